Background: an optimization exercise with open tools, aiming at small area. Do not read the settings as production practice. RTL that was checked went through simulation tests only; none was proved equivalent to the original. Runs are listed by start time; runs that overlapped did not see each other's results, and the first one shown may already differ from the original design. The series may have gaps, and a smaller design here may also do less where the tests do not look. Function not checked in run 1: the RTL went through the layout flow alone. The clock port is modelled as an ideal driver; clocking choices that lean on that would not hold on a real chip. Power figures rest on the tool's default switching activity, not on a simulated workload.

==> flow/run.sh <==
#!/bin/bash
# synth_recipe.tcl (not shown) runs the flow's synth.tcl, then flattens the netlist and writes it again
# the make line also repeats each setting of config.mk as NAME=value (left out here)
make -C /OpenROAD-flow-scripts/flow DESIGN_CONFIG=/design/flow/config.mk WORK_HOME=/design/flow/orfs CLKGATE_MAP_FILE= SYNTH_SCRIPT=/design/flow/synth_recipe.tcl finish
==> flow/config.mk <==
export PLATFORM = sky130hd
export DESIGN_NAME = elevator
export DESIGN_NICKNAME = elevator
export VERILOG_FILES = /design/flow/design.v
export SDC_FILE = /design/flow/constraint.sdc
export NUM_CORES = 4
export LEC_CHECK = 0
export CAP_MARGIN = 20
export CORE_MARGIN = 2
export CORE_UTILIZATION = 40
export PLACE_DENSITY = 0.6
export SLEW_MARGIN = 20
==> flow/constraint.sdc <==
create_clock -name core_clock -period 10.0 [get_ports {clk}]
set_input_delay 2.0000 -clock core_clock [delete_from_list [all_inputs] [get_ports {clk}]]
set_output_delay 2.0000 -clock core_clock [all_outputs]
set_load 0.01 [all_outputs]
==> flow/design.v <==
module frequency_divider(clk_1KHz,rst,en_100Hz);
	input clk_1KHz,rst;
	output en_100Hz;
	reg clk_100Hz;
	reg [31:0]cnt_100Hz;
	parameter N_100=50000000;parameter N_1000=50000000;
	assign en_100Hz = !(cnt_100Hz < N_100/100/2/(N_1000/1000)-1) && !clk_100Hz;
	always @ (posedge clk_1KHz)
		begin
			if (!rst) 
				begin
				clk_100Hz<=1'b0;
				cnt_100Hz<=1'b0;
				end
			else
			begin
					if (cnt_100Hz < N_100/100/2/(N_1000/1000)-1) cnt_100Hz<=cnt_100Hz+1'b1;
					else
						begin	
							cnt_100Hz<=1'b0;
							clk_100Hz<=~clk_100Hz;
						end
			end
		end
endmodule
module keyboard_shake(clk,rst_n,en,F_IN,F_OUT);
input clk,rst_n,en,F_IN;
output reg F_OUT;
parameter S0=0,S1=1,S2=2,S3=3;
reg [1:0]state;
always @ (state)
begin
	if (state==S3) F_OUT=1'b0;
	else F_OUT=1'b1;
end
always @ (posedge clk)
begin
	if (!rst_n) state<=S0;
	else if (en)
	begin
	if (F_IN == 1'b0)
		begin
		case (state)
			S0:state<=S1;
			S1:state<=S2;
			S2:state<=S3;
			S3:state<=S3;
			default:state<=S0;
		endcase
		end
	else
		begin
		case (state)
			S0:state<=S0;
			S1:state<=S0;
			S2:state<=S0;
			S3:state<=S0;
			default:state<=S0;
		endcase
		end
	end
end
endmodule
module floor(Fin_1up,Fin_2up,Fin_3up,Fin_2dn,Fin_3dn,Fin_4dn,
Fin_1,Fin_2,Fin_3,Fin_4,clk_1KHz,rst_n,c_floor,drc,Fout_1up,Fout_2up,Fout_3up,Fout_2dn,Fout_3dn,Fout_4dn,
Fout_1,Fout_2,Fout_3,Fout_4,arrival,door,lock,err,full);
input lock,err,full;
input Fin_1up,Fin_2up,Fin_3up;
input Fin_2dn,Fin_3dn,Fin_4dn;
input Fin_1,Fin_2,Fin_3,Fin_4;
input clk_1KHz,rst_n;
input [1:0]c_floor,drc;
output reg Fout_1up,Fout_2up,Fout_3up,Fout_2dn,Fout_3dn,Fout_4dn,Fout_1,Fout_2,Fout_3,Fout_4;
output reg arrival,door;
reg [15:0]cnt_0;
reg [31:0]cnt_1;
reg [31:0]cnt_2;
reg [31:0]cnt_3;
reg [31:0]cnt_4;
reg [15:0]c0; 
always @ (posedge clk_1KHz)
begin
c0=cnt_0;
if (!rst_n)
	begin
	Fout_1up<=1;Fout_2up<=1;Fout_3up<=1;Fout_2dn<=1;Fout_3dn<=1;Fout_4dn<=1;Fout_1<=1;Fout_2<=1;Fout_3<=1;Fout_4<=1;
	arrival<=1;door<=1;
	cnt_0<=0;cnt_1<=0;cnt_2<=0;cnt_3<=0;cnt_4<=0;
	end
else if (err) 
	begin
	Fout_1up<=1;Fout_2up<=1;Fout_3up<=1;Fout_2dn<=1;Fout_3dn<=1;Fout_4dn<=1;Fout_1<=0;Fout_2<=1;Fout_3<=1;Fout_4<=1;
	if (c_floor==2'b00) door<=0;else begin arrival<=1; door<=1;end
	end
else if (full) 
	begin
	if (lock) 
		case (c_floor)
		2'b00:begin if (Fout_1==1'b0) begin arrival<=0;Fout_1<=1'b1;end end
		2'b01:begin if (Fout_2==1'b0) begin arrival<=0;Fout_2<=1'b1;end end
		2'b10:begin if (Fout_3==1'b0) begin arrival<=0;Fout_3<=1'b1;end end
		2'b11:begin if (Fout_4==1'b0) begin arrival<=0;Fout_4<=1'b1;end end
		endcase
	if (Fin_1up==0) Fout_1up<=0; 
	if (Fin_2up==0) Fout_2up<=0;
	if (Fin_3up==0) Fout_3up<=0;
	if (Fin_2dn==0) Fout_2dn<=0;
	if (Fin_3dn==0) Fout_3dn<=0;
	if (Fin_4dn==0) Fout_4dn<=0;
	if (Fin_1==0) begin cnt_1<=cnt_1+1'b1; if (cnt_1<=1000) Fout_1<=0;else Fout_1<=1;end else cnt_1<=0; 
	if (Fin_2==0) begin cnt_2<=cnt_2+1'b1; if (cnt_2<=1000) Fout_2<=0;else Fout_2<=1;end else cnt_2<=0;
	if (Fin_3==0) begin cnt_3<=cnt_3+1'b1; if (cnt_3<=1000) Fout_3<=0;else Fout_3<=1;end else cnt_3<=0;
	if (Fin_4==0) begin cnt_4<=cnt_4+1'b1; if (cnt_4<=1000) Fout_4<=0;else Fout_4<=1;end else cnt_4<=0;
		if (arrival==0) 
		begin
		if ((c0<=6000))
		begin
		case (c_floor) 
		2'b00:begin if (Fout_1==1'b0) begin begin if (c0>1000)c0=1000;end Fout_1<=1'b1;end end
		2'b01:begin if (Fout_2==1'b0) begin begin if (c0>1000)c0=1000;end Fout_2<=1'b1;end end
		2'b10:begin if (Fout_3==1'b0) begin begin if (c0>1000)c0=1000;end Fout_3<=1'b1;end end
		2'b11:begin if (Fout_4==1'b0) begin begin if (c0>1000)c0=1000;end Fout_4<=1'b1;end end
		endcase
			if (c0<=1000)
				cnt_0<=c0+1'b1;
			else begin 
				door<=0;
				cnt_0<=c0+1'b1;
				end
		end
		else 
		begin
			door<=1; 
			arrival<=1;
			cnt_0<=0;
		end
		end
	end
else if (lock||(drc==2'b00||arrival==0)) 
	begin
	if (arrival==1) 
	begin
	case ({c_floor,drc}) 
		4'b0000:begin if ((Fout_1up==1'b0)||(Fout_1==1'b0))begin arrival<=0;Fout_1up<=1'b1;Fout_1<=1'b1;end end
		4'b0001:begin if ((Fout_1up==1'b0)||(Fout_1==1'b0))begin arrival<=0;Fout_1up<=1'b1;Fout_1<=1'b1;end end
		4'b0010:begin if ((Fout_1up==1'b0)||(Fout_1==1'b0))begin arrival<=0;Fout_1up<=1'b1;Fout_1<=1'b1;end end
		4'b0100:begin if ((Fout_2up==1'b0)||(Fout_2dn==1'b0)||(Fout_2==1'b0))
			begin arrival<=0;Fout_2up<=1'b1;Fout_2dn<=1'b1;Fout_2<=1'b1;end end
		4'b0101:begin if ((Fout_2up==1'b0)||(Fout_2==1'b0))begin arrival<=0;Fout_2up<=1'b1;Fout_2<=1'b1;end end
		4'b0110:begin if ((Fout_2dn==1'b0)||(Fout_2==1'b0))begin arrival<=0;Fout_2dn<=1'b1;Fout_2<=1'b1;end end
		4'b1000:begin if ((Fout_3up==1'b0)||(Fout_3dn==1'b0)||(Fout_3==1'b0))
			begin arrival<=0;Fout_3up<=1'b1;Fout_3dn<=1'b1;Fout_3<=1'b1;end end
		4'b1001:begin if ((Fout_3up==1'b0)||(Fout_3==1'b0))begin arrival<=0;Fout_3up<=1'b1;Fout_3<=1'b1;end end
		4'b1010:begin if ((Fout_3dn==1'b0)||(Fout_3==1'b0))begin arrival<=0;Fout_3dn<=1'b1;Fout_3<=1'b1;end end
		4'b1100:begin if ((Fout_4dn==1'b0)||(Fout_4==1'b0))begin arrival<=0;Fout_4dn<=1'b1;Fout_4<=1'b1;end end
		4'b1101:begin if ((Fout_4dn==1'b0)||(Fout_4==1'b0))begin arrival<=0;Fout_4dn<=1'b1;Fout_4<=1'b1;end end
		4'b1110:begin if ((Fout_4dn==1'b0)||(Fout_4==1'b0))begin arrival<=0;Fout_4dn<=1'b1;Fout_4<=1'b1;end end
		default:arrival<=1;
	endcase
	if (Fin_1up==0) Fout_1up<=0; 
	if (Fin_2up==0) Fout_2up<=0;
	if (Fin_3up==0) Fout_3up<=0;
	if (Fin_2dn==0) Fout_2dn<=0;
	if (Fin_3dn==0) Fout_3dn<=0;
	if (Fin_4dn==0) Fout_4dn<=0;
	if (Fin_1==0) begin cnt_1<=cnt_1+1'b1; if (cnt_1<=1000) Fout_1<=0;else Fout_1<=1;end else cnt_1<=0;
	if (Fin_2==0) begin cnt_2<=cnt_2+1'b1; if (cnt_2<=1000) Fout_2<=0;else Fout_2<=1;end else cnt_2<=0;
	if (Fin_3==0) begin cnt_3<=cnt_3+1'b1; if (cnt_3<=1000) Fout_3<=0;else Fout_3<=1;end else cnt_3<=0;
	if (Fin_4==0) begin cnt_4<=cnt_4+1'b1; if (cnt_4<=1000) Fout_4<=0;else Fout_4<=1;end else cnt_4<=0;
	end
	else begin 
	if (Fin_1up==0) Fout_1up<=0; 
	if (Fin_2up==0) Fout_2up<=0;
	if (Fin_3up==0) Fout_3up<=0;
	if (Fin_2dn==0) Fout_2dn<=0;
	if (Fin_3dn==0) Fout_3dn<=0;
	if (Fin_4dn==0) Fout_4dn<=0;
	if (Fin_1==0) begin cnt_1<=cnt_1+1'b1; if (cnt_1<=1000) Fout_1<=0;else Fout_1<=1;end else cnt_1<=0;
	if (Fin_2==0) begin cnt_2<=cnt_2+1'b1; if (cnt_2<=1000) Fout_2<=0;else Fout_2<=1;end else cnt_2<=0;
	if (Fin_3==0) begin cnt_3<=cnt_3+1'b1; if (cnt_3<=1000) Fout_3<=0;else Fout_3<=1;end else cnt_3<=0;
	if (Fin_4==0) begin cnt_4<=cnt_4+1'b1; if (cnt_4<=1000) Fout_4<=0;else Fout_4<=1;end else cnt_4<=0;
		if (c0<=6000)
		begin
			case ({c_floor,drc}) 
		4'b0000:begin if ((Fout_1up==1'b0)||(Fout_1==1'b0))begin Fout_1up<=1'b1;Fout_1<=1'b1;begin if (c0>1000)c0=1000;end end end
		4'b0001:begin if ((Fout_1up==1'b0)||(Fout_1==1'b0))begin Fout_1up<=1'b1;Fout_1<=1'b1;begin if (c0>1000)c0=1000;end end end
		4'b0010:begin if ((Fout_1up==1'b0)||(Fout_1==1'b0))begin Fout_1up<=1'b1;Fout_1<=1'b1;begin if (c0>1000)c0=1000;end end end
		4'b0100:begin if ((Fout_2up==1'b0)||(Fout_2dn==1'b0)||(Fout_2==1'b0))
			begin Fout_2up<=1'b1;Fout_2dn<=1'b1;Fout_2<=1'b1;begin if (c0>1000)c0=1000;end end end
		4'b0101:begin if ((Fout_2up==1'b0)||(Fout_2==1'b0))begin Fout_2up<=1'b1;Fout_2<=1'b1;begin if (c0>1000)c0=1000;end end end
		4'b0110:begin if ((Fout_2dn==1'b0)||(Fout_2==1'b0))begin Fout_2dn<=1'b1;Fout_2<=1'b1;begin if (c0>1000)c0=1000;end end end
		4'b1000:begin if ((Fout_3up==1'b0)||(Fout_3dn==1'b0)||(Fout_3==1'b0))
			begin Fout_3up<=1'b1;Fout_3dn<=1'b1;Fout_3<=1'b1;begin if (c0>1000)c0=1000;end end end
		4'b1001:begin if ((Fout_3up==1'b0)||(Fout_3==1'b0))begin Fout_3up<=1'b1;Fout_3<=1'b1;begin if (c0>1000)c0=1000;end end end
		4'b1010:begin if ((Fout_3dn==1'b0)||(Fout_3==1'b0))begin Fout_3dn<=1'b1;Fout_3<=1'b1;begin if (c0>1000)c0=1000;end end end
		4'b1100:begin if ((Fout_4dn==1'b0)||(Fout_4==1'b0))begin Fout_4dn<=1'b1;Fout_4<=1'b1;begin if (c0>1000)c0=1000;end end end
		4'b1101:begin if ((Fout_4dn==1'b0)||(Fout_4==1'b0))begin Fout_4dn<=1'b1;Fout_4<=1'b1;begin if (c0>1000)c0=1000;end end end
		4'b1110:begin if ((Fout_4dn==1'b0)||(Fout_4==1'b0))begin Fout_4dn<=1'b1;Fout_4<=1'b1;begin if (c0>1000)c0=1000;end end end
		default:arrival<=1;
		endcase
			if (c0<=1000)
				cnt_0<=c0+1'b1;
			else begin 
				door<=0;
				cnt_0<=c0+1'b1;
				end
		end
		else begin 
			door<=1;
			arrival<=1;
			cnt_0<=0;
		end
		end
	end
else 
	begin
	if (Fin_1up==0) Fout_1up<=0;
	if (Fin_2up==0) Fout_2up<=0;
	if (Fin_3up==0) Fout_3up<=0;
	if (Fin_2dn==0) Fout_2dn<=0;
	if (Fin_3dn==0) Fout_3dn<=0;
	if (Fin_4dn==0) Fout_4dn<=0;
	if (Fin_1==0) begin cnt_1<=cnt_1+1'b1; if (cnt_1<=1000) Fout_1<=0;else Fout_1<=1;end else cnt_1<=0;
	if (Fin_2==0) begin cnt_2<=cnt_2+1'b1; if (cnt_2<=1000) Fout_2<=0;else Fout_2<=1;end else cnt_2<=0;
	if (Fin_3==0) begin cnt_3<=cnt_3+1'b1; if (cnt_3<=1000) Fout_3<=0;else Fout_3<=1;end else cnt_3<=0;
	if (Fin_4==0) begin cnt_4<=cnt_4+1'b1; if (cnt_4<=1000) Fout_4<=0;else Fout_4<=1;end else cnt_4<=0;
	end
end
endmodule
module state(Fin_1up,Fin_2up,Fin_3up,Fin_2dn,Fin_3dn,Fin_4dn,Fin_1,Fin_2,Fin_3,Fin_4,clk_1KHz,rst_n,c_floor,drc,t_floor,full,arrival);
input full,arrival;
input Fin_1up,Fin_2up,Fin_3up;
input Fin_2dn,Fin_3dn,Fin_4dn;
input Fin_1,Fin_2,Fin_3,Fin_4;
input [1:0]c_floor;
input clk_1KHz,rst_n;
output reg [1:0]drc; 
output reg [1:0]t_floor; 
always @ (posedge clk_1KHz)
begin
if (!rst_n) begin drc<=2'b00; t_floor<=2'b00; end
else if (full) 
	begin
		if (drc==2'b00) 
		case (c_floor)
		2'b00:
			begin
				if (Fin_1==0) drc<=2'b00;
				if (Fin_2==0) drc<=2'b01;
				if (Fin_3==0) drc<=2'b01;
				if (Fin_4==0) drc<=2'b01;
			end
		2'b01:
			begin
				if (Fin_1==0) drc<=2'b10;
				if (Fin_2==0) drc<=2'b00;
				if (Fin_3==0) drc<=2'b01;
				if (Fin_4==0) drc<=2'b01;
			end
		2'b10:
			begin
				if (Fin_1==0) drc<=2'b10;
				if (Fin_2==0) drc<=2'b10;
				if (Fin_3==0) drc<=2'b00;
				if (Fin_4==0) drc<=2'b01;
			end
		2'b11:
			begin
				if (Fin_1==0) drc<=2'b10;
				if (Fin_2==0) drc<=2'b10;
				if (Fin_3==0) drc<=2'b10;
				if (Fin_4==0) drc<=2'b00;
			end
		default:drc<=2'b00;
		endcase
		else if (drc==2'b01) 
			case (c_floor)
			2'b00:begin  
						if (Fin_2==0) t_floor<=2'b01; 
						else if (Fin_3==0) t_floor<=2'b10; 
						else if (Fin_4==0) t_floor<=2'b11; 
						else begin t_floor<=2'b00; drc<=2'b00;end 
					end
			2'b01:begin  
						if (Fin_3==0) t_floor<=2'b10;
						else if (Fin_4==0) t_floor<=2'b11;
						else begin t_floor<=2'b01; drc<=2'b00;end
					end	
			2'b10:begin  
						if (Fin_4==0) t_floor<=2'b11;
						else begin t_floor<=2'b10; drc<=2'b00;end
					end	
			2'b11:begin  
						begin t_floor<=2'b11; drc<=2'b00;end
					end	
			default:;
			endcase
		else if (drc==2'b10) 
			case (c_floor)
			2'b11:begin 
						if (Fin_3==0) t_floor<=2'b10;
						else if (Fin_2==0) t_floor<=2'b01;
						else if (Fin_1==0) t_floor<=2'b00;
						else begin t_floor<=2'b11; drc<=2'b00;end
					end
			2'b10:begin 
						if (Fin_2==0) t_floor<=2'b01;
						else if (Fin_1==0) t_floor<=2'b00;
						else begin t_floor<=2'b10; drc<=2'b00;end
					end	
			2'b01:begin 
						if (Fin_1==0) t_floor<=2'b00;
						else begin t_floor<=2'b01; drc<=2'b00;end
					end	
			2'b00:begin 
						begin t_floor<=2'b00; drc<=2'b00;end
					end	
			default:;
			endcase
		else drc<=2'b00;
	end
else 
	begin
		if (drc==2'b00) 
		case (c_floor)
		2'b00: 
			begin
				if (Fin_1up==0) drc<=2'b01;
				if (Fin_2up==0) drc<=2'b01;
				if (Fin_3up==0) drc<=2'b01;
				if (Fin_2dn==0) drc<=2'b01;
				if (Fin_3dn==0) drc<=2'b01;
				if (Fin_4dn==0) drc<=2'b01;
				if (Fin_1==0) drc<=2'b00;
				if (Fin_2==0) drc<=2'b01;
				if (Fin_3==0) drc<=2'b01;
				if (Fin_4==0) drc<=2'b01;
			end
		2'b01: 
			begin
			if (Fin_1up==0) drc<=2'b10;	 
				if (Fin_2up==0) drc<=2'b01; 
				if (Fin_3up==0) drc<=2'b01; 
				if (Fin_2dn==0) drc<=2'b10; 
				if (Fin_3dn==0) drc<=2'b01; 
				if (Fin_4dn==0) drc<=2'b01; 
				if (Fin_1==0) drc<=2'b10;	 
				if (Fin_2==0) drc<=2'b00;	 
				if (Fin_3==0) drc<=2'b01;	 
				if (Fin_4==0) drc<=2'b01;	 
			end
		2'b10: 
			begin
				if (Fin_1up==0) drc<=2'b10;
				if (Fin_2up==0) drc<=2'b10;
				if (Fin_3up==0) drc<=2'b01;
				if (Fin_2dn==0) drc<=2'b10;
				if (Fin_3dn==0) drc<=2'b10;
				if (Fin_4dn==0) drc<=2'b01;
				if (Fin_1==0) drc<=2'b10;
				if (Fin_2==0) drc<=2'b10;
				if (Fin_3==0) drc<=2'b00;
				if (Fin_4==0) drc<=2'b01;
			end
		2'b11: 
			begin
				if (Fin_1up==0) drc<=2'b10;
				if (Fin_2up==0) drc<=2'b10;
				if (Fin_3up==0) drc<=2'b10;
				if (Fin_2dn==0) drc<=2'b10;
				if (Fin_3dn==0) drc<=2'b10;
				if (Fin_4dn==0) drc<=2'b10;
				if (Fin_1==0) drc<=2'b10;
				if (Fin_2==0) drc<=2'b10;
				if (Fin_3==0) drc<=2'b10;
				if (Fin_4==0) drc<=2'b00;
			end
		default:drc<=2'b00;
		endcase
		else if (drc==2'b01) 
			case (c_floor)
			2'b00:begin 
						if ((Fin_2==0)|(Fin_2dn==0)|(Fin_2up==0)) t_floor<=2'b01;
						else if ((Fin_3==0)|(Fin_3dn==0)|(Fin_3up==0)) t_floor<=2'b10;
						else if ((Fin_4==0)|(Fin_4dn==0)) t_floor<=2'b11;
						else begin if (arrival==1)begin t_floor<=2'b00; drc<=2'b00;end else t_floor<=2'b00; end
					end
			2'b01:begin 
						if ((Fin_3==0)|(Fin_3dn==0)|(Fin_3up==0)) t_floor<=2'b10;
						else if ((Fin_4==0)|(Fin_4dn==0)) t_floor<=2'b11;
						else begin if (arrival==1)begin t_floor<=2'b01; drc<=2'b00;end else t_floor<=2'b01; end
					end	
			2'b10:begin 
						if ((Fin_4==0)|(Fin_4dn==0)) t_floor<=2'b11;
						else begin if (arrival)begin t_floor<=2'b10; drc<=2'b00;end else t_floor<=2'b10; end
					end	
			2'b11:begin 
						begin if (arrival)begin t_floor<=2'b11; drc<=2'b00;end else t_floor<=2'b11;end
					end	
			default:;
			endcase
		else if (drc==2'b10) 
			case (c_floor)
			2'b11:begin 
						if ((Fin_3==0)|(Fin_3dn==0)|(Fin_3up==0)) t_floor<=2'b10;
						else if ((Fin_2==0)|(Fin_2dn==0)|(Fin_2up==0)) t_floor<=2'b01;
						else if ((Fin_1==0)|(Fin_1up==0)) t_floor<=2'b00;
						else begin if (arrival)begin t_floor<=2'b11; drc<=2'b00;end else t_floor<=2'b11;end
					end
			2'b10:begin 
						if ((Fin_2==0)|(Fin_2dn==0)|(Fin_2up==0)) t_floor<=2'b01;
						else if ((Fin_1==0)|(Fin_1up==0)) t_floor<=2'b00;
						else begin if (arrival)begin t_floor<=2'b10; drc<=2'b00;end else t_floor<=2'b10; end
					end	
			2'b01:begin 
						if ((Fin_1==0)|(Fin_1up==0)) t_floor<=2'b00;
						else begin if (arrival)begin t_floor<=2'b01; drc<=2'b00;end else t_floor<=2'b01; end
					end	
			2'b00:begin 
						begin if (arrival)begin t_floor<=2'b00; drc<=2'b00;end else t_floor<=2'b00; end
					end	
			default:;
			endcase
		else drc<=2'b00;
	end
end	
endmodule
module motor_12(t_floor,clk_1KHz,rst_n,arrival,c_floor,lock);
input [1:0]t_floor;
output reg [1:0]c_floor;
output reg lock;
reg [1:0]c_floor_delay;
input clk_1KHz,rst_n,arrival;
reg [15:0]cnt_3;
reg clk_3Hz;
wire step;
assign step = (arrival==1) && (c_floor!=t_floor) && !(cnt_3<3000) && !clk_3Hz;
always @ (posedge clk_1KHz)
begin
if (!rst_n) begin cnt_3<=0; clk_3Hz<=0; end
else if (arrival==1)
	begin
	if (c_floor==t_floor) cnt_3<=0;
	else
		begin 
			if (cnt_3<3000)
				begin
				cnt_3<=cnt_3+1'b1;
				clk_3Hz<=0;
				end
			else
				begin
				cnt_3<=0;
				clk_3Hz<=1;
				end
		end
	end
	else cnt_3<=0;
end
always @ (posedge clk_1KHz)
	begin
	if (!rst_n) c_floor<=2'b00;
	else if (step)
	begin
	if (c_floor<t_floor)c_floor<=c_floor+1'b1;
	else if (c_floor>t_floor)c_floor<=c_floor-1'b1;
	else c_floor<=c_floor;
	end
	end
always @ (posedge clk_1KHz)
begin
	if (!rst_n) begin lock<=0; c_floor_delay<=2'b00; end
	else begin
	lock <= (c_floor[1]^c_floor_delay[1])|(c_floor[0]^c_floor_delay[0]);
	c_floor_delay <= c_floor;
	end
end
endmodule
module dot_matrix_ev(Fin_1up,Fin_2up,Fin_3up,Fin_2dn,Fin_3dn,Fin_4dn,Fin_1,Fin_2,Fin_3,Fin_4,drc,clk,rst_n,row,col,door,c_floor,err);
input door,err;
input Fin_1up,Fin_2up,Fin_3up;
input Fin_2dn,Fin_3dn,Fin_4dn;
input Fin_1,Fin_2,Fin_3,Fin_4;
input [1:0]drc,c_floor;
input clk,rst_n;
output reg [15:0] row; 
output reg [3:0] col; 
reg clk2;
reg [1:0]cnt_d;
integer j,k;
(* mem2reg *) reg [15:0]    r[0:15];
reg [7:0]    R[0:99];
wire en2;
always @* 
   begin
      for (k=0;k<100;k=k+1) R[k]=8'b0000_0000;
      R[0]=8'b0001_0000;R[1]=8'b0010_0000;R[2]=8'b0100_0000;
		R[3]=8'b1111_1111;R[4]=8'b0100_0000;R[5]=8'b0010_0000;
		R[6]=8'b0001_0000;R[7]=8'b0000_0000; 
		R[8]=8'b0000_1000;R[9]=8'b0000_0100;R[10]=8'b0000_0010;
		R[11]=8'b1111_1111;R[12]=8'b0000_0010;R[13]=8'b0000_0100;
		R[14]=8'b0000_1000;R[15]=8'b0000_0000; 
		R[16]=8'b0001_1000; 
		R[17]=8'b0000_0000;R[18]=8'b0010_0010;R[19]=8'b0111_1110;
		R[20]=8'b0000_0010;R[21]=8'b0000_0000;R[22]=8'b0000_0000;
		R[23]=8'b0000_0000;R[24]=8'b0000_0000; 
		R[25]=8'b0000_0000;R[26]=8'b0010_0010;R[27]=8'b0100_0110;
		R[28]=8'b0100_1010;R[29]=8'b0101_0010;R[30]=8'b0010_0010;
		R[31]=8'b0000_0000;R[32]=8'b0000_0000; 
		R[33]=8'b0000_0000;R[34]=8'b0010_0010;R[35]=8'b0100_0001;
		R[36]=8'b0100_1001;R[37]=8'b0100_1001;R[38]=8'b0011_0110;
		R[39]=8'b0000_0000;R[40]=8'b0000_0000; 
		R[41]=8'b0000_0100;R[42]=8'b0000_1100;R[43]=8'b0001_0100;
		R[44]=8'b0010_0100;R[45]=8'b0111_1111;R[46]=8'b0000_0100;
		R[47]=8'b0000_0000;R[48]=8'b0000_0000; 
		R[49]=8'b0100_0010;R[50]=8'b0010_0100;R[51]=8'b0001_1000;
		R[52]=8'b0001_1000;R[53]=8'b0010_0100;R[54]=8'b0100_0010;
		R[55]=8'b1000_0001;R[56]=8'b0000_0000; 
		R[99]=8'b0000_0000; 
	end
localparam [15:0] R97=16'b1000_0000_0000_0001; 
localparam [15:0] R98=16'b1111_1111_1111_1111; 
assign en2 = (j==100/2-1) && !clk2; 
always @(posedge clk) 
begin
	if (!rst_n) begin r[15]<=16'b0; cnt_d<=2'b00; end
	else if (en2)
	begin
	r[15]<={!Fin_4dn,!Fin_3up,!Fin_3dn,!Fin_2up,!Fin_2dn,!Fin_1up,4'b0000,!Fin_4,!Fin_3,!Fin_2,!Fin_1}; 
	if (door==0) 
		case (cnt_d)
		2'b00:cnt_d<=2'b01;
		2'b01:cnt_d<=2'b10;
		2'b10:cnt_d<=2'b11;
		2'b11:cnt_d<=2'b11;
		default:cnt_d<=2'b11;
		endcase
	else 
		case (cnt_d) 
		2'b00:cnt_d<=2'b00;
		2'b01:cnt_d<=2'b00;
		2'b10:cnt_d<=2'b01;
		2'b11:cnt_d<=2'b10;
		default:cnt_d<=2'b00;
		endcase
	end
end
always @(posedge clk) 
begin
	if (!rst_n)
	begin
	r[0]<=16'b0;r[1]<=16'b0;r[2]<=16'b0;r[3]<=16'b0;r[4]<=16'b0;r[5]<=16'b0;r[6]<=16'b0;
	r[7]<=16'b0;r[8]<=16'b0;r[9]<=16'b0;r[10]<=16'b0;r[11]<=16'b0;r[12]<=16'b0;r[13]<=16'b0;r[14]<=16'b0;
	end
	else
	begin
	begin
	if (err) 
	begin r[0][7:0]<=R[49];r[1][7:0]<=R[50];r[2][7:0]<=R[51];r[3][7:0]<=R[52];r[4][7:0]<=R[53];r[5][7:0]<=R[54];r[6][7:0]<=R[55];end
	else
	case (drc) 
	2'b00:begin r[0][7:0]<=R[16];r[1][7:0]<=R[16];r[2][7:0]<=R[16];r[3][7:0]<=R[16];r[4][7:0]<=R[16];r[5][7:0]<=R[16];r[6][7:0]<=R[99];end
	2'b01:begin r[0][7:0]<=R[0];r[1][7:0]<=R[1];r[2][7:0]<=R[2];r[3][7:0]<=R[3];r[4][7:0]<=R[4];r[5][7:0]<=R[5];r[6][7:0]<=R[6];end
	2'b10:begin r[0][7:0]<=R[8];r[1][7:0]<=R[9];r[2][7:0]<=R[10];r[3][7:0]<=R[11];r[4][7:0]<=R[12];r[5][7:0]<=R[13];r[6][7:0]<=R[14];end
	default:;
	endcase
	end
	case (c_floor) 
	2'b00:begin r[0][15:8]<=R[17];r[1][15:8]<=R[18];r[2][15:8]<=R[19];r[3][15:8]<=R[20];r[4][15:8]<=R[21];r[5][15:8]<=R[22];r[6][15:8]<=R[23];end
	2'b01:begin r[0][15:8]<=R[25];r[1][15:8]<=R[26];r[2][15:8]<=R[27];r[3][15:8]<=R[28];r[4][15:8]<=R[29];r[5][15:8]<=R[30];r[6][15:8]<=R[31];end
	2'b10:begin r[0][15:8]<=R[33];r[1][15:8]<=R[34];r[2][15:8]<=R[35];r[3][15:8]<=R[36];r[4][15:8]<=R[37];r[5][15:8]<=R[38];r[6][15:8]<=R[39];end
	2'b11:begin r[0][15:8]<=R[41];r[1][15:8]<=R[42];r[2][15:8]<=R[43];r[3][15:8]<=R[44];r[4][15:8]<=R[45];r[5][15:8]<=R[46];r[6][15:8]<=R[47];end
	default:;
	endcase
	case (cnt_d) 
	2'b00:begin r[7]<=R98; r[8]<=R98; r[9]<=R98; r[10]<=R98; r[11]<=R98; r[12]<=R98; r[13]<=R98; r[14]<=R98;end
	2'b01:begin r[7]<=R98; r[8]<=R98; r[9]<=R98; r[10]<=R97; r[11]<=R97; r[12]<=R98; r[13]<=R98; r[14]<=R98;end
	2'b10:begin r[7]<=R98; r[8]<=R98; r[9]<=R97; r[10]<=R97; r[11]<=R97; r[12]<=R97; r[13]<=R98; r[14]<=R98;end
	2'b11:begin r[7]<=R98; r[8]<=R97; r[9]<=R97; r[10]<=R97; r[11]<=R97; r[12]<=R97; r[13]<=R97; r[14]<=R98;end
	default:;
	endcase
	end
end
always @(posedge clk) 
	begin
	if (!rst_n) begin col<=4'b1111; row<=16'b0; end
	else
	begin
	col<=col+1'b1;
	row<=r[col];
	end
	end
always @(posedge clk) 
begin
	if (!rst_n) begin j<=0; clk2<=1'b0; end
        else if (j==100/2-1)  
           begin
             j<=0; clk2<=~clk2;
           end
        else  j<=j+1;
end
endmodule
module elevator(
  input  clk,
  input  rst_n,
  input  Fin_1up, Fin_2up, Fin_3up,
  input  Fin_2dn, Fin_3dn, Fin_4dn,
  input  Fin_1, Fin_2, Fin_3, Fin_4,
  input  full,
  input  err,
  output [15:0] row,
  output [3:0]  col,
  output [1:0]  c_floor,
  output [1:0]  drc,
  output        door,
  output [9:0]  req_n
);
  wire en_100Hz;
  wire [9:0] key_n;
  wire [1:0] t_floor;
  wire lock, arrival;
  wire Fout_1up, Fout_2up, Fout_3up, Fout_2dn, Fout_3dn, Fout_4dn, Fout_1, Fout_2, Fout_3, Fout_4;
  frequency_divider inst13(.clk_1KHz(clk), .rst(rst_n), .en_100Hz(en_100Hz));
  keyboard_shake sh0(.clk(clk), .rst_n(rst_n), .en(en_100Hz), .F_IN(Fin_1up), .F_OUT(key_n[0]));
  keyboard_shake sh1(.clk(clk), .rst_n(rst_n), .en(en_100Hz), .F_IN(Fin_2up), .F_OUT(key_n[1]));
  keyboard_shake sh2(.clk(clk), .rst_n(rst_n), .en(en_100Hz), .F_IN(Fin_3up), .F_OUT(key_n[2]));
  keyboard_shake sh3(.clk(clk), .rst_n(rst_n), .en(en_100Hz), .F_IN(Fin_2dn), .F_OUT(key_n[3]));
  keyboard_shake sh4(.clk(clk), .rst_n(rst_n), .en(en_100Hz), .F_IN(Fin_3dn), .F_OUT(key_n[4]));
  keyboard_shake sh5(.clk(clk), .rst_n(rst_n), .en(en_100Hz), .F_IN(Fin_4dn), .F_OUT(key_n[5]));
  keyboard_shake sh6(.clk(clk), .rst_n(rst_n), .en(en_100Hz), .F_IN(Fin_1),   .F_OUT(key_n[6]));
  keyboard_shake sh7(.clk(clk), .rst_n(rst_n), .en(en_100Hz), .F_IN(Fin_2),   .F_OUT(key_n[7]));
  keyboard_shake sh8(.clk(clk), .rst_n(rst_n), .en(en_100Hz), .F_IN(Fin_3),   .F_OUT(key_n[8]));
  keyboard_shake sh9(.clk(clk), .rst_n(rst_n), .en(en_100Hz), .F_IN(Fin_4),   .F_OUT(key_n[9]));
  floor inst(.Fin_1up(key_n[0]), .Fin_2up(key_n[1]), .Fin_3up(key_n[2]),
             .Fin_2dn(key_n[3]), .Fin_3dn(key_n[4]), .Fin_4dn(key_n[5]),
             .Fin_1(key_n[6]), .Fin_2(key_n[7]), .Fin_3(key_n[8]), .Fin_4(key_n[9]),
             .clk_1KHz(clk), .rst_n(rst_n), .c_floor(c_floor), .drc(drc),
             .Fout_1up(Fout_1up), .Fout_2up(Fout_2up), .Fout_3up(Fout_3up),
             .Fout_2dn(Fout_2dn), .Fout_3dn(Fout_3dn), .Fout_4dn(Fout_4dn),
             .Fout_1(Fout_1), .Fout_2(Fout_2), .Fout_3(Fout_3), .Fout_4(Fout_4),
             .arrival(arrival), .door(door), .lock(lock), .err(err), .full(full));
  state inst2(.Fin_1up(Fout_1up), .Fin_2up(Fout_2up), .Fin_3up(Fout_3up),
              .Fin_2dn(Fout_2dn), .Fin_3dn(Fout_3dn), .Fin_4dn(Fout_4dn),
              .Fin_1(Fout_1), .Fin_2(Fout_2), .Fin_3(Fout_3), .Fin_4(Fout_4),
              .clk_1KHz(clk), .rst_n(rst_n), .c_floor(c_floor), .drc(drc), .t_floor(t_floor),
              .full(full), .arrival(arrival));
  motor_12 inst1(.t_floor(t_floor), .clk_1KHz(clk), .rst_n(rst_n), .arrival(arrival),
                 .c_floor(c_floor), .lock(lock));
  dot_matrix_ev inst4(.Fin_1up(Fout_1up), .Fin_2up(Fout_2up), .Fin_3up(Fout_3up),
                      .Fin_2dn(Fout_2dn), .Fin_3dn(Fout_3dn), .Fin_4dn(Fout_4dn),
                      .Fin_1(Fout_1), .Fin_2(Fout_2), .Fin_3(Fout_3), .Fin_4(Fout_4),
                      .drc(drc), .clk(clk), .rst_n(rst_n), .row(row), .col(col),
                      .door(door), .c_floor(c_floor), .err(err));
  assign req_n = {Fout_4, Fout_3, Fout_2, Fout_1, Fout_4dn, Fout_3dn, Fout_2dn, Fout_3up, Fout_2up, Fout_1up};
endmodule
==> results.txt, run 1 <==
run status: timing/DRC/antenna clean
Slowest-stage cell, CP: ha_1
flops & latches, synth: 327
mapped cell area: 0.01572 mm2
Critical path buffers and inverters: 1
clock skew: 0.02039 ns
Root Driver: clkbuf_16
Setup Crit Path Kind: reg -> reg
Setup WS post-layout: 5.718 ns
Startpoint Class: flop
combinational power share: 17.8%
initial antenna violation count: 0
share of cells above drive strength 1: 5.539%
# fillers: 3791
IO Count: 49
Syn-to-layout area delta: 14.17%
post-detail-place hpwl: 26020 um
DRT Pass-1 Iters: 7
die extent in x: 202.3 um
PortBufs: 48
synth top area cells: dfxtp_1 42%, nor2_1 6.9%, xor2_1 5.3%, nand2_1 3.8%, a21oi_1 3.8%
CTS tree: yes
diodes inserted: 0
Routed wire per std cell: 15.50 um
sw frac: 28.81%
worst slew pin tran: 0.9228 ns
RSZ-0062 raised after global routing: no
grt ovf: 0
Max-Cap Viols: 0
crit path time final: 4.282 ns
Bufs on Longest Clock Path: 3
slew margin rel.: 38.39%
nets@finish: 1988
Post-DRT Antenna Nets: 0
area leader, netlist: dfxtp_1
Hold Buf Count CTS: 0
Arr. time, crit path: 4.65 ns
Synth top area share: 41.64%
Most used DFF post-synth: dfxtp_1
row cnt: 72
RePlAce Congestion: 0.9197
sequential share of the synthesized area: 41.64%
Worst setup EP type: flop
clock latency on the worst-skew pair: 0.54 ns
die height: 202.3 um
final wirelength: 38520 um
Final period util: 42.82%
largest net degree at the start of global routing: 70
Final Max Tran Viols: 0
drt first-iter violations: 896
setup bufs post-CTS: 0
setup_tns: 0 ns
Finish-stage setup viols: 0
pre-CTS setup slack: 5.285 ns
Flop pwr share: 40.9%
Yosys warnings: 7
clk sink count: 327
CP Max Fanout: 21
Worst EP required: 10.37 ns
Reg clk slew, reported paths: 0.07 ns
Clk network pwr share: 41.3%
count of cell types in the netlist: 84
switching power: 1.002 mW
Syn Area/Cell: 8.215 um2
Pint: 2.477 mW
CP peak stage delay: 0.70 ns
via count: 13520
CP delay by family, top: simple AND/OR/NAND/NOR gates
Post-synth EDFFs: 0
maximum vdd drop: 0.1173 mV
global-route wire length before repair: 64800 um
vias in the first global route: 12880
f_max: 0.2335 GHz
area of the core: 0.03874 mm2
Final Hold Vio Count: 0
Power Dens Cells: 193.8 mW/mm2
die area: 0.04091 mm2
CTS HTree Levels: 2
GRT Resource Usage Total: 18.78%
CTS Buf Count: 37
Via density: 5.439
LEAKAGE: 6.461 nW
drt drc: 0
Syn Inst Count: 1914
post-cts repair resize count: 0
Async SR Flop Fraction: 0%
Starting Density: 40.59%
crit-path cells: inv_1 > ha_1 > or3_1 > nand2_1 > a2111oi_0 > nand3_1 > and2_1 > ha_1 > nor2_1 > nor2_1 > o211ai_1 > a221oi_1 > o21ai_0 > a21oi_1
worst min path class: reg -> reg
-- cells by family (layout without fill, tap and decap cells) --
family | after synthesis | in the layout | synth area share, %
mux | 17 | 17 | 1.130
other cells | 1 | 33 | 0.02385
simple gates | 842 | 842 | 26.24
compound gates | 381 | 381 | 15.65
fa+ha+maj | 34 | 34 | 2.706
xor+xnor | 150 | 150 | 8.356
flops | 327 | 327 | 41.64
buf+inv | 162 | 184 | 4.265
-- cells in the final DEF (no fill, tap or decap), drive strengths merged, types with 28 or more instances in the layout --
master	Yosys	layout
nand4	44	44
nor4	41	41
xnor2	54	54
clkdlybuf4s50	0	47
ha	34	34
nand3	90	90
nand2	159	159
or3	32	32
xor2	96	96
inv	53	54
a31oi	28	28
conb	1	33
nor2	289	289
a21oi	120	120
o21ai	82	82
dfxtp	327	327
clkbuf	84	51
nor2b	34	34
nor3	39	39
and3	32	32
-- flip-flops by register name, summed over array words and instances (netlist names), 4 cells and up --
signal            cells
inst4.r              37
inst.cnt_1           32
inst.cnt_2           32
inst.cnt_3           32
inst.cnt_4           32
inst13.cnt_100Hz     32
inst4.j              32
inst.cnt_0           16
inst1.cnt_3          16
inst4.row            16
inst4.col             4
-- synthesized netlist by cell type, drive strengths merged (7+ instances only) --
cell / count
a211oi: 15
a21boi: 12
a21oi: 120
a221oi: 8
a222oi: 7
a22oi: 11
a31oi: 28
and2: 23
and3: 32
and4: 13
buf: 25
clkbuf: 84
dfxtp: 327
ha: 34
inv: 53
mux2i: 11
nand2: 159
nand2b: 11
nand3: 90
nand4: 44
nor2: 289
nor2b: 34
nor3: 39
nor4: 41
o2111ai: 7
o211ai: 12
o21ai: 82
o221ai: 7
o22ai: 7
or2: 8
or3: 32
or4: 8
xnor2: 54
xor2: 96
-- metal layers --
| layer | track usage [%] | vias to the layer above | part of all wire, % |
|---|---|---|---|
| met5 | 0 | - | 0 |
| met2 | 29.61 | 383 | 44 |
| met4 | 6.621 | 0 | 2.7 |
| met1 | 25.71 | 6289 | 47 |
| met3 | 3.467 | 72 | 5.9 |
| li1 | - | 6778 | - |
-- path summary, 6_finish.rpt --
path / startpoint / endpoint / slack, ns / cells after the start
max: inst2.drc[0]$_SDFFE_PN0P_ / inst.cnt_0[2]$_SDFFE_PN0P_ / 5.72 / 14
min: inst13.cnt_100Hz[0]$_SDFF_PN0_ / inst13.cnt_100Hz[0]$_SDFF_PN0_ / 0.42 / 1
max reg2reg: inst2.drc[0]$_SDFFE_PN0P_ / inst.cnt_0[2]$_SDFFE_PN0P_ / 5.72 / 14
min reg2reg: inst13.cnt_100Hz[0]$_SDFF_PN0_ / inst13.cnt_100Hz[0]$_SDFF_PN0_ / 0.42 / 1
-- power groups by stage --
stage | registers [mW] | clock network, mW | logic [mW]
after global routing | 1.43 | 1.54 | 0.676
after CTS | 1.42 | 1.48 | 0.611
after global placement | 1.45 | 0 | 0.601
final | 1.42 | 1.44 | 0.618
after floorplan | 1.43 | 0 | 0.446
after detailed placement | 1.45 | 0 | 0.606
-- metrics by stage --
step / std cells / utilization, % / hold slack (ns) / power, mW / area, um2
4_1_cts: 2486 / 46.34 / 0.4291 / 3.510 / 17950
3_3_place_gp: 2419 / 42.94 / 0.4064 / 2.052 / 16630
5_1_grt: 2486 / 46.34 / 0.4498 / 3.644 / 17950
6_report: 2486 / 46.34 / 0.4248 / 3.480 / 17950
2_1_floorplan: 1946 / - / 0.3978 / 1.877 / 15840
3_5_place_dp: 2419 / 42.96 / 0.4175 / 2.059 / 16640
-- cell type report --
type,count,area (um2),share of cell area (%)
clock inverters,16,241.5,1.345
flip-flops and latches,327,6546,36.47
well taps,518,648.1,3.611
multi-input cells,1457,8652,48.20
clock buffers,51,1069,5.952
inverters,53,198.9,1.108
repair buffers,64,595.6,3.318
==> run 2, diff against run 1 <==
--- a/flow/design.v
+++ b/flow/design.v
@@ -1,25 +1,16 @@
-module frequency_divider(clk_1KHz,rst,en_100Hz);
+module frequency_divider(clk_1KHz,rst,en_100Hz,en2,en2_dd);
 	input clk_1KHz,rst;
-	output en_100Hz;
-	reg clk_100Hz;
-	reg [31:0]cnt_100Hz;
-	parameter N_100=50000000;parameter N_1000=50000000;
-	assign en_100Hz = !(cnt_100Hz < N_100/100/2/(N_1000/1000)-1) && !clk_100Hz;
+	output en_100Hz,en2,en2_dd;
+	reg [3:0] u;  
+	reg [3:0] t;  
+	assign en_100Hz = (u==4'd4);
+	assign en2      = (t==4'd4) && (u==4'd9);
+	assign en2_dd   = (t==4'd5) && (u==4'd1);
 	always @ (posedge clk_1KHz)
-		begin
-			if (!rst) 
-				begin
-				clk_100Hz<=1'b0;
-				cnt_100Hz<=1'b0;
-				end
-			else
-			begin
-					if (cnt_100Hz < N_100/100/2/(N_1000/1000)-1) cnt_100Hz<=cnt_100Hz+1'b1;
-					else
-						begin	
-							cnt_100Hz<=1'b0;
-							clk_100Hz<=~clk_100Hz;
-						end
-			end
+		if (!rst) begin u<=4'd0; t<=4'd0; end
+		else if (u==4'd9) begin
+			u<=4'd0;
+			t<=(t==4'd9) ? 4'd0 : t+1'b1;
 		end
+		else u<=u+1'b1;
 endmodule
@@ -74,8 +65,8 @@
 output reg arrival,door;
-reg [15:0]cnt_0;
-reg [31:0]cnt_1;
-reg [31:0]cnt_2;
-reg [31:0]cnt_3;
-reg [31:0]cnt_4;
-reg [15:0]c0; 
+reg [12:0]cnt_0;
+reg [9:0]cnt_1;
+reg [9:0]cnt_2;
+reg [9:0]cnt_3;
+reg [9:0]cnt_4;
+reg [12:0]c0; 
 always @ (posedge clk_1KHz)
@@ -109,6 +100,6 @@
 	if (Fin_4dn==0) Fout_4dn<=0;
-	if (Fin_1==0) begin cnt_1<=cnt_1+1'b1; if (cnt_1<=1000) Fout_1<=0;else Fout_1<=1;end else cnt_1<=0; 
-	if (Fin_2==0) begin cnt_2<=cnt_2+1'b1; if (cnt_2<=1000) Fout_2<=0;else Fout_2<=1;end else cnt_2<=0;
-	if (Fin_3==0) begin cnt_3<=cnt_3+1'b1; if (cnt_3<=1000) Fout_3<=0;else Fout_3<=1;end else cnt_3<=0;
-	if (Fin_4==0) begin cnt_4<=cnt_4+1'b1; if (cnt_4<=1000) Fout_4<=0;else Fout_4<=1;end else cnt_4<=0;
+	if (Fin_1==0) begin if (cnt_1!=10'd1001) cnt_1<=cnt_1+1'b1; if (cnt_1!=10'd1001) Fout_1<=0;else Fout_1<=1;end else cnt_1<=0; 
+	if (Fin_2==0) begin if (cnt_2!=10'd1001) cnt_2<=cnt_2+1'b1; if (cnt_2!=10'd1001) Fout_2<=0;else Fout_2<=1;end else cnt_2<=0;
+	if (Fin_3==0) begin if (cnt_3!=10'd1001) cnt_3<=cnt_3+1'b1; if (cnt_3!=10'd1001) Fout_3<=0;else Fout_3<=1;end else cnt_3<=0;
+	if (Fin_4==0) begin if (cnt_4!=10'd1001) cnt_4<=cnt_4+1'b1; if (cnt_4!=10'd1001) Fout_4<=0;else Fout_4<=1;end else cnt_4<=0;
 		if (arrival==0) 
@@ -165,6 +156,6 @@
 	if (Fin_4dn==0) Fout_4dn<=0;
-	if (Fin_1==0) begin cnt_1<=cnt_1+1'b1; if (cnt_1<=1000) Fout_1<=0;else Fout_1<=1;end else cnt_1<=0;
-	if (Fin_2==0) begin cnt_2<=cnt_2+1'b1; if (cnt_2<=1000) Fout_2<=0;else Fout_2<=1;end else cnt_2<=0;
-	if (Fin_3==0) begin cnt_3<=cnt_3+1'b1; if (cnt_3<=1000) Fout_3<=0;else Fout_3<=1;end else cnt_3<=0;
-	if (Fin_4==0) begin cnt_4<=cnt_4+1'b1; if (cnt_4<=1000) Fout_4<=0;else Fout_4<=1;end else cnt_4<=0;
+	if (Fin_1==0) begin if (cnt_1!=10'd1001) cnt_1<=cnt_1+1'b1; if (cnt_1!=10'd1001) Fout_1<=0;else Fout_1<=1;end else cnt_1<=0;
+	if (Fin_2==0) begin if (cnt_2!=10'd1001) cnt_2<=cnt_2+1'b1; if (cnt_2!=10'd1001) Fout_2<=0;else Fout_2<=1;end else cnt_2<=0;
+	if (Fin_3==0) begin if (cnt_3!=10'd1001) cnt_3<=cnt_3+1'b1; if (cnt_3!=10'd1001) Fout_3<=0;else Fout_3<=1;end else cnt_3<=0;
+	if (Fin_4==0) begin if (cnt_4!=10'd1001) cnt_4<=cnt_4+1'b1; if (cnt_4!=10'd1001) Fout_4<=0;else Fout_4<=1;end else cnt_4<=0;
 	end
@@ -177,6 +168,6 @@
 	if (Fin_4dn==0) Fout_4dn<=0;
-	if (Fin_1==0) begin cnt_1<=cnt_1+1'b1; if (cnt_1<=1000) Fout_1<=0;else Fout_1<=1;end else cnt_1<=0;
-	if (Fin_2==0) begin cnt_2<=cnt_2+1'b1; if (cnt_2<=1000) Fout_2<=0;else Fout_2<=1;end else cnt_2<=0;
-	if (Fin_3==0) begin cnt_3<=cnt_3+1'b1; if (cnt_3<=1000) Fout_3<=0;else Fout_3<=1;end else cnt_3<=0;
-	if (Fin_4==0) begin cnt_4<=cnt_4+1'b1; if (cnt_4<=1000) Fout_4<=0;else Fout_4<=1;end else cnt_4<=0;
+	if (Fin_1==0) begin if (cnt_1!=10'd1001) cnt_1<=cnt_1+1'b1; if (cnt_1!=10'd1001) Fout_1<=0;else Fout_1<=1;end else cnt_1<=0;
+	if (Fin_2==0) begin if (cnt_2!=10'd1001) cnt_2<=cnt_2+1'b1; if (cnt_2!=10'd1001) Fout_2<=0;else Fout_2<=1;end else cnt_2<=0;
+	if (Fin_3==0) begin if (cnt_3!=10'd1001) cnt_3<=cnt_3+1'b1; if (cnt_3!=10'd1001) Fout_3<=0;else Fout_3<=1;end else cnt_3<=0;
+	if (Fin_4==0) begin if (cnt_4!=10'd1001) cnt_4<=cnt_4+1'b1; if (cnt_4!=10'd1001) Fout_4<=0;else Fout_4<=1;end else cnt_4<=0;
 		if (c0<=6000)
@@ -222,6 +213,6 @@
 	if (Fin_4dn==0) Fout_4dn<=0;
-	if (Fin_1==0) begin cnt_1<=cnt_1+1'b1; if (cnt_1<=1000) Fout_1<=0;else Fout_1<=1;end else cnt_1<=0;
-	if (Fin_2==0) begin cnt_2<=cnt_2+1'b1; if (cnt_2<=1000) Fout_2<=0;else Fout_2<=1;end else cnt_2<=0;
-	if (Fin_3==0) begin cnt_3<=cnt_3+1'b1; if (cnt_3<=1000) Fout_3<=0;else Fout_3<=1;end else cnt_3<=0;
-	if (Fin_4==0) begin cnt_4<=cnt_4+1'b1; if (cnt_4<=1000) Fout_4<=0;else Fout_4<=1;end else cnt_4<=0;
+	if (Fin_1==0) begin if (cnt_1!=10'd1001) cnt_1<=cnt_1+1'b1; if (cnt_1!=10'd1001) Fout_1<=0;else Fout_1<=1;end else cnt_1<=0;
+	if (Fin_2==0) begin if (cnt_2!=10'd1001) cnt_2<=cnt_2+1'b1; if (cnt_2!=10'd1001) Fout_2<=0;else Fout_2<=1;end else cnt_2<=0;
+	if (Fin_3==0) begin if (cnt_3!=10'd1001) cnt_3<=cnt_3+1'b1; if (cnt_3!=10'd1001) Fout_3<=0;else Fout_3<=1;end else cnt_3<=0;
+	if (Fin_4==0) begin if (cnt_4!=10'd1001) cnt_4<=cnt_4+1'b1; if (cnt_4!=10'd1001) Fout_4<=0;else Fout_4<=1;end else cnt_4<=0;
 	end
@@ -427,33 +418,17 @@
 endmodule
-module motor_12(t_floor,clk_1KHz,rst_n,arrival,c_floor,lock);
+module motor_12(t_floor,clk_1KHz,rst_n,arrival,c_floor,lock,c_floor_delay,c_floor_dd);
 input [1:0]t_floor;
 output reg [1:0]c_floor;
-output reg lock;
-reg [1:0]c_floor_delay;
+output lock;
+output reg [1:0]c_floor_delay;
+output reg [1:0]c_floor_dd;
 input clk_1KHz,rst_n,arrival;
-reg [15:0]cnt_3;
-reg clk_3Hz;
+reg [11:0]cnt_3;
 wire step;
-assign step = (arrival==1) && (c_floor!=t_floor) && !(cnt_3<3000) && !clk_3Hz;
+assign step = (arrival==1) && (c_floor!=t_floor) && (cnt_3==12'd3000);
 always @ (posedge clk_1KHz)
 begin
-if (!rst_n) begin cnt_3<=0; clk_3Hz<=0; end
-else if (arrival==1)
-	begin
-	if (c_floor==t_floor) cnt_3<=0;
-	else
-		begin 
-			if (cnt_3<3000)
-				begin
-				cnt_3<=cnt_3+1'b1;
-				clk_3Hz<=0;
-				end
-			else
-				begin
-				cnt_3<=0;
-				clk_3Hz<=1;
-				end
-		end
-	end
-	else cnt_3<=0;
+if (!rst_n) cnt_3<=0;
+else if (arrival==1 && c_floor!=t_floor && cnt_3!=12'd3000) cnt_3<=cnt_3+1'b1;
+else cnt_3<=0;
 end
@@ -465,12 +440,12 @@
 	if (c_floor<t_floor)c_floor<=c_floor+1'b1;
-	else if (c_floor>t_floor)c_floor<=c_floor-1'b1;
-	else c_floor<=c_floor;
+	else c_floor<=c_floor-1'b1;
 	end
 	end
+assign lock = (c_floor_delay!=c_floor_dd);
 always @ (posedge clk_1KHz)
 begin
-	if (!rst_n) begin lock<=0; c_floor_delay<=2'b00; end
+	if (!rst_n) begin c_floor_delay<=2'b00; c_floor_dd<=2'b00; end
 	else begin
-	lock <= (c_floor[1]^c_floor_delay[1])|(c_floor[0]^c_floor_delay[0]);
 	c_floor_delay <= c_floor;
+	c_floor_dd <= c_floor_delay;
 	end
@@ -478,4 +453,4 @@
 endmodule
-module dot_matrix_ev(Fin_1up,Fin_2up,Fin_3up,Fin_2dn,Fin_3dn,Fin_4dn,Fin_1,Fin_2,Fin_3,Fin_4,drc,clk,rst_n,row,col,door,c_floor,err);
-input door,err;
+module dot_matrix_ev(Fin_1up,Fin_2up,Fin_3up,Fin_2dn,Fin_3dn,Fin_4dn,Fin_1,Fin_2,Fin_3,Fin_4,drc,clk,rst_n,row,col,door,c_floor_dd,err,en2,en2_dd);
+input door,err,en2,en2_dd;
 input Fin_1up,Fin_2up,Fin_3up;
@@ -483,49 +458,26 @@
 input Fin_1,Fin_2,Fin_3,Fin_4;
-input [1:0]drc,c_floor;
+input [1:0]drc,c_floor_dd;
 input clk,rst_n;
-output reg [15:0] row; 
-output reg [3:0] col; 
-reg clk2;
-reg [1:0]cnt_d;
-integer j,k;
-(* mem2reg *) reg [15:0]    r[0:15];
-reg [7:0]    R[0:99];
-wire en2;
-always @* 
-   begin
-      for (k=0;k<100;k=k+1) R[k]=8'b0000_0000;
-      R[0]=8'b0001_0000;R[1]=8'b0010_0000;R[2]=8'b0100_0000;
-		R[3]=8'b1111_1111;R[4]=8'b0100_0000;R[5]=8'b0010_0000;
-		R[6]=8'b0001_0000;R[7]=8'b0000_0000; 
-		R[8]=8'b0000_1000;R[9]=8'b0000_0100;R[10]=8'b0000_0010;
-		R[11]=8'b1111_1111;R[12]=8'b0000_0010;R[13]=8'b0000_0100;
-		R[14]=8'b0000_1000;R[15]=8'b0000_0000; 
-		R[16]=8'b0001_1000; 
-		R[17]=8'b0000_0000;R[18]=8'b0010_0010;R[19]=8'b0111_1110;
-		R[20]=8'b0000_0010;R[21]=8'b0000_0000;R[22]=8'b0000_0000;
-		R[23]=8'b0000_0000;R[24]=8'b0000_0000; 
-		R[25]=8'b0000_0000;R[26]=8'b0010_0010;R[27]=8'b0100_0110;
-		R[28]=8'b0100_1010;R[29]=8'b0101_0010;R[30]=8'b0010_0010;
-		R[31]=8'b0000_0000;R[32]=8'b0000_0000; 
-		R[33]=8'b0000_0000;R[34]=8'b0010_0010;R[35]=8'b0100_0001;
-		R[36]=8'b0100_1001;R[37]=8'b0100_1001;R[38]=8'b0011_0110;
-		R[39]=8'b0000_0000;R[40]=8'b0000_0000; 
-		R[41]=8'b0000_0100;R[42]=8'b0000_1100;R[43]=8'b0001_0100;
-		R[44]=8'b0010_0100;R[45]=8'b0111_1111;R[46]=8'b0000_0100;
-		R[47]=8'b0000_0000;R[48]=8'b0000_0000; 
-		R[49]=8'b0100_0010;R[50]=8'b0010_0100;R[51]=8'b0001_1000;
-		R[52]=8'b0001_1000;R[53]=8'b0010_0100;R[54]=8'b0100_0010;
-		R[55]=8'b1000_0001;R[56]=8'b0000_0000; 
-		R[99]=8'b0000_0000; 
-	end
-localparam [15:0] R97=16'b1000_0000_0000_0001; 
-localparam [15:0] R98=16'b1111_1111_1111_1111; 
-assign en2 = (j==100/2-1) && !clk2; 
-always @(posedge clk) 
+output reg [15:0] row;
+output reg [3:0] col;
+reg rst_d;           
+reg [1:0] m_d,m_dd;  
+reg [1:0] cnt_d;     
+reg door_s;          
+reg [9:0] lamps;     
+wire [1:0] m = err ? 2'd3 : drc;
+always @(posedge clk)
 begin
-	if (!rst_n) begin r[15]<=16'b0; cnt_d<=2'b00; end
-	else if (en2)
-	begin
-	r[15]<={!Fin_4dn,!Fin_3up,!Fin_3dn,!Fin_2up,!Fin_2dn,!Fin_1up,4'b0000,!Fin_4,!Fin_3,!Fin_2,!Fin_1}; 
-	if (door==0) 
+	rst_d <= !rst_n;
+	m_d <= m;
+	m_dd <= m_d;
+	if (en2) door_s <= door;
+end
+always @(posedge clk)
+begin
+	if (!rst_n) begin lamps<=10'b0; cnt_d<=2'b00; end
+	else begin
+	if (en2) lamps<={!Fin_4dn,!Fin_3up,!Fin_3dn,!Fin_2up,!Fin_2dn,!Fin_1up,!Fin_4,!Fin_3,!Fin_2,!Fin_1};
+	if (en2_dd) begin
+	if (door_s==0)
 		case (cnt_d)
@@ -533,12 +485,8 @@
 		2'b01:cnt_d<=2'b10;
-		2'b10:cnt_d<=2'b11;
-		2'b11:cnt_d<=2'b11;
 		default:cnt_d<=2'b11;
 		endcase
-	else 
-		case (cnt_d) 
-		2'b00:cnt_d<=2'b00;
-		2'b01:cnt_d<=2'b00;
-		2'b10:cnt_d<=2'b01;
+	else
+		case (cnt_d)
 		2'b11:cnt_d<=2'b10;
+		2'b10:cnt_d<=2'b01;
 		default:cnt_d<=2'b00;
@@ -546,56 +494,45 @@
 	end
+	end
 end
-always @(posedge clk) 
+always @(posedge clk)
+	if (!rst_n) col<=4'b1111;
+	else col<=col+1'b1;
+reg [7:0] sym, dig;
+reg open;
+wire [3:0] c = col - 1'b1;  
+always @*
 begin
-	if (!rst_n)
-	begin
-	r[0]<=16'b0;r[1]<=16'b0;r[2]<=16'b0;r[3]<=16'b0;r[4]<=16'b0;r[5]<=16'b0;r[6]<=16'b0;
-	r[7]<=16'b0;r[8]<=16'b0;r[9]<=16'b0;r[10]<=16'b0;r[11]<=16'b0;r[12]<=16'b0;r[13]<=16'b0;r[14]<=16'b0;
-	end
-	else
-	begin
-	begin
-	if (err) 
-	begin r[0][7:0]<=R[49];r[1][7:0]<=R[50];r[2][7:0]<=R[51];r[3][7:0]<=R[52];r[4][7:0]<=R[53];r[5][7:0]<=R[54];r[6][7:0]<=R[55];end
-	else
-	case (drc) 
-	2'b00:begin r[0][7:0]<=R[16];r[1][7:0]<=R[16];r[2][7:0]<=R[16];r[3][7:0]<=R[16];r[4][7:0]<=R[16];r[5][7:0]<=R[16];r[6][7:0]<=R[99];end
-	2'b01:begin r[0][7:0]<=R[0];r[1][7:0]<=R[1];r[2][7:0]<=R[2];r[3][7:0]<=R[3];r[4][7:0]<=R[4];r[5][7:0]<=R[5];r[6][7:0]<=R[6];end
-	2'b10:begin r[0][7:0]<=R[8];r[1][7:0]<=R[9];r[2][7:0]<=R[10];r[3][7:0]<=R[11];r[4][7:0]<=R[12];r[5][7:0]<=R[13];r[6][7:0]<=R[14];end
-	default:;
+	case ({m_dd, c[2:0]})
+	5'b00_000,5'b00_001,5'b00_010,5'b00_011,5'b00_100,5'b00_101: sym=8'b0001_1000;
+	5'b01_000: sym=8'b0001_0000; 5'b01_001: sym=8'b0010_0000; 5'b01_010: sym=8'b0100_0000;
+	5'b01_011: sym=8'b1111_1111; 5'b01_100: sym=8'b0100_0000; 5'b01_101: sym=8'b0010_0000;
+	5'b01_110: sym=8'b0001_0000;
+	5'b10_000: sym=8'b0000_1000; 5'b10_001: sym=8'b0000_0100; 5'b10_010: sym=8'b0000_0010;
+	5'b10_011: sym=8'b1111_1111; 5'b10_100: sym=8'b0000_0010; 5'b10_101: sym=8'b0000_0100;
+	5'b10_110: sym=8'b0000_1000;
+	5'b11_000: sym=8'b0100_0010; 5'b11_001: sym=8'b0010_0100; 5'b11_010: sym=8'b0001_1000;
+	5'b11_011: sym=8'b0001_1000; 5'b11_100: sym=8'b0010_0100; 5'b11_101: sym=8'b0100_0010;
+	5'b11_110: sym=8'b1000_0001;
+	default: sym=8'b0000_0000;
 	endcase
-	end
-	case (c_floor) 
-	2'b00:begin r[0][15:8]<=R[17];r[1][15:8]<=R[18];r[2][15:8]<=R[19];r[3][15:8]<=R[20];r[4][15:8]<=R[21];r[5][15:8]<=R[22];r[6][15:8]<=R[23];end
-	2'b01:begin r[0][15:8]<=R[25];r[1][15:8]<=R[26];r[2][15:8]<=R[27];r[3][15:8]<=R[28];r[4][15:8]<=R[29];r[5][15:8]<=R[30];r[6][15:8]<=R[31];end
-	2'b10:begin r[0][15:8]<=R[33];r[1][15:8]<=R[34];r[2][15:8]<=R[35];r[3][15:8]<=R[36];r[4][15:8]<=R[37];r[5][15:8]<=R[38];r[6][15:8]<=R[39];end
-	2'b11:begin r[0][15:8]<=R[41];r[1][15:8]<=R[42];r[2][15:8]<=R[43];r[3][15:8]<=R[44];r[4][15:8]<=R[45];r[5][15:8]<=R[46];r[6][15:8]<=R[47];end
-	default:;
+	case ({c_floor_dd, c[2:0]})
+	5'b00_001: dig=8'b0010_0010; 5'b00_010: dig=8'b0111_1110; 5'b00_011: dig=8'b0000_0010;
+	5'b01_001: dig=8'b0010_0010; 5'b01_010: dig=8'b0100_0110; 5'b01_011: dig=8'b0100_1010;
+	5'b01_100: dig=8'b0101_0010; 5'b01_101: dig=8'b0010_0010;
+	5'b10_001: dig=8'b0010_0010; 5'b10_010: dig=8'b0100_0001; 5'b10_011: dig=8'b0100_1001;
+	5'b10_100: dig=8'b0100_1001; 5'b10_101: dig=8'b0011_0110;
+	5'b11_000: dig=8'b0000_0100; 5'b11_001: dig=8'b0000_1100; 5'b11_010: dig=8'b0001_0100;
+	5'b11_011: dig=8'b0010_0100; 5'b11_100: dig=8'b0111_1111; 5'b11_101: dig=8'b0000_0100;
+	default: dig=8'b0000_0000;
 	endcase
-	case (cnt_d) 
-	2'b00:begin r[7]<=R98; r[8]<=R98; r[9]<=R98; r[10]<=R98; r[11]<=R98; r[12]<=R98; r[13]<=R98; r[14]<=R98;end
-	2'b01:begin r[7]<=R98; r[8]<=R98; r[9]<=R98; r[10]<=R97; r[11]<=R97; r[12]<=R98; r[13]<=R98; r[14]<=R98;end
-	2'b10:begin r[7]<=R98; r[8]<=R98; r[9]<=R97; r[10]<=R97; r[11]<=R97; r[12]<=R97; r[13]<=R98; r[14]<=R98;end
-	2'b11:begin r[7]<=R98; r[8]<=R97; r[9]<=R97; r[10]<=R97; r[11]<=R97; r[12]<=R97; r[13]<=R97; r[14]<=R98;end
-	default:;
+	case (cnt_d)
+	2'b00: open = 1'b0;
+	2'b01: open = (c==4'd10)||(c==4'd11);
+	2'b10: open = (c>=4'd9)&&(c<=4'd12);
+	default: open = (c>=4'd8)&&(c<=4'd13);
 	endcase
-	end
-end
-always @(posedge clk) 
-	begin
-	if (!rst_n) begin col<=4'b1111; row<=16'b0; end
-	else
-	begin
-	col<=col+1'b1;
-	row<=r[col];
-	end
-	end
-always @(posedge clk) 
-begin
-	if (!rst_n) begin j<=0; clk2<=1'b0; end
-        else if (j==100/2-1)  
-           begin
-             j<=0; clk2<=~clk2;
-           end
-        else  j<=j+1;
+	if (col==4'd0) row = {2'b00,lamps[9:4],4'b0000,lamps[3:0]};
+	else if (col==4'd15) row = {16{!rst_d}};
+	else if (col[3]) row = {1'b1,{14{!open}},1'b1};
+	else row = {dig,sym};
 end
@@ -617,3 +554,4 @@
 );
-  wire en_100Hz;
+  wire en_100Hz, en2, en2_dd;
+  wire [1:0] c_floor_delay, c_floor_dd;
   wire [9:0] key_n;
@@ -622,3 +560,3 @@
   wire Fout_1up, Fout_2up, Fout_3up, Fout_2dn, Fout_3dn, Fout_4dn, Fout_1, Fout_2, Fout_3, Fout_4;
-  frequency_divider inst13(.clk_1KHz(clk), .rst(rst_n), .en_100Hz(en_100Hz));
+  frequency_divider inst13(.clk_1KHz(clk), .rst(rst_n), .en_100Hz(en_100Hz), .en2(en2), .en2_dd(en2_dd));
   keyboard_shake sh0(.clk(clk), .rst_n(rst_n), .en(en_100Hz), .F_IN(Fin_1up), .F_OUT(key_n[0]));
@@ -647,3 +585,4 @@
   motor_12 inst1(.t_floor(t_floor), .clk_1KHz(clk), .rst_n(rst_n), .arrival(arrival),
-                 .c_floor(c_floor), .lock(lock));
+                 .c_floor(c_floor), .lock(lock),
+                 .c_floor_delay(c_floor_delay), .c_floor_dd(c_floor_dd));
   dot_matrix_ev inst4(.Fin_1up(Fout_1up), .Fin_2up(Fout_2up), .Fin_3up(Fout_3up),
@@ -652,3 +591,3 @@
                       .drc(drc), .clk(clk), .rst_n(rst_n), .row(row), .col(col),
-                      .door(door), .c_floor(c_floor), .err(err));
+                      .door(door), .c_floor_dd(c_floor_dd), .err(err), .en2(en2), .en2_dd(en2_dd));
   assign req_n = {Fout_4, Fout_3, Fout_2, Fout_1, Fout_4dn, Fout_3dn, Fout_2dn, Fout_3up, Fout_2up, Fout_1up};
==> run 2 against run 1 <==
Compared with the run above: utilization decreased by 0.72 points; via count decreased by 34%; maximum frequency decreased by 31%; count of clock-buffer cells in the layout decreased by 32; die area decreased by 40%; critical path depth decreased by 4; cell area decreased by 42%; final cell count decreased by 39%; combinational power decreased by 67%; critical endpoint is now row[9]; highest routed layer unchanged.
==> results.txt, run 2 <==
run status: timing/DRC/antenna clean
clock skew: 0.01067 ns (-0.009718 ns)
final cell count without fillers: 1526 (-39%)
pre-CTS setup slack: 4.328 ns (-0.9571 ns)
r2r endpoint: inst.cnt_0[12]$_SDFFE_PN0P_
worst hold path depth: 0 (-1)
top cells by count, synth: 147 x nor2_1, 136 x dfxtp_1, 121 x nand2_1
grt met1 use: 28.80% (+3.1 points)
most numerous cell in the Yosys netlist: nor2_1
CP Max Fanout: 26 (+24%)
post-cts repair resize count: 0 (unchanged)
DRT Pass-1 Iters: 5 (-2)
Startpoint Class: flop
crit path time final: 6.220 ns (+1.938 ns)
total power: 1.441 mW (-59%)
clock latency on the worst-skew pair: 0.43 ns (-0.11 ns)
synth top area cells: dfxtp_1 29%, nor2_1 5.9%, a21oi_1 5.3%, nand2_1 4.9%, ha_1 4.3%
IO Count: 49 (unchanged)
area of the core: 0.02271 mm2 (-41%)
vias in the first global route: 8376 (-35%)
worst slew pin tran: 0.8634 ns (-0.05943 ns)
grt ovf: 0 (unchanged)
grt met2 use: 35.45% (+5.8 points)
initial antenna violation count: 0 (unchanged)
die area: 0.02443 mm2 (-40%)
Syn Inst Count: 1239 (-35%)
Async SR Flop Fraction: 0% (unchanged)
busiest grt layer: met2
RePlAce Congestion: 0.8974 (-2.4%)
maximum vdd drop: 0.1164 mV (-0.79%)
Synth top area share: 29.34% (-12 points)
Routed wire per std cell: 17.10 um (+10%)
Post-synth EDFFs: 1 (+1)
Starting Density: 40.87% (+0.28 points)
Final period util: 62.20% (+19 points)
r2r worst-path depth: 14 (unchanged)
diodes inserted: 0 (unchanged)
WHS: 0.3227 ns (-0.1021 ns)
CTS tree: yes
Power Dens Cells: 139.1 mW/mm2 (-28%)
slew margin rel.: 42.36% (+4.0 points)
Post-DRT Antenna Nets: 0 (unchanged)
row cnt: 55 (-24%)
M3 GR Usage: 4.154% (+0.69 points)
die extent in x: 156.3 um (-23%)
Hold Path Origin: inst4.m_d[1]$_SDFF_PP1_
Bufs on Longest Clock Path: 2 (-1)
Setup Crit Path Kind: reg -> out
die height: 156.3 um (-23%)
fin area: 0.01036 mm2 (-42%)
flops & latches, synth: 137 (-58%)
Reg2Reg Setup Slack: 5.96 ns (+0.24 ns)
Largest Register: inst.cnt_0
largest net degree at the start of global routing: 53 (-24%)
setup_tns: 0 ns (unchanged)
via count: 8957 (-34%)
placed inst area: 0.009738 mm2 (-41%)
Syn Area/Cell: 7.490 um2 (-8.8%)
biggest regs: inst.cnt_0 x13, inst1.cnt_3 x12
DP Cell Count: 1495 (-38%)
PortBufs: 48 (unchanged)
Via density: 5.870 (+7.9%)
clk sink count: 137 (-58%)
CTS HTree Levels: 4 (+2)
Arr. time, crit path: 4.22 ns (-0.43 ns)
Worst setup EP type: output port
final wirelength: 26100 um (-32%)
sequential share of the synthesized area: 29.66% (-12 points)
LEAKAGE: 3.749 nW (-42%)
drt drc: 0 (unchanged)
Root Driver: clkbuf_16
share of cells above drive strength 1: 6.527% (+0.99 points)
post-detail-place hpwl: 17980 um (-31%)
final core utilization: 45.62% (-0.72 points)
Hold EP: inst4.m_dd[1]$_DFF_P_
count of cell types in the netlist: 95 (+13%)
max reg flops: 13 (-65%)
Final Hold Vio Count: 0 (unchanged)
nets@finish: 1275 (-36%)
commonest non-fill, non-tap cell in the layout: nor2_1
commonest cells after routing, fill and taps aside: 147 x nor2_1, 136 x dfxtp_1, 121 x nand2_1
area leader, netlist: dfxtp_1
setup bufs post-CTS: 0 (unchanged)
Reg clk slew, reported paths: 0.06 ns (about the same)
GRT Resource Usage Total: 21.76% (+3.0 points)
worst min path class: reg -> reg
drt first-iter violations: 667 (-26%)
f_max: 0.1608 GHz (-31%)
Final Max Tran Viols: 0 (unchanged)
global-route wire length before repair: 43270 um (-33%)
Hold Buf Count CTS: 0 (unchanged)
reg2reg start: inst2.drc[0]$_SDFFE_PN0P_
RSZ-0062 raised after global routing: no
Worst EP required: 8.00 ns (-2.37 ns)
Setup WS post-layout: 3.780 ns (-1.938 ns)
Finish-stage setup viols: 0 (unchanged)
CTS Buf Count: 17 (-54%)
Syn-to-layout area delta: 11.64%
Max-Cap Viols: 0 (unchanged)
mapped cell area: 0.009280 mm2 (-41%)
Yosys warnings: 6 (-1)
Most used DFF post-synth: dfxtp_1
==> run 2: cell count changes after synthesis, sizes merged, moves of 21 or more <==
cell / change
dfxtp: -191
nor2: -141
xor2: -62
nand3: -39
nand2: -38
xnor2: -33
nor4: -29
nand4: -27
clkbuf: -26
a21oi: -21
==> run 2: where the power goes <==
part | total, mW | switching, mW | internal (mW)
Combinational | 0.207 | 0.115 | 0.0921
Sequential | 0.573 | 0.0190 | 0.554
Clock | 0.661 | 0.253 | 0.408
==> run 2: how the worst max path moves through the flow <==
stage | startpoint | endpoint | cells after the start
floorplan | inst4.col[0]$_SDFF_PN1_ | row[11] | 11
global placement | inst4.col[0]$_SDFF_PN1_ | row[13] | 10
detailed placement | inst4.col[0]$_SDFF_PN1_ | row[10] | 10
CTS | inst4.col[0]$_SDFF_PN1_ | row[10] | 10
global route | inst4.col[0]$_SDFF_PN1_ | row[10] | 10
finish | inst4.col[0]$_SDFF_PN1_ | row[9] | 10
==> run 2: worst max-delay path: stages (launching register included) <==
cell             delay [ns]
dfxtp_1                0.48
inv_1                  0.10
ha_1                   0.29
ha_1                   0.82
clkinv_1               0.46
a21oi_1                0.27
nor4_1                 0.08
o21ai_1                0.42
a21oi_1                0.13
a21oi_1                0.19
clkdlybuf4s50_1        0.56
==> run 2: logic make-up (layout without fill, tap and decap cells) <==
kind of cell    count (synthesis)  count (layout)  synth area share, %
compound gates                349             349                24.69
mux                            12              12                1.470
simple gates                  518             518                27.72
flops                         137             137                29.66
buf+inv                       136             138                6.957
xor+xnor                       55              55                5.191
fa+ha+maj                      32              32                4.314
==> run 2: per-layer routing <==
layer	vias up	wire, um
met1	4178	11920
met4	0	491
met5	-	0
met2	295	11890
li1	4441	-
met3	43	1795
==> run 2: cell type report <==
cell class / instances / area [um2]
Clock buffer: 19 / 452.9
Clock inverter: 12 / 163.9
Fill cell: 2277 / 12350
Inverter: 47 / 176.4
Multi-Input combinational cell: 966 / 5892
Sequential cell: 137 / 2753
Tap cell: 285 / 356.6
Timing Repair Buffer: 60 / 565.5
==> run 3, diff against run 2 <==
==> flow/design.v (replaced) <==
module frequency_divider(clk_1KHz,rst,col,en_100Hz,en2,en2_dd);
	input clk_1KHz,rst;
	input [3:0] col;
	output en_100Hz,en2,en2_dd;
	reg [2:0] a, b;
	wire a4 = (a==3'd4);
	assign en_100Hz = a4 && col[0];                          
	assign en2      = a4 && (b==3'd4) && (col[1:0]==2'd0);   
	assign en2_dd   = (a==3'd1) && (b==3'd0) && (col[1:0]==2'd2);  
	always @ (posedge clk_1KHz)
		if (!rst) begin a<=3'd0; b<=3'd0; end
		else if (a4) begin
			a<=3'd0;
			b<=(b==3'd4) ? 3'd0 : b+1'b1;
		end
		else a<=a+1'b1;
endmodule
module keyboard_shake(clk,rst_n,en,F_IN,F_OUT);
input clk,rst_n,en,F_IN;
output F_OUT;
reg [1:0]state;
assign F_OUT = !(state[1] && !state[0]);
always @ (posedge clk)
begin
	if (!rst_n) state<=2'b00;
	else if (en)
	begin
		if (F_IN == 1'b0) state<={state[1]|state[0], !state[1]};
		else state<=2'b00;
	end
end
endmodule
module floor(Fin_1up,Fin_2up,Fin_3up,Fin_2dn,Fin_3dn,Fin_4dn,
Fin_1,Fin_2,Fin_3,Fin_4,clk_1KHz,rst_n,c_floor,drc,Fout_1up,Fout_2up,Fout_3up,Fout_2dn,Fout_3dn,Fout_4dn,
Fout_1,Fout_2,Fout_3,Fout_4,arrival,door,lock,err,full);
input lock,err,full;
input Fin_1up,Fin_2up,Fin_3up;
input Fin_2dn,Fin_3dn,Fin_4dn;
input Fin_1,Fin_2,Fin_3,Fin_4;
input clk_1KHz,rst_n;
input [1:0]c_floor,drc;
output Fout_1up,Fout_2up,Fout_3up,Fout_2dn,Fout_3dn,Fout_4dn,Fout_1,Fout_2,Fout_3,Fout_4;
output reg arrival,door;
reg [2:0] up_n;
reg [3:1] dn_n;
reg [3:0] car_n;
assign {Fout_3up,Fout_2up,Fout_1up} = up_n;
assign {Fout_4dn,Fout_3dn,Fout_2dn} = dn_n;
assign {Fout_4,Fout_3,Fout_2,Fout_1} = car_n;
wire [2:0] kup = ~{Fin_3up,Fin_2up,Fin_1up};
wire [3:1] kdn = ~{Fin_4dn,Fin_3dn,Fin_2dn};
wire [3:0] kcar = ~{Fin_4,Fin_3,Fin_2,Fin_1};
localparam [12:0] X0 = 13'd586;
reg [12:0] x;
reg c0_open;
wire x_1000 = x[0] & !x[2] & !x[5] & !x[6] & !x[7] & !x[8] & !x[9];                             
wire x_5000 = !x[0] & x[1] & x[3] & !x[4] & x[5] & !x[6] & x[8] & !x[9] & !x[11] & !x[12];  
wire [12:0] x_next = {x[11:0], !(x[12]^x[9])};
localparam [9:0] K0 = 10'd761;
reg [9:0] cnt_k [0:3];
wire [3:0] expd;  
genvar g;
generate for (g=0; g<4; g=g+1) begin : ck
	wire low9 = &cnt_k[g][8:0];
	assign expd[g] = low9 & cnt_k[g][9];
	always @ (posedge clk_1KHz)
		if (!rst_n) cnt_k[g] <= K0;
		else if (!err) begin
			if (!kcar[g]) cnt_k[g] <= K0;
			else cnt_k[g] <= {cnt_k[g][8:0], !(cnt_k[g][9]^cnt_k[g][6]) | low9};
		end
end endgenerate
wire [3:0] at = 4'b0001 << c_floor;
wire [2:0] sup = at[2:0] & {3{drc!=2'b10}};
wire [3:1] sdn = at[3:1] & {3{drc!=2'b01}};
wire [3:0] scar = at;
wire any_s = |(sup & ~up_n) | |(sdn & ~dn_n) | |(scar & ~car_n);
wire car_here = |(at & ~car_n);
wire c0_run = !(c0_open && x_5000);
reg [2:0] clr_up_hi, clr_up_lo;
reg [3:1] clr_dn_hi, clr_dn_lo;
reg [3:0] clr_car_hi, clr_car_lo;  
reg cond;
always @*
begin
	clr_up_hi = 0; clr_up_lo = 0; clr_dn_hi = 0; clr_dn_lo = 0; clr_car_hi = 0; clr_car_lo = 0;
	cond = lock || drc==2'b00 || !arrival;
	if (full) begin
		clr_car_lo = (lock && car_here) ? at : 4'b0;
		clr_car_hi = (!arrival && c0_run && car_here) ? at : 4'b0;
	end else if (cond) begin
		if (arrival) begin
			if (any_s) begin clr_up_lo = sup; clr_dn_lo = sdn; clr_car_lo = scar; end
		end else if (c0_run && any_s) begin
			clr_up_hi = sup; clr_dn_hi = sdn; clr_car_hi = scar;
		end
	end
end
wire match = full ? car_here : any_s;
always @ (posedge clk_1KHz)
begin
if (!rst_n)
	begin
	up_n<=3'b111; dn_n<=3'b111; car_n<=4'b1111;
	arrival<=1; door<=1; x<=X0; c0_open<=0;
	end
else if (err)
	begin
	up_n<=3'b111; dn_n<=3'b111; car_n<=4'b1110;
	if (c_floor==2'b00) door<=0; else begin arrival<=1; door<=1; end
	end
else
	begin
	up_n <= clr_up_hi | (~kup & (up_n | clr_up_lo));
	dn_n <= clr_dn_hi | (~kdn & (dn_n | clr_dn_lo));
	car_n <= clr_car_hi | (kcar & expd) | (~kcar & (car_n | clr_car_lo));
	if (!arrival) begin
		if (c0_run) begin
			if ((match && c0_open) || (!c0_open && x_1000)) begin x <= X0; c0_open <= 1; end
			else x <= x_next;
			if (!match && c0_open) door <= 0;
		end else begin
			door <= 1; arrival <= 1; x <= X0; c0_open <= 0;
		end
	end else if (full ? (lock && car_here) : (cond && any_s))
		arrival <= 0;
	end
end
endmodule
module state(Fin_1up,Fin_2up,Fin_3up,Fin_2dn,Fin_3dn,Fin_4dn,Fin_1,Fin_2,Fin_3,Fin_4,clk_1KHz,rst_n,c_floor,drc,t_floor,full,arrival);
input full,arrival;
input Fin_1up,Fin_2up,Fin_3up;
input Fin_2dn,Fin_3dn,Fin_4dn;
input Fin_1,Fin_2,Fin_3,Fin_4;
input [1:0]c_floor;
input clk_1KHz,rst_n;
output reg [1:0]drc; 
output reg [1:0]t_floor; 
wire [3:0] car = ~{Fin_4,Fin_3,Fin_2,Fin_1};
wire [3:0] hall = ~{Fin_4dn, Fin_3dn|Fin_3up, Fin_2dn|Fin_2up, Fin_1up} & 4'b1111;
wire [3:0] hall_n = {Fin_4dn, Fin_3dn&Fin_3up, Fin_2dn&Fin_2up, Fin_1up};
wire [3:0] req = full ? car : (car | ~hall_n);
reg [1:0] idle_drc;
always @*
begin
	idle_drc = 2'b00;
	if (full)
		case (c_floor)
		2'b00: idle_drc = (car[3]|car[2]|car[1]) ? 2'b01 : 2'b00;
		2'b01: idle_drc = (car[3]|car[2]) ? 2'b01 : car[1] ? 2'b00 : car[0] ? 2'b10 : 2'b00;
		2'b10: idle_drc = car[3] ? 2'b01 : car[2] ? 2'b00 : (car[1]|car[0]) ? 2'b10 : 2'b00;
		default: idle_drc = car[3] ? 2'b00 : (car[2]|car[1]|car[0]) ? 2'b10 : 2'b00;
		endcase
	else
		case (c_floor)
		2'b00: idle_drc = (car[3]|car[2]|car[1]) ? 2'b01 : car[0] ? 2'b00 :
		                  (!Fin_1up|!Fin_2up|!Fin_3up|!Fin_2dn|!Fin_3dn|!Fin_4dn) ? 2'b01 : 2'b00;
		2'b01: idle_drc = (car[3]|car[2]) ? 2'b01 : car[1] ? 2'b00 : car[0] ? 2'b10 :
		                  (!Fin_4dn|!Fin_3dn) ? 2'b01 : !Fin_2dn ? 2'b10 : (!Fin_3up|!Fin_2up) ? 2'b01 :
		                  !Fin_1up ? 2'b10 : 2'b00;
		2'b10: idle_drc = car[3] ? 2'b01 : car[2] ? 2'b00 : (car[1]|car[0]) ? 2'b10 :
		                  !Fin_4dn ? 2'b01 : (!Fin_3dn|!Fin_2dn) ? 2'b10 : !Fin_3up ? 2'b01 :
		                  (!Fin_2up|!Fin_1up) ? 2'b10 : 2'b00;
		default: idle_drc = car[3] ? 2'b00 :
		                  (car[2]|car[1]|car[0]|!Fin_1up|!Fin_2up|!Fin_3up|!Fin_2dn|!Fin_3dn|!Fin_4dn) ? 2'b10 : 2'b00;
		endcase
end
reg [1:0] up_t, dn_t;
reg up_any, dn_any;
always @*
begin
	case (c_floor)
	2'b00: begin up_any = |req[3:1]; up_t = req[1] ? 2'd1 : req[2] ? 2'd2 : 2'd3; end
	2'b01: begin up_any = |req[3:2]; up_t = req[2] ? 2'd2 : 2'd3; end
	2'b10: begin up_any = req[3]; up_t = 2'd3; end
	default: begin up_any = 1'b0; up_t = 2'd3; end
	endcase
	case (c_floor)
	2'b11: begin dn_any = |req[2:0]; dn_t = req[2] ? 2'd2 : req[1] ? 2'd1 : 2'd0; end
	2'b10: begin dn_any = |req[1:0]; dn_t = req[1] ? 2'd1 : 2'd0; end
	2'b01: begin dn_any = req[0]; dn_t = 2'd0; end
	default: begin dn_any = 1'b0; dn_t = 2'd0; end
	endcase
end
always @ (posedge clk_1KHz)
begin
if (!rst_n) begin drc<=2'b00; t_floor<=2'b00; end
else case (drc)
	2'b00: drc <= idle_drc;
	2'b01: if (up_any) t_floor <= up_t;
	       else begin t_floor <= c_floor; if (full || arrival) drc <= 2'b00; end
	2'b10: if (dn_any) t_floor <= dn_t;
	       else begin t_floor <= c_floor; if (full || arrival) drc <= 2'b00; end
	default: drc <= 2'b00;
	endcase
end
endmodule
module motor_12(t_floor,clk_1KHz,rst_n,arrival,c_floor,lock,c_floor_delay,c_floor_dd);
input [1:0]t_floor;
output reg [1:0]c_floor;
output lock;
output reg [1:0]c_floor_delay;
output reg [1:0]c_floor_dd;
input clk_1KHz,rst_n,arrival;
localparam [11:0] S = 12'd3967;
reg [11:0]cnt_3;
wire run = arrival && (c_floor!=t_floor);
wire t_end = cnt_3[0] & !cnt_3[2] & cnt_3[3] & cnt_3[4] & !cnt_3[5] & cnt_3[6] & cnt_3[8] & !cnt_3[9] & !cnt_3[10];
wire step = run && t_end;
always @ (posedge clk_1KHz)
begin
if (!rst_n) cnt_3<=S;
else if (run && !t_end) cnt_3<={cnt_3[10:0], !(cnt_3[11]^cnt_3[10])};
else cnt_3<=S;
end
always @ (posedge clk_1KHz)
	begin
	if (!rst_n) c_floor<=2'b00;
	else if (step)
	begin
	if (c_floor<t_floor)c_floor<=c_floor+1'b1;
	else c_floor<=c_floor-1'b1;
	end
	end
assign lock = (c_floor_delay!=c_floor_dd);
always @ (posedge clk_1KHz)
begin
	if (!rst_n) begin c_floor_delay<=2'b00; c_floor_dd<=2'b00; end
	else begin
	c_floor_delay <= c_floor;
	c_floor_dd <= c_floor_delay;
	end
end
endmodule
module dot_matrix_ev(Fin_1up,Fin_2up,Fin_3up,Fin_2dn,Fin_3dn,Fin_4dn,Fin_1,Fin_2,Fin_3,Fin_4,drc,clk,rst_n,row,col,door,c_floor_dd,err,en2,en2_dd);
input door,err,en2,en2_dd;
input Fin_1up,Fin_2up,Fin_3up;
input Fin_2dn,Fin_3dn,Fin_4dn;
input Fin_1,Fin_2,Fin_3,Fin_4;
input [1:0]drc,c_floor_dd;
input clk,rst_n;
output reg [15:0] row;
output reg [3:0] col;
reg rst_d;           
reg [1:0] m_d,m_dd;  
reg [1:0] cnt_d;     
reg door_s;          
reg [9:0] lamps;     
wire [1:0] m = err ? 2'd3 : drc;
always @(posedge clk)
begin
	rst_d <= !rst_n;
	m_d <= m;
	m_dd <= m_d;
	if (en2) door_s <= door;
end
always @(posedge clk)
begin
	if (!rst_n) begin lamps<=10'b0; cnt_d<=2'b00; end
	else begin
	if (en2) lamps<={!Fin_4dn,!Fin_3up,!Fin_3dn,!Fin_2up,!Fin_2dn,!Fin_1up,!Fin_4,!Fin_3,!Fin_2,!Fin_1};
	if (en2_dd) begin
	if (door_s==0)
		case (cnt_d)
		2'b00:cnt_d<=2'b01;
		2'b01:cnt_d<=2'b10;
		default:cnt_d<=2'b11;
		endcase
	else
		case (cnt_d)
		2'b11:cnt_d<=2'b10;
		2'b10:cnt_d<=2'b01;
		default:cnt_d<=2'b00;
		endcase
	end
	end
end
always @(posedge clk)
	if (!rst_n) col<=4'b1111;
	else col<=col+1'b1;
reg [7:0] sym, dig;
reg open;
wire [3:0] c = col - 1'b1;  
always @*
begin
	case ({m_dd, c[2:0]})
	5'b00_000,5'b00_001,5'b00_010,5'b00_011,5'b00_100,5'b00_101: sym=8'b0001_1000;
	5'b01_000: sym=8'b0001_0000; 5'b01_001: sym=8'b0010_0000; 5'b01_010: sym=8'b0100_0000;
	5'b01_011: sym=8'b1111_1111; 5'b01_100: sym=8'b0100_0000; 5'b01_101: sym=8'b0010_0000;
	5'b01_110: sym=8'b0001_0000;
	5'b10_000: sym=8'b0000_1000; 5'b10_001: sym=8'b0000_0100; 5'b10_010: sym=8'b0000_0010;
	5'b10_011: sym=8'b1111_1111; 5'b10_100: sym=8'b0000_0010; 5'b10_101: sym=8'b0000_0100;
	5'b10_110: sym=8'b0000_1000;
	5'b11_000: sym=8'b0100_0010; 5'b11_001: sym=8'b0010_0100; 5'b11_010: sym=8'b0001_1000;
	5'b11_011: sym=8'b0001_1000; 5'b11_100: sym=8'b0010_0100; 5'b11_101: sym=8'b0100_0010;
	5'b11_110: sym=8'b1000_0001;
	default: sym=8'b0000_0000;
	endcase
	case ({c_floor_dd, c[2:0]})
	5'b00_001: dig=8'b0010_0010; 5'b00_010: dig=8'b0111_1110; 5'b00_011: dig=8'b0000_0010;
	5'b01_001: dig=8'b0010_0010; 5'b01_010: dig=8'b0100_0110; 5'b01_011: dig=8'b0100_1010;
	5'b01_100: dig=8'b0101_0010; 5'b01_101: dig=8'b0010_0010;
	5'b10_001: dig=8'b0010_0010; 5'b10_010: dig=8'b0100_0001; 5'b10_011: dig=8'b0100_1001;
	5'b10_100: dig=8'b0100_1001; 5'b10_101: dig=8'b0011_0110;
	5'b11_000: dig=8'b0000_0100; 5'b11_001: dig=8'b0000_1100; 5'b11_010: dig=8'b0001_0100;
	5'b11_011: dig=8'b0010_0100; 5'b11_100: dig=8'b0111_1111; 5'b11_101: dig=8'b0000_0100;
	default: dig=8'b0000_0000;
	endcase
	case (cnt_d)
	2'b00: open = 1'b0;
	2'b01: open = (c==4'd10)||(c==4'd11);
	2'b10: open = (c>=4'd9)&&(c<=4'd12);
	default: open = (c>=4'd8)&&(c<=4'd13);
	endcase
	if (col==4'd0) row = {2'b00,lamps[9:4],4'b0000,lamps[3:0]};
	else if (col==4'd15) row = {16{!rst_d}};
	else if (col[3]) row = {1'b1,{14{!open}},1'b1};
	else row = {dig,sym};
end
endmodule
module elevator(
  input  clk,
  input  rst_n,
  input  Fin_1up, Fin_2up, Fin_3up,
  input  Fin_2dn, Fin_3dn, Fin_4dn,
  input  Fin_1, Fin_2, Fin_3, Fin_4,
  input  full,
  input  err,
  output [15:0] row,
  output [3:0]  col,
  output [1:0]  c_floor,
  output [1:0]  drc,
  output        door,
  output [9:0]  req_n
);
  wire en_100Hz, en2, en2_dd;
  wire [1:0] c_floor_delay, c_floor_dd;
  wire [9:0] key_n;
  wire [1:0] t_floor;
  wire lock, arrival;
  wire Fout_1up, Fout_2up, Fout_3up, Fout_2dn, Fout_3dn, Fout_4dn, Fout_1, Fout_2, Fout_3, Fout_4;
  frequency_divider inst13(.clk_1KHz(clk), .rst(rst_n), .col(col), .en_100Hz(en_100Hz), .en2(en2), .en2_dd(en2_dd));
  keyboard_shake sh0(.clk(clk), .rst_n(rst_n), .en(en_100Hz), .F_IN(Fin_1up), .F_OUT(key_n[0]));
  keyboard_shake sh1(.clk(clk), .rst_n(rst_n), .en(en_100Hz), .F_IN(Fin_2up), .F_OUT(key_n[1]));
  keyboard_shake sh2(.clk(clk), .rst_n(rst_n), .en(en_100Hz), .F_IN(Fin_3up), .F_OUT(key_n[2]));
  keyboard_shake sh3(.clk(clk), .rst_n(rst_n), .en(en_100Hz), .F_IN(Fin_2dn), .F_OUT(key_n[3]));
  keyboard_shake sh4(.clk(clk), .rst_n(rst_n), .en(en_100Hz), .F_IN(Fin_3dn), .F_OUT(key_n[4]));
  keyboard_shake sh5(.clk(clk), .rst_n(rst_n), .en(en_100Hz), .F_IN(Fin_4dn), .F_OUT(key_n[5]));
  keyboard_shake sh6(.clk(clk), .rst_n(rst_n), .en(en_100Hz), .F_IN(Fin_1),   .F_OUT(key_n[6]));
  keyboard_shake sh7(.clk(clk), .rst_n(rst_n), .en(en_100Hz), .F_IN(Fin_2),   .F_OUT(key_n[7]));
  keyboard_shake sh8(.clk(clk), .rst_n(rst_n), .en(en_100Hz), .F_IN(Fin_3),   .F_OUT(key_n[8]));
  keyboard_shake sh9(.clk(clk), .rst_n(rst_n), .en(en_100Hz), .F_IN(Fin_4),   .F_OUT(key_n[9]));
  floor inst(.Fin_1up(key_n[0]), .Fin_2up(key_n[1]), .Fin_3up(key_n[2]),
             .Fin_2dn(key_n[3]), .Fin_3dn(key_n[4]), .Fin_4dn(key_n[5]),
             .Fin_1(key_n[6]), .Fin_2(key_n[7]), .Fin_3(key_n[8]), .Fin_4(key_n[9]),
             .clk_1KHz(clk), .rst_n(rst_n), .c_floor(c_floor), .drc(drc),
             .Fout_1up(Fout_1up), .Fout_2up(Fout_2up), .Fout_3up(Fout_3up),
             .Fout_2dn(Fout_2dn), .Fout_3dn(Fout_3dn), .Fout_4dn(Fout_4dn),
             .Fout_1(Fout_1), .Fout_2(Fout_2), .Fout_3(Fout_3), .Fout_4(Fout_4),
             .arrival(arrival), .door(door), .lock(lock), .err(err), .full(full));
  state inst2(.Fin_1up(Fout_1up), .Fin_2up(Fout_2up), .Fin_3up(Fout_3up),
              .Fin_2dn(Fout_2dn), .Fin_3dn(Fout_3dn), .Fin_4dn(Fout_4dn),
              .Fin_1(Fout_1), .Fin_2(Fout_2), .Fin_3(Fout_3), .Fin_4(Fout_4),
              .clk_1KHz(clk), .rst_n(rst_n), .c_floor(c_floor), .drc(drc), .t_floor(t_floor),
              .full(full), .arrival(arrival));
  motor_12 inst1(.t_floor(t_floor), .clk_1KHz(clk), .rst_n(rst_n), .arrival(arrival),
                 .c_floor(c_floor), .lock(lock),
                 .c_floor_delay(c_floor_delay), .c_floor_dd(c_floor_dd));
  dot_matrix_ev inst4(.Fin_1up(Fout_1up), .Fin_2up(Fout_2up), .Fin_3up(Fout_3up),
                      .Fin_2dn(Fout_2dn), .Fin_3dn(Fout_3dn), .Fin_4dn(Fout_4dn),
                      .Fin_1(Fout_1), .Fin_2(Fout_2), .Fin_3(Fout_3), .Fin_4(Fout_4),
                      .drc(drc), .clk(clk), .rst_n(rst_n), .row(row), .col(col),
                      .door(door), .c_floor_dd(c_floor_dd), .err(err), .en2(en2), .en2_dd(en2_dd));
  assign req_n = {Fout_4, Fout_3, Fout_2, Fout_1, Fout_4dn, Fout_3dn, Fout_2dn, Fout_3up, Fout_2up, Fout_1up};
endmodule
==> run 3 against run 2 <==
Compared with the run above: power decreased by 4.8%; routed wire length down 32%; clock skew fell by 0.0042 ns; critical path type unchanged; sequential share of layout area rose by 7.9 points; still clean on timing, DRC and antenna; combinational power fell by 19%; via count is 33% lower; first-iteration DRC count shrank 38%.
==> results.txt, run 3 <==
Post-DRT Antenna Nets: 0 (unchanged)
Worst EP required: 8.00 ns (about the same)
Root Driver: clkbuf_16
PortBufs: 48 (unchanged)
global-route wire length before repair: 29550 um (-32%)
count of cell types in the netlist: 80 (-16%)
Post-Synth Adder-Cell Area: 3.857% (-0.46 points)
drt drc: 0 (unchanged)
Worst setup EP type: output port
commonest non-fill, non-tap cell in the layout: dfxtp_1
Starting Density: 40.93% (+0.064 points)
Via density: 5.771 (-1.7%)
Hold Buf Count CTS: 0 (unchanged)
r2r endpoint: inst.x[1]$_SDFFE_PN1P_
via count: 6036 (-33%)
final cell count without fillers: 1046 (-31%)
largest net degree at the start of global routing: 56 (+5.7%)
Power Dens Cells: 172.9 mW/mm2 (+24%)
top cells by count, synth: 135 x dfxtp_1, 71 x nand2_1, 64 x a21oi_1
largest family of logic cells by synthesized area: compound AO/OA/AOI/OAI gates
die extent in x: 134.5 um (-14%)
post-detail-place hpwl: 12760 um (-29%)
max reg flops: 40 (+27)
grt ovf: 0 (unchanged)
Finish-stage setup viols: 0 (unchanged)
biggest regs: inst.cnt_k x40, inst.x x13, inst1.cnt_3 x12
die area: 0.01809 mm2 (-26%)
Final period util: 58.08% (-4.1 points)
Yosys warnings: 7 (+1)
mapped cell area: 0.006812 mm2 (-27%)
setup_tns: 0 ns (unchanged)
total power: 1.372 mW (-4.8%)
CTS Buf Count: 17 (unchanged)
f_max: 0.1722 GHz (+7.1%)
worst slew pin tran: 0.9226 ns (+0.05922 ns)
clk sink count: 136 (-0.73%)
maximum vdd drop: 0.1197 mV (+2.9%)
RePlAce Congestion: 0.8962 (-0.13%)
Reg2Reg Setup Slack: 7.42 ns (+1.46 ns)
reg2reg start: inst1.c_floor[0]$_SDFFE_PN0P_
post-cts repair resize count: 0 (unchanged)
commonest cells after routing, fill and taps aside: 135 x dfxtp_1, 71 x nand2_1, 64 x a21oi_1
Post-synth EDFFs: 1 (unchanged)
mux cell area share after synthesis: 1.176% (-0.29 points)
Most used DFF post-synth: dfxtp_1
placed inst area: 0.007316 mm2 (-25%)
share of cells above drive strength 1: 7.627% (+1.1 points)
crit-path cells: inv_1 > ha_1 > xor2_1 > o21ai_0 > a32o_1 > a21bo_1 > a31oi_1 > clkdlybuf4s50_1
r2r worst-path depth: 6 (-8)
Async SR Flop Fraction: 0% (unchanged)
Syn Inst Count: 801 (-35%)
Synth top area share: 39.68% (+10 points)
slew margin rel.: 38.34% (-4.0 points)
run status: timing/DRC/antenna clean
DP Cell Count: 1014 (-32%)
LEAKAGE: 2.839 nW (-24%)
Arr. time, crit path: 3.81 ns (-0.41 ns)
initial antenna violation count: 0 (unchanged)
area leader, netlist: dfxtp_1
flops & latches, synth: 136 (-0.73%)
GRT Resource Usage Total: 20.44% (-1.3 points)
row cnt: 47 (-15%)
final wirelength: 17850 um (-32%)
CTS tree: yes
CP peak stage delay: 0.72 ns (-0.10 ns)
die height: 134.5 um (-14%)
Setup Crit Path Kind: reg -> out
Startpoint Class: flop
clock latency on the worst-skew pair: 0.43 ns (about the same)
Syn-to-layout area delta: 16.46%
synth top area cells: dfxtp_1 40%, a21oi_1 4.7%, nand2_1 3.9%, ha_1 3.9%, o22a_1 3.3%
drt first-iter violations: 415 (-38%)
sequential share of the synthesized area: 40.12% (+10 points)
clock skew: 0.006458 ns (-0.004216 ns)
setup bufs post-CTS: 0 (unchanged)
most numerous cell in the Yosys netlist: dfxtp_1
Hold Path Origin: inst4.m_d[1]$_SDFF_PP1_
IO Count: 49 (unchanged)
post-synthesis compound-gate area fraction: 25.70% (+1.0 points)
vias in the first global route: 5984 (-29%)
Final Max Tran Viols: 0 (unchanged)
nets@finish: 848 (-33%)
Largest Register: inst.cnt_k
RSZ-0062 raised after global routing: no
Simple-Gate Fraction of Synth Area: 21.16% (-6.6 points)
crit path time final: 5.808 ns (-0.4114 ns)
Routed wire per std cell: 17.06 um (-0.22%)
diodes inserted: 0 (unchanged)
worst min path class: reg -> reg
DRT Pass-1 Iters: 6 (+1)
Syn Area/Cell: 8.504 um2 (+14%)
area of the core: 0.01664 mm2 (-27%)
fin area: 0.007933 mm2 (-23%)
CP Max Fanout: 14 (-46%)
CP delay by family, top: compound AO/OA/AOI/OAI gates
XOR/XNOR Fraction of Synth Area: 2.039% (-3.2 points)
CTS HTree Levels: 4 (unchanged)
Hold EP: inst4.m_dd[1]$_DFF_P_
Critical path buffers and inverters: 2 (-1)
Max-Cap Viols: 0 (unchanged)
worst hold path depth: 0 (unchanged)
Reg clk slew, reported paths: 0.06 ns (about the same)
Final Hold Vio Count: 0 (unchanged)
Slowest-stage cell, CP: xor2_1
Bufs on Longest Clock Path: 2 (unchanged)
run 3: cell types whose count changed in the layout (fill, tap and decap cells not counted), sizes merged, moves of 16 or more:
cell,change
nor2,-88
nand2,-50
o21ai,-43
a21oi,-33
xor2,-26
o22a,+25
inv,-17
and2,-16
run 3: how the worst max path moves through the flow:
| stage | startpoint | endpoint | slack [ns] | depth (start not counted) |
|---|---|---|---|---|
| final | inst4.col[0]$_SDFF_PN1_ | row[8] | 4.19 | 8 |
| after global routing | inst4.col[0]$_SDFF_PN1_ | row[8] | 3.98 | 8 |
| after CTS | inst4.col[0]$_SDFF_PN1_ | row[8] | 4.20 | 8 |
| after detailed placement | inst4.col[0]$_SDFF_PN1_ | row[8] | 4.64 | 8 |
| after global placement | inst4.col[0]$_SDFF_PN1_ | row[8] | 4.78 | 8 |
| after floorplan | inst4.col[0]$_SDFF_PN1_ | row[14] | 5.83 | 8 |
run 3: stage by stage:
step,worst slack [ns],hold WS [ns],utilization (%)
floorplan,5.834,0.3096,-
global placement,4.781,0.3137,43.96
detailed placement,4.643,0.3225,43.96
CTS,4.201,0.3358,47.67
global route,3.979,0.3488,47.67
finish,4.192,0.3373,47.67
run 3: layer usage:
metal  global-route usage [%]  wire [um]  vias to the layer above
met1                    25.32       7963                     2868
met2                    34.04       8444                      195
met3                    4.129        959                       34
li1                         -          -                     2939
met5                        0          0                        -
met4                    9.942        481                        0
run 3: kinds of logic after synthesis:
kind of cell	after synthesis
simple gates	287
compound gates	243
flops	136
buf+inv	91
fa+ha+maj	21
xor+xnor	15
mux	8
run 3: cell type report:
class / count / area [um2]
Fill cell: 1605 / 8710
Multi-Input combinational cell: 574 / 3674
Sequential cell: 136 / 2733
Timing Repair Buffer: 53 / 518.0
Clock buffer: 20 / 478.0
Tap cell: 220 / 275.3
Clock inverter: 12 / 138.9
Inverter: 31 / 116.4
run 3: worst reg2reg max path: stages, from the launching register on:
cell and delay (ns):
dfxtp_1 0.42, inv_1 0.19, ha_1 0.46, nand2b_1 0.19, nand4_1 0.35, o32ai_1 0.64, o21ai_0 0.18
run 3: where the power goes:
| group | switching [mW] | internal, mW | total [mW] |
|---|---|---|---|
| Sequential | 0.0146 | 0.550 | 0.565 |
| Combinational | 0.0922 | 0.0762 | 0.168 |
| Clock | 0.241 | 0.398 | 0.638 |
| Total | 0.348 | 1.02 | 1.37 |
==> run 4, diff against run 3 <==
--- a/flow/design.v
+++ b/flow/design.v
@@ -5,2 +5,12 @@
 	reg [2:0] a, b;
+	function [2:0] inc5;  
+		input [2:0] v;
+		case (v)
+		3'd0: inc5 = 3'd1;
+		3'd1: inc5 = 3'd2;
+		3'd2: inc5 = 3'd3;
+		3'd3: inc5 = 3'd4;
+		default: inc5 = 3'd0;
+		endcase
+	endfunction
 	wire a4 = (a==3'd4);
@@ -11,7 +21,6 @@
 		if (!rst) begin a<=3'd0; b<=3'd0; end
-		else if (a4) begin
-			a<=3'd0;
-			b<=(b==3'd4) ? 3'd0 : b+1'b1;
+		else begin
+			a<=inc5(a);
+			if (a4) b<=inc5(b);
 		end
-		else a<=a+1'b1;
 endmodule
@@ -139,47 +148,17 @@
 wire [3:0] car = ~{Fin_4,Fin_3,Fin_2,Fin_1};
-wire [3:0] hall = ~{Fin_4dn, Fin_3dn|Fin_3up, Fin_2dn|Fin_2up, Fin_1up} & 4'b1111;
-wire [3:0] hall_n = {Fin_4dn, Fin_3dn&Fin_3up, Fin_2dn&Fin_2up, Fin_1up};
-wire [3:0] req = full ? car : (car | ~hall_n);
-reg [1:0] idle_drc;
-always @*
-begin
-	idle_drc = 2'b00;
-	if (full)
-		case (c_floor)
-		2'b00: idle_drc = (car[3]|car[2]|car[1]) ? 2'b01 : 2'b00;
-		2'b01: idle_drc = (car[3]|car[2]) ? 2'b01 : car[1] ? 2'b00 : car[0] ? 2'b10 : 2'b00;
-		2'b10: idle_drc = car[3] ? 2'b01 : car[2] ? 2'b00 : (car[1]|car[0]) ? 2'b10 : 2'b00;
-		default: idle_drc = car[3] ? 2'b00 : (car[2]|car[1]|car[0]) ? 2'b10 : 2'b00;
-		endcase
-	else
-		case (c_floor)
-		2'b00: idle_drc = (car[3]|car[2]|car[1]) ? 2'b01 : car[0] ? 2'b00 :
-		                  (!Fin_1up|!Fin_2up|!Fin_3up|!Fin_2dn|!Fin_3dn|!Fin_4dn) ? 2'b01 : 2'b00;
-		2'b01: idle_drc = (car[3]|car[2]) ? 2'b01 : car[1] ? 2'b00 : car[0] ? 2'b10 :
-		                  (!Fin_4dn|!Fin_3dn) ? 2'b01 : !Fin_2dn ? 2'b10 : (!Fin_3up|!Fin_2up) ? 2'b01 :
-		                  !Fin_1up ? 2'b10 : 2'b00;
-		2'b10: idle_drc = car[3] ? 2'b01 : car[2] ? 2'b00 : (car[1]|car[0]) ? 2'b10 :
-		                  !Fin_4dn ? 2'b01 : (!Fin_3dn|!Fin_2dn) ? 2'b10 : !Fin_3up ? 2'b01 :
-		                  (!Fin_2up|!Fin_1up) ? 2'b10 : 2'b00;
-		default: idle_drc = car[3] ? 2'b00 :
-		                  (car[2]|car[1]|car[0]|!Fin_1up|!Fin_2up|!Fin_3up|!Fin_2dn|!Fin_3dn|!Fin_4dn) ? 2'b10 : 2'b00;
-		endcase
-end
-reg [1:0] up_t, dn_t;
-reg up_any, dn_any;
-always @*
-begin
-	case (c_floor)
-	2'b00: begin up_any = |req[3:1]; up_t = req[1] ? 2'd1 : req[2] ? 2'd2 : 2'd3; end
-	2'b01: begin up_any = |req[3:2]; up_t = req[2] ? 2'd2 : 2'd3; end
-	2'b10: begin up_any = req[3]; up_t = 2'd3; end
-	default: begin up_any = 1'b0; up_t = 2'd3; end
-	endcase
-	case (c_floor)
-	2'b11: begin dn_any = |req[2:0]; dn_t = req[2] ? 2'd2 : req[1] ? 2'd1 : 2'd0; end
-	2'b10: begin dn_any = |req[1:0]; dn_t = req[1] ? 2'd1 : 2'd0; end
-	2'b01: begin dn_any = req[0]; dn_t = 2'd0; end
-	default: begin dn_any = 1'b0; dn_t = 2'd0; end
-	endcase
-end
+wire [3:0] hup = full ? 4'b0 : ~{1'b1,Fin_3up,Fin_2up,Fin_1up};
+wire [3:0] hdn = full ? 4'b0 : ~{Fin_4dn,Fin_3dn,Fin_2dn,1'b1};
+wire [3:0] req = car | hup | hdn;
+wire [3:0] at = 4'b0001 << c_floor;
+wire [3:0] above = {at[2]|at[1]|at[0], at[1]|at[0], at[0], 1'b0};
+wire [3:0] below = {1'b0, at[3], at[3]|at[2], at[3]|at[2]|at[1]};
+wire car_a = |(car & above), car_h = |(car & at), car_b = |(car & below);
+wire dn_a = |(hdn & above), dn_hb = |(hdn & ~above);
+wire up_ha = |(hup & ~below), up_b = |(hup & below);
+wire go_up = car_a | (!car_h & !car_b & (dn_a | (!dn_hb & up_ha)));
+wire go_dn = !car_a & !car_h & (car_b | (!dn_a & (dn_hb | (!up_ha & up_b))));
+wire [3:0] ra = req & above, rb = req & below;
+wire up_any = |ra, dn_any = |rb;
+wire [1:0] up_t = ra[1] ? 2'd1 : ra[2] ? 2'd2 : 2'd3;
+wire [1:0] dn_t = rb[2] ? 2'd2 : rb[1] ? 2'd1 : 2'd0;
 always @ (posedge clk_1KHz)
@@ -188,3 +167,3 @@
 else case (drc)
-	2'b00: drc <= idle_drc;
+	2'b00: drc <= {go_dn, go_up};
 	2'b01: if (up_any) t_floor <= up_t;
@@ -220,4 +199,4 @@
 	begin
-	if (c_floor<t_floor)c_floor<=c_floor+1'b1;
-	else c_floor<=c_floor-1'b1;
+	if (c_floor<t_floor) c_floor<={c_floor[1]^c_floor[0], !c_floor[0]};
+	else c_floor<={c_floor[1]^!c_floor[0], !c_floor[0]};
 	end
@@ -279,40 +258,33 @@
 	if (!rst_n) col<=4'b1111;
-	else col<=col+1'b1;
-reg [7:0] sym, dig;
-reg open;
-wire [3:0] c = col - 1'b1;  
+	else col<={col[3]^(&col[2:0]), col[2]^(&col[1:0]), col[1]^col[0], !col[0]};
+wire [7:0] c_is = 8'b1 << col[2:0];
+wire [3:0] m_is = 4'b1 << m_dd;
+wire [3:0] f_is = 4'b1 << c_floor_dd;
+wire [7:0] sym;
+assign sym[0] = (m_is[1] & (c_is[4])) | (m_is[2] & (c_is[4])) | (m_is[3] & (c_is[7]));
+assign sym[1] = (m_is[1] & (c_is[4])) | (m_is[2] & (c_is[3] | c_is[4] | c_is[5])) | (m_is[3] & (c_is[1] | c_is[6]));
+assign sym[2] = (m_is[1] & (c_is[4])) | (m_is[2] & (c_is[2] | c_is[4] | c_is[6])) | (m_is[3] & (c_is[2] | c_is[5]));
+assign sym[3] = (m_is[0] & (c_is[1] | c_is[2] | c_is[3] | c_is[4] | c_is[5] | c_is[6])) | (m_is[1] & (c_is[4])) | (m_is[2] & (c_is[1] | c_is[4] | c_is[7])) | (m_is[3] & (c_is[3] | c_is[4]));
+assign sym[4] = (m_is[0] & (c_is[1] | c_is[2] | c_is[3] | c_is[4] | c_is[5] | c_is[6])) | (m_is[1] & (c_is[1] | c_is[4] | c_is[7])) | (m_is[2] & (c_is[4])) | (m_is[3] & (c_is[3] | c_is[4]));
+assign sym[5] = (m_is[1] & (c_is[2] | c_is[4] | c_is[6])) | (m_is[2] & (c_is[4])) | (m_is[3] & (c_is[2] | c_is[5]));
+assign sym[6] = (m_is[1] & (c_is[3] | c_is[4] | c_is[5])) | (m_is[2] & (c_is[4])) | (m_is[3] & (c_is[1] | c_is[6]));
+assign sym[7] = (m_is[1] & (c_is[4])) | (m_is[2] & (c_is[4])) | (m_is[3] & (c_is[7]));
+wire [7:0] dig;
+assign dig[0] = (f_is[2] & (c_is[3] | c_is[4] | c_is[5])) | (f_is[3] & (c_is[5]));
+assign dig[1] = (f_is[0] & (c_is[2] | c_is[3] | c_is[4])) | (f_is[1] & (c_is[2] | c_is[3] | c_is[4] | c_is[5] | c_is[6])) | (f_is[2] & (c_is[2] | c_is[6])) | (f_is[3] & (c_is[5]));
+assign dig[2] = (f_is[0] & (c_is[3])) | (f_is[1] & (c_is[3])) | (f_is[2] & (c_is[6])) | (f_is[3] & (c_is[1] | c_is[2] | c_is[3] | c_is[4] | c_is[5] | c_is[6]));
+assign dig[3] = (f_is[0] & (c_is[3])) | (f_is[1] & (c_is[4])) | (f_is[2] & (c_is[4] | c_is[5])) | (f_is[3] & (c_is[2] | c_is[5]));
+assign dig[4] = (f_is[0] & (c_is[3])) | (f_is[1] & (c_is[5])) | (f_is[2] & (c_is[6])) | (f_is[3] & (c_is[3] | c_is[5]));
+assign dig[5] = (f_is[0] & (c_is[2] | c_is[3])) | (f_is[1] & (c_is[2] | c_is[6])) | (f_is[2] & (c_is[2] | c_is[6])) | (f_is[3] & (c_is[4] | c_is[5]));
+assign dig[6] = (f_is[0] & (c_is[3])) | (f_is[1] & (c_is[3] | c_is[4] | c_is[5])) | (f_is[2] & (c_is[3] | c_is[4] | c_is[5])) | (f_is[3] & (c_is[5]));
+assign dig[7] = 1'b0;
+wire [1:0] d = col[2] ? ~col[1:0] : col[1:0];
+wire open = (d[1] & cnt_d[1]) | ((d[1] | cnt_d[1]) & d[0] & cnt_d[0]);
+wire lit = !rst_d;           
+wire mid = lit & !open;
+wire c0 = (col[2:0]==3'd0);  
 always @*
 begin
-	case ({m_dd, c[2:0]})
-	5'b00_000,5'b00_001,5'b00_010,5'b00_011,5'b00_100,5'b00_101: sym=8'b0001_1000;
-	5'b01_000: sym=8'b0001_0000; 5'b01_001: sym=8'b0010_0000; 5'b01_010: sym=8'b0100_0000;
-	5'b01_011: sym=8'b1111_1111; 5'b01_100: sym=8'b0100_0000; 5'b01_101: sym=8'b0010_0000;
-	5'b01_110: sym=8'b0001_0000;
-	5'b10_000: sym=8'b0000_1000; 5'b10_001: sym=8'b0000_0100; 5'b10_010: sym=8'b0000_0010;
-	5'b10_011: sym=8'b1111_1111; 5'b10_100: sym=8'b0000_0010; 5'b10_101: sym=8'b0000_0100;
-	5'b10_110: sym=8'b0000_1000;
-	5'b11_000: sym=8'b0100_0010; 5'b11_001: sym=8'b0010_0100; 5'b11_010: sym=8'b0001_1000;
-	5'b11_011: sym=8'b0001_1000; 5'b11_100: sym=8'b0010_0100; 5'b11_101: sym=8'b0100_0010;
-	5'b11_110: sym=8'b1000_0001;
-	default: sym=8'b0000_0000;
-	endcase
-	case ({c_floor_dd, c[2:0]})
-	5'b00_001: dig=8'b0010_0010; 5'b00_010: dig=8'b0111_1110; 5'b00_011: dig=8'b0000_0010;
-	5'b01_001: dig=8'b0010_0010; 5'b01_010: dig=8'b0100_0110; 5'b01_011: dig=8'b0100_1010;
-	5'b01_100: dig=8'b0101_0010; 5'b01_101: dig=8'b0010_0010;
-	5'b10_001: dig=8'b0010_0010; 5'b10_010: dig=8'b0100_0001; 5'b10_011: dig=8'b0100_1001;
-	5'b10_100: dig=8'b0100_1001; 5'b10_101: dig=8'b0011_0110;
-	5'b11_000: dig=8'b0000_0100; 5'b11_001: dig=8'b0000_1100; 5'b11_010: dig=8'b0001_0100;
-	5'b11_011: dig=8'b0010_0100; 5'b11_100: dig=8'b0111_1111; 5'b11_101: dig=8'b0000_0100;
-	default: dig=8'b0000_0000;
-	endcase
-	case (cnt_d)
-	2'b00: open = 1'b0;
-	2'b01: open = (c==4'd10)||(c==4'd11);
-	2'b10: open = (c>=4'd9)&&(c<=4'd12);
-	default: open = (c>=4'd8)&&(c<=4'd13);
-	endcase
-	if (col==4'd0) row = {2'b00,lamps[9:4],4'b0000,lamps[3:0]};
-	else if (col==4'd15) row = {16{!rst_d}};
-	else if (col[3]) row = {1'b1,{14{!open}},1'b1};
+	if (col[3]) row = {lit,{14{mid}},lit};
+	else if (c0) row = {2'b00,lamps[9:4],4'b0000,lamps[3:0]};
 	else row = {dig,sym};
--- a/flow/config.mk
+++ b/flow/config.mk
@@ -9,4 +9,5 @@
 export CORE_MARGIN = 2
-export CORE_UTILIZATION = 40
-export PLACE_DENSITY = 0.6
+export CORE_UTILIZATION = 70
+export CTS_BUF_LIST = sky130_fd_sc_hd__clkbuf_4 sky130_fd_sc_hd__clkbuf_8
+export PLACE_DENSITY = 0.8
 export SLEW_MARGIN = 20
==> run 4 against run 3 <==
Compared with the run above: critical path depth is 1 lower; final cell count is 12% lower; sequential power hardly changed; largest power group is now registers; first-iteration DRC count is 62% higher.
==> results.txt, run 4 <==
crit path time final: 5.564 ns (-0.2441 ns)
Max-Cap Viols: 0 (unchanged)
via count: 6125 (+1.5%)
most numerous cell in the Yosys netlist: dfxtp_1
maximum vdd drop: 0.1102 mV (-8.0%)
Hold Buf Count CTS: 0 (unchanged)
Root Driver: clkbuf_8
Reg clk slew, reported paths: 0.08 ns (+0.02 ns)
largest net degree at the start of global routing: 63 (+13%)
die height: 99.82 um (-26%)
Worst setup EP type: output port
RSZ-0062 raised after global routing: no
setup_tns: 0 ns (unchanged)
die area: 0.009963 mm2 (-45%)
synth top area cells: dfxtp_1 42%, nor2_1 5.7%, a21oi_1 5.6%, nand2_1 3.4%, o22a_1 3.3%
commonest non-fill, non-tap cell in the layout: dfxtp_1
CTS tree: yes
worst min path class: reg -> reg
Final Max Tran Viols: 0 (unchanged)
Final Hold Vio Count: 0 (unchanged)
drt first-iter violations: 673 (+62%)
initial antenna violation count: 0 (unchanged)
commonest cells after routing, fill and taps aside: 135 x dfxtp_1, 98 x nor2_1, 72 x a21oi_1
GRT Resource Usage Total: 34.61% (+14 points)
Finish-stage setup viols: 0 (unchanged)
post-cts repair resize count: 0 (unchanged)
CP Max Fanout: 25 (+11)
diodes inserted: 0 (unchanged)
LEAKAGE: 2.636 nW (-7.1%)
Power Dens Cells: 159.5 mW/mm2 (-7.7%)
vias in the first global route: 5829 (-2.6%)
max reg flops: 40 (unchanged)
WHS: 0.3306 ns (-0.006746 ns)
CTS HTree Levels: 4 (unchanged)
Syn Area/Cell: 8.176 um2 (-3.9%)
clock latency on the worst-skew pair: 0.45 ns (+0.02 ns)
post-detail-place hpwl: 11280 um (-12%)
global-route wire length before repair: 27830 um (-5.8%)
biggest regs: inst.cnt_k x40, inst.x x13, inst1.cnt_3 x12
Via density: 6.629 (+15%)
mapped cell area: 0.006426 mm2 (-5.7%)
reg2reg start: inst2.drc[0]$_SDFFE_PN0P_
run status: timing/DRC/antenna clean
Slowest-stage cell, CP: dfxtp_1
area of the core: 0.008806 mm2 (-47%)
nets@finish: 828 (-2.4%)
CP peak stage delay: 0.89 ns (+0.17 ns)
crit-path cells: clkinv_1 > ha_1 > a21oi_1 > a21oi_1 > a2111oi_0 > o31ai_1 > clkdlybuf4s50_1
clk sink count: 136 (unchanged)
Final period util: 55.64% (-2.4 points)
die extent in x: 99.82 um (-26%)
DRT Pass-1 Iters: 6 (unchanged)
sequential share of the synthesized area: 42.52% (+2.4 points)
top cells by count, synth: 135 x dfxtp_1, 98 x nor2_1, 72 x a21oi_1
Routed wire per std cell: 18.45 um (+8.1%)
Yosys warnings: 7 (unchanged)
Critical path buffers and inverters: 2 (unchanged)
most used cell, CP: a21oi_1
IO Count: 49 (unchanged)
Startpoint Class: flop
Worst EP required: 8.00 ns (about the same)
drt drc: 0 (unchanged)
count of cell types in the netlist: 64 (-20%)
row cnt: 34 (-28%)
Async SR Flop Fraction: 0% (unchanged)
Largest Register: inst.cnt_k
flops & latches, synth: 136 (unchanged)
slew margin rel.: 33.11% (-5.2 points)
final wirelength: 17050 um (-4.5%)
PortBufs: 48 (unchanged)
Post-DRT Antenna Nets: 0 (unchanged)
Bufs on Longest Clock Path: 2 (unchanged)
Syn-to-layout area delta: 12.68%
worst slew pin tran: 0.9996 ns (+0.07697 ns)
setup bufs post-CTS: 0 (unchanged)
Syn Inst Count: 786 (-1.9%)
Arr. time, crit path: 3.56 ns (-0.25 ns)
share of cells above drive strength 1: 6.985% (-0.64 points)
RePlAce Congestion: 0.9213 (+2.8%)
Most used DFF post-synth: dfxtp_1
f_max: 0.1797 GHz (+4.4%)
Synth top area share: 42.06% (+2.4 points)
Setup Crit Path Kind: reg -> out
area leader, netlist: dfxtp_1
Starting Density: 72.98% (+32 points)
Crit. Startpoint: inst4.col[2]$_SDFF_PN1_
CTS Buf Count: 17 (unchanged)
grt ovf: 0 (unchanged)
Hold Path Origin: inst4.m_d[0]$_SDFF_PP1_
CP delay by family, top: buffers and inverters
Post-synth EDFFs: 1 (unchanged)
clock skew: 0.01805 ns (+0.01160 ns)
## run 4: cell count changes after synthesis, moves of 6 or more
cell / previous run / this run
a21oi_1: 64 / 72
ha_1: 21 / 11
nand2_1: 71 / 59
nand3_1: 44 / 25
nor2_1: 60 / 98
nor2b_1: 9 / 19
nor3_1: 18 / 26
o31ai_1: 6 / 12
## run 4: worst paths after layout
path	end	slack, ns	depth (start not counted)
setup / recovery	row[10]	4.44	7
hold / removal	inst4.m_dd[0]$_DFF_P_	0.33	0
setup reg to reg	inst.car_n[2]$_SDFF_PP1_	7.52	8
hold reg to reg	inst4.m_dd[0]$_DFF_P_	0.33	0
## run 4: logic make-up after synthesis
kind of cell             Yosys count  synth area share, %
AND/OR/NAND/NOR                  294                21.90
XOR/XNOR                          16                2.181
AO/OA/AOI/OAI                    237                24.51
multiplexers                       5               0.9735
flip-flops                       136                42.52
adder cells (fa/ha/maj)           11                2.142
buffers and inverters             87                5.763
## run 4: report_power, final
group | internal (mW) | switching [mW]
logic | 0.0590 | 0.0696
clock network | 0.215 | 0.244
registers | 0.549 | 0.0186
## run 4: cell type report
class / instances / area, um2
clock buffer: 18 / 247.7
clock inverter: 14 / 152.6
fill: 547 / 1565
inverter: 32 / 120.1
multi-input combinational: 563 / 3334
sequential: 136 / 2733
tap: 108 / 135.1
timing repair buffer: 53 / 518.0
## run 4: routing by layer
| layer | global-route usage (%) | share of wire [%] | vias up |
|---|---|---|---|
| li1 | - | - | 2854 |
| met1 | 44.22 | 40 | 2808 |
| met2 | 56.65 | 47 | 402 |
| met3 | 7.451 | 10 | 61 |
| met4 | 15.49 | 3.2 | 0 |
| met5 | 0 | 0 | - |
## run 4: stage by stage
stage | setup WS (ns) | total power [mW] | utilization [%] | std cells | cell area [um2]
finish | 4.436 | 1.155 | 82.23 | 924 | 7241
global route | 4.246 | 1.189 | 82.23 | 924 | 7241
CTS | 4.478 | 1.154 | 82.17 | 924 | 7236
detailed placement | 4.983 | 0.7061 | 77.62 | 892 | 6835
global placement | 5.008 | 0.7023 | 77.62 | 892 | 6835
floorplan | 6.266 | 0.6511 | - | 786 | 6426
==> run 5, diff against run 4 <==
--- a/flow/config.mk
+++ b/flow/config.mk
@@ -10,3 +10,3 @@
 export CORE_UTILIZATION = 70
-export CTS_BUF_LIST = sky130_fd_sc_hd__clkbuf_4 sky130_fd_sc_hd__clkbuf_8
+export CTS_BUF_LIST = sky130_fd_sc_hd__clkbuf_8
 export PLACE_DENSITY = 0.8
==> run 5 against run 4 <==
Compared with the run above: combinational power barely moved; critical path depth did not move; largest power group unchanged; maximum frequency did not move.
==> results.txt, run 5 <==
CP peak stage delay: 0.89 ns (about the same)
die extent in x: 99.82 um (unchanged)
mapped cell area: 0.006426 mm2 (unchanged)
Hold Buf Count CTS: 0 (unchanged)
run status: timing/DRC/antenna clean
setup bufs post-CTS: 0 (unchanged)
Bufs on Longest Clock Path: 2 (unchanged)
biggest regs: inst.cnt_k x40, inst.x x13, inst1.cnt_3 x12
grt ovf: 0 (unchanged)
most used cell, CP: a21oi_1
f_max: 0.1797 GHz (unchanged)
crit path time final: 5.564 ns (unchanged)
count of cell types in the netlist: 64 (unchanged)
global-route wire length before repair: 27830 um (unchanged)
diodes inserted: 0 (unchanged)
die area: 0.009963 mm2 (unchanged)
drt drc: 0 (unchanged)
largest net degree at the start of global routing: 63 (unchanged)
CP Max Fanout: 25 (unchanged)
CTS tree: yes
maximum vdd drop: 0.1102 mV (unchanged)
Post-synth EDFFs: 1 (unchanged)
worst min path class: reg -> reg
Post-DRT Antenna Nets: 0 (unchanged)
drt first-iter violations: 673 (unchanged)
Startpoint Class: flop
CTS HTree Levels: 4 (unchanged)
GRT Resource Usage Total: 34.61% (unchanged)
Final period util: 55.64% (unchanged)
Most used DFF post-synth: dfxtp_1
Critical path buffers and inverters: 2 (unchanged)
crit-path cells: clkinv_1 > ha_1 > a21oi_1 > a21oi_1 > a2111oi_0 > o31ai_1 > clkdlybuf4s50_1
Root Driver: clkbuf_8
sequential share of the synthesized area: 42.52% (unchanged)
die height: 99.82 um (unchanged)
Final Max Tran Viols: 0 (unchanged)
LEAKAGE: 2.636 nW (unchanged)
pre-CTS setup slack: 4.983 ns (unchanged)
Worst EP required: 8.00 ns (about the same)
WHS: 0.3306 ns (unchanged)
Finish-stage setup viols: 0 (unchanged)
share of cells above drive strength 1: 6.985% (unchanged)
flops & latches, synth: 136 (unchanged)
final core utilization: 82.23% (unchanged)
Post-Synth Adder-Cell Area: 2.142% (unchanged)
Final Hold Vio Count: 0 (unchanged)
mux cell area share after synthesis: 0.9735% (unchanged)
r2r worst-path depth: 8 (unchanged)
XOR/XNOR Fraction of Synth Area: 2.181% (unchanged)
top cells by count, synth: 135 x dfxtp_1, 98 x nor2_1, 72 x a21oi_1
initial antenna violation count: 0 (unchanged)
Syn Area/Cell: 8.176 um2 (unchanged)
clock latency on the worst-skew pair: 0.45 ns (about the same)
clock skew: 0.01805 ns (unchanged)
fin area: 0.007241 mm2 (unchanged)
PortBufs: 48 (unchanged)
DP Cell Count: 892 (unchanged)
IO Count: 49 (unchanged)
DRT Pass-1 Iters: 6 (unchanged)
placed inst area: 0.006835 mm2 (unchanged)
post-cts repair resize count: 0 (unchanged)
RePlAce Congestion: 0.9213 (unchanged)
Setup Crit Path Kind: reg -> out
clk sink count: 136 (unchanged)
total power: 1.155 mW (unchanged)
Hold Path Origin: inst4.m_d[0]$_SDFF_PP1_
Via density: 6.629 (unchanged)
largest family of logic cells by synthesized area: compound AO/OA/AOI/OAI gates
Synth top area share: 42.06% (unchanged)
row cnt: 34 (unchanged)
final wirelength: 17050 um (unchanged)
Syn-to-layout area delta: 12.68% (unchanged)
post-synthesis compound-gate area fraction: 24.51% (unchanged)
reg2reg start: inst2.drc[0]$_SDFFE_PN0P_
most numerous cell in the Yosys netlist: dfxtp_1
Async SR Flop Fraction: 0% (unchanged)
area leader, netlist: dfxtp_1
Simple-Gate Fraction of Synth Area: 21.90% (unchanged)
Syn Inst Count: 786 (unchanged)
commonest non-fill, non-tap cell in the layout: dfxtp_1
Slowest-stage cell, CP: dfxtp_1
via count: 6125 (unchanged)
setup_tns: 0 ns (unchanged)
Largest Register: inst.cnt_k
Crit. Startpoint: inst4.col[2]$_SDFF_PN1_
Reg2Reg Setup Slack: 7.52 ns (about the same)
Worst setup EP type: output port
Arr. time, crit path: 3.56 ns (about the same)
Starting Density: 72.98% (unchanged)
Setup WS post-layout: 4.436 ns (unchanged)
Max-Cap Viols: 0 (unchanged)
max reg flops: 40 (unchanged)
Reg clk slew, reported paths: 0.08 ns (about the same)
slew margin rel.: 33.11% (unchanged)
RSZ-0062 raised after global routing: no
area of the core: 0.008806 mm2 (unchanged)
worst slew pin tran: 0.9996 ns (unchanged)
CTS Buf Count: 17 (unchanged)
post-detail-place hpwl: 11280 um (unchanged)
CP delay by family, top: buffers and inverters
vias in the first global route: 5829 (unchanged)
synth top area cells: dfxtp_1 42%, nor2_1 5.7%, a21oi_1 5.6%, nand2_1 3.4%, o22a_1 3.3%
final cell count without fillers: 924 (unchanged)
Routed wire per std cell: 18.45 um (unchanged)
Yosys warnings: 7 (unchanged)
Power Dens Cells: 159.5 mW/mm2 (unchanged)
Crit path depth: 7 (unchanged)
crit path to: row[10]
commonest cells after routing, fill and taps aside: 135 x dfxtp_1, 98 x nor2_1, 72 x a21oi_1
r2r endpoint: inst.car_n[2]$_SDFF_PP1_
nets@finish: 828 (unchanged)
[run 5: worst reg2reg max path, cell delays in order, from the launching register on]
cell and delay [ns]:
dfxtp_1 0.43, inv_1 0.09, ha_1 0.34, or2_2 0.34, o32a_1 0.23, a31oi_1 0.23
nor2_1 0.09, nor3_1 0.47, a211o_1 0.22
[run 5: how the worst min path moves through the flow]
stage                            end  depth (start not counted)  slack (ns)
2_1_floorplan  inst4.m_dd[0]$_DFF_P_                          0        0.31
3_3_place_gp   inst4.m_dd[1]$_DFF_P_                          0        0.31
3_5_place_dp   inst4.m_dd[0]$_DFF_P_                          0        0.31
4_1_cts        inst4.m_dd[0]$_DFF_P_                          0        0.33
5_1_grt        inst4.m_dd[0]$_DFF_P_                          0        0.33
6_report       inst4.m_dd[0]$_DFF_P_                          0        0.33
[run 5: per-layer routing]
metal	share of wire, %	vias up	wire length, um	track usage [%]
met3	10	61	1709	7.451
met2	47	402	8046	56.65
met4	3.2	0	553	15.49
met1	40	2808	6742	44.22
met5	0	-	0	0
li1	-	2854	-	-
[run 5: logic make-up (layout without fill, tap and decap cells)]
group / count (synthesis) / after routing
compound gates: 237 / 237
xor+xnor: 16 / 16
fa+ha+maj: 11 / 11
buf+inv: 87 / 117
flops: 136 / 136
mux: 5 / 5
simple gates: 294 / 294
[run 5: power breakdown]
group / internal [mW] / switching (mW)
sequential: 0.549 / 0.0186
combinational: 0.0590 / 0.0696
clock: 0.215 / 0.244
[run 5: final cells by class]
cell class	instances	area, um2
Fill cell	547	1565
Tap cell	108	135.1
Multi-Input combinational cell	563	3334
Timing Repair Buffer	53	518.0
Clock inverter	14	152.6
Sequential cell	136	2733
Inverter	32	120.1
Clock buffer	18	247.7
==> run 6, diff against run 5 <==
==> flow/flow/run.sh (new file) <==
#!/bin/bash
# Own layout flow: the standard layout (standard.sh, unchanged synthesis)
# with three changes to how the layout is made:
#  - the port buffers are buf_1 cells (buffer_ports -buffer_cell),
#  - after floorplanning every combinational cell is set to its smallest drive
#    strength (flow/downsize.tcl); repair_design sizes up what needs it,
#  - clock tree synthesis without dummy loads, on the buffers listed below.
set -euo pipefail
here=$(pwd)
export BUFFER_PORTS_ARGS="-buffer_cell sky130_fd_sc_hd__buf_1"
export POST_FLOORPLAN_TCL="$here/flow/downsize.tcl"
export CTS_ARGS="-sink_clustering_enable -repair_clock_nets -dont_use_dummy_load -buf_list {${CTS_BUFS:-sky130_fd_sc_hd__clkbuf_8}}"
bash standard.sh > "$here/standard.log" 2>&1
==> flow/flow/downsize.tcl (new file) <==
# Give every combinational cell the smallest drive strength of its kind (same
# function, same base name); repair_design later sizes up what needs it.
set block [ord::get_db_block]
set db [ord::get_db]
set dont_use {}
if { [info exists ::env(DONT_USE_CELLS)] } { set dont_use $::env(DONT_USE_CELLS) }
proc ds_usable { name dont_use } {
  foreach p $dont_use { if { [string match $p $name] } { return 0 } }
  return 1
}
set n 0
set saved 0.0
foreach inst [$block getInsts] {
  set m [$inst getMaster]
  set name [$m getName]
  if { [$m getType] ne "CORE" } { continue }
  if { ![regexp {^(sky130_fd_sc_hd__[a-z0-9]+)_([0-9]+)$} $name -> base drive] } { continue }
  if { [regexp {^sky130_fd_sc_hd__(df|edf|sdf|dl|tap|fill|decap|conb|clk)} $name] } { continue }
  set best $m
  set barea [expr { [$m getWidth] * [$m getHeight] }]
  foreach d {0 1 2 3 4 6 8 12 16} {
    set cn ${base}_$d
    if { $cn eq $name } { continue }
    set cm [$db findMaster $cn]
    if { $cm eq "NULL" || $cm eq "" } { continue }
    if { ![ds_usable $cn $dont_use] } { continue }
    if { [sta::find_liberty_cell $cn] eq "" } { continue }
    set a [expr { [$cm getWidth] * [$cm getHeight] }]
    if { $a < $barea } { set best $cm; set barea $a }
  }
  if { $best ne $m } {
    set saved [expr { $saved + ([$m getWidth] * [$m getHeight] - $barea) / 1e6 }]
    replace_cell [$inst getName] [$best getName]
    incr n
  }
}
puts "downsize: $n cells made smaller, [format %.1f $saved] um2 saved"
==> flow/standard.sh (new file) <==
#!/bin/bash
# synth_recipe.tcl (not shown) runs the flow's synth.tcl, then flattens the netlist and writes it again
# the make line also repeats each setting of config.mk as NAME=value (left out here)
make -C /OpenROAD-flow-scripts/flow DESIGN_CONFIG=/design/flow/config.mk WORK_HOME=/design/flow/orfs CLKGATE_MAP_FILE= SYNTH_SCRIPT=/design/flow/synth_recipe.tcl "${@:-finish}"
--- a/flow/config.mk
+++ b/flow/config.mk
@@ -10,3 +10,2 @@
 export CORE_UTILIZATION = 70
-export CTS_BUF_LIST = sky130_fd_sc_hd__clkbuf_8
 export PLACE_DENSITY = 0.8
removed: flow/run.sh
==> run 6 against run 5 <==
Compared with the run above: sequential share of layout area is 2.6 points higher; maximum frequency is 7.2% higher; non-clock buffer count stayed put; cell area is 6.5% lower; register-to-register slack worse by 0.25 ns; sequential cell count stayed put; power is 14% lower; utilization is 5.4 points lower; synthesized cell count stayed put.
==> results.txt, run 6 <==
largest family of logic cells by synthesized area: compound AO/OA/AOI/OAI gates
grt ovf: 0 (unchanged)
CP Max Fanout: 25 (unchanged)
Crit path depth: 9 (+2)
crit-path cells: clkinv_1 > ha_1 > inv_1 > nor2_1 > nand2b_1 > o211ai_1 > a221oi_1 > o31ai_1 > buf_1
sequential share of the synthesized area: 42.52% (unchanged)
clock latency on the worst-skew pair: 0.43 ns (-0.02 ns)
Worst setup EP type: output port
Largest Register: inst.cnt_k
Slowest-stage cell, CP: dfxtp_1
top cells by count, synth: 135 x dfxtp_1, 98 x nor2_1, 72 x a21oi_1
r2r endpoint: inst2.drc[1]$_SDFFE_PN0P_
area of the core: 0.008806 mm2 (unchanged)
worst min path class: reg -> reg
Post-DRT Antenna Nets: 0 (unchanged)
clk sink count: 136 (unchanged)
global-route wire length before repair: 25210 um (-9.4%)
Reg clk slew, reported paths: 0.06 ns (-0.02 ns)
LEAKAGE: 2.409 nW (-8.6%)
Syn Inst Count: 786 (unchanged)
Post-synth EDFFs: 1 (unchanged)
die area: 0.009963 mm2 (unchanged)
Power Dens Cells: 147.1 mW/mm2 (-7.8%)
worst hold path depth: 0 (unchanged)
Worst EP required: 8.00 ns (about the same)
r2r worst-path depth: 6 (-2)
mapped cell area: 0.006426 mm2 (unchanged)
mux cell area share after synthesis: 0.9735% (unchanged)
vias in the first global route: 5582 (-4.2%)
Simple-Gate Fraction of Synth Area: 21.90% (unchanged)
Hold Path Origin: inst4.m_d[0]$_SDFF_PP1_
CTS HTree Levels: 4 (unchanged)
Routed wire per std cell: 17.06 um (-7.5%)
Critical path buffers and inverters: 3 (+1)
post-synthesis compound-gate area fraction: 24.51% (unchanged)
Hold Buf Count CTS: 0 (unchanged)
Syn-to-layout area delta: 5.296%
CP peak stage delay: 0.88 ns (about the same)
via count: 5930 (-3.2%)
commonest cells after routing, fill and taps aside: 135 x dfxtp_1, 98 x nor2_1, 72 x a21oi_1
RePlAce Congestion: 0.9507 (+3.2%)
flops & latches, synth: 136 (unchanged)
DP Cell Count: 892 (unchanged)
RSZ-0062 raised after global routing: no
clock skew: 0.03770 ns (+0.01964 ns)
maximum vdd drop: 0.1329 mV (+21%)
final core utilization: 76.84% (-5.4 points)
setup_tns: 0 ns (unchanged)
Post-Synth Adder-Cell Area: 2.142% (unchanged)
Final period util: 51.91% (-3.7 points)
Syn Area/Cell: 8.176 um2 (unchanged)
Hold EP: inst4.m_dd[0]$_DFF_P_
Setup Crit Path Kind: reg -> out
Synth top area share: 42.06% (unchanged)
Startpoint Class: flop
drt first-iter violations: 406 (-40%)
crit path time final: 5.191 ns (-0.3735 ns)
reg2reg start: inst1.c_floor[1]$_SDFFE_PN0P_
row cnt: 34 (unchanged)
commonest non-fill, non-tap cell in the layout: dfxtp_1
WHS: 0.3360 ns (+0.005405 ns)
post-cts repair resize count: 0 (unchanged)
slew margin rel.: 31.12% (-2.0 points)
PortBufs: 48 (unchanged)
initial antenna violation count: 0 (unchanged)
XOR/XNOR Fraction of Synth Area: 2.181% (unchanged)
worst slew pin tran: 1.029 ns (+0.02977 ns)
CTS tree: yes
diodes inserted: 0 (unchanged)
CP delay by family, top: flip-flops
Most used DFF post-synth: dfxtp_1
Reg2Reg Setup Slack: 7.27 ns (-0.25 ns)
Via density: 6.524 (-1.6%)
post-detail-place hpwl: 10540 um (-6.6%)
Arr. time, crit path: 3.19 ns (-0.37 ns)
IO Count: 49 (unchanged)
run status: timing/DRC/antenna clean
most numerous cell in the Yosys netlist: dfxtp_1
largest net degree at the start of global routing: 64 (+1.6%)
CTS Buf Count: 17 (unchanged)
Finish-stage setup viols: 0 (unchanged)
Bufs on Longest Clock Path: 2 (unchanged)
Starting Density: 72.98% (unchanged)
drt drc: 0 (unchanged)
max reg flops: 40 (unchanged)
area leader, netlist: dfxtp_1
count of cell types in the netlist: 64 (unchanged)
Async SR Flop Fraction: 0% (unchanged)
total power: 995.4 uW (-14%)
synth top area cells: dfxtp_1 42%, nor2_1 5.7%, a21oi_1 5.6%, nand2_1 3.4%, o22a_1 3.3%
Final Hold Vio Count: 0 (unchanged)
die extent in x: 99.82 um (unchanged)
Max-Cap Viols: 0 (unchanged)
biggest regs: inst.cnt_k x40, inst.x x13, inst1.cnt_3 x12
Final Max Tran Viols: 0 (unchanged)
die height: 99.82 um (unchanged)
DRT Pass-1 Iters: 6 (unchanged)
setup bufs post-CTS: 0 (unchanged)
Yosys warnings: 7 (unchanged)
final wirelength: 15510 um (-9.0%)
share of cells above drive strength 1: 5.119% (-1.9 points)
Root Driver: clkbuf_8
nets@finish: 828 (unchanged)
final cell count without fillers: 909 (-1.6%)
GRT Resource Usage Total: 31.11% (-3.5 points)
f_max: 0.1926 GHz (+7.2%)
[run 6: logic make-up (layout without fill, tap and decap cells)]
kind of cell | count (synthesis) | count (layout)
AOI/OAI and AO/OA | 237 | 237
xor gates and xnor gates | 16 | 16
adders and majority gates | 11 | 11
buffers and inverters | 87 | 102
DFF | 136 | 136
muxes | 5 | 5
and+or+nand+nor | 294 | 294
[run 6: per-stage QoR]
step,setup WS (ns),instance area [um2]
after global placement,5.419,6528
after CTS,4.894,6761
after global routing,4.644,6766
final,4.809,6766
after detailed placement,5.334,6528
after floorplan,6.266,6426
[run 6: routing by layer]
| layer | vias to the layer above | global-route usage (%) | share of wire (%) |
|---|---|---|---|
| met4 | 0 | 14.96 | 2.9 |
| met1 | 2764 | 37.47 | 41 |
| met5 | - | 0 | 0 |
| met2 | 289 | 53.12 | 49 |
| met3 | 50 | 6.616 | 6.9 |
| li1 | 2827 | - | - |
[run 6: area by class of cell]
class	count	area, um2
tap	108	135.1
timing repair buffer	53	217.7
clock buffer	17	234.0
fill	674	2039
sequential	136	2733
multi-input combinational	563	3327
inverter	32	120.1
[run 6: how the worst max path moves through the flow]
| stage | startpoint | endpoint | slack [ns] |
|---|---|---|---|
| 4_1_cts | inst4.col[2]$_SDFF_PN1_ | row[9] | 4.89 |
| 2_1_floorplan | inst4.col[0]$_SDFF_PN1_ | row[9] | 6.27 |
| 6_report | inst4.col[2]$_SDFF_PN1_ | row[9] | 4.81 |
| 3_3_place_gp | inst4.col[2]$_SDFF_PN1_ | row[10] | 5.42 |
| 5_1_grt | inst4.col[2]$_SDFF_PN1_ | row[9] | 4.64 |
| 3_5_place_dp | inst4.col[2]$_SDFF_PN1_ | row[9] | 5.33 |
[run 6: report_power, final]
group	leakage, nW	switching, mW	internal, mW
logic	1.18	0.0683	0.0372
registers	1.10	0.0181	0.550
clock network	0.122	0.173	0.149
==> run 7, diff against run 6 <==
==> flow/flow/run.sh (replaced) <==
#!/bin/bash
# Own layout flow: the standard layout (standard.sh, with the standard
# synthesis unchanged) with these changes to how the layout is made:
#  - the port buffers are buf_1 cells (buffer_ports -buffer_cell),
#  - after floorplanning every combinational cell is set to its smallest drive
#    strength (flow/downsize.tcl); repair_design sizes up what needs it,
#  - the clock tree is a root buffer and 8 leaf buffers, each driving an equal
#    share of the registers (flow/clocktree.tcl, run before CTS); TritonCTS is
#    then pointed at the clock port net only, which it leaves alone.
# Each tool's output stays in the ORFS logs under orfs/logs; make's own output
# goes to standard.log.
set -euo pipefail
here=$(pwd)
export BUFFER_PORTS_ARGS="-buffer_cell sky130_fd_sc_hd__buf_1"
export POST_FLOORPLAN_TCL="$here/flow/downsize.tcl"
export PRE_CTS_TCL="$here/flow/clocktree.tcl"
export CLK_TREE_LEAVES=8
export CLK_TREE_LEAF_BUF=sky130_fd_sc_hd__clkbuf_8
export CLK_TREE_ROOT_BUF=sky130_fd_sc_hd__clkbuf_16
export CTS_ARGS="-clk_nets clk -dont_use_dummy_load -buf_list sky130_fd_sc_hd__clkbuf_8"
bash standard.sh > "$here/standard.log" 2>&1
==> flow/flow/clocktree.tcl (new file) <==
# A small two-level clock tree, built instead of TritonCTS's H-tree: the clock
# port drives one root buffer, which drives CLK_TREE_LEAVES leaf buffers, each
# driving an equal share of the registers (recursive median cuts of the
# register positions). Buffers sit at the centre of what they drive.
set block [ord::get_db_block]
set db [ord::get_db]
set nleaf 8
if { [info exists ::env(CLK_TREE_LEAVES)] } { set nleaf $::env(CLK_TREE_LEAVES) }
set leafname sky130_fd_sc_hd__clkbuf_8
if { [info exists ::env(CLK_TREE_LEAF_BUF)] } { set leafname $::env(CLK_TREE_LEAF_BUF) }
set rootname sky130_fd_sc_hd__clkbuf_16
if { [info exists ::env(CLK_TREE_ROOT_BUF)] } { set rootname $::env(CLK_TREE_ROOT_BUF) }

set clknet [[$block findBTerm clk] getNet]
set pts {}
foreach it [$clknet getITerms] {
  set bb [[$it getInst] getBBox]
  lappend pts [list [expr {([$bb xMin]+[$bb xMax])/2}] [expr {([$bb yMin]+[$bb yMax])/2}] $it]
}
set npins [llength $pts]

# split a point list into k groups of near-equal size by median cuts
proc ct_split { pts k } {
  if { $k <= 1 } { return [list $pts] }
  set xs [lsort -integer -index 0 $pts]
  set ys [lsort -integer -index 1 $pts]
  set dx [expr {[lindex $xs end 0] - [lindex $xs 0 0]}]
  set dy [expr {[lindex $ys end 1] - [lindex $ys 0 1]}]
  set s [expr {$dx >= $dy ? $xs : $ys}]
  set k1 [expr {$k / 2}]
  set n1 [expr {int(round(double([llength $s]) * $k1 / $k))}]
  return [concat [ct_split [lrange $s 0 [expr {$n1 - 1}]] $k1] \
                 [ct_split [lrange $s $n1 end] [expr {$k - $k1}]]]
}
proc ct_centre { pts } {
  set sx 0; set sy 0
  foreach p $pts { incr sx [lindex $p 0]; incr sy [lindex $p 1] }
  set n [llength $pts]
  return [list [expr {$sx / $n}] [expr {$sy / $n}]]
}
proc ct_buffer { block master name c innet outname } {
  set inst [odb::dbInst_create $block $master $name]
  $inst setLocation [expr {[lindex $c 0] - [$master getWidth]/2}] [expr {[lindex $c 1] - [$master getHeight]/2}]
  $inst setPlacementStatus PLACED
  set net [odb::dbNet_create $block $outname]
  $net setSigType CLOCK
  [$inst findITerm A] connect $innet
  [$inst findITerm X] connect $net
  return $net
}

set groups [ct_split $pts $nleaf]
set rootnet [ct_buffer $block [$db findMaster $rootname] clkroot_buf [ct_centre $pts] $clknet clkroot_net]
set k 0
foreach g $groups {
  set net [ct_buffer $block [$db findMaster $leafname] clkleaf_buf_$k [ct_centre $g] $rootnet clkleaf_net_$k]
  foreach p $g {
    set it [lindex $p 2]
    $it disconnect
    $it connect $net
  }
  incr k
}
puts "clocktree: root $rootname, $nleaf $leafname leaves, $npins clock pins"
==> run 7 against run 6 <==
Compared with the run above: still clean; clock power decreased by 23%; final cell count decreased by 0.88%; die area unchanged; synthesized cell count did not move; clock skew is 0.023 ns lower; via count decreased by 2.1%; sequential power barely moved; critical path depth unchanged; global-route usage shrank 1.8 points; utilization is 1.1 points lower; maximum frequency is 1.6% higher; critical endpoint unchanged; largest cell class unchanged.
==> results.txt, run 7 <==
run status: timing/DRC/antenna clean
largest net degree at the start of global routing: 64 (unchanged)
most numerous cell in the Yosys netlist: dfxtp_1
row cnt: 34 (unchanged)
Worst setup EP type: output port
crit path time final: 5.110 ns (-0.08123 ns)
Final Hold Vio Count: 0 (unchanged)
Worst EP required: 8.00 ns (about the same)
Reg2Reg Setup Slack: 7.28 ns (about the same)
Syn Area/Cell: 8.176 um2 (unchanged)
Via density: 6.445 (-1.2%)
Power Dens Cells: 137.9 mW/mm2 (-6.3%)
Max-Cap Viols: 0 (unchanged)
DRT Pass-1 Iters: 5 (-1)
diodes inserted: 0 (unchanged)
Critical path buffers and inverters: 3 (unchanged)
Pint: 677.8 uW (-8.0%)
top cells by count, synth: 135 x dfxtp_1, 98 x nor2_1, 72 x a21oi_1
grt ovf: 0 (unchanged)
count of cell types in the netlist: 64 (unchanged)
final core utilization: 75.72% (-1.1 points)
RSZ-0062 raised after global routing: no
clock skew: 0.01511 ns (-0.02259 ns)
combinational power share: 11.4% (+0.8 points)
Clk network pwr share: 26.9% (-5.4 points)
worst slew pin tran: 1.030 ns (+0.0008041 ns)
Arr. time, crit path: 3.11 ns (-0.08 ns)
CP peak stage delay: 0.89 ns (about the same)
area of the core: 0.008806 mm2 (unchanged)
Slowest-stage cell, CP: dfxtp_1
Finish-stage setup viols: 0 (unchanged)
CP delay by family, top: flip-flops
mapped cell area: 0.006426 mm2 (unchanged)
LEAKAGE: 2.357 nW (-2.2%)
Syn Inst Count: 786 (unchanged)
# fillers: 694 (+3.0%)
post-cts repair resize count: 0 (unchanged)
sw frac: 26.28% (+0.27 points)
Most used DFF post-synth: dfxtp_1
vias in the first global route: 5445 (-2.5%)
Async SR Flop Fraction: 0% (unchanged)
Post-DRT Antenna Nets: 0 (unchanged)
CP Max Fanout: 25 (unchanged)
Synth top area share: 42.06% (unchanged)
Startpoint Class: flop
Syn-to-layout area delta: 3.758%
Flop pwr share: 61.7% (+4.6 points)
f_max: 0.1957 GHz (+1.6%)
Largest Register: inst.cnt_k
Setup Crit Path Kind: reg -> out
Routed wire per std cell: 16.80 um (-1.5%)
RePlAce Congestion: 0.9507 (unchanged)
die extent in x: 99.82 um (unchanged)
Hold Buf Count CTS: 0 (unchanged)
area leader, netlist: dfxtp_1
Post-synth EDFFs: 1 (unchanged)
Final Max Tran Viols: 0 (unchanged)
share of cells above drive strength 1: 4.161% (-0.96 points)
clock latency on the worst-skew pair: 0.35 ns (-0.08 ns)
via count: 5807 (-2.1%)
die height: 99.82 um (unchanged)
Final period util: 51.10% (-0.81 points)
synth top area cells: dfxtp_1 42%, nor2_1 5.7%, a21oi_1 5.6%, nand2_1 3.4%, o22a_1 3.3%
worst min path class: reg -> reg
max reg flops: 40 (unchanged)
drt drc: 0 (unchanged)
PortBufs: 48 (unchanged)
nets@finish: 820 (-0.97%)
GRT Resource Usage Total: 29.28% (-1.8 points)
crit-path cells: clkinv_1 > ha_1 > inv_1 > nor2_1 > nand2b_1 > o211ai_1 > a221oi_1 > o31ai_1 > buf_1
initial antenna violation count: 0 (unchanged)
IO Count: 49 (unchanged)
slew margin rel.: 31.07% (-0.054 points)
Reg clk slew, reported paths: 0.11 ns (+0.05 ns)
post-detail-place hpwl: 10540 um (unchanged)
maximum vdd drop: 0.1487 mV (+12%)
biggest regs: inst.cnt_k x40, inst.x x13, inst1.cnt_3 x12
flops & latches, synth: 136 (unchanged)
sequential share of the synthesized area: 42.52% (unchanged)
setup bufs post-CTS: 0 (unchanged)
switching power: 241.6 uW (-6.7%)
setup_tns: 0 ns (unchanged)
global-route wire length before repair: 24850 um (-1.5%)
final wirelength: 15140 um (-2.4%)
die area: 0.009963 mm2 (unchanged)
commonest non-fill, non-tap cell in the layout: dfxtp_1
drt first-iter violations: 380 (-6.4%)
commonest cells after routing, fill and taps aside: 135 x dfxtp_1, 98 x nor2_1, 72 x a21oi_1
Yosys warnings: 7 (unchanged)
Starting Density: 72.98% (unchanged)
==> run 7: cell types whose count changed in the layout (fill, tap and decap cells not counted) <==
cell	delta
clkbuf_8	-9
clkbuf_16	+1
==> run 7: per-layer routing <==
| metal | global-route usage (%) | wire, um | vias up |
|---|---|---|---|
| li1 | - | - | 2813 |
| met1 | 37.24 | 6419 | 2733 |
| met2 | 53.27 | 7494 | 219 |
| met3 | 2.228 | 858 | 42 |
| met4 | 8.851 | 367 | 0 |
| met5 | 0 | 0 | - |
==> run 7: final timing paths <==
path	endpoint	cells after the start	startpoint
hold reg to reg	inst4.m_dd[0]$_DFF_P_	0	inst4.m_d[0]$_SDFF_PP1_
setup reg to reg	inst2.drc[1]$_SDFFE_PN0P_	6	inst1.c_floor[1]$_SDFFE_PN0P_
hold / removal	inst4.m_dd[0]$_DFF_P_	0	inst4.m_d[0]$_SDFF_PP1_
setup / recovery	row[9]	9	inst4.col[2]$_SDFF_PN1_
==> run 7: layout make-up <==
| type | instances | area, um2 | area share (%) |
|---|---|---|---|
| Timing Repair Buffer | 53 | 217.7 | 3.265 |
| Inverter | 32 | 120.1 | 1.801 |
| Tap cell | 108 | 135.1 | 2.027 |
| Sequential cell | 136 | 2733 | 40.98 |
| Buffer | 9 | 135.1 | 2.027 |
| Multi-Input combinational cell | 563 | 3327 | 49.90 |
==> run 7: cell families (layout without fill, tap and decap cells) <==
kind of cell | Yosys count | after routing | share of synthesized area, %
AOI/OAI and AO/OA | 237 | 237 | 24.51
xor gates and xnor gates | 16 | 16 | 2.181
adders and majority gates | 11 | 11 | 2.142
buffers and inverters | 87 | 94 | 5.763
DFF | 136 | 136 | 42.52
muxes | 5 | 5 | 0.9735
and+or+nand+nor | 294 | 294 | 21.90
==> run 7: metrics by stage <==
step / worst slack, ns / hold slack [ns] / power, mW / std cells / cell area [um2]
2_1_floorplan: 6.266 / 0.3096 / 0.6511 / 786 / 6426
3_3_place_gp: 5.419 / 0.3129 / 0.6787 / 892 / 6528
3_5_place_dp: 5.334 / 0.3157 / 0.6826 / 892 / 6528
4_1_cts: 5.346 / 0.3157 / 0.8671 / 901 / 6663
5_1_grt: 4.702 / 0.3452 / 0.9575 / 901 / 6668
6_report: 4.890 / 0.3420 / 0.9193 / 901 / 6668
==> run 7: power by group through the flow <==
stage	sequential, mW	clock [mW]	combinational, mW
floorplan	0.571	0	0.0801
global placement	0.579	0	0.100
detailed placement	0.580	0	0.103
CTS	0.580	0.184	0.103
global route	0.569	0.273	0.115
finish	0.567	0.247	0.105
==> run 8, diff against run 7 <==
--- a/flow/design.v
+++ b/flow/design.v
@@ -70,2 +70,3 @@
 wire [3:0] expd;  
+wire ck_hold = rst_n & err;   
 genvar g;
@@ -74,8 +75,7 @@
 	assign expd[g] = low9 & cnt_k[g][9];
+	wire shift = rst_n & !err & kcar[g];
+	wire load = !(ck_hold | shift);    
+	wire [9:0] sh = {cnt_k[g][8:0], !(cnt_k[g][9]^cnt_k[g][6]) | low9};
 	always @ (posedge clk_1KHz)
-		if (!rst_n) cnt_k[g] <= K0;
-		else if (!err) begin
-			if (!kcar[g]) cnt_k[g] <= K0;
-			else cnt_k[g] <= {cnt_k[g][8:0], !(cnt_k[g][9]^cnt_k[g][6]) | low9};
-		end
+		cnt_k[g] <= ({10{ck_hold}} & cnt_k[g]) | ({10{shift}} & sh) | ({10{load}} & K0);
 end endgenerate
@@ -113,3 +113,3 @@
 	up_n<=3'b111; dn_n<=3'b111; car_n<=4'b1111;
-	arrival<=1; door<=1; x<=X0; c0_open<=0;
+	arrival<=1; door<=1;
 	end
@@ -127,7 +127,5 @@
 		if (c0_run) begin
-			if ((match && c0_open) || (!c0_open && x_1000)) begin x <= X0; c0_open <= 1; end
-			else x <= x_next;
 			if (!match && c0_open) door <= 0;
 		end else begin
-			door <= 1; arrival <= 1; x <= X0; c0_open <= 0;
+			door <= 1; arrival <= 1;
 		end
@@ -137,2 +135,12 @@
 end
+wire x_run = rst_n & !err & !arrival;
+wire x_hold = rst_n & (err | arrival);
+wire x_restart = c0_run & ((match & c0_open) | (!c0_open & x_1000));
+wire x_step = x_run & c0_run & !x_restart;
+wire x_load = !(x_hold | x_step);
+always @ (posedge clk_1KHz)
+begin
+	x <= ({13{x_hold}} & x) | ({13{x_step}} & x_next) | ({13{x_load}} & X0);
+	c0_open <= (x_hold & c0_open) | (x_run & (x_restart | (c0_run & c0_open)));
+end
 endmodule
@@ -285,8 +293,6 @@
 wire c0 = (col[2:0]==3'd0);  
+wire [15:0] lamp_row = {2'b00,lamps[9:4],4'b0000,lamps[3:0]};
+wire [15:0] door_row = {lit,{14{mid}},lit};
 always @*
-begin
-	if (col[3]) row = {lit,{14{mid}},lit};
-	else if (c0) row = {2'b00,lamps[9:4],4'b0000,lamps[3:0]};
-	else row = {dig,sym};
-end
+	row = ({16{col[3]}} & door_row) | ({16{!col[3]}} & ({dig,sym} | ({16{c0}} & lamp_row)));
 endmodule
==> run 8 against run 7 <==
Compared with the run above: combinational power about the same; critical path depth down 1; die area down 2.8%; maximum frequency is 5.9% higher; synthesized cell count decreased by 9.5%; cell area decreased by 3.5%; critical endpoint is now row[4].
==> results.txt, run 8 <==
multi-input logic area: 0.003124 mm2 (-6.1%)
Syn Area/Cell: 8.772 um2 (+7.3%)
top cells by count, synth: 135 x dfxtp_1, 59 x nor2_1, 58 x a21oi_1
CP peak stage delay: 0.72 ns (-0.17 ns)
LEAKAGE: 2.226 nW (-5.6%)
die height: 98.40 um (-1.4%)
slew margin rel.: 30.83% (-0.24 points)
DRT Pass-1 Iters: 5 (unchanged)
clock latency on the worst-skew pair: 0.34 ns (about the same)
via count: 5274 (-9.2%)
grt ovf: 0 (unchanged)
Final Hold Vio Count: 0 (unchanged)
Hold Buf Count CTS: 0 (unchanged)
Slowest-stage cell, CP: dfxtp_1
drt drc: 0 (unchanged)
area of the core: 0.008678 mm2 (-1.4%)
Arr. time, crit path: 2.83 ns (-0.28 ns)
post-cts repair resize count: 0 (unchanged)
worst slew pin tran: 1.028 ns (-0.001790 ns)
Async SR Flop Fraction: 0% (unchanged)
run status: timing/DRC/antenna clean
Worst EP required: 8.00 ns (about the same)
final wirelength: 13860 um (-8.5%)
Power Dens Cells: 141.3 mW/mm2 (+2.5%)
Syn Inst Count: 711 (-9.5%)
CP Max Fanout: 19 (-24%)
drt first-iter violations: 259 (-32%)
final cell count without fillers: 827 (-8.2%)
storage element area: 0.002733 mm2 (unchanged)
max reg flops: 40 (unchanged)
IO Count: 49 (unchanged)
diodes inserted: 0 (unchanged)
PortBufs: 48 (unchanged)
Largest Register: inst.cnt_k
f_max: 0.2072 GHz (+5.9%)
Starting Density: 71.87% (-1.1 points)
Max-Cap Viols: 0 (unchanged)
Finish-stage setup viols: 0 (unchanged)
Post-DRT Antenna Nets: 0 (unchanged)
crit-path cells: clkinv_1 > ha_1 > nor2_1 > a21o_1 > o22ai_1 > a211oi_1 > o21ai_0 > buf_1
die extent in x: 98.40 um (-1.4%)
count of cell types in the netlist: 61 (-4.7%)
# fillers: 678 (-2.3%)
maximum vdd drop: 0.1347 mV (-9.4%)
total power: 909.2 uW (-1.1%)
Worst setup EP type: output port
Reg clk slew, reported paths: 0.10 ns (about the same)
Syn-to-layout area delta: 3.169%
die area: 0.009682 mm2 (-2.8%)
Final Max Tran Viols: 0 (unchanged)
Setup Crit Path Kind: reg -> out
Startpoint Class: flop
Post-synth EDFFs: 1 (unchanged)
Most used DFF post-synth: dfxtp_1
vias in the first global route: 4756 (-13%)
post-detail-place hpwl: 9901 um (-6.1%)
commonest cells after routing, fill and taps aside: 135 x dfxtp_1, 59 x nor2_1, 58 x a21oi_1
RSZ-0062 raised after global routing: no
sequential share of the synthesized area: 43.81% (+1.3 points)
setup bufs post-CTS: 0 (unchanged)
setup_tns: 0 ns (unchanged)
Synth top area share: 43.33% (+1.3 points)
GRT Resource Usage Total: 27.59% (-1.7 points)
worst min path class: reg -> reg
synth top area cells: dfxtp_1 43%, a21oi_1 4.7%, o21ai_0 4.3%, o22a_1 3.9%, nor2_1 3.6%
biggest regs: inst.cnt_k x40, inst.x x13, inst1.cnt_3 x12
global-route wire length before repair: 22860 um (-8.0%)
flops & latches, synth: 136 (unchanged)
DP Cell Count: 818 (-8.3%)
RePlAce Congestion: 0.9159 (-3.7%)
Routed wire per std cell: 16.76 um (-0.26%)
Final period util: 48.26% (-2.8 points)
final core utilization: 74.15% (-1.6 points)
crit path time final: 4.826 ns (-0.2838 ns)
nets@finish: 746 (-9.0%)
share of cells above drive strength 1: 4.729% (+0.57 points)
commonest non-fill, non-tap cell in the layout: dfxtp_1
clock skew: 0.01023 ns (-0.004878 ns)
initial antenna violation count: 0 (unchanged)
area leader, netlist: dfxtp_1
Via density: 6.377 (-1.1%)
largest net degree at the start of global routing: 48 (-25%)
row cnt: 34 (unchanged)
mapped cell area: 0.006237 mm2 (-2.9%)
Yosys warnings: 7 (unchanged)
most numerous cell in the Yosys netlist: dfxtp_1
[run 8: cell types whose count changed after synthesis, moves of 6 or more]
cell / previous run / this run
o31ai_1: 12 / 4
nand2_1: 59 / 39
inv_1: 28 / 22
a22o_1: 3 / 22
nor3_1: 26 / 19
nor2_1: 98 / 59
o21ai_0: 41 / 54
a21oi_1: 72 / 58
nor4_1: 9 / 2
[run 8: layer usage]
metal	global-route usage, %	wire, um	vias up
met5	0	0	-
met4	7.271	295	0
met3	3.006	937	23
met2	45.21	6446	182
met1	39.14	6181	2469
li1	-	-	2600
[run 8: final timing paths]
kind / start / endpoint / slack (ns) / cells past startpoint
worst min-delay path: inst4.m_d[0]$_SDFF_PP1_ / inst4.m_dd[0]$_DFF_P_ / 0.34 / 0
worst max register to register: inst1.c_floor[0]$_SDFFE_PN0P_ / inst.x[7]$_DFF_P_ / 6.73 / 6
worst min register to register: inst4.m_d[0]$_SDFF_PP1_ / inst4.m_dd[0]$_DFF_P_ / 0.34 / 0
worst max-delay path: inst4.col[2]$_SDFF_PN1_ / row[4] / 5.17 / 8
[run 8: cell families (layout without fill, tap and decap cells)]
| group | count (synthesis) | in the layout | share of synthesized area [%] |
|---|---|---|---|
| flops | 136 | 136 | 43.81 |
| simple gates | 214 | 214 | 16.93 |
| xor+xnor | 12 | 12 | 1.685 |
| compound gates | 250 | 250 | 27.94 |
| mux | 10 | 10 | 1.886 |
| buf+inv | 78 | 86 | 5.537 |
| fa+ha+maj | 11 | 11 | 2.207 |
[run 8: area by class of cell]
class / count / share of cell area (%)
well taps: 108 / 2.100
inverters: 24 / 1.400
multi-input cells: 497 / 48.55
plain buffers: 9 / 2.100
flip-flops and latches: 136 / 42.47
repair buffers: 53 / 3.383
[run 8: report_power, final]
| group | switching, mW | internal [mW] | leakage (nW) | total (mW) |
|---|---|---|---|---|
| Clock | 0.152 | 0.0911 | 0.0698 | 0.243 |
| Sequential | 0.0146 | 0.549 | 1.10 | 0.564 |
| Combinational | 0.0650 | 0.0373 | 1.05 | 0.102 |
| Total | 0.232 | 0.677 | 2.23 | 0.909 |
[run 8: per-stage QoR]
stage	hold WS (ns)	instance area (um2)	setup WS, ns
after floorplan	0.3096	6237	6.036
after detailed placement	0.3211	6300	5.508
final	0.3429	6435	5.174
after CTS	0.3211	6435	5.529
after global placement	0.3131	6300	5.580
after global routing	0.3563	6435	4.891
[run 8: critical path: cells and delay by family, from the launching register on]
family	cells	cell delay, ns
DFF	1	0.72
AOI/OAI and AO/OA	4	0.58
buffers and inverters	2	0.55
adders and majority gates	1	0.41
and+or+nand+nor	1	0.23
==> run 9, diff against run 8 <==
--- a/flow/design.v
+++ b/flow/design.v
@@ -235,3 +235,3 @@
 reg [9:0] lamps;     
-wire [1:0] m = err ? 2'd3 : drc;
+wire [1:0] m = {!err & (drc[1] | drc[0]), err | drc[0]};
 always @(posedge clk)
@@ -243,7 +243,9 @@
 end
+wire l_hold = rst_n & !en2, l_load = rst_n & en2;
+always @(posedge clk)
+	lamps <= ({10{l_hold}} & lamps) | ({10{l_load}} & ~{Fin_4dn,Fin_3up,Fin_3dn,Fin_2up,Fin_2dn,Fin_1up,Fin_4,Fin_3,Fin_2,Fin_1});
 always @(posedge clk)
 begin
-	if (!rst_n) begin lamps<=10'b0; cnt_d<=2'b00; end
+	if (!rst_n) cnt_d<=2'b00;
 	else begin
-	if (en2) lamps<={!Fin_4dn,!Fin_3up,!Fin_3dn,!Fin_2up,!Fin_2dn,!Fin_1up,!Fin_4,!Fin_3,!Fin_2,!Fin_1};
 	if (en2_dd) begin
@@ -268,3 +270,3 @@
 wire [7:0] c_is = 8'b1 << col[2:0];
-wire [3:0] m_is = 4'b1 << m_dd;
+wire [3:0] m_is = {m_dd==2'b01, m_dd==2'b10, m_dd==2'b11, m_dd==2'b00};  
 wire [3:0] f_is = 4'b1 << c_floor_dd;
--- a/flow/flow/run.sh
+++ b/flow/flow/run.sh
@@ -18,3 +18,3 @@
 export CLK_TREE_LEAF_BUF=sky130_fd_sc_hd__clkbuf_8
-export CLK_TREE_ROOT_BUF=sky130_fd_sc_hd__clkbuf_16
+export CLK_TREE_ROOT_BUF=sky130_fd_sc_hd__clkbuf_8
 export CTS_ARGS="-clk_nets clk -dont_use_dummy_load -buf_list sky130_fd_sc_hd__clkbuf_8"
==> run 9 against run 8 <==
Compared with the run above: still clean on timing, DRC and antenna; worst hold slack lost 0.0014 ns; routed wire length up 0.63%; sequential share of layout area grew 0.15 points; critical path depth increased by 1; final cell count rose by 1.3%; utilization decreased by 0.26 points; cell area shrank 0.35%; clock skew is 0.0011 ns lower; critical path type unchanged; largest power group unchanged.
==> results.txt, run 9 <==
run status: timing/DRC/antenna clean
commonest cells after routing, fill and taps aside: 135 x dfxtp_1, 74 x nor2_1, 70 x a21oi_1
Max-Cap Viols: 0 (unchanged)
setup bufs post-CTS: 0 (unchanged)
RePlAce Congestion: 0.9700 (+5.9%)
# fillers: 691 (+1.9%)
final core utilization: 73.89% (-0.26 points)
Slowest-stage cell, CP: dfxtp_1
drt first-iter violations: 457 (+76%)
Via density: 6.506 (+2.0%)
setup_tns: 0 ns (unchanged)
Routed wire per std cell: 16.64 um (-0.69%)
Most used DFF post-synth: dfxtp_1
die extent in x: 98.35 um (about the same)
largest net degree at the start of global routing: 37 (-23%)
diodes inserted: 0 (unchanged)
Synth top area share: 43.37% (+0.044 points)
row cnt: 34 (unchanged)
final wirelength: 13950 um (+0.63%)
clock skew: 0.009174 ns (-0.001054 ns)
Arr. time, crit path: 2.83 ns (about the same)
Syn Inst Count: 727 (+2.3%)
Post-synth EDFFs: 1 (unchanged)
Worst EP required: 8.00 ns (about the same)
initial antenna violation count: 0 (unchanged)
Finish-stage setup viols: 0 (unchanged)
Async SR Flop Fraction: 0% (unchanged)
Largest Register: inst.cnt_k
top cells by count, synth: 135 x dfxtp_1, 74 x nor2_1, 70 x a21oi_1
IO Count: 49 (unchanged)
DRT Pass-1 Iters: 7 (+2)
Worst setup EP type: output port
Starting Density: 71.80% (-0.072 points)
biggest regs: inst.cnt_k x40, inst.x x13, inst1.cnt_3 x12
CP peak stage delay: 0.78 ns (+0.06 ns)
global-route wire length before repair: 23070 um (+0.94%)
sequential share of the synthesized area: 43.86% (+0.044 points)
CP Max Fanout: 22 (+3)
Power Dens Cells: 139.1 mW/mm2 (-1.6%)
flops & latches, synth: 136 (unchanged)
PortBufs: 48 (unchanged)
Final Max Tran Viols: 0 (unchanged)
Syn Area/Cell: 8.571 um2 (-2.3%)
Hold Buf Count CTS: 0 (unchanged)
nets@finish: 757 (+1.5%)
crit path time final: 4.828 ns (+0.002610 ns)
Setup Crit Path Kind: reg -> out
RSZ-0062 raised after global routing: no
area leader, netlist: dfxtp_1
max reg flops: 40 (unchanged)
die area: 0.009672 mm2 (-0.10%)
die height: 98.35 um (about the same)
post-detail-place hpwl: 10030 um (+1.3%)
commonest non-fill, non-tap cell in the layout: dfxtp_1
Yosys warnings: 7 (unchanged)
Final period util: 48.28% (about the same)
share of cells above drive strength 1: 4.795% (+0.066 points)
clock latency on the worst-skew pair: 0.39 ns (+0.05 ns)
vias in the first global route: 4955 (+4.2%)
CP delay by family, top: flip-flops
mapped cell area: 0.006231 mm2 (-0.10%)
maximum vdd drop: 0.1169 mV (-13%)
count of cell types in the netlist: 68 (+11%)
GRT Resource Usage Total: 27.91% (+0.32 points)
area of the core: 0.008678 mm2 (unchanged)
Reg clk slew, reported paths: 0.10 ns (about the same)
slew margin rel.: 34.89% (+4.1 points)
worst slew pin tran: 0.9743 ns (-0.05406 ns)
via count: 5452 (+3.4%)
total power: 891.7 uW (-1.9%)
Startpoint Class: flop
synth top area cells: dfxtp_1 43%, a21oi_1 5.6%, nor2_1 4.5%, o21ai_0 3.8%, o22a_1 3.4%
LEAKAGE: 2.217 nW (-0.42%)
post-cts repair resize count: 0 (unchanged)
Syn-to-layout area delta: 2.912%
most numerous cell in the Yosys netlist: dfxtp_1
grt ovf: 0 (unchanged)
crit-path cells: inv_1 > ha_1 > a21oi_1 > o21ai_0 > nor2_1 > a31oi_1 > a21oi_1 > o21ai_0 > buf_1
drt drc: 0 (unchanged)
Final Hold Vio Count: 0 (unchanged)
Critical path buffers and inverters: 2 (unchanged)
f_max: 0.2071 GHz (about the same)
worst min path class: reg -> reg
Post-DRT Antenna Nets: 0 (unchanged)
run 9: layer usage:
layer	global-route usage (%)	vias up	wire [um]
met1	36.99	2572	6043
met4	10.22	0	485
met2	47.10	206	6516
met3	3.364	50	902
li1	-	2624	-
met5	0	-	0
run 9: final cells by class:
class	count	area, um2	share of cell area (%)
multi-input cells	508	3117	48.60
flip-flops and latches	136	2733	42.61
repair buffers	52	210.2	3.278
well taps	108	135.1	2.107
plain buffers	9	123.9	1.932
inverters	25	93.84	1.463
run 9: worst reg2reg max path, stage by stage (launching register included):
cell and delay (ns):
dfxtp_1 0.82, clkinv_1 0.49, ha_1 0.41, a21oi_1 0.23
nand3_1 0.27, or2_2 0.36
run 9: metrics by stage:
step	area, um2	setup slack, ns	hold slack (ns)	cells
after floorplan	6231	6.289	0.3096	727
after global placement	6289	5.624	0.3127	829
after detailed placement	6289	5.501	0.3200	829
after CTS	6412	5.499	0.3200	838
after global routing	6412	4.885	0.3490	838
final	6412	5.172	0.3415	838
run 9: logic make-up after synthesis:
kind of cell	synth area share, %
flip-flops	43.86
AND/OR/NAND/NOR	18.63
adder cells (fa/ha/maj)	2.209
XOR/XNOR	1.827
buffers and inverters	5.783
multiplexers	0.8835
AO/OA/AOI/OAI	26.81
run 9: final timing paths:
kind,from,end,slack (ns),depth (start not counted)
max,inst4.col[2]$_SDFF_PN1_,row[3],5.17,9
min,inst4.m_d[1]$_DFF_P_,inst4.m_dd[1]$_DFF_P_,0.34,0
max reg2reg,inst1.c_floor[0]$_SDFFE_PN0P_,inst1.cnt_3[5]$_SDFF_PN1_,7.31,5
min reg2reg,inst4.m_d[1]$_DFF_P_,inst4.m_dd[1]$_DFF_P_,0.34,0
run 9: where the power goes:
| part | leakage, nW | switching (mW) | internal [mW] |
|---|---|---|---|
| sequential | 1.10 | 0.0154 | 0.549 |
| clock | 0.0647 | 0.151 | 0.0816 |
| combinational | 1.05 | 0.0602 | 0.0338 |
| total | 2.22 | 0.227 | 0.665 |
==> run 10, diff against run 9 <==
--- a/flow/flow/run.sh
+++ b/flow/flow/run.sh
@@ -1,4 +1,9 @@
 #!/bin/bash
-# Own layout flow: the standard layout (standard.sh, with the standard
-# synthesis unchanged) with these changes to how the layout is made:
+# Own layout flow: the standard layout (standard.sh) with these changes to
+# how the layout is made:
+#  - the standard synthesis runs unchanged (standard.sh synth); then only its
+#    combinational logic is re-mapped for area (flow/remap.sh, ABC with
+#    flow/remap.abc). The registers keep their instances, names and cell
+#    types. flow/eqcheck.sh proves the re-mapped netlist equal to the standard
+#    one; if that proof fails, the standard netlist is kept.
 #  - the port buffers are buf_1 cells (buffer_ports -buffer_cell),
@@ -9,4 +14,4 @@
 #    then pointed at the clock port net only, which it leaves alone.
-# Each tool's output stays in the ORFS logs under orfs/logs; make's own output
-# goes to standard.log.
+# Logs: synth.log and standard.log (make), remap.log and eqcheck.log (yosys);
+# each ORFS step's tool log stays under orfs/logs.
 set -euo pipefail
@@ -20,2 +25,15 @@
 export CTS_ARGS="-clk_nets clk -dont_use_dummy_load -buf_list sky130_fd_sc_hd__clkbuf_8"
+
+bash standard.sh synth > "$here/synth.log" 2>&1
+res="$here/orfs/results/$FLOW_PLATFORM/elevator/base"
+cp "$res/1_2_yosys.v" "$here/standard_1_2_yosys.v"
+if bash flow/remap.sh "$here/standard_1_2_yosys.v" "$here/remapped_1_2_yosys.v" "$here/remap.log" \
+   && bash flow/eqcheck.sh "$here/standard_1_2_yosys.v" "$here/remapped_1_2_yosys.v" "$here/eqcheck.log"; then
+  sleep 1
+  cp "$here/remapped_1_2_yosys.v" "$res/1_2_yosys.v"
+  touch "$res/1_2_yosys.v"
+  echo "remapped netlist in use" >> "$here/synth.log"
+else
+  echo "remap or its proof failed: standard netlist kept" >> "$here/synth.log"
+fi
 bash standard.sh > "$here/standard.log" 2>&1
==> flow/flow/eqcheck.sh (new file) <==
#!/bin/bash
# Prove that the re-mapped netlist does what the standard synthesis netlist
# does: both are flattened to the library cells' functions, the registers are
# paired by instance name (their D and Q pins), and the logic between them is
# compared (yosys equiv_*).  usage: eqcheck.sh STANDARD.v REMAPPED.v LOG
set -uo pipefail
lib=$FLOW_HOME/platforms/$FLOW_PLATFORM/lib/sky130_fd_sc_hd__tt_025C_1v80.lib
yosys_bin=$FLOW_HOME/../tools/install/yosys/bin/yosys
[[ -x $yosys_bin ]] || yosys_bin=yosys
"$yosys_bin" -l "$3" -q -p "
read_liberty -ignore_miss_func $lib
read_verilog $1
rename $FLOW_TOP gold
read_verilog -overwrite $2
rename $FLOW_TOP gate
hierarchy -check
flatten gold gate
rename -hide gold/w:_* gate/w:_*
opt_clean
equiv_make gold gate eq
hierarchy -top eq
equiv_simple -undef
equiv_induct -undef
equiv_status -assert
"
==> flow/flow/remap.abc (new file) <==
strash
&get -n
&fraig -x
&put
scorr
balance -l
resub -K 6 -l
rewrite -l
resub -K 6 -N 2 -l
refactor -l
resub -K 8 -l
balance -l
resub -K 8 -N 2 -l
rewrite -l
resub -K 10 -l
rewrite -z -l
resub -K 10 -N 2 -l
balance -l
resub -K 12 -l
refactor -z -l
resub -K 12 -N 2 -l
rewrite -z -l
balance -l
balance -l
resub -K 6 -l
rewrite -l
resub -K 6 -N 2 -l
refactor -l
resub -K 8 -l
balance -l
resub -K 8 -N 2 -l
rewrite -l
resub -K 10 -l
rewrite -z -l
resub -K 10 -N 2 -l
balance -l
resub -K 12 -l
refactor -z -l
resub -K 12 -N 2 -l
rewrite -z -l
balance -l
&get -n
&deepsyn -T 60
&dch -f
&nf -R 1000
&put
==> flow/flow/remap.sh (new file) <==
#!/bin/bash
# Re-map the combinational logic of the standard synthesis netlist for area.
# The registers stay as they are: their cell types are black boxes here, so
# every register keeps its instance, name and cell type; only the logic
# between them is rebuilt (ABC, flow/remap.abc) from the library cells'
# functions.  usage: remap.sh IN.v OUT.v LOG
set -euo pipefail
in=$1; out=$2; log=$3
here=$(cd "$(dirname "$0")" && pwd)
lib=$FLOW_HOME/platforms/$FLOW_PLATFORM/lib/sky130_fd_sc_hd__tt_025C_1v80.lib
yosys_bin=$FLOW_HOME/../tools/install/yosys/bin/yosys
[[ -x $yosys_bin ]] || yosys_bin=yosys
dont=""
for c in probe_p_8 probec_p_8 'lpflow_*'; do dont="$dont -dont_use sky130_fd_sc_hd__$c"; done
seq=$(grep -o 'sky130_fd_sc_hd__[a-z0-9_]*' "$in" | sort -u | grep -E '__(df|edf|sdf|dl)' | tr '\n' ' ')
cat > "$out.ys" <<EOT
read_liberty -ignore_miss_func $lib
blackbox $seq
read_verilog $in
hierarchy -top $FLOW_TOP
flatten
opt_clean -purge
tee -o $out.stat_before stat -liberty $lib
abc -script $here/remap.abc -liberty $lib $dont
opt_clean -purge
read_liberty -lib -overwrite -ignore_miss_func $lib
hilomap -singleton -hicell sky130_fd_sc_hd__conb_1 HI -locell sky130_fd_sc_hd__conb_1 LO
splitnets
rename -hide w:_*_.*
opt_clean -purge
tee -o $out.stat_after stat -liberty $lib
check -assert
write_verilog -noattr -nohex -nodec $out
EOT
"$yosys_bin" -l "$log" -q -s "$out.ys"
==> run 10 against run 9 <==
Compared with the run above: critical path type unchanged; sequential share of layout area is 4.1 points higher; utilization is 3.0 points higher; register-to-register slack worse by 0.69 ns; synthesized cell count is 20% lower; still clean; sequential cell count stayed put; clock power hardly changed.
==> results.txt, run 10 <==
Power Dens Cells: 149.4 mW/mm2 (+7.5%)
Syn Area/Cell: 9.256 um2 (+8.0%)
placed inst area: 0.005727 mm2 (-8.9%)
fin area: 0.005851 mm2 (-8.8%)
Via density: 6.460 (-0.70%)
Hold Buf Count CTS: 0 (unchanged)
CP Max Fanout: 17 (-23%)
setup_tns: 0 ns (unchanged)
GRT Resource Usage Total: 31.09% (+3.2 points)
DRT Pass-1 Iters: 5 (-2)
Routed wire per std cell: 18.01 um (+8.2%)
DP Cell Count: 736 (-11%)
drt first-iter violations: 585 (+28%)
share of cells above drive strength 1: 1.866% (-2.9 points)
grt ovf: 0 (unchanged)
worst min path class: reg -> reg
nets@finish: 659 (-13%)
total power: 874.2 uW (-2.0%)
Syn-to-layout area delta: 8.416%
Final period util: 50.98% (+2.7 points)
vias in the first global route: 4567 (-7.8%)
max reg flops: 40 (unchanged)
Finish-stage setup viols: 0 (unchanged)
Max-Cap Viols: 0 (unchanged)
# fillers: 543 (-21%)
via count: 4813 (-12%)
mapped cell area: 0.005396 mm2 (-13%)
Starting Density: 70.94% (-0.86 points)
maximum vdd drop: 0.1280 mV (+9.5%)
clock skew: 0.01789 ns (+0.008720 ns)
post-cts repair resize count: 0 (unchanged)
post-detail-place hpwl: 9634 um (-3.9%)
die extent in x: 91.80 um (-6.7%)
PortBufs: 48 (unchanged)
final cell count without fillers: 745 (-11%)
drt drc: 0 (unchanged)
final wirelength: 13420 um (-3.8%)
Final Max Tran Viols: 0 (unchanged)
RePlAce Congestion: 0.9509 (-2.0%)
setup bufs post-CTS: 0 (unchanged)
largest net degree at the start of global routing: 32 (-14%)
Reg clk slew, reported paths: 0.10 ns (about the same)
row cnt: 32 (-5.9%)
worst slew pin tran: 0.9558 ns (-0.01857 ns)
LEAKAGE: 1.936 nW (-13%)
clock latency on the worst-skew pair: 0.41 ns (+0.02 ns)
crit path time final: 5.098 ns (+0.2698 ns)
commonest non-fill, non-tap cell in the layout: dfxtp_1
Post-DRT Antenna Nets: 0 (unchanged)
area of the core: 0.007607 mm2 (-12%)
biggest regs: inst.cnt_k x40, inst.x x13, inst1.cnt_3 x12
Worst EP required: 8.00 ns (about the same)
Syn Inst Count: 583 (-20%)
slew margin rel.: 36.05% (+1.2 points)
Final Hold Vio Count: 0 (unchanged)
Startpoint Class: flop
run status: timing/DRC/antenna clean
Largest Register: inst.cnt_k
global-route wire length before repair: 21910 um (-5.0%)
Arr. time, crit path: 3.10 ns (+0.27 ns)
commonest cells after routing, fill and taps aside: 135 x dfxtp_1, 68 x nand2_1, 48 x buf_1
IO Count: 49 (unchanged)
Worst setup EP type: output port
Yosys warnings: 7 (unchanged)
diodes inserted: 0 (unchanged)
f_max: 0.1961 GHz (-5.3%)
Setup Crit Path Kind: reg -> out
die height: 91.80 um (-6.7%)
initial antenna violation count: 0 (unchanged)
die area: 0.008427 mm2 (-13%)
RSZ-0062 raised after global routing: no
[run 10: changes by cell type in the layout (fill, tap and decap cells not counted), moves of 8 or more]
| cell | delta |
|---|---|
| a21oi_1 | -41 |
| nor2_1 | -29 |
| inv_1 | -24 |
| nand2_1 | +20 |
| or2_2 | -15 |
| or2_0 | +12 |
| ha_1 | -11 |
| a211oi_1 | -10 |
| a221oi_1 | -8 |
| a22oi_1 | +8 |
[run 10: critical path: stages, from the launching register on]
cell and delay (ns):
dfxtp_1 0.70, nand3_1 0.22, nor2b_1 0.21, nand2_1 0.07
o21ai_0 0.08, a21oi_1 0.44, clkinv_1 0.20, a21oi_1 0.25
a311o_1 0.20, xor2_1 0.15, nand2_1 0.06, buf_1 0.12
[run 10: power breakdown]
group / total (mW) / switching (mW) / internal [mW]
registers: 0.562 / 0.0128 / 0.550
clock network: 0.236 / 0.155 / 0.0815
logic: 0.0758 / 0.0504 / 0.0254
[run 10: area by class of cell]
class	count	area, um2	share of cell area [%]
multi-input combinational	439	2634	45.02
timing repair buffer	51	202.7	3.464
sequential	136	2733	46.71
buffer	9	123.9	2.117
tap	102	127.6	2.181
inverter	8	30.03	0.5133
[run 10: stage by stage]
stage | setup WS, ns | hold WS, ns | utilization, %
2_1_floorplan | 5.793 | 0.3096 | -
3_3_place_gp | 5.486 | 0.3145 | 75.28
3_5_place_dp | 5.392 | 0.3144 | 75.28
4_1_cts | 5.382 | 0.3144 | 76.91
5_1_grt | 4.616 | 0.3454 | 76.91
6_report | 4.902 | 0.3314 | 76.91
[run 10: path summary, 6_finish.rpt]
| path | from | to | slack (ns) | cells after the start |
|---|---|---|---|---|
| worst min-delay path | inst4.m_d[1]$_DFF_P_ | inst4.m_dd[1]$_DFF_P_ | 0.33 | 0 |
| worst max-delay path | inst4.col[0]$_SDFF_PN1_ | row[2] | 4.90 | 11 |
| worst min register to register | inst4.m_d[1]$_DFF_P_ | inst4.m_dd[1]$_DFF_P_ | 0.33 | 0 |
| worst max register to register | inst1.c_floor[1]$_SDFFE_PN0P_ | inst.up_n[1]$_SDFF_PP1_ | 6.62 | 11 |
[run 10: routing by layer]
layer,track usage (%),up-vias,part of all wire [%]
met4,11.57,0,3.5
met2,53.98,215,48
met1,40.41,2254,42
met5,0,-,0
met3,2.958,45,6.0
li1,-,2299,-
==> run 11, diff against run 10 <==
--- a/flow/design.v
+++ b/flow/design.v
@@ -214,5 +214,5 @@
 begin
-	if (!rst_n) begin c_floor_delay<=2'b00; c_floor_dd<=2'b00; end
+	if (!rst_n) begin c_floor_delay<=2'b10; c_floor_dd<=2'b10; end
 	else begin
-	c_floor_delay <= c_floor;
+	c_floor_delay <= {!c_floor[0], c_floor[1]^c_floor[0]};
 	c_floor_dd <= c_floor_delay;
@@ -271,3 +271,3 @@
 wire [3:0] m_is = {m_dd==2'b01, m_dd==2'b10, m_dd==2'b11, m_dd==2'b00};  
-wire [3:0] f_is = 4'b1 << c_floor_dd;
+wire [3:0] f_is = {c_floor_dd==2'b00, c_floor_dd==2'b11, c_floor_dd==2'b01, c_floor_dd==2'b10};  
 wire [7:0] sym;
--- a/flow/flow/run.sh
+++ b/flow/flow/run.sh
@@ -11,3 +11,3 @@
 #    strength (flow/downsize.tcl); repair_design sizes up what needs it,
-#  - the clock tree is a root buffer and 8 leaf buffers, each driving an equal
+#  - the clock tree is a root inverter and 8 leaf inverters, each driving an equal
 #    share of the registers (flow/clocktree.tcl, run before CTS); TritonCTS is
@@ -22,4 +22,4 @@
 export CLK_TREE_LEAVES=8
-export CLK_TREE_LEAF_BUF=sky130_fd_sc_hd__clkbuf_8
-export CLK_TREE_ROOT_BUF=sky130_fd_sc_hd__clkbuf_8
+export CLK_TREE_LEAF_BUF=sky130_fd_sc_hd__inv_8
+export CLK_TREE_ROOT_BUF=sky130_fd_sc_hd__inv_4
 export CTS_ARGS="-clk_nets clk -dont_use_dummy_load -buf_list sky130_fd_sc_hd__clkbuf_8"
--- a/flow/flow/clocktree.tcl
+++ b/flow/flow/clocktree.tcl
@@ -3,3 +3,4 @@
 # driving an equal share of the registers (recursive median cuts of the
-# register positions). Buffers sit at the centre of what they drive.
+# register positions). Buffers sit at the centre of what they drive. The
+# root and leaf cells may be buffers or inverters (two inversions).
 set block [ord::get_db_block]
@@ -46,4 +47,7 @@
   $net setSigType CLOCK
-  [$inst findITerm A] connect $innet
-  [$inst findITerm X] connect $net
+  foreach mt [$master getMTerms] {
+    if { [$mt getSigType] ne "SIGNAL" } { continue }
+    if { [$mt getIoType] eq "OUTPUT" } { [$inst findITerm [$mt getName]] connect $net
+    } else { [$inst findITerm [$mt getName]] connect $innet }
+  }
   return $net
--- a/flow/config.mk
+++ b/flow/config.mk
@@ -9,4 +9,4 @@
 export CORE_MARGIN = 2
-export CORE_UTILIZATION = 70
-export PLACE_DENSITY = 0.8
+export CORE_UTILIZATION = 85
+export PLACE_DENSITY = 0.92
 export SLEW_MARGIN = 20
==> run 11 against run 10 <==
Compared with the run above: the run now fails in global placement; area after synthesis barely moved; synthesized cell count rose by 4.3%.
==> results.txt, run 11 <==
run status: aborted with a tool error
Starting Density: 86.51% (+16 points)
die height: 83.70 um (-8.8%)
die extent in x: 83.70 um (-8.8%)
mapped cell area: 0.005399 mm2 (about the same)
Err: [ERROR GPL-0301] Utilization 102.209 % exceeds 100%.
Syn Inst Count: 608 (+4.3%)
Failed at: global placement
PortBufs: 48 (unchanged)
Yosys warnings: 7 (unchanged)
row cnt: 29 (-9.4%)
Syn Area/Cell: 8.880 um2 (-4.1%)
IO Count: 49 (unchanged)
==> run 12, diff against run 11 <==
--- a/flow/flow/run.sh
+++ b/flow/flow/run.sh
@@ -11,3 +11,3 @@
 #    strength (flow/downsize.tcl); repair_design sizes up what needs it,
-#  - the clock tree is a root inverter and 8 leaf inverters, each driving an equal
+#  - the clock tree is a root buffer and 8 leaf buffers, each driving an equal
 #    share of the registers (flow/clocktree.tcl, run before CTS); TritonCTS is
@@ -22,4 +22,4 @@
 export CLK_TREE_LEAVES=8
-export CLK_TREE_LEAF_BUF=sky130_fd_sc_hd__inv_8
-export CLK_TREE_ROOT_BUF=sky130_fd_sc_hd__inv_4
+export CLK_TREE_LEAF_BUF=sky130_fd_sc_hd__clkbuf_8
+export CLK_TREE_ROOT_BUF=sky130_fd_sc_hd__clkbuf_8
 export CTS_ARGS="-clk_nets clk -dont_use_dummy_load -buf_list sky130_fd_sc_hd__clkbuf_8"
--- a/flow/flow/remap.sh
+++ b/flow/flow/remap.sh
@@ -4,4 +4,5 @@
 # every register keeps its instance, name and cell type; only the logic
-# between them is rebuilt (ABC, flow/remap.abc) from the library cells'
-# functions.  usage: remap.sh IN.v OUT.v LOG
+# between them is rebuilt by ABC (flow/remap.abc) from the library cells'
+# functions. ABC's &deepsyn is run with four seeds in parallel and the
+# smallest result is kept.  usage: remap.sh IN.v OUT.v LOG
 set -euo pipefail
@@ -15,3 +16,5 @@
 seq=$(grep -o 'sky130_fd_sc_hd__[a-z0-9_]*' "$in" | sort -u | grep -E '__(df|edf|sdf|dl)' | tr '\n' ' ')
-cat > "$out.ys" <<EOT
+for s in 1 2 3 4; do
+  sed "s/^&deepsyn .*/\&deepsyn -T 60 -S $s/" "$here/remap.abc" > "$out.$s.abc"
+  cat > "$out.$s.ys" <<EOT
 read_liberty -ignore_miss_func $lib
@@ -22,4 +25,4 @@
 opt_clean -purge
-tee -o $out.stat_before stat -liberty $lib
-abc -script $here/remap.abc -liberty $lib $dont
+tee -o $out.$s.stat_before stat -liberty $lib
+abc -script $out.$s.abc -liberty $lib $dont
 opt_clean -purge
@@ -30,6 +33,18 @@
 opt_clean -purge
-tee -o $out.stat_after stat -liberty $lib
+tee -o $out.$s.stat_after stat -liberty $lib
 check -assert
-write_verilog -noattr -nohex -nodec $out
+write_verilog -noattr -nohex -nodec $out.$s
 EOT
-"$yosys_bin" -l "$log" -q -s "$out.ys"
+  "$yosys_bin" -l "$log.$s" -q -s "$out.$s.ys" > /dev/null 2>&1 &
+done
+wait
+best=""; barea=""
+for s in 1 2 3 4; do
+  [[ -s $out.$s ]] || continue
+  a=$(awk '/Chip area/ {print $NF}' "$out.$s.stat_after")
+  echo "seed $s: area $a" >> "$log"
+  if [[ -z $best ]] || awk -v a="$a" -v b="$barea" 'BEGIN {exit !(a < b)}'; then best=$s; barea=$a; fi
+done
+[[ -n $best ]] || { echo "no re-mapped netlist" >> "$log"; exit 1; }
+echo "kept seed $best (area $barea)" >> "$log"
+cp "$out.$best" "$out"
--- a/flow/config.mk
+++ b/flow/config.mk
@@ -9,4 +9,4 @@
 export CORE_MARGIN = 2
-export CORE_UTILIZATION = 85
-export PLACE_DENSITY = 0.92
+export CORE_UTILIZATION = 65
+export PLACE_DENSITY = 0.8
 export SLEW_MARGIN = 20
==> run 12 against run 11 <==
Compared with the run above: now clean on timing, DRC and antenna; area after synthesis is 0.63% lower; synthesized cell count is 3.9% lower.
==> results.txt, run 12 <==
run status: timing/DRC/antenna clean
Setup Crit Path Kind: reg -> out
drt drc: 0
via count: 4682
share of cells above drive strength 1: 1.711%
Post-DRT Antenna Nets: 0
GRT Resource Usage Total: 27.79%
r2r endpoint: inst.dn_n[2]$_SDFF_PP1_
Hold EP: inst4.m_dd[0]$_DFF_P_
Reg2Reg Setup Slack: 7.10 ns
diodes inserted: 0
Syn Inst Count: 584 (-3.9%)
PortBufs: 48 (unchanged)
Startpoint Class: flop
nets@finish: 659
slew margin rel.: 33.43%
area of the core: 0.008093 mm2
row cnt: 33 (+14%)
Slowest-stage cell, CP: dfxtp_1
Finish-stage setup viols: 0
post-cts repair resize count: 0
global-route wire length before repair: 20530 um
Final Hold Vio Count: 0
die extent in x: 94.85 um (+13%)
RePlAce Congestion: 0.9377
final cell count without fillers: 748
r2r worst-path depth: 9
Hold Buf Count CTS: 0
Worst setup EP type: output port
Worst EP required: 8.00 ns
worst slew pin tran: 0.9962 ns
CP delay by family, top: compound AO/OA/AOI/OAI gates
Largest Register: inst.cnt_k
Reg clk slew, reported paths: 0.10 ns
clock skew: 0.009927 ns
worst min path class: reg -> reg
biggest regs: inst.cnt_k x40, inst.x x13, inst1.cnt_3 x12
setup_tns: 0 ns
Starting Density: 66.30% (-20 points)
post-detail-place hpwl: 9071 um
Final period util: 46.82%
Syn Area/Cell: 9.187 um2 (+3.5%)
Hold Path Origin: inst4.m_d[0]$_DFF_P_
CP Max Fanout: 13
RSZ-0062 raised after global routing: no
final wirelength: 12420 um
vias in the first global route: 4321
CP peak stage delay: 0.61 ns
Yosys warnings: 7 (unchanged)
grt ovf: 0
maximum vdd drop: 0.1356 mV
setup bufs post-CTS: 0
IO Count: 49 (unchanged)
final core utilization: 71.86%
drt first-iter violations: 260
Critical path buffers and inverters: 1
max reg flops: 40
die area: 0.008997 mm2
mapped cell area: 0.005365 mm2 (-0.63%)
initial antenna violation count: 0
Syn-to-layout area delta: 8.396%
reg2reg start: inst1.c_floor[1]$_SDFFE_PN0P_
clock latency on the worst-skew pair: 0.38 ns
largest net degree at the start of global routing: 30
Max-Cap Viols: 0
die height: 94.85 um (+13%)
# fillers: 653
Routed wire per std cell: 16.61 um
crit path time final: 4.682 ns
Arr. time, crit path: 2.68 ns
LEAKAGE: 1.993 nW
f_max: 0.2136 GHz
Power Dens Cells: 150.9 mW/mm2
commonest cells after routing, fill and taps aside: 135 x dfxtp_1, 76 x nand2_1, 48 x buf_1
crit-path cells: xor2_1 > a21oi_1 > o21ai_0 > o31a_1 > nand2_1 > a22o_1 > buf_1
Final Max Tran Viols: 0
worst hold path depth: 0
commonest non-fill, non-tap cell in the layout: dfxtp_1
DRT Pass-1 Iters: 5
Via density: 6.259
DP Cell Count: 739
-- run 12: power by group --
group | internal (mW) | switching (mW) | total [mW]
Sequential | 0.553 | 0.0175 | 0.570
Combinational | 0.0259 | 0.0478 | 0.0737
Clock | 0.0817 | 0.152 | 0.234
-- run 12: through the flow --
stage	area, um2	hold slack (ns)	worst slack [ns]	total power [mW]
floorplan	5365	0.3096	6.146	0.6261
global placement	5692	0.3121	5.763	0.6531
detailed placement	5692	0.3160	5.639	0.6552
CTS	5816	0.3160	5.643	0.8311
global route	5816	0.3428	5.175	0.9141
finish	5816	0.3352	5.318	0.8778
-- run 12: worst max path at each step --
| stage | from | end | slack (ns) | depth (start not counted) |
|---|---|---|---|---|
| 3_5_place_dp | rst_n | inst.x[11]$_DFF_P_ | 5.64 | 7 |
| 6_report | inst4.col[1]$_SDFF_PN1_ | row[8] | 5.32 | 7 |
| 2_1_floorplan | inst4.col[1]$_SDFF_PN1_ | row[8] | 6.15 | 6 |
| 5_1_grt | inst4.col[1]$_SDFF_PN1_ | row[8] | 5.17 | 7 |
| 4_1_cts | rst_n | inst.x[11]$_DFF_P_ | 5.64 | 7 |
| 3_3_place_gp | rst_n | inst.x[12]$_DFF_P_ | 5.76 | 7 |
-- run 12: area by class of cell --
type / count / area, um2 / area share, %
Inverter: 9 / 33.78 / 0.5809
Sequential cell: 136 / 2733 / 46.99
Timing Repair Buffer: 50 / 195.2 / 3.356
Multi-Input combinational cell: 439 / 2599 / 44.69
Buffer: 9 / 123.9 / 2.130
Tap cell: 105 / 131.4 / 2.259
-- run 12: metal layers --
metal	track usage, %	vias to the layer above	share of wire, %
met1	37.62	2219	44
met3	2.394	25	5.9
li1	-	2288	-
met2	48.64	150	49
met5	0	-	0
met4	5.918	0	1.8
==> run 13, diff against run 12 <==
--- a/flow/flow/run.sh
+++ b/flow/flow/run.sh
@@ -11,3 +11,3 @@
 #    strength (flow/downsize.tcl); repair_design sizes up what needs it,
-#  - the clock tree is a root buffer and 8 leaf buffers, each driving an equal
+#  - the clock tree is a root inverter and 8 leaf inverters, each driving an equal
 #    share of the registers (flow/clocktree.tcl, run before CTS); TritonCTS is
@@ -22,4 +22,4 @@
 export CLK_TREE_LEAVES=8
-export CLK_TREE_LEAF_BUF=sky130_fd_sc_hd__clkbuf_8
-export CLK_TREE_ROOT_BUF=sky130_fd_sc_hd__clkbuf_8
+export CLK_TREE_LEAF_BUF=sky130_fd_sc_hd__inv_8
+export CLK_TREE_ROOT_BUF=sky130_fd_sc_hd__inv_4
 export CTS_ARGS="-clk_nets clk -dont_use_dummy_load -buf_list sky130_fd_sc_hd__clkbuf_8"
==> run 13 against run 12 <==
Compared with the run above: final cell count is 18% higher; power rose to 2.7 times the previous value; still clean on timing, DRC and antenna; clock skew grew 0.032 ns; global-route usage grew 13 points; first-iteration DRC count increased to 2.6 times the previous value; sequential cell count did not move; worst hold slack lost 0.025 ns; sequential power barely moved; area after synthesis did not move; sequential share of layout area fell by 9.6 points.
==> results.txt, run 13 <==
global-route wire length before repair: 28590 um (+39%)
Arr. time, crit path: 2.99 ns (+0.31 ns)
GRT Resource Usage Total: 40.72% (+13 points)
biggest regs: inst.cnt_k x40, inst.x x13, inst1.cnt_3 x12
run status: timing/DRC/antenna clean
largest net degree at the start of global routing: 30 (unchanged)
top layer in use: met4
Worst EP required: 8.00 ns (about the same)
final wirelength: 18170 um (+46%)
Final Hold Vio Count: 0 (unchanged)
drt drc: 0 (unchanged)
CTS Buf Count: 3
area of the core: 0.008093 mm2 (unchanged)
post-cts repair resize count: 0 (unchanged)
mapped cell area: 0.005365 mm2 (unchanged)
grt ovf: 0 (unchanged)
Reg clk slew, reported paths: 0.06 ns (-0.04 ns)
fin area: 0.007315 mm2 (+26%)
Post-DRT Antenna Nets: 0 (unchanged)
row cnt: 33 (unchanged)
worst slew pin tran: 1.024 ns (+0.02772 ns)
drt first-iter violations: 674 (+160%)
Routed wire per std cell: 20.51 um (+24%)
crit path time final: 4.994 ns (+0.3123 ns)
Max-Cap Viols: 0 (unchanged)
initial antenna violation count: 0 (unchanged)
Startpoint Class: flop
Final period util: 49.94% (+3.1 points)
post-detail-place hpwl: 9071 um (unchanged)
f_max: 0.2002 GHz (-6.3%)
IO Count: 49 (unchanged)
maximum vdd drop: 0.5341 mV (+290%)
placed inst area: 0.005692 mm2 (unchanged)
setup bufs post-CTS: 0 (unchanged)
met3 WL post-DR: 1760 um (+140%)
Worst setup EP type: output port
DRT Pass-1 Iters: 7 (+2)
share of cells above drive strength 1: 19.08% (+17 points)
total power: 2.378 mW (+170%)
Via density: 6.714 (+7.3%)
CTS tree: yes
Largest Register: inst.cnt_k
clock skew: 0.04235 ns (+0.03242 ns)
Yosys warnings: 7 (unchanged)
die area: 0.008997 mm2 (unchanged)
met2 WL: 8949 um (+48%)
Final Max Tran Viols: 0 (unchanged)
Syn Area/Cell: 9.187 um2 (unchanged)
# fillers: 351 (-46%)
RePlAce Congestion: 0.9377 (unchanged)
PortBufs: 48 (unchanged)
storage element area: 0.002733 mm2 (unchanged)
Finish-stage setup viols: 0 (unchanged)
max reg flops: 40 (unchanged)
Setup Crit Path Kind: reg -> out
die extent in x: 94.85 um (unchanged)
pre-CTS setup slack: 5.639 ns (unchanged)
Starting Density: 66.30% (unchanged)
slew margin rel.: 31.57% (-1.9 points)
commonest cells after routing, fill and taps aside: 136 x inv_8, 135 x dfxtp_1, 76 x nand2_1
via count: 5949 (+27%)
setup_tns: 0 ns (unchanged)
Syn Inst Count: 584 (unchanged)
Setup WS post-layout: 5.006 ns (-0.3123 ns)
nets@finish: 797 (+21%)
vias in the first global route: 5997 (+39%)
diodes inserted: 0 (unchanged)
multi-input logic area: 0.002599 mm2 (unchanged)
RSZ-0062 raised after global routing: no
DRT met1 WL: 6246 um (+16%)
clock latency on the worst-skew pair: 0.73 ns (+0.35 ns)
Power Dens Cells: 325.2 mW/mm2 (+120%)
CP Max Fanout: 13 (unchanged)
die height: 94.85 um (unchanged)
LEAKAGE: 2.809 nW (+41%)
worst min path class: reg -> reg
Hold Buf Count CTS: 0 (unchanged)
Syn-to-layout area delta: 36.33%
commonest non-fill, non-tap cell in the layout: inv_8
## run 13: cell types whose count changed in the layout (fill, tap and decap cells not counted)
cell      delta
inv_4        +8
clkbuf_8     -6
inv_8      +136
## run 13: power by group
| part | internal [mW] | switching, mW |
|---|---|---|
| registers | 0.553 | 0.0185 |
| clock network | 0.653 | 1.08 |
| logic | 0.0260 | 0.0515 |
| total | 1.23 | 1.15 |
## run 13: cell type report, clock buffers not listed
type	count	area share, %
sequential	136	37.36
multi-input combinational	439	35.53
clock inverter	144	21.62
timing repair buffer	50	2.668
tap	105	1.796
inverter	9	0.4619
## run 13: worst max-delay path, cell delays in order (launching register included)
cell     delay, ns
dfxtp_1       0.60
xor2_1        0.39
a21oi_1       0.07
o21ai_0       0.56
o31a_1        0.30
nand2_1       0.08
a22o_1        0.17
buf_1         0.12
## run 13: per-stage QoR
step	hold slack, ns	std cells	util (%)
after floorplan	0.3096	584	-
after global placement	0.3121	739	70.33
after detailed placement	0.3160	739	70.33
after CTS	0.3292	886	90.38
after global routing	0.3374	886	90.38
final	0.3102	886	90.38
## run 13: final timing paths
| check | from | endpoint | slack, ns | cells after the start |
|---|---|---|---|---|
| setup / recovery | inst4.col[1]$_SDFF_PN1_ | row[8] | 5.01 | 7 |
| hold / removal | inst4.m_d[0]$_DFF_P_ | inst4.m_dd[0]$_DFF_P_ | 0.31 | 0 |
| setup reg to reg | inst1.c_floor[1]$_SDFFE_PN0P_ | inst.dn_n[2]$_SDFF_PP1_ | 6.81 | 9 |
| hold reg to reg | inst4.m_d[0]$_DFF_P_ | inst4.m_dd[0]$_DFF_P_ | 0.31 | 0 |
## run 13: layer usage
| metal | vias to the layer above | global-route usage [%] |
|---|---|---|
| met2 | 464 | 69.03 |
| li1 | 2592 | - |
| met4 | 0 | 26.93 |
| met5 | - | 0 |
| met1 | 2744 | 43.19 |
| met3 | 149 | 13.17 |
==> run 14, diff against run 13 <==
--- a/flow/flow/run.sh
+++ b/flow/flow/run.sh
@@ -11,3 +11,3 @@
 #    strength (flow/downsize.tcl); repair_design sizes up what needs it,
-#  - the clock tree is a root inverter and 8 leaf inverters, each driving an equal
+#  - the clock tree is a root buffer and 8 leaf buffers, each driving an equal
 #    share of the registers (flow/clocktree.tcl, run before CTS); TritonCTS is
@@ -22,4 +22,4 @@
 export CLK_TREE_LEAVES=8
-export CLK_TREE_LEAF_BUF=sky130_fd_sc_hd__inv_8
-export CLK_TREE_ROOT_BUF=sky130_fd_sc_hd__inv_4
+export CLK_TREE_LEAF_BUF=sky130_fd_sc_hd__clkbuf_8
+export CLK_TREE_ROOT_BUF=sky130_fd_sc_hd__clkbuf_8
 export CTS_ARGS="-clk_nets clk -dont_use_dummy_load -buf_list sky130_fd_sc_hd__clkbuf_8"
--- a/flow/flow/remap.sh
+++ b/flow/flow/remap.sh
@@ -17,3 +17,3 @@
 for s in 1 2 3 4; do
-  sed "s/^&deepsyn .*/\&deepsyn -T 60 -S $s/" "$here/remap.abc" > "$out.$s.abc"
+  sed "s/^&deepsyn .*/\&deepsyn -T 120 -S $s/" "$here/remap.abc" > "$out.$s.abc"
   cat > "$out.$s.ys" <<EOT
==> run 14 against run 13 <==
Compared with the run above: still clean; maximum frequency rose by 5.5%; sequential share of layout area grew 9.6 points; power is 64% lower; final cell count is 13% lower; clock skew fell by 0.033 ns; via count is 20% lower; worst setup slack improved by 0.26 ns.
==> results.txt, run 14 <==
run status: timing/DRC/antenna clean
Starting Density: 66.37% (+0.077 points)
vias in the first global route: 4413 (-26%)
multi-input logic area: 0.002594 mm2 (-0.19%)
die area: 0.009007 mm2 (+0.12%)
CP Max Fanout: 14 (+1)
post-detail-place hpwl: 9188 um (+1.3%)
LEAKAGE: 2.006 nW (-29%)
drt first-iter violations: 327 (-51%)
diodes inserted: 0 (unchanged)
commonest non-fill, non-tap cell in the layout: dfxtp_1
Syn Inst Count: 605 (+3.6%)
Final Hold Vio Count: 0 (unchanged)
clock latency on the worst-skew pair: 0.38 ns (-0.35 ns)
Hold EP: inst4.m_dd[1]$_DFF_P_
die extent in x: 94.91 um (about the same)
GRT Resource Usage Total: 27.75% (-13 points)
RePlAce Congestion: 0.9249 (-1.4%)
row cnt: 33 (unchanged)
Reg clk slew, reported paths: 0.10 ns (+0.04 ns)
f_max: 0.2112 GHz (+5.5%)
crit path time final: 4.734 ns (-0.2595 ns)
setup_tns: 0 ns (unchanged)
Routed wire per std cell: 16.31 um (-20%)
post-cts repair resize count: 0 (unchanged)
Syn-to-layout area delta: 8.246%
Via density: 6.174 (-8.0%)
nets@finish: 679 (-15%)
pre-CTS setup slack: 5.682 ns (+0.04250 ns)
Worst setup EP type: output port
worst min path class: reg -> reg
PortBufs: 48 (unchanged)
final wirelength: 12530 um (-31%)
Hold Buf Count CTS: 0 (unchanged)
commonest cells after routing, fill and taps aside: 135 x dfxtp_1, 85 x nand2_1, 52 x o21ai_0, 52 x nor2_1, 51 x a21oi_1
maximum vdd drop: 0.1319 mV (-75%)
worst hold path depth: 0 (unchanged)
Post-DRT Antenna Nets: 0 (unchanged)
IO Count: 49 (unchanged)
Startpoint Class: flop
Arr. time, crit path: 2.73 ns (-0.26 ns)
slew margin rel.: 32.97% (+1.4 points)
setup bufs post-CTS: 0 (unchanged)
largest net degree at the start of global routing: 30 (unchanged)
Worst EP required: 8.00 ns (about the same)
# fillers: 663 (+89%)
worst slew pin tran: 1.003 ns (-0.02083 ns)
area of the core: 0.008093 mm2 (unchanged)
Final period util: 47.34% (-2.6 points)
via count: 4742 (-20%)
Setup WS post-layout: 5.266 ns (+0.2595 ns)
reg2reg start: inst1.c_floor[1]$_SDFFE_PN0P_
Finish-stage setup viols: 0 (unchanged)
global-route wire length before repair: 20380 um (-29%)
share of cells above drive strength 1: 1.508% (-18 points)
storage element area: 0.002733 mm2 (unchanged)
grt ovf: 0 (unchanged)
Final Max Tran Viols: 0 (unchanged)
clock skew: 0.009028 ns (-0.03332 ns)
initial antenna violation count: 0 (unchanged)
Syn Area/Cell: 8.878 um2 (-3.4%)
RSZ-0062 raised after global routing: no
drt drc: 0 (unchanged)
mapped cell area: 0.005371 mm2 (+0.12%)
Yosys warnings: 7 (unchanged)
Power Dens Cells: 149.0 mW/mm2 (-54%)
final core utilization: 71.85% (-19 points)
Hold Path Origin: inst4.m_d[1]$_DFF_P_
Reg2Reg Setup Slack: 7.07 ns (+0.26 ns)
Largest Register: inst.cnt_k
die height: 94.91 um (about the same)
max reg flops: 40 (unchanged)
biggest regs: inst.cnt_k x40, inst.x x13, inst1.cnt_3 x12
r2r endpoint: inst.dn_n[3]$_SDFF_PP1_
Setup Crit Path Kind: reg -> out
r2r worst-path depth: 10 (+1)
Max-Cap Viols: 0 (unchanged)
DRT Pass-1 Iters: 5 (-2)
## run 14: worst max path at each step
stage | to | startpoint | slack (ns) | cells past startpoint
CTS | inst.x[12]$_DFF_P_ | rst_n | 5.66 | 7
global placement | inst.x[10]$_DFF_P_ | rst_n | 5.79 | 7
global route | row[11] | inst4.col[0]$_SDFF_PN1_ | 5.06 | 9
floorplan | row[8] | inst4.col[0]$_SDFF_PN1_ | 6.05 | 7
detailed placement | inst.x[8]$_DFF_P_ | rst_n | 5.68 | 8
finish | row[11] | inst4.col[0]$_SDFF_PN1_ | 5.27 | 9
## run 14: metal layers
metal  wire [um]  track usage, %  up-vias
li1            -               -     2329
met1        5435           35.76     2217
met2        6116           49.70      169
met3         694           2.634       27
met4         282           7.488        0
met5           0               0        -
## run 14: final cells by class
class	instances	area share [%]
Sequential cell	136	47.00
Multi-Input combinational cell	457	44.61
Timing Repair Buffer	49	3.228
Tap cell	105	2.260
Buffer	9	2.130
Inverter	12	0.7747
## run 14: critical path, cell delays in order, from the launching register on
cell	delay, ns
dfxtp_1	0.63
or2_0	0.28
and2_0	0.25
a21oi_1	0.10
o21a_1	0.23
a31oi_1	0.26
o21ai_0	0.22
a21oi_1	0.17
a31oi_1	0.06
buf_1	0.16
## run 14: stage by stage
stage	cells	power, mW	area, um2	hold WS [ns]
global route	768	0.9007	5814	0.3467
detailed placement	759	0.6462	5690	0.3121
floorplan	605	0.6173	5371	0.3096
finish	768	0.8666	5814	0.3363
CTS	768	0.8222	5814	0.3121
global placement	759	0.6440	5690	0.3101
## run 14: power by group
group / switching [mW] / internal, mW / leakage (nW)
combinational: 0.0492 / 0.0244 / 0.839
sequential: 0.0122 / 0.549 / 1.10
clock: 0.150 / 0.0816 / 0.0647
==> run 15, diff against run 14 <==
--- a/flow/flow/run.sh
+++ b/flow/flow/run.sh
@@ -11,3 +11,3 @@
 #    strength (flow/downsize.tcl); repair_design sizes up what needs it,
-#  - the clock tree is a root buffer and 8 leaf buffers, each driving an equal
+#  - the clock tree is 4 buffers driven by the clock port, each driving an equal
 #    share of the registers (flow/clocktree.tcl, run before CTS); TritonCTS is
@@ -21,5 +21,5 @@
 export PRE_CTS_TCL="$here/flow/clocktree.tcl"
-export CLK_TREE_LEAVES=8
-export CLK_TREE_LEAF_BUF=sky130_fd_sc_hd__clkbuf_8
-export CLK_TREE_ROOT_BUF=sky130_fd_sc_hd__clkbuf_8
+export CLK_TREE_LEAVES=4
+export CLK_TREE_LEAF_BUF=sky130_fd_sc_hd__clkbuf_16
+export CLK_TREE_ROOT_BUF=none
 export CTS_ARGS="-clk_nets clk -dont_use_dummy_load -buf_list sky130_fd_sc_hd__clkbuf_8"
--- a/flow/flow/clocktree.tcl
+++ b/flow/flow/clocktree.tcl
@@ -1,6 +1 @@
-# A small two-level clock tree, built instead of TritonCTS's H-tree: the clock
-# port drives one root buffer, which drives CLK_TREE_LEAVES leaf buffers, each
-# driving an equal share of the registers (recursive median cuts of the
-# register positions). Buffers sit at the centre of what they drive. The
-# root and leaf cells may be buffers or inverters (two inversions).
 set block [ord::get_db_block]
@@ -56,3 +51,7 @@
 set groups [ct_split $pts $nleaf]
-set rootnet [ct_buffer $block [$db findMaster $rootname] clkroot_buf [ct_centre $pts] $clknet clkroot_net]
+if { $rootname eq "none" } {
+  set rootnet $clknet
+} else {
+  set rootnet [ct_buffer $block [$db findMaster $rootname] clkroot_buf [ct_centre $pts] $clknet clkroot_net]
+}
 set k 0
@@ -68 +67,3 @@
 puts "clocktree: root $rootname, $nleaf $leafname leaves, $npins clock pins"
+# TritonCTS, which runs next, is told to leave the clock port's net alone
+set_cts_config -skip_nets [$clknet getName]
--- a/flow/flow/remap.sh
+++ b/flow/flow/remap.sh
@@ -17,3 +17,3 @@
 for s in 1 2 3 4; do
-  sed "s/^&deepsyn .*/\&deepsyn -T 120 -S $s/" "$here/remap.abc" > "$out.$s.abc"
+  sed "s/^&deepsyn .*/\&deepsyn -T 60 -S $s/" "$here/remap.abc" > "$out.$s.abc"
   cat > "$out.$s.ys" <<EOT
==> run 15 against run 14 <==
Compared with the run above: cell area down 0.39%; highest routed layer unchanged; routed wire length down 1.1%; first-iteration DRC count down 16%; still clean; critical path type unchanged.
==> results.txt, run 15 <==
LEAKAGE: 1.978 nW (-1.4%)
Final Hold Vio Count: 0 (unchanged)
Max-Cap Viols: 0 (unchanged)
CP Max Fanout: 13 (-1)
crit path time final: 4.484 ns (-0.2506 ns)
GRT Resource Usage Total: 27.64% (-0.11 points)
Starting Density: 66.30% (-0.077 points)
worst min path class: reg -> reg
# fillers: 651 (-1.8%)
commonest non-fill, non-tap cell in the layout: dfxtp_1
final core utilization: 71.57% (-0.28 points)
Worst setup EP type: output port
largest net degree at the start of global routing: 35 (+17%)
Yosys warnings: 7 (unchanged)
area of the core: 0.008093 mm2 (unchanged)
share of cells above drive strength 1: 0.9404% (-0.57 points)
CP peak stage delay: 0.61 ns (-0.02 ns)
clock latency on the worst-skew pair: 0.18 ns (-0.20 ns)
die height: 94.85 um (about the same)
Reg clk slew, reported paths: 0.12 ns (+0.02 ns)
clock skew: 0.009829 ns (+0.0008014 ns)
Hold Path Origin: inst4.m_d[0]$_DFF_P_
Finish-stage setup viols: 0 (unchanged)
Via density: 6.250 (+1.2%)
diodes inserted: 0 (unchanged)
mapped cell area: 0.005365 mm2 (-0.12%)
Hold Buf Count CTS: 0 (unchanged)
Slowest-stage cell, CP: dfxtp_1
drt drc: 0 (unchanged)
grt ovf: 0 (unchanged)
vias in the first global route: 4231 (-4.1%)
Reg2Reg Setup Slack: 7.07 ns (about the same)
setup_tns: 0 ns (unchanged)
Worst EP required: 8.00 ns (about the same)
Startpoint Class: flop
Syn Area/Cell: 9.187 um2 (+3.5%)
f_max: 0.2230 GHz (+5.6%)
RePlAce Congestion: 0.9377 (+1.4%)
Post-DRT Antenna Nets: 0 (unchanged)
slew margin rel.: 34.64% (+1.7 points)
Setup Crit Path Kind: reg -> out
Final period util: 44.84% (-2.5 points)
post-cts repair resize count: 0 (unchanged)
post-detail-place hpwl: 9071 um (-1.3%)
setup bufs post-CTS: 0 (unchanged)
row cnt: 33 (unchanged)
biggest regs: inst.cnt_k x40, inst.x x13, inst1.cnt_3 x12
reg2reg start: inst1.c_floor[1]$_SDFFE_PN0P_
drt first-iter violations: 275 (-16%)
RSZ-0062 raised after global routing: no
PortBufs: 48 (unchanged)
Arr. time, crit path: 2.48 ns (-0.25 ns)
die extent in x: 94.85 um (about the same)
Syn Inst Count: 584 (-3.5%)
commonest cells after routing, fill and taps aside: 135 x dfxtp_1, 76 x nand2_1, 48 x buf_1
Largest Register: inst.cnt_k
worst slew pin tran: 0.9780 ns (-0.02512 ns)
Final Max Tran Viols: 0 (unchanged)
via count: 4644 (-2.1%)
maximum vdd drop: 0.1491 mV (+13%)
crit-path cells: xor2_1 > a21oi_1 > o21ai_0 > o31a_1 > nand2_1 > a22o_1 > buf_1
global-route wire length before repair: 20360 um (about the same)
initial antenna violation count: 0 (unchanged)
Syn-to-layout area delta: 7.952%
run status: timing/DRC/antenna clean
Power Dens Cells: 146.7 mW/mm2 (-1.6%)
Routed wire per std cell: 16.68 um (+2.2%)
Crit. Startpoint: inst4.col[1]$_SDFF_PN1_
DRT Pass-1 Iters: 5 (unchanged)
max reg flops: 40 (unchanged)
final wirelength: 12390 um (-1.1%)
die area: 0.008997 mm2 (-0.12%)
IO Count: 49 (unchanged)
nets@finish: 654 (-3.7%)
==> run 15: final timing paths <==
kind                                                end  depth (start not counted)
worst max-delay path                             row[8]                          7
worst min-delay path              inst4.m_dd[0]$_DFF_P_                          0
worst max register to register  inst.up_n[2]$_SDFF_PP1_                          9
worst min register to register    inst4.m_dd[0]$_DFF_P_                          0
==> run 15: power breakdown <==
group	switching (mW)	internal, mW
Clock	0.130	0.0750
Sequential	0.0174	0.553
Combinational	0.0478	0.0259
==> run 15: final cells by class <==
cell class	instances	area, um2	area share, %
Multi-Input combinational cell	439	2599	44.87
Buffer	4	100.1	1.728
Sequential cell	136	2733	47.18
Timing Repair Buffer	50	195.2	3.370
Inverter	9	33.78	0.5833
Tap cell	105	131.4	2.268
==> run 15: critical path, delay by kind of cell (launching register included) <==
kind,cells,cell delay (ns)
AOI/OAI and AO/OA,4,1.09
DFF,1,0.61
xor gates and xnor gates,1,0.39
buffers and inverters,1,0.12
and+or+nand+nor,1,0.08
==> run 15: routing by layer <==
metal | part of all wire, % | GRT usage [%]
met5 | 0 | 0
met4 | 1.3 | 4.469
met3 | 5.4 | 1.596
met2 | 50 | 49.17
met1 | 44 | 37.82
==> run 15: per-stage QoR <==
step	setup slack, ns	hold WS [ns]	power [mW]	std cells	area (um2)
2_1_floorplan	6.146	0.3096	0.6261	584	5365
3_3_place_gp	5.763	0.3121	0.6531	739	5692
3_5_place_dp	5.639	0.3160	0.6552	739	5692
4_1_cts	5.643	0.3160	0.8113	743	5792
5_1_grt	5.386	0.3459	0.8823	743	5792
6_report	5.516	0.3393	0.8498	743	5792

[re-timing with driven ports]
No port has a modelled driver above. Below, the same layouts with a new extraction and two added sets of constraints.
Step 1 (the two cells are an assumption about what drives the block):
set clk [get_ports {clk}]
set_driving_cell -lib_cell sky130_fd_sc_hd__clkbuf_16 $clk
set_driving_cell -lib_cell sky130_fd_sc_hd__buf_2 [delete_from_list [all_inputs] $clk]
Step 2 adds t to the input delays and takes it off the output delays; t is the mean of the earliest and latest rising clock arrival at the registers after step 1. Input paths then give back, and output paths get back, about the clock's delay inside the block.
Slacks: ideal / step 1 / step 2; pairs: ideal / step 1.
run | shift t [ns] | setup WS [ns] | worst hold slack (ns) | worst setup path after step 2 | worst slew at a driven data input, ns
run 1 | 0.583 | 5.718 / 5.718 / 5.280 | 0.425 / 0.425 / 0.425 | input to register | 0.09
run 2 | 0.465 | 3.780 / 3.735 / 4.200 | 0.323 / 0.323 / 0.323 | register to output | 0.06
run 3 | 0.463 | 4.192 / 4.152 / 4.615 | 0.337 / 0.337 / 0.337 | register to output | 0.05
run 4 | 0.473 | 4.436 / 4.402 / 4.875 | 0.331 / 0.331 / 0.331 | register to output | 0.03
run 5 | 0.473 | 4.436 / 4.402 / 4.875 | 0.331 / 0.331 / 0.331 | register to output | 0.03
run 6 | 0.450 | 4.809 / 4.775 / 5.224 | 0.336 / 0.336 / 0.336 | register to output | 0.05
run 7 | 0.378 | 4.890 / 4.854 / 5.232 | 0.342 / 0.342 / 0.342 | register to output | 0.05
run 8 | 0.367 | 5.174 / 5.142 / 5.455 | 0.343 / 0.343 / 0.343 | input to register | 0.04
run 9 | 0.415 | 5.172 / 5.142 / 5.557 | 0.342 / 0.342 / 0.342 | register to output | 0.03
run 10 | 0.429 | 4.902 / 4.871 / 5.300 | 0.331 / 0.331 / 0.331 | register to output | 0.04
run 12 | 0.407 | 5.318 / 5.289 / 5.613 | 0.335 / 0.335 / 0.335 | input to register | 0.04
run 13 | 0.746 | 5.006 / 4.970 / 5.313 | 0.310 / 0.310 / 0.310 | input to register | 0.04
run 14 | 0.410 | 5.266 / 5.234 / 5.581 | 0.336 / 0.336 / 0.336 | input to register | 0.04
run 15 | 0.255 | 5.516 / 5.437 / 5.616 | 0.339 / 0.339 / 0.339 | input to register | 0.04
After both steps every run listed still meets setup and hold. The setup slack of run 1, which loses most, moves by 0.000 ns with the drivers and by -0.438 ns with both steps.
